Source: an optimization exercise on an open RTL-to-GDS flow (aim: small area). Production flows keep margins and buffers that such runs may drop. At most, simulation tests tie the RTL to the original design; equivalence was not proved. Runs are listed by start time; runs that overlapped did not see each other's results, and the first one shown may already differ from the original design. Some runs may be left out. An edit can pass the tests and still lose a function that they never use. No functional check of the RTL was part of runs 8 to 10 and 18. Power is estimated from default activity; no workload was simulated.

[config.mk]
export PLATFORM = sky130hd
export DESIGN_NAME = easy_fifo_sync
export DESIGN_NICKNAME = easy_fifo_sync
export VERILOG_FILES = /design/flow/design.v
export SDC_FILE = /design/flow/constraint.sdc
export NUM_CORES = 4
export LEC_CHECK = 0
export CAP_MARGIN = 20
export CORE_MARGIN = 2
export CORE_UTILIZATION = 40
export PLACE_DENSITY = 0.6
export SLEW_MARGIN = 20
[run.sh]
#!/bin/bash
# synth_recipe.tcl (not shown) runs the flow's synth.tcl, then flattens the netlist and writes it again
# the make line also repeats each setting of config.mk as NAME=value (left out here)
make -C /OpenROAD-flow-scripts/flow DESIGN_CONFIG=/design/flow/config.mk WORK_HOME=/design/flow/orfs CLKGATE_MAP_FILE= SYNTH_SCRIPT=/design/flow/synth_recipe.tcl finish
[constraint.sdc]
create_clock -name core_clock -period 6.0 [get_ports {clk}]
set_input_delay 1.2000 -clock core_clock [delete_from_list [all_inputs] [get_ports {clk}]]
set_output_delay 1.2000 -clock core_clock [all_outputs]
set_load 0.01 [all_outputs]
[design.v]
`timescale 1ns/1ps
module sync_fifo #
(
	parameter int DWIDTH = 32,
	parameter int DEPTH	= 512
)
(
	input logic clk,
	input logic rst,
	input logic [DWIDTH-1:0] wr_data,
	input logic wr_en,
	input logic rd_en,
	output logic [DWIDTH-1:0] rd_data,
	output logic wr_full,
	output logic rd_empty,
	output logic [$clog2(DEPTH):0] fifo_cnt
);
	localparam int LUT_DEPTH = DEPTH < 16 ? DEPTH : 16;
	localparam int BRAM_DEPTH = 1 << $clog2(DEPTH-LUT_DEPTH);
	localparam RAM_STYLE = BRAM_DEPTH > 32 ? "block" : "distributed";
	logic [DWIDTH-1:0] fifo_lutram[LUT_DEPTH-1:0];
	logic [$clog2(LUT_DEPTH)-1:0] lutram_rd_addr;
	logic [$clog2(LUT_DEPTH)-1:0] lutram_wr_addr;
	logic [$clog2(LUT_DEPTH):0] lutram_rd_ptr;
	logic [$clog2(LUT_DEPTH):0] lutram_wr_ptr;
	logic [$clog2(LUT_DEPTH):0] lutram_cnt;
	logic [DWIDTH-1:0] data_from_fifo;
	logic lutram_empty;
	logic lutram_full;
	logic bram_full;
	logic bram_empty;
	logic input_to_output;
	logic input_to_lutram;
	if (DEPTH > 16) begin
		logic [DWIDTH-1:0] fifo_bram[BRAM_DEPTH-1:0];
		logic [$clog2(BRAM_DEPTH)-1:0] bram_rd_addr;
		logic [$clog2(BRAM_DEPTH)-1:0] bram_wr_addr;
		logic [$clog2(BRAM_DEPTH):0] bram_rd_ptr;
		logic [$clog2(BRAM_DEPTH):0] bram_wr_ptr;
		logic [DWIDTH-1:0] bram_reg_1, bram_reg_2;
		logic bram_valid_1, bram_valid_2;
		logic bram_to_lutram, bram_to_lutram_1, bram_to_lutram_2;
		logic input_to_bram;
		always_ff @(posedge clk) begin
			bram_reg_1 <= fifo_bram[bram_rd_addr];
			bram_reg_2 <= bram_reg_1;
		end
		always_ff @(posedge clk) begin
			if (rst) begin
				lutram_rd_ptr <= {{$clog2(LUT_DEPTH)+1}{1'b0}};
				lutram_wr_ptr <= {{$clog2(LUT_DEPTH)+1}{1'b0}};
				bram_rd_ptr <= {{$clog2(BRAM_DEPTH)+1}{1'b0}};
				bram_wr_ptr <= {{$clog2(BRAM_DEPTH)+1}{1'b0}};
				bram_valid_1 <= 1'b0;
				bram_valid_2 <= 1'b0;
				bram_to_lutram <= 1'b0;
				bram_to_lutram_1 <= 1'b0;
				bram_to_lutram_2 <= 1'b0;
				fifo_cnt <= {($clog2(DEPTH)+1){1'b0}};
			end
			else begin
				fifo_cnt <= bram_wr_ptr-bram_rd_ptr+lutram_cnt+(bram_to_lutram_1 & bram_valid_1)+(bram_to_lutram_2 & bram_valid_2);
				if (~bram_full & input_to_bram) begin
					fifo_bram[bram_wr_addr] <= wr_data;
					bram_wr_ptr <= bram_wr_ptr + 1'b1;
				end
				if (input_to_lutram)
					fifo_lutram[lutram_wr_addr] <= wr_data;
				else if (bram_to_lutram_2 & bram_valid_2)
					fifo_lutram[lutram_wr_addr] <= bram_reg_2;
				if (input_to_lutram | (bram_to_lutram_2 & bram_valid_2))
					lutram_wr_ptr <= lutram_wr_ptr + 1'b1;
				if (bram_rd_ptr != bram_wr_ptr && bram_to_lutram)
					bram_rd_ptr <= bram_rd_ptr + 1'b1;
				bram_valid_1 <= bram_rd_ptr != bram_wr_ptr;
				bram_valid_2 <= bram_valid_1;
				bram_to_lutram_1 <= bram_to_lutram;
				bram_to_lutram_2 <= bram_to_lutram_1;
				if (lutram_rd_addr + 3'd4 == lutram_wr_addr)
					bram_to_lutram <= 1'b1;
				else if (lutram_wr_addr + 3'd5 == lutram_rd_addr)
					bram_to_lutram <= 1'b0;
				if (rd_en && lutram_rd_ptr != lutram_wr_ptr)
					lutram_rd_ptr <= lutram_rd_ptr + 1'b1;
			end
		end
		assign wr_full = bram_full;
		assign bram_full = bram_rd_ptr == {~bram_wr_ptr[$clog2(BRAM_DEPTH)], bram_wr_addr};
		assign bram_empty = bram_rd_ptr == bram_wr_ptr && ~bram_valid_1 && ~bram_valid_2;
		assign bram_wr_addr = bram_wr_ptr[$clog2(BRAM_DEPTH)-1:0];
		assign bram_rd_addr = bram_rd_ptr[$clog2(BRAM_DEPTH)-1:0];
		assign input_to_bram = wr_en && (~bram_empty || lutram_full);
	end
	else begin
		always_ff @(posedge clk) begin
			if (rst) begin
				lutram_rd_ptr <= {($clog2(LUT_DEPTH)+1){1'b0}};
				lutram_wr_ptr <= {($clog2(LUT_DEPTH)+1){1'b0}};
				fifo_cnt <= {($clog2(DEPTH)+1){1'b0}};
			end
			else begin
				fifo_cnt <= lutram_wr_ptr - lutram_rd_ptr;
				if (input_to_lutram) begin
					fifo_lutram[lutram_wr_addr] <= wr_data;
					lutram_wr_ptr <= lutram_wr_ptr + 1'b1;
				end
				if (rd_en && lutram_rd_ptr != lutram_wr_ptr)
					lutram_rd_ptr <= lutram_rd_ptr + 1'b1;
			end
		end
		assign wr_full = lutram_full;
		assign bram_full = 1'b1;
		assign bram_empty = 1'b1;
	end
	assign lutram_wr_addr = lutram_wr_ptr[$clog2(LUT_DEPTH)-1:0];
	assign lutram_rd_addr = lutram_rd_ptr[$clog2(LUT_DEPTH)-1:0];
	assign lutram_full = lutram_rd_ptr == {~lutram_wr_ptr[$clog2(LUT_DEPTH)],lutram_wr_addr};
	assign lutram_empty = lutram_rd_ptr == lutram_wr_ptr;
	assign lutram_cnt = lutram_wr_ptr - lutram_rd_ptr;
	assign input_to_output = lutram_empty & bram_empty & rd_en;
	assign input_to_lutram = ~input_to_output & wr_en & ~lutram_full & bram_empty;
	assign rd_data = lutram_empty ? wr_data : data_from_fifo;
	assign rd_empty = lutram_empty & (~wr_en | ~bram_empty);
	assign data_from_fifo = fifo_lutram[lutram_rd_addr];
endmodule
`timescale 1ns/1ps
module easy_fifo_sync #
(
    parameter int DWIDTH = 32,
    parameter int DEPTH = 64,
    parameter int INPUT_REG = 0,
    parameter int OUTPUT_REG = 0
)
(
    input logic rst,
    input logic clk,
    input logic [DWIDTH-1:0] wr_data,
    input logic wr_en,
    output logic wr_full,
    input logic rd_en,
    output logic [DWIDTH-1:0] rd_data,
    output logic rd_empty,
	output logic [$clog2(DEPTH):0] fifo_cnt
);
    logic wr_clk_int, rd_clk_int;
    logic [DWIDTH-1:0] wr_data_int, rd_data_int;
    logic wr_en_int, rd_en_int;
    logic wr_full_int, rd_empty_int;
    assign wr_clk_int = clk;
    assign rd_clk_int = clk;
    if (INPUT_REG) begin
        always_ff @(posedge wr_clk_int) begin
            if (rst) begin
                wr_data_int <= {DWIDTH{1'b0}};
                wr_en_int <= 1'b0;
            end
            else if (~wr_full) begin
                wr_data_int <= wr_data;
                wr_en_int <= wr_en;
            end
        end
	 	assign wr_full = wr_full_int & wr_en_int;
    end
    else begin
        assign wr_data_int = wr_data;
        assign wr_en_int = wr_en;
		assign wr_full = wr_full_int;
    end
    if (OUTPUT_REG) begin
        always_ff @(posedge rd_clk_int) begin
            if (rst) begin
                rd_data <= {DWIDTH{1'b0}};
                rd_empty <= 1'b1;
            end
            else if (rd_en_int) begin
                rd_data <= rd_data_int;
                rd_empty <= rd_empty_int;
            end
        end
		assign rd_en_int = rd_en | rd_empty;
    end
    else begin
        assign rd_data = rd_data_int;
        assign rd_empty = rd_empty_int;
		assign rd_en_int = rd_en;
    end
    sync_fifo #(
        .DWIDTH   (DWIDTH),
        .DEPTH    (DEPTH)
    ) u_sync_fifo (
    	.clk      (clk),
        .rst      (rst),
        .wr_data  (wr_data_int),
        .wr_en    (wr_en_int),
        .rd_en    (rd_en_int),
        .rd_data  (rd_data_int),
        .wr_full  (wr_full_int),
        .rd_empty (rd_empty_int),
		.fifo_cnt (fifo_cnt)
    );
endmodule
==> summary.txt, run 1 <==
outcome=timing/DRC/antenna clean; YS warnings=1; Flop pwr share=between 50% and 60%; drt first-iter violations=~7000; element type at the critical path start=register; Final nets=between 5000 and 6000; Core Box Area=roughly 250000 um2; Max-Cap Viols=0; Psw=between 8 and 9 mW; worst hold path type=reg -> reg; Post-DP HPWL=~160000 um; Synth top area share=75.3%; PortBufs=76; fin crit share=around 87%; Post-synth ARST share=0%; Worst Path Required=4.80 ns; P per Cell Area=346 nW/um2; Slowest-stage cell, CP=dfxtp_4; min Tclk post-route=5.24 ns; #FFs+latches synth=around 2700; most frequent CP cell=mux4_2; vias in the first global route=48900; critical path's top delay family=multiplexers; Reg2Reg Depth=8; final setup vio count=0; Die Height=just over 500 um; worst clock skew=about 0.076 ns; Post-Syn Instances=between 4000 and 5000; Post-Synthesis Cell Area=102000 um2; Max Clock Freq=approximately 0.19 GHz; library cells used by synthesis=57; DRC Markers=0; Rows=185; cts hold-fix bufs=0; Worst slew margin=between 10% and 20%; Critical Path Max Stage Delay=between 0.7 and 0.8 ns; number of setup buffers added after CTS=0; Avg Vias per Cell=around 5.8; Worst Setup End Kind=output pin; Setup CP Type=reg -> out; Final Routed Wirelength=275000 um; Clk pin slew, worst setup/hold paths=around 0.06 ns; clock buffer depth=4; clock latency on the worst-skew pair=0.93 ns; Pleak=35.3 nW; Seq/Total Area, Yosys=approximately 77%; max-slew violations=0; Initial Util=between 40% and 50%; Max H-tree Level=5; post-route cell area=approximately 120000 um2; share of cells above drive strength 1=28.5%; internal power=between 30 and 40 mW; io pins=77; DP Area=~110000 um2; cts bufs inserted=between 200 and 300; post-CTS sizing=0; largest net degree at the start of global routing=107; Stages on worst setup path=5; clock root cell=clkbuf_16; CP bufs+invs=2; crit path cell chain=buf_4, mux4_2, mux4_2, mux2_2, clkdlybuf4s50_1; sw frac=between 20% and 30%; Min-Delay Path Depth=0; CTS tree=built; drt wl/cell=32.3 um; Worst Max-Slew Pin Slew=~1.2 ns; RSZ-0062 raised after global routing=false; first-pass GRT wire length=383000 um; combinational group share of total power=7.9%; die width=a little over 500 um; Die ar.=259000 um2; Final Hold Fails=0; vias=between 40000 and 50000; Num Clock Sinks=approximately 2700; cell taking the most area after synthesis=edfxtp_1; GRT Total Usage=around a fifth; crit-path max FO=31; gr ovfl total=0; Layout area overhead=14.5%; ANT nets after route=0; ys flop type=edfxtp_1; ranking of synthesized cells by area=edfxtp_1, mux4_2, dfxtp_1; Post-Syn Area per Cell=22.2 um2; number of synthesized flops with an enable pin=~2600; initial antenna violation count=40; first-pass iteration count of the detailed router=5; maximum VDD drop=265 uV; Total Neg Setup Slack=0 ns; global placer's final weighted congestion=between 0.8 and 0.9; clock power share=approximately two fifths; Syn Nets=around 4700; worst hold margin=approximately 0.3 ns; worst path arrival time=about 4.0 ns
-- per-layer routing --
metal / part of all wire (%) / wire length [um] / GRT usage [%]
met1: 41 / 113000 / 30.4
met2: 46 / 126000 / 32.1
met4: 3.3 / 8950 / 6.51
met5: 0.032 / 89 / 0
met3: 9.7 / 26500 / 4.86
-- synthesized netlist by cell type (3+ instances only) --
cell / number
a2111oi_0: 17
a211oi_1: 16
a21o_1: 4
a21oi_1: 69
a221oi_1: 7
a22oi_1: 10
a311oi_1: 8
a31oi_1: 22
and2_1: 3
and3_1: 39
buf_1: 22
buf_2: 65
buf_4: 35
buf_6: 15
clkbuf_1: 103
dfxtp_1: 104
edfxtp_1: 2560
fa_1: 7
ha_1: 29
inv_1: 25
mux2_2: 66
mux2i_1: 118
mux4_2: 679
nand2_1: 199
nand2b_1: 4
nand3_1: 31
nand4_1: 9
nor2_1: 158
nor2b_1: 17
nor3_1: 30
o21ai_0: 22
o221ai_1: 5
o22ai_1: 34
o311ai_0: 3
o41ai_1: 3
or3_1: 3
xnor2_1: 20
xor2_1: 16
-- flip-flops by register name, summed over array words and instances, names as in the netlist, named ones only --
signal and flops:
u_sync_fifo.genblk1.bram_to_lutram 1, u_sync_fifo.lutram_wr_ptr 5, u_sync_fifo.genblk1.bram_rd_ptr 7, u_sync_fifo.genblk1.bram_valid_1 1, u_sync_fifo.genblk1.bram_reg_1 32, u_sync_fifo.fifo_cnt 7
u_sync_fifo.genblk1.fifo_bram 2048, u_sync_fifo.genblk1.bram_reg_2 32, u_sync_fifo.lutram_rd_ptr 5, u_sync_fifo.fifo_lutram 512, u_sync_fifo.genblk1.bram_to_lutram_2 1, u_sync_fifo.genblk1.bram_valid_2 1
u_sync_fifo.genblk1.bram_wr_ptr 7, u_sync_fifo.genblk1.bram_to_lutram_1 1
-- cell type report --
| class | instances | area [um2] |
|---|---|---|
| antenna | 9 | 22.5 |
| clock buffer | 374 | 7710 |
| clock inverter | 100 | 886 |
| fill | 20700 | 137000 |
| inverter | 29 | 114 |
| multi-input combinational | 1668 | 22400 |
| sequential | 2664 | 79000 |
| tap | 3366 | 4210 |
| timing repair buffer | 294 | 2510 |
-- per-stage QoR --
| step | setup WS [ns] | util, % | total power [mW] | instances |
|---|---|---|---|---|
| 3_5_place_dp | 1.35 | 42.6 | 24.3 | 8021 |
| 5_1_grt | 0.557 | 46.0 | 41.6 | 8499 |
| 4_1_cts | 0.610 | 46.0 | 40.7 | 8495 |
| 3_3_place_gp | 1.30 | 42.6 | 24.3 | 8016 |
| 2_1_floorplan | 0.930 | - | 22.8 | 4602 |
| 6_report | 0.760 | 46.0 | 40.5 | 8504 |
-- path summary, 6_finish.rpt --
kind | from | to | slack, ns
setup reg to reg | u_sync_fifo.lutram_wr_ptr[3] | u_sync_fifo.fifo_lutram[5][7] | 1.50
hold / removal | u_sync_fifo.genblk1.bram_reg_1[23] | u_sync_fifo.genblk1.bram_reg_2[23] | 0.31
setup / recovery | register | rd_data[9] | 0.76
hold reg to reg | u_sync_fifo.genblk1.bram_reg_1[23] | u_sync_fifo.genblk1.bram_reg_2[23] | 0.31
-- placed cells by master (no fill, tap or decap), types with 43 or more instances in the layout --
cell             count
nor2_4              77
mux2_2              66
buf_4              196
nor2_1              81
a21oi_1             69
clkdlybuf4s50_1     43
dfxtp_1             96
mux4_2             679
edfxtp_1          2560
nand2_1            198
clkbuf_16          289
mux2i_1            118
clkbuf_1            69
-- cells by family after synthesis --
logic type,Yosys count,share of synthesized area [%]
multiplexers,863,16.9
flip-flops,2664,77.4
XOR/XNOR,36,0.309
AND/OR/NAND/NOR,501,2.13
AO/OA/AOI/OAI,232,1.48
buffers and inverters,270,1.32
adder cells (fa/ha/maj),36,0.493
-- power groups by stage --
stage	Sequential, mW	Clock (mW)	Combinational [mW]
finish	20.7	16.6	3.18
global route	20.7	17.5	3.42
CTS	20.7	16.8	3.23
detailed placement	21.1	0	3.22
global placement	21.1	0	3.18
floorplan	21.0	0	1.81
==> run 2: changes to the inputs <==
==> design.v (replaced) <==
`timescale 1ns/1ps
module sync_fifo #
(
	parameter int DWIDTH = 32,
	parameter int DEPTH	= 64
)
(
	input logic clk,
	input logic rst,
	input logic [DWIDTH-1:0] wr_data,
	input logic wr_en,
	input logic rd_en,
	output logic [DWIDTH-1:0] rd_data,
	output logic wr_full,
	output logic rd_empty,
	output logic [$clog2(DEPTH):0] fifo_cnt
);
	localparam int AW = $clog2(DEPTH);    
	localparam int CW = AW + 1;            
	localparam int SEG = 4;                
	localparam int SW = $clog2(SEG);
	localparam int NSEG = DEPTH / SEG;
	localparam int DL = SEG - 1;           
	logic [DWIDTH-1:0] ring [DEPTH-1:0];
	logic [DWIDTH-1:0] dly [DL-1:0];
	logic [DL-1:0] dly_v;                  
	logic [AW-1:0] hp;                     
	logic [CW-1:0] n;                      
	logic ring_empty;
	logic [CW-1:0] held;
	logic wr_acc, rd_acc, rd_ring, rd_wait;
	logic [AW-1:0] ins_pos;
	logic can_ins, ins, take;
	logic [DWIDTH-1:0] src;
	logic [DL:0] head_sel;                 
	logic [DL:0] pending;
	assign ring_empty = n == '0;
	always_comb begin
		held = n;
		for (int i = 0; i < DL; i++)
			held = held + CW'(dly_v[i]);
	end
	assign wr_full = held == CW'(DEPTH);
	assign wr_acc = wr_en & ~wr_full;
	assign pending = {wr_acc, dly_v};
	always_comb begin
		logic found;
		head_sel = '0;
		src = wr_data;
		found = 1'b0;
		for (int i = DL - 1; i >= 0; i--)
			if (dly_v[i] && !found) begin
				head_sel[i] = 1'b1;
				src = dly[i];
				found = 1'b1;
			end
		head_sel[DL] = ~found;
	end
	assign rd_empty = ring_empty ? ~(|dly_v | wr_en) : (hp[SW-1:0] != '0);
	assign rd_data = ring_empty ? src : ring[{hp[AW-1:SW], {SW{1'b0}}}];
	assign rd_acc = rd_en & ~rd_empty;
	assign rd_ring = rd_acc & ~ring_empty;
	assign rd_wait = rd_acc & ring_empty;
	assign ins_pos = ring_empty ? '0 : hp - n[AW-1:0] + 1'b1;
	assign can_ins = ins_pos[SW-1:0] == '0;
	assign ins = (|pending) & can_ins & ~rd_wait;
	assign take = ins | rd_wait;
	always_ff @(posedge clk) begin
		if (rst) begin
			n <= '0;
			hp <= '0;
			dly_v <= '0;
			fifo_cnt <= '0;
		end
		else begin
			n <= n + CW'(ins) - CW'(rd_ring);
			hp <= ring_empty ? '0 : hp + 1'b1 - AW'(rd_ring);
			dly_v[0] <= wr_acc & ~(take & head_sel[DL]);
			for (int i = 1; i < DL; i++)
				dly_v[i] <= dly_v[i-1] & ~(take & head_sel[i-1]);
			fifo_cnt <= held;
		end
	end
	always_ff @(posedge clk) begin
		dly[0] <= wr_data;
		for (int i = 1; i < DL; i++)
			dly[i] <= dly[i-1];
	end
	always_ff @(posedge clk) begin
		for (int p = 0; p < DEPTH; p++) begin
			if (p % SEG == 0 && ins && ins_pos[AW-1:SW] == (AW-SW)'(p / SEG))
				ring[p] <= src;
			else
				ring[p] <= ring[(p + DEPTH - 1) % DEPTH];
		end
	end
endmodule
`timescale 1ns/1ps
module easy_fifo_sync #
(
    parameter int DWIDTH = 32,
    parameter int DEPTH = 64,
    parameter int INPUT_REG = 0,
    parameter int OUTPUT_REG = 0
)
(
    input logic rst,
    input logic clk,
    input logic [DWIDTH-1:0] wr_data,
    input logic wr_en,
    output logic wr_full,
    input logic rd_en,
    output logic [DWIDTH-1:0] rd_data,
    output logic rd_empty,
	output logic [$clog2(DEPTH):0] fifo_cnt
);
    sync_fifo #(
        .DWIDTH   (DWIDTH),
        .DEPTH    (DEPTH)
    ) u_sync_fifo (
    	.clk      (clk),
        .rst      (rst),
        .wr_data  (wr_data),
        .wr_en    (wr_en),
        .rd_en    (rd_en),
        .rd_data  (rd_data),
        .wr_full  (wr_full),
        .rd_empty (rd_empty),
		.fifo_cnt (fifo_cnt)
    );
endmodule
==> run 2 against run 1 <==
  * Still clean on timing, DRC and antenna
  * Cell count shrank 33%
  * First-iteration DRC count is 72% lower
  * Sequential power decreased by 3%
  * Sequential share of layout area shrank 0.46 points
  * Power shrank 4.6%
  * Setup slack worse by 0.51 ns
  * Area after synthesis fell by 46%
  * Clock power decreased by 25%
  * Combinational power increased by about 90%
  * Final area fell by 45%
==> summary.txt, run 2 <==
first-pass iteration count of the detailed router=8; cts bufs inserted=~190; worst clock skew=approximately 0.017 ns; Final Hold Fails=0; setup ws final=0.251 ns; CTS tree=built; Largest regs=u_sync_fifo.ring x2048, u_sync_fifo.dly x96; Slowest-stage cell, CP=inv_1; commonest cells after routing, fill and taps aside=dfxtp_1, mux2_2, clkbuf_16; #FFs+latches synth=~2200; ranking of synthesized cells by area=dfxtp_1, mux2_2, a22oi_1; share of cells above drive strength 1=a little under a quarter; fin crit share=95.8%; Rows=approximately 140; pre-CTS setup slack=about 0.96 ns; clock root cell=clkbuf_16; first-pass GRT wire length=approximately 190000 um; Psw=around 10 mW; combinational group share of total power=between 10% and 20%; Critical Path Max Stage Delay=about 0.82 ns; maximum VDD drop=about 280 uV; Max Clock Freq=~0.17 GHz; largest net degree at the start of global routing=70; Core Box Area=~140000 um2; cell with the most instances after synthesis=dfxtp_1; library cells used by synthesis=62; PortBufs=between 70 and 80; Final Routed Wirelength=128000 um; Largest register FFs=about 2000; commonest non-fill, non-tap cell in the layout=dfxtp_1; Clk pin slew, worst setup/hold paths=0.06 ns; cell taking the most area after synthesis=dfxtp_1; drt wl/cell=~22 um; element type at the critical path start=register; Worst Path Required=approximately 4.8 ns; Setup CP Type=reg -> out; ys flop type=dfxtp_1; outcome=timing/DRC/antenna clean; CP bufs+invs=4; Total Neg Setup Slack=0 ns; min Tclk post-route=5.75 ns; Seq/Total Area, Yosys=between 70% and 80%; gr ovfl total=0; clock power share=about a third; GRT Total Usage=between 15 and 20%; Post-DP HPWL=approximately 70000 um; Syn Nets=3686; top post-synthesis cells by count=dfxtp_1, mux2_2, a22oi_1, o22ai_1, clkbuf_1; final setup vio count=0; Flop pwr share=between 50% and 60%; number of synthesized flops with an enable pin=0; Die Height=between 300 and 400 um; drt first-iter violations=roughly 2000; ANT nets after route=0; layout filler cell count=11800; die width=approximately 370 um; Synth top area share=78.8%; Layout area overhead=17.4%; critical path's top delay family=buffers and inverters; vias=between 20000 and 30000; Die ar.=141000 um2; worst path arrival time=around 4.6 ns; max-slew violations=0; Num Clock Sinks=2167; sw frac=roughly a quarter; vias in the first global route=about 27000; RSZ-0062 raised after global routing=false; internal power=roughly 28 mW; Avg Vias per Cell=approximately 4.8; number of setup buffers added after CTS=0; Post-Syn Instances=roughly 3600; YS warnings=3; Max-Cap Viols=0; Largest Register=u_sync_fifo.ring; cts hold-fix bufs=0; Initial Util=about 40%; Worst Max-Slew Pin Slew=about 1.1 ns; Pleak=approximately 26 nW; global placer's final weighted congestion=~0.74; clock buffer depth=3; post-CTS sizing=0; Worst slew margin=between 20% and 30%; Post-synth ARST share=0%; P per Cell Area=about 600 nW/um2; clock latency on the worst-skew pair=~0.79 ns; crit-path max FO=30; Worst Setup End Kind=output pin; Post-Synthesis Cell Area=about 55000 um2; most frequent CP cell=inv_1; Final nets=~3900; Max H-tree Level=4; worst hold path type=reg -> reg; initial antenna violation count=1; io pins=between 70 and 80; crit path cell chain=inv_1, ha_4, inv_1, buf_4, o22ai_1, nor4_1, a31oi_1, clkdlybuf4s50_1; DRC Markers=0; Post-Syn Area per Cell=~15 um2
## run 2: power by group through the flow
stage,clock network [mW],registers (mW),logic [mW]
after global placement,0,20.3,6.04
after CTS,12.7,20.1,6.13
final,12.5,20.1,6.04
after floorplan,0,19.7,3.50
after global routing,13.3,20.5,6.45
after detailed placement,0,20.3,6.07
## run 2: kinds of logic after synthesis
logic type	Yosys count	share of synthesized area, %
AOI/OAI and AO/OA	473	6.06
xor gates and xnor gates	19	0.302
adders and majority gates	39	0.941
buffers and inverters	214	1.69
DFF	2167	78.8
muxes	512	10.5
and+or+nand+nor	187	1.71
## run 2: routing by layer
metal  up-vias  routed length (um)  GRT usage (%)
met5         -                   0              0
met4         0                2860           5.52
met2       635               58100           28.4
met3       191                5490           2.59
met1     13700               61500           25.5
li1      12900                   -              -
## run 2: final timing paths
path,start,end,slack [ns],cells after the start
setup / recovery,u_sync_fifo.hp[2],rd_data[11],0.25,8
hold / removal,u_sync_fifo.ring[30][8],u_sync_fifo.ring[31][8],0.31,0
setup reg to reg,u_sync_fifo.n[0],u_sync_fifo.n[6],1.56,19
hold reg to reg,u_sync_fifo.ring[30][8],u_sync_fifo.ring[31][8],0.31,0
## run 2: worst register-to-register path, cell delays in order, from the launching register on
cell	delay, ns
dfxtp_1	0.37
fa_1	0.55
ha_1	0.18
inv_1	0.07
fa_1	0.48
nand3b_1	0.20
xor2_1	0.19
and4b_1	0.30
o21bai_4	0.20
o21ai_0	0.11
nor2_1	0.11
ha_1	0.19
inv_1	0.06
fa_1	0.43
nand2b_1	0.17
a21oi_1	0.19
o21ai_0	0.13
a21oi_1	0.18
or3_1	0.12
a21oi_1	0.06
## run 2: area by class of cell
class | count | area [um2] | share of cell area (%)
antenna | 1 | 2.50 | 0.00387
timing repair buffer | 165 | 1450 | 2.25
inverter | 33 | 124 | 0.192
sequential | 2167 | 43400 | 67.2
clock buffer | 283 | 5660 | 8.77
tap | 1794 | 2240 | 3.48
multi-input combinational | 1230 | 10900 | 16.9
clock inverter | 67 | 823 | 1.27
## run 2: through the flow
| step | power, mW | area [um2] | hold WS, ns | util, % | std cells |
|---|---|---|---|---|---|
| after floorplan | 23.2 | 55000 | 0.310 | - | 3611 |
| after global placement | 26.3 | 58100 | 0.310 | 42.4 | 5389 |
| after detailed placement | 26.4 | 58100 | 0.312 | 42.4 | 5389 |
| after CTS | 38.9 | 64600 | 0.317 | 47.1 | 5739 |
| after global routing | 40.2 | 64600 | 0.316 | 47.1 | 5739 |
| final | 38.6 | 64600 | 0.310 | 47.2 | 5740 |
==> run 3: changes to the inputs <==
--- a/config.mk
+++ b/config.mk
@@ -10,2 +10,4 @@
 export CORE_UTILIZATION = 40
+export CTS_BUF_LIST = sky130_fd_sc_hd__clkbuf_8
+export CTS_CLUSTER_SIZE = 20
 export PLACE_DENSITY = 0.6
==> run 3 against run 2 <==
  * First-iteration DRC count rose by 5.5%
  * Power down 2.2%
  * Critical path depth rose by 1
  * Via count up 2.5%
  * Wire length up 1.0%
  * Register-to-register slack worse by 0.04 ns
  * Clock-buffer cell count up 132
  * Sequential share of layout area is 0.059 points higher
  * Hold slack lost 0.015 ns
  * Final area barely moved
  * Combinational power hardly changed
  * Cell count grew 3.5%
==> summary.txt, run 3 <==
die width=approximately 370 um; number of synthesized flops with an enable pin=0; cell with the most instances after synthesis=dfxtp_1; ranking of synthesized cells by area=dfxtp_1, mux2_2, a22oi_1; Worst Min Path Start=u_sync_fifo.ring[46][6]; Final Routed Wirelength=between 100000 and 150000 um; Final Hold Fails=0; Post-DP HPWL=around 70000 um; Seq/Total Area, Yosys=roughly 80%; Syn Nets=~3700; initial antenna violation count=4; Layout area overhead=17.3%; cell taking the most area after synthesis=dfxtp_1; final setup vio count=0; largest net degree at the start of global routing=70; global placer's final weighted congestion=between 0.7 and 0.8; Largest register FFs=between 2000 and 2500; Max-Cap Viols=0; Post-Syn Instances=3611; top post-synthesis cells by count=dfxtp_1, mux2_2, a22oi_1, o22ai_1, clkbuf_1; Setup CP Type=reg -> out; Largest Register=u_sync_fifo.ring; worst path arrival time=approximately 4.5 ns; YS warnings=3; clock power share=between 30% and 40%; Avg Vias per Cell=around 4.7; Synth top area share=78.8%; Initial Util=40.2%; Die ar.=roughly 140000 um2; library cells used by synthesis=62; first-pass iteration count of the detailed router=6; outcome=timing/DRC/antenna clean; Psw=10.3 mW; drt wl/cell=21.8 um; Post-Syn Area per Cell=about 15 um2; Core Box Area=137000 um2; RSZ-0062 raised after global routing=false; crit-path max FO=15; vias in the first global route=28600; vias=28100; worst hold margin=0.295 ns; maximum VDD drop=around 270 uV; fin crit share=a little over nine tenths; #FFs+latches synth=2167; cts hold-fix bufs=0; Total Neg Setup Slack=0 ns; share of cells above drive strength 1=between 20% and 30%; P per Cell Area=a little under 600 nW/um2; worst hold path type=reg -> reg; ANT nets after route=0; Pleak=26.4 nW; clock buffer depth=4; DRC Markers=0; Flop pwr share=a little over half; gr ovfl total=0; combinational group share of total power=about 16%; commonest non-fill, non-tap cell in the layout=dfxtp_1; Max H-tree Level=5; drt first-iter violations=a little over 2000; GRT Total Usage=18.1%; max-slew violations=0; Rows=approximately 140; Post-synth ARST share=0%; Worst slew margin=roughly 28%; layout filler cell count=11900; Reg2Reg Depth=19; io pins=slightly below 80; Worst Setup End Kind=output pin; min Tclk post-route=5.74 ns; Max Clock Freq=around 0.17 GHz; Critical path origin=u_sync_fifo.hp[3]; ys flop type=dfxtp_1; PortBufs=76; Final nets=approximately 4000; Die Height=about 370 um; Worst Max-Slew Pin Slew=between 1 and 1.5 ns; Clk pin slew, worst setup/hold paths=0.06 ns; Worst R2R Start=u_sync_fifo.n[0]; worst clock skew=0.0480 ns; sw frac=a little over a quarter; Min-Delay Path Depth=0; first-pass GRT wire length=approximately 190000 um; clock latency on the worst-skew pair=~0.96 ns; commonest cells after routing, fill and taps aside=dfxtp_1, mux2_2, clkbuf_8; Worst Path Required=about 4.8 ns; element type at the critical path start=register; cts bufs inserted=roughly 320; internal power=approximately 27 mW; Largest regs=u_sync_fifo.ring x2048, u_sync_fifo.dly x96; CTS tree=built; Post-Synthesis Cell Area=roughly 55000 um2; Num Clock Sinks=roughly 2200; clock root cell=clkbuf_8
run 3: cells by family after synthesis:
family                     Yosys count  share of synthesized area (%)
DFF                               2167                           78.8
muxes                              512                           10.5
AOI/OAI and AO/OA                  473                           6.06
buffers and inverters              214                           1.69
and+or+nand+nor                    187                           1.71
adders and majority gates           39                          0.941
xor gates and xnor gates            19                          0.302
run 3: area by class of cell:
cell class                 instances  area [um2]  area share [%]
antenna                            3        7.51          0.0116
clock buffer                     415        5710            8.85
clock inverter                   133         687            1.06
inverter                          33         128           0.198
multi-input combinational       1230       10900            16.9
sequential                      2167       43400            67.2
tap                             1794        2240            3.48
timing repair buffer             166        1470            2.28
run 3: final timing paths:
check | end | slack (ns)
max | rd_data[25] | 0.26
min | u_sync_fifo.ring[47][6] | 0.29
max reg2reg | u_sync_fifo.n[6] | 1.52
min reg2reg | u_sync_fifo.ring[47][6] | 0.29
run 3: repair_timing:
action	CTS	global route
gates resized for setup	1	1
endpoints found under the setup margin	1	1
setup buffers	0	1
run 3: critical path: stages, from the launching register on:
cell and delay (ns):
dfxtp_1 0.49, inv_1 0.17, ha_4 0.21, inv_2 0.47
a41o_2 0.82, buf_4 0.32, a211o_1 0.14, nor3_1 0.05
nor2_1 0.28, clkdlybuf4s50_1 0.60
run 3: power by group through the flow:
| stage | clock network (mW) | registers, mW | logic [mW] |
|---|---|---|---|
| final | 11.6 | 20.1 | 6.05 |
| after global routing | 12.5 | 20.5 | 6.46 |
| after CTS | 11.9 | 20.1 | 6.13 |
| after detailed placement | 0 | 20.3 | 6.07 |
| after global placement | 0 | 20.3 | 6.04 |
| after floorplan | 0 | 19.7 | 3.50 |
run 3: per-layer routing:
layer	vias to the layer above	global-route usage [%]	wire [um]	share of wire, %
met1	13900	25.3	61700	48
met4	0	6.47	3060	2.4
met3	248	3.08	5780	4.5
li1	13200	-	-	-
met5	-	0	0	0
met2	734	28.4	58700	45
run 3: stage by stage:
stage / cell area, um2 / setup slack, ns / util, % / power [mW] / std cells
6_report: 64500 / 0.263 / 47.1 / 37.8 / 5941
5_1_grt: 64500 / 0.0760 / 47.1 / 39.5 / 5940
4_1_cts: 64500 / 0.0291 / 47.1 / 38.1 / 5937
3_5_place_dp: 58100 / 0.960 / 42.4 / 26.4 / 5389
3_3_place_gp: 58100 / 0.978 / 42.4 / 26.3 / 5389
2_1_floorplan: 55000 / 1.79 / - / 23.2 / 3611
==> run 4: changes to the inputs <==
--- a/config.mk
+++ b/config.mk
@@ -10,4 +10,4 @@
 export CORE_UTILIZATION = 40
-export CTS_BUF_LIST = sky130_fd_sc_hd__clkbuf_8
-export CTS_CLUSTER_SIZE = 20
+export CTS_BUF_LIST = sky130_fd_sc_hd__clkbuf_4 sky130_fd_sc_hd__clkbuf_8
+export CTS_CLUSTER_SIZE = 30
 export PLACE_DENSITY = 0.6
==> run 4 against run 3 <==
  * Still clean on timing, DRC and antenna
  * Final area rose by 0.58%
  * First-iteration DRC count rose by 1.0%
  * Flip-flop and latch count did not move
  * Core utilization rose by 0.27 points
  * Wire length rose by 0.26%
  * Combinational power barely moved
  * Maximum frequency barely moved
  * Via count barely moved
  * Clock power rose by 5%
  * Sequential power barely moved
  * Largest power group unchanged
==> summary.txt, run 4 <==
Core Box Area=between 100000 and 150000 um2; first-pass GRT wire length=188000 um; clock power share=31.9%; worst path arrival time=about 4.5 ns; combinational group share of total power=around 16%; Num Clock Sinks=2167; worst hold path type=reg -> reg; #FFs+latches synth=2167; share of cells above drive strength 1=~28%; Seq/Total Area, Yosys=between 70% and 80%; P per Cell Area=between 500 and 600 nW/um2; Final Hold Fails=0; internal power=between 20 and 30 mW; worst hold margin=0.293 ns; Worst Max-Slew Pin Slew=about 1.1 ns; io pins=slightly below 80; max-slew violations=0; Rows=approximately 140; Final nets=3997; Psw=between 10 and 15 mW; die width=around 370 um; first-pass iteration count of the detailed router=5; Die ar.=roughly 140000 um2; Worst Path Required=4.80 ns; Largest Register=u_sync_fifo.ring; min Tclk post-route=between 5 and 6 ns; Worst slew margin=between 20% and 30%; maximum VDD drop=273 uV; clock buffer depth=4; clock root cell=clkbuf_8; Final Routed Wirelength=about 130000 um; Worst Setup End Kind=output pin; YS warnings=3; Clk pin slew, worst setup/hold paths=around 0.060 ns; Initial Util=approximately two fifths; gr ovfl total=0; Max Clock Freq=about 0.17 GHz; Max-Cap Viols=0; vias in the first global route=between 20000 and 30000; Post-synth ARST share=0%; worst clock skew=~0.046 ns; PortBufs=76; Die Height=roughly 370 um; fin crit share=~96%; element type at the critical path start=register; drt first-iter violations=around 2100; vias=about 28000; Reg2Reg Depth=19; Largest regs=u_sync_fifo.ring x2048, u_sync_fifo.dly x96; number of synthesized flops with an enable pin=0; final setup vio count=0; library cells used by synthesis=a little over 60; cell with the most instances after synthesis=dfxtp_1; Post-DP HPWL=between 70000 and 80000 um; largest net degree at the start of global routing=70; Avg Vias per Cell=4.73; cts bufs inserted=roughly 320; Setup CP Type=reg -> out; Min-Delay Path Depth=0; ranking of synthesized cells by area=dfxtp_1, mux2_2, a22oi_1; Post-Synthesis Cell Area=55000 um2; sw frac=between 20 and 30%; GRT Total Usage=a little under a fifth; RSZ-0062 raised after global routing=false; initial antenna violation count=4; Post-Syn Instances=3611; ys flop type=dfxtp_1; clock latency on the worst-skew pair=approximately 0.96 ns; Flop pwr share=52.3%; outcome=timing/DRC/antenna clean; Syn Nets=around 3700; Synth top area share=around four fifths; Max H-tree Level=5; drt wl/cell=about 22 um; Largest register FFs=2048; Total Neg Setup Slack=0 ns; crit-path max FO=30; Post-Syn Area per Cell=around 15 um2; cell taking the most area after synthesis=dfxtp_1; DRC Markers=0; CTS tree=built; global placer's final weighted congestion=between 0.7 and 0.8; ANT nets after route=0; Layout area overhead=17.9%; commonest cells after routing, fill and taps aside=dfxtp_1, mux2_2, clkbuf_8; commonest non-fill, non-tap cell in the layout=dfxtp_1; Pleak=around 26 nW; top post-synthesis cells by count=dfxtp_1, mux2_2, a22oi_1, o22ai_1, clkbuf_1
## run 4: cell counts after synthesis
No cell type changed its count.
## run 4: kinds of logic (layout without fill, tap and decap cells)
family	count (synthesis)	count (layout)	share of synthesized area (%)
AOI/OAI and AO/OA	473	473	6.06
xor gates and xnor gates	19	19	0.302
adders and majority gates	39	39	0.941
buffers and inverters	214	747	1.69
DFF	2167	2167	78.8
muxes	512	512	10.5
other	0	4	0
and+or+nand+nor	187	187	1.71
## run 4: power groups by stage
| stage | combinational [mW] | clock [mW] | sequential [mW] |
|---|---|---|---|
| 2_1_floorplan | 3.50 | 0 | 19.7 |
| 3_3_place_gp | 6.04 | 0 | 20.3 |
| 3_5_place_dp | 6.07 | 0 | 20.3 |
| 4_1_cts | 6.13 | 12.5 | 20.1 |
| 5_1_grt | 6.47 | 13.1 | 20.5 |
| 6_report | 6.06 | 12.2 | 20.1 |
## run 4: worst max-delay path, cell delays in order, from the launching register on
cell and delay, ns:
dfxtp_1 0.40, inv_1 0.20, ha_4 0.61, clkinvlp_4 0.73
buf_4 0.40, o22ai_1 0.18, nor4_1 0.09, a31oi_1 0.36
clkdlybuf4s50_1 0.61
## run 4: path summary, 6_finish.rpt
| path | from | end | slack, ns |
|---|---|---|---|
| min | u_sync_fifo.ring[46][6] | u_sync_fifo.ring[47][6] | 0.29 |
| max | u_sync_fifo.hp[2] | rd_data[20] | 0.26 |
| min reg2reg | u_sync_fifo.ring[46][6] | u_sync_fifo.ring[47][6] | 0.29 |
| max reg2reg | u_sync_fifo.n[0] | u_sync_fifo.n[6] | 1.55 |
## run 4: metrics by stage
| step | instance area, um2 | utilization (%) | std cells | power (mW) | setup WS, ns |
|---|---|---|---|---|---|
| 2_1_floorplan | 55000 | - | 3611 | 23.2 | 1.79 |
| 3_3_place_gp | 58100 | 42.4 | 5389 | 26.3 | 0.978 |
| 3_5_place_dp | 58100 | 42.4 | 5389 | 26.4 | 0.960 |
| 4_1_cts | 64900 | 47.4 | 5937 | 38.7 | 0.0288 |
| 5_1_grt | 64900 | 47.4 | 5940 | 40.1 | 0.0799 |
| 6_report | 64900 | 47.4 | 5942 | 38.4 | 0.258 |
## run 4: per-layer routing
metal | vias to the layer above | GRT usage [%] | wire [um]
met5 | - | 0 | 0
met2 | 750 | 28.5 | 58900
met3 | 246 | 3.00 | 5620
li1 | 13200 | - | -
met4 | 0 | 6.46 | 2970
met1 | 13800 | 25.3 | 62100
## run 4: repair_timing
| action | in CTS | in global routing |
|---|---|---|
| setup endpoints to repair | 1 | 1 |
| gates cloned | 0 | 0 |
| buffers inserted | 0 | 1 |
| hold buffers | 0 | 0 |
| gates resized for setup | 1 | 1 |
## run 4: layout make-up
type / instances / area, um2
Antenna cell: 4 / 10.0
Fill cell: 11800 / 72100
Multi-Input combinational cell: 1230 / 10900
Sequential cell: 2167 / 43400
Clock inverter: 34 / 315
Tap cell: 1794 / 2240
Clock buffer: 514 / 6450
Timing Repair Buffer: 166 / 1470
Inverter: 33 / 128
==> run 5: changes to the inputs <==
==> flow/run.sh (new file) <==
#!/bin/bash
# Standard layout with smaller port buffers and a leaner clock tree.
set -o pipefail
export BUFFER_PORTS_ARGS="-buffer_cell sky130_fd_sc_hd__buf_1"
export CTS_ARGS="-sink_clustering_enable -repair_clock_nets -dont_use_dummy_load -sink_buffer_max_cap_derate 0.1"
cp standard.sh standard_copy.sh.txt 2>/dev/null
bash standard.sh finish > standard.log 2>&1
==> standard.sh (new file) <==
#!/bin/bash
# synth_recipe.tcl (not shown) runs the flow's synth.tcl, then flattens the netlist and writes it again
# the make line also repeats each setting of config.mk as NAME=value (left out here)
make -C /OpenROAD-flow-scripts/flow DESIGN_CONFIG=/design/flow/config.mk WORK_HOME=/design/flow/orfs CLKGATE_MAP_FILE= SYNTH_SCRIPT=/design/flow/synth_recipe.tcl "${@:-finish}"
--- a/config.mk
+++ b/config.mk
@@ -10,4 +10,2 @@
 export CORE_UTILIZATION = 40
-export CTS_BUF_LIST = sky130_fd_sc_hd__clkbuf_4 sky130_fd_sc_hd__clkbuf_8
-export CTS_CLUSTER_SIZE = 30
 export PLACE_DENSITY = 0.6
removed: run.sh
==> run 5 against run 4 <==
  * Core utilization fell by 2.0 points
  * Via count fell by 0.36%
  * Flip-flop and latch count did not move
  * First-iteration DRC count rose by 1.7%
  * Hold slack got worse by 0.11 ns
  * Sequential share of layout area rose by 2.9 points
  * Combinational power fell by 3%
  * Clock skew rose by 0.023 ns
  * Area after synthesis did not move
  * Critical endpoint is now rd_data[1]
==> summary.txt, run 5 <==
outcome=timing/DRC/antenna clean; vias in the first global route=28500; worst clock skew=approximately 0.069 ns; worst path arrival time=around 4.5 ns; Slowest-stage cell, CP=a41o_2; worst hold endpoint=u_sync_fifo.dly[0][14]; clock root cell=clkbuf_4; Worst Path Required=approximately 4.8 ns; Largest regs=u_sync_fifo.ring x2048, u_sync_fifo.dly x96; Rows=~140; Post-Synthesis Cell Area=around 55000 um2; Pleak=approximately 25 nW; YS warnings=3; Worst slew margin=29.5%; global placer's final weighted congestion=0.752; worst hold margin=0.181 ns; Max H-tree Level=5; io pins=a little under 80; Reg2Reg Depth=19; pre-CTS setup slack=between 1 and 1.5 ns; Post-synth ARST share=0%; Num Clock Sinks=around 2200; cts bufs inserted=~320; vias=around 28000; Die Height=between 300 and 400 um; internal power=25.3 mW; drt wl/cell=22.2 um; reg-to-reg endpoint=u_sync_fifo.n[6]; most frequent CP cell=a21oi_1; clock latency on the worst-skew pair=approximately 1.3 ns; element type at the critical path start=register; post-CTS sizing=0; Die ar.=~140000 um2; Core Box Area=about 140000 um2; Clk pin slew, worst setup/hold paths=roughly 0.06 ns; Syn Nets=approximately 3700; Worst Setup End Kind=output pin; Largest Register=u_sync_fifo.ring; Max-Cap Viols=0; cell taking the most area after synthesis=dfxtp_1; die width=375 um; layout filler cell count=roughly 12000; fin util=between 40 and 50%; Total Neg Setup Slack=0 ns; Worst Min Path Start=wr_data[14]; Critical Path Max Stage Delay=~0.57 ns; largest net degree at the start of global routing=52; worst hold path type=in -> reg; Avg Vias per Cell=between 4 and 5; Worst R2R Start=u_sync_fifo.n[0]; PortBufs=76; P per Cell Area=563 nW/um2; max-slew violations=0; ANT nets after route=0; sw frac=27.9%; fin crit share=~95%; Final Routed Wirelength=about 130000 um; setup ws final=0.308 ns; Synth top area share=~79%; number of synthesized flops with an enable pin=0; clock buffer depth=4; initial antenna violation count=1; Post-Syn Instances=3611; Layout area overhead=13.1%; crit path cell chain=inv_1, ha_4, inv_2, a41o_2, buf_4, a21oi_1, a21oi_1, buf_1; Post-Syn Area per Cell=~15 um2; crit-path max FO=17; Max Clock Freq=about 0.18 GHz; maximum VDD drop=about 270 uV; first-pass iteration count of the detailed router=6; share of cells above drive strength 1=a little under a quarter; top post-synthesis cells by count=dfxtp_1, mux2_2, a22oi_1, o22ai_1, clkbuf_1; ys flop type=dfxtp_1; Flop pwr share=a little under three fifths; Min-Delay Path Depth=1; final setup vio count=0; Overall Power=~35 mW; Post-DP HPWL=just under 70000 um; first-pass GRT wire length=~190000 um; Psw=roughly 10 mW; Final Hold Fails=0; Final nets=~4000; #FFs+latches synth=2167; library cells used by synthesis=62; Worst Max-Slew Pin Slew=between 1 and 1.5 ns; CTS tree=built; Initial Util=roughly 40%; cell with the most instances after synthesis=dfxtp_1; RSZ-0062 raised after global routing=false; commonest non-fill, non-tap cell in the layout=dfxtp_1; commonest cells after routing, fill and taps aside=dfxtp_1, mux2_2, clkbuf_8; combinational group share of total power=16.8%; Setup CP Type=reg -> out; Largest register FFs=approximately 2000; DRC Markers=0; FF-to-FF setup slack=roughly 1.2 ns; gr ovfl total=0; GRT Total Usage=between 10% and 20%; Seq/Total Area, Yosys=about four fifths; drt first-iter violations=about 2100; clock power share=between 20% and 30%; min Tclk post-route=5.69 ns; ranking of synthesized cells by area=dfxtp_1, mux2_2, a22oi_1
-- run 5: cell counts after synthesis --
No cell type changed its count.
-- run 5: worst max path at each step --
stage | startpoint | endpoint | slack, ns | cells after the start
5_1_grt | u_sync_fifo.hp[5] | rd_data[1] | 0.16 | 9
6_report | u_sync_fifo.hp[2] | rd_data[1] | 0.31 | 8
3_3_place_gp | u_sync_fifo.n[0] | u_sync_fifo.n[6] | 1.14 | 19
2_1_floorplan | u_sync_fifo.n[0] | u_sync_fifo.n[6] | 1.79 | 20
3_5_place_dp | u_sync_fifo.n[0] | u_sync_fifo.n[6] | 1.17 | 19
4_1_cts | u_sync_fifo.hp[2] | rd_data[1] | 0.15 | 8
-- run 5: cell families after synthesis --
family,after synthesis,synth area share (%)
muxes,512,10.5
adders and majority gates,39,0.941
and+or+nand+nor,187,1.71
DFF,2167,78.8
xor gates and xnor gates,19,0.302
buffers and inverters,214,1.69
AOI/OAI and AO/OA,473,6.06
-- run 5: routing by layer --
metal | wire length, um | up-vias | part of all wire, % | track usage [%]
met4 | 3370 | 0 | 2.6 | 6.93
met3 | 5940 | 243 | 4.7 | 3.34
met1 | 60500 | 13900 | 48 | 24.8
li1 | - | 13100 | - | -
met5 | 0 | - | 0 | 0
met2 | 57300 | 800 | 45 | 27.8
-- run 5: layout make-up --
cell class | instances | area [um2] | area share [%]
repair buffers | 192 | 1350 | 2.17
well taps | 1794 | 2240 | 3.61
inverters | 33 | 124 | 0.199
multi-input cells | 1230 | 10900 | 17.5
clock buffers | 322 | 4230 | 6.79
flip-flops and latches | 2167 | 43400 | 69.7
diodes | 1 | 2.50 | 0.00402
-- run 5: critical path, delay by kind of cell (launching register included) --
kind,cells,cell delay (ns)
adder cells (fa/ha/maj),1,0.21
flip-flops,1,0.48
AO/OA/AOI/OAI,3,1.15
buffers and inverters,4,1.38
-- run 5: power groups by stage --
| stage | Combinational (mW) | Clock (mW) | Sequential, mW |
|---|---|---|---|
| finish | 5.87 | 9.12 | 20.1 |
| global route | 6.29 | 10.0 | 20.4 |
| CTS | 5.95 | 9.38 | 20.1 |
| detailed placement | 5.90 | 0 | 20.3 |
| global placement | 5.86 | 0 | 20.3 |
| floorplan | 3.50 | 0 | 19.7 |
-- run 5: stage by stage --
| stage | area (um2) | instances |
|---|---|---|
| 3_5_place_dp | 57700 | 5384 |
| 6_report | 62200 | 5739 |
| 3_3_place_gp | 57700 | 5384 |
| 2_1_floorplan | 55000 | 3611 |
| 5_1_grt | 62200 | 5739 |
| 4_1_cts | 62200 | 5738 |
-- run 5: repair_timing --
item	CTS	global route
buffers inserted	1	0
hold buffers	31	0
hold endpoints to repair	31	0
setup endpoints to repair	2	0
==> run 6: changes to the inputs <==
==> flow/run.sh (replaced) <==
#!/bin/bash
# Standard layout with smaller port buffers and a leaner clock tree.
set -o pipefail
export BUFFER_PORTS_ARGS="-buffer_cell sky130_fd_sc_hd__buf_1"
export CTS_ARGS="-sink_clustering_enable -repair_clock_nets -dont_use_dummy_load -sink_clustering_size 20 -sink_clustering_max_diameter 50 -sink_clustering_buffer sky130_fd_sc_hd__clkbuf_8"
bash standard.sh finish > standard.log 2>&1
--- a/config.mk
+++ b/config.mk
@@ -9,4 +9,4 @@
 export CORE_MARGIN = 2
-export CORE_UTILIZATION = 40
-export PLACE_DENSITY = 0.6
+export CORE_UTILIZATION = 60
+export PLACE_DENSITY = 0.75
 export SLEW_MARGIN = 20
==> run 6 against run 5 <==
  * Still clean
  * Cell count decreased by 14%
  * Register-to-register slack better by 0.05 ns
  * Power down 8.7%
  * Combinational power decreased by 3.9%
  * Sequential power about the same
==> summary.txt, run 6 <==
Post-DP HPWL=65900 um; setup ws final=around 0.76 ns; cts bufs inserted=~130; Synth top area share=78.8%; P per Cell Area=between 500 and 600 nW/um2; worst clock skew=roughly 0.063 ns; maximum VDD drop=~400 uV; worst hold path type=reg -> reg; clock buffer depth=3; crit-path max FO=35; PortBufs=76; Post-Syn Area per Cell=approximately 15 um2; library cells used by synthesis=62; Die Height=a little over 300 um; DP Area=between 50000 and 60000 um2; Worst R2R Start=u_sync_fifo.n[0]; YS warnings=3; Worst Max-Slew Pin Slew=between 1 and 1.5 ns; combinational group share of total power=between 15 and 20%; drt wl/cell=between 20 and 25 um; share of cells above drive strength 1=approximately a fifth; Worst Min Path Start=u_sync_fifo.ring[1][6]; Post-Syn Instances=3611; largest net degree at the start of global routing=65; Post-synth ARST share=0%; ANT nets after route=0; number of setup buffers added after CTS=0; layout filler cell count=6461; clock power share=19.7%; Final Routed Wirelength=117000 um; first-pass GRT wire length=171000 um; Die ar.=94200 um2; Clk pin slew, worst setup/hold paths=~0.11 ns; Syn Nets=about 3700; cts hold-fix bufs=0; Setup CP Type=reg -> out; Num Clock Sinks=2167; n_diodes=0; RSZ-0062 raised after global routing=false; Post-Synthesis Cell Area=between 50000 and 60000 um2; clock latency on the worst-skew pair=between 0.7 and 0.8 ns; Overall Power=32.0 mW; CTS tree=built; Critical path origin=u_sync_fifo.hp[2]; post-route cell area=between 50000 and 60000 um2; gr ovfl total=0; Initial Util=between 60 and 70%; Max H-tree Level=4; outcome=timing/DRC/antenna clean; element type at the critical path start=register; GRT Total Usage=around a quarter; Total Neg Setup Slack=0 ns; number of synthesized flops with an enable pin=0; vias=approximately 27000; top post-synthesis cells by count=dfxtp_1, mux2_2, a22oi_1, o22ai_1, clkbuf_1; Core Box Area=91200 um2; Worst Path Required=4.80 ns; Pleak=around 24 nW; ranking of synthesized cells by area=dfxtp_1, mux2_2, a22oi_1; first-pass iteration count of the detailed router=6; Worst Setup End Kind=output pin; Post-Place Cells=between 4000 and 5000; commonest non-fill, non-tap cell in the layout=dfxtp_1; post-CTS sizing=0; internal power=about 23 mW; pre-CTS setup slack=between 1 and 1.5 ns; drt first-iter violations=2466; Flop pwr share=~63%; Psw=approximately 9.0 mW; Largest regs=u_sync_fifo.ring x2048, u_sync_fifo.dly x96; #FFs+latches synth=2167; min Tclk post-route=5.24 ns; Seq/Total Area, Yosys=between 70% and 80%; Largest Register=u_sync_fifo.ring; Max Clock Freq=about 0.19 GHz; cell with the most instances after synthesis=dfxtp_1; vias in the first global route=about 27000; sw frac=between 20% and 30%; Final Hold Fails=0; fin crit share=87.3%; ys flop type=dfxtp_1; DRC Markers=0; Layout area overhead=6.88%; io pins=between 70 and 80; Worst slew margin=between 20% and 30%; Avg Vias per Cell=about 5.5; initial antenna violation count=1; Final nets=roughly 3800; Rows=111; Largest register FFs=2048; die width=around 310 um; commonest cells after routing, fill and taps aside=dfxtp_1, mux2_2, a22oi_1; Max-Cap Viols=0; worst path arrival time=just over 4 ns; global placer's final weighted congestion=a little under 0.8; cell taking the most area after synthesis=dfxtp_1; max-slew violations=0; final setup vio count=0; fin cells=~4900; clock root cell=clkbuf_16
run 6: cell counts after synthesis:
No cell type changed its count.
run 6: cell families after synthesis:
family,Yosys count,synth area share [%]
AOI/OAI and AO/OA,473,6.06
xor gates and xnor gates,19,0.302
adders and majority gates,39,0.941
buffers and inverters,214,1.69
DFF,2167,78.8
muxes,512,10.5
and+or+nand+nor,187,1.71
run 6: per-stage QoR:
stage / utilization, % / hold slack [ns]
after floorplan: - / 0.310
after global routing: 64.5 / 0.288
after CTS: 64.5 / 0.278
after detailed placement: 62.2 / 0.312
final: 64.5 / 0.280
after global placement: 62.2 / 0.310
run 6: worst max-delay path, cell delays in order (launching register included):
cell	delay, ns
dfxtp_1	0.52
inv_1	0.18
ha_4	0.39
inv_1	0.92
o22ai_1	0.17
nor4_1	0.69
a31oi_1	0.22
buf_1	0.20
run 6: final timing paths:
path	end	slack, ns	depth (start not counted)
max	rd_data[11]	0.76	7
max reg2reg	u_sync_fifo.n[6]	1.22	19
min	u_sync_fifo.ring[2][6]	0.28	0
min reg2reg	u_sync_fifo.ring[2][6]	0.28	0
run 6: final cells by class:
cell class,instances,area (um2),share of cell area (%)
Clock buffer,134,2040,3.46
Timing Repair Buffer,158,901,1.53
Inverter,33,124,0.211
Multi-Input combinational cell,1230,10900,18.5
Sequential cell,2167,43400,73.8
Tap cell,1186,1480,2.52
run 6: power by group through the flow:
stage	Sequential, mW	Clock (mW)	Combinational (mW)
floorplan	19.7	0	3.50
global placement	20.2	0	5.54
global route	20.4	6.93	6.03
CTS	20.0	6.41	5.68
detailed placement	20.3	0	5.63
finish	20.1	6.30	5.64
run 6: per-layer routing:
metal	wire [um]	GRT usage (%)	share of wire (%)	vias up
met5	0	0	0	-
met4	2930	7.49	2.5	0
met3	7050	4.56	6.0	199
met2	53300	39.3	45	779
met1	53800	35.0	46	13600
li1	-	-	-	12600
==> run 7: changes to the inputs <==
--- a/config.mk
+++ b/config.mk
@@ -9,4 +9,4 @@
 export CORE_MARGIN = 2
-export CORE_UTILIZATION = 60
-export PLACE_DENSITY = 0.75
+export CORE_UTILIZATION = 40
+export PLACE_DENSITY = 0.6
 export SLEW_MARGIN = 20
==> run 7 against run 6 <==
  * Still clean
  * Highest routed layer unchanged
  * Area after synthesis is the same
  * Non-clock buffer count increased by 2
  * Synthesized cell count unchanged
  * Sequential power hardly changed
==> summary.txt, run 7 <==
P per Cell Area=~540 nW/um2; highest metal used=met4; cts bufs inserted=138; max-slew violations=0; die width=375 um; met1 wire length=60100 um; Post-synth ARST share=0%; min Tclk post-route=roughly 5.4 ns; commonest cells after routing, fill and taps aside=dfxtp_1, mux2_2, a22oi_1; Post-DP HPWL=roughly 69000 um; vias=~27000; RSZ-0062 raised after global routing=false; ANT nets after route=0; WL met3=approximately 5400 um; clock buffer depth=3; cell with the most instances after synthesis=dfxtp_1; Worst Path Required=between 4 and 5 ns; vias in the first global route=roughly 27000; Num Clock Sinks=2167; #FFs+latches synth=between 2000 and 2500; Max Clock Freq=~0.19 GHz; worst hold path type=reg -> reg; Worst Setup End Kind=output pin; gr ovfl total=0; global placer's final weighted congestion=0.752; crit-path max FO=slightly above 50; DRC Markers=0; Avg Vias per Cell=about 5; element type at the critical path start=register; Total Neg Setup Slack=0 ns; drt wl/cell=about 22 um; met2 wire length=55500 um; Final Hold Fails=0; ranking of synthesized cells by area=dfxtp_1, mux2_2, a22oi_1; Layout area overhead=8.58%; number of setup buffers added after CTS=0; PortBufs=76; Initial Util=between 40% and 50%; Syn Nets=3686; worst hold margin=~0.29 ns; Final nets=3805; Largest Register=u_sync_fifo.ring; Core Box Area=between 100000 and 150000 um2; largest net degree at the start of global routing=52; clock root cell=clkbuf_16; Clk pin slew, worst setup/hold paths=roughly 0.1 ns; ys flop type=dfxtp_1; Post-Place Cells=around 5400; layout filler cell count=12200; initial antenna violation count=0; Rows=~140; first-pass GRT wire length=180000 um; cell taking the most area after synthesis=dfxtp_1; fin cells=5524; Post-Syn Area per Cell=approximately 15 um2; worst path arrival time=~4.2 ns; commonest non-fill, non-tap cell in the layout=dfxtp_1; Die Height=between 300 and 400 um; Synth top area share=78.8%; fin crit share=roughly nine tenths; first-pass iteration count of the detailed router=8; post-CTS sizing=0; Worst slew margin=between 20% and 30%; Post-Syn Instances=~3600; Post-Synthesis Cell Area=55000 um2; Pleak=23.6 nW; final setup vio count=0; Largest regs=u_sync_fifo.ring x2048, u_sync_fifo.dly x96; Die ar.=~140000 um2; Seq/Total Area, Yosys=between 70% and 80%; top post-synthesis cells by count=dfxtp_1, mux2_2, a22oi_1, o22ai_1, clkbuf_1; library cells used by synthesis=62; share of cells above drive strength 1=20.2%; Largest register FFs=between 2000 and 2500; outcome=timing/DRC/antenna clean; drt first-iter violations=roughly 2100; worst clock skew=between 0.08 and 0.09 ns; clock latency on the worst-skew pair=between 0.7 and 0.8 ns; Max H-tree Level=4; maximum VDD drop=roughly 290 uV; GRT Total Usage=17.4%; Setup CP Type=reg -> out; Worst Max-Slew Pin Slew=1.06 ns; Final Routed Wirelength=approximately 120000 um; number of synthesized flops with an enable pin=0; io pins=slightly below 80; cts hold-fix bufs=0; CTS tree=built; YS warnings=3; Max-Cap Viols=0
==> run 7: cell counts after synthesis <==
Identical to the previous run, type by type.
==> run 7: final cells by class <==
type | count | area, um2 | area share [%]
inverter | 33 | 124 | 0.207
timing repair buffer | 160 | 1020 | 1.70
multi-input combinational | 1230 | 10900 | 18.2
antenna | 2 | 5.00 | 0.00838
clock buffer | 138 | 2090 | 3.50
tap | 1794 | 2240 | 3.76
sequential | 2167 | 43400 | 72.6
==> run 7: path summary, 6_finish.rpt <==
path,start,endpoint,slack (ns),cells past startpoint
max,u_sync_fifo.hp[3],rd_data[23],0.59,7
min,u_sync_fifo.ring[10][17],u_sync_fifo.ring[11][17],0.29,0
max reg2reg,u_sync_fifo.n[0],u_sync_fifo.n[6],1.15,19
min reg2reg,u_sync_fifo.ring[10][17],u_sync_fifo.ring[11][17],0.29,0
==> run 7: logic make-up (layout without fill, tap and decap cells) <==
| group | count (synthesis) | count (layout) | synth area share, % |
|---|---|---|---|
| buffers and inverters | 214 | 331 | 1.69 |
| other | 0 | 2 | 0 |
| adders and majority gates | 39 | 39 | 0.941 |
| DFF | 2167 | 2167 | 78.8 |
| muxes | 512 | 512 | 10.5 |
| xor gates and xnor gates | 19 | 19 | 0.302 |
| AOI/OAI and AO/OA | 473 | 473 | 6.06 |
| and+or+nand+nor | 187 | 187 | 1.71 |
==> run 7: per-stage QoR <==
stage          area [um2]  worst slack [ns]  utilization, %  total power, mW
6_report            59800             0.595            43.6             32.3
5_1_grt             59800             0.512            43.6             33.8
4_1_cts             59800             0.570            43.6             32.6
3_5_place_dp        57700              1.17            42.1             26.2
3_3_place_gp        57700              1.14            42.1             26.1
2_1_floorplan       55000              1.79               -             23.2
==> run 7: power by group <==
part | total, mW | switching [mW] | leakage [nW] | internal [mW]
combinational | 5.84 | 3.68 | 4.86 | 2.16
clock | 6.47 | 4.13 | 1.08 | 2.34
sequential | 20.0 | 1.41 | 17.7 | 18.6
==> run 7: layer usage <==
layer | vias up | global-route usage [%]
met1 | 13500 | 24.6
met4 | 0 | 5.50
met3 | 199 | 2.72
li1 | 12600 | -
met2 | 603 | 27.2
met5 | - | 0
==> run 7: worst max-delay path: stages (launching register included) <==
cell and delay, ns:
dfxtp_1 0.51, ha_4 0.85, inv_2 0.34, a41o_2 0.53
buf_4 0.28, a2111oi_0 0.46, a21oi_1 0.27, buf_1 0.22
==> run 8: changes to the inputs <==
==> design.v (replaced) <==
`timescale 1ns/1ps
module fifo_mux2i (
	input logic s,
	input logic a,      
	input logic b,
	output logic y
);
	assign y = ~(s ? a : b);
endmodule
module fifo_aoi222 (
	input logic a0, b0, a1, b1, a2, b2,
	output logic y
);
	assign y = ~((a0 & b0) | (a1 & b1) | (a2 & b2));
endmodule
module fifo_aoi22 (
	input logic a0, b0, a1, b1,
	output logic y
);
	assign y = ~((a0 & b0) | (a1 & b1));
endmodule
module fifo_oai22 (
	input logic a0, b0, a1, b1,
	output logic y
);
	assign y = ~((a0 | b0) & (a1 | b1));
endmodule
module fifo_nor4 (
	input logic a, b, c, d,
	output logic y
);
	assign y = ~(a | b | c | d);
endmodule
module fifo_nand4 (
	input logic a, b, c, d,
	output logic y
);
	assign y = ~(a & b & c & d);
endmodule
module fifo_nand2 (
	input logic a, b,
	output logic y
);
	assign y = ~(a & b);
endmodule
module fifo_inv (
	input logic a,
	output logic y
);
	assign y = ~a;
endmodule
`timescale 1ns/1ps
module easy_fifo_sync #
(
    parameter int DWIDTH = 32,
    parameter int DEPTH = 64,
    parameter int INPUT_REG = 0,
    parameter int OUTPUT_REG = 0
)
(
    input logic rst,
    input logic clk,
    input logic [DWIDTH-1:0] wr_data,
    input logic wr_en,
    output logic wr_full,
    input logic rd_en,
    output logic [DWIDTH-1:0] rd_data,
    output logic rd_empty,
	output logic [$clog2(DEPTH):0] fifo_cnt
);
	localparam int AW = $clog2(DEPTH);    
	localparam int CW = AW + 1;            
	localparam int SEG = 4;                
	localparam int SW = $clog2(SEG);
	localparam int NSEG = DEPTH / SEG;     
	localparam int DL = SEG - 1;           
	logic [DWIDTH-1:0] ring [DEPTH-1:0];
	logic [DWIDTH-1:0] dly [DL-1:0];
	logic [DL-1:0] dly_v;                  
	logic [AW-1:0] hp;                     
	logic [CW-1:0] n;                      
	logic ring_empty;
	logic [CW-1:0] held;
	logic wr_acc, rd_acc, rd_ring, rd_wait;
	logic [AW-1:0] ins_pos;
	logic can_ins, ins, take;
	logic [DL:0] head_sel;                 
	logic [NSEG-1:0] ins_seg;              
	logic [NSEG-1:0] tap_sel;              
	logic [DWIDTH-1:0] src, src_n;         
	logic [DWIDTH-1:0] ring_d [NSEG-1:0];  
	assign ring_empty = n == '0;
	always_comb begin
		held = n;
		for (int i = 0; i < DL; i++)
			held = held + CW'(dly_v[i]);
	end
	assign wr_full = held == CW'(DEPTH);
	assign wr_acc = wr_en & ~wr_full;
	always_comb begin
		logic found;
		head_sel = '0;
		found = 1'b0;
		for (int i = DL - 1; i >= 0; i--)
			if (dly_v[i] && !found) begin
				head_sel[i] = 1'b1;
				found = 1'b1;
			end
		head_sel[DL] = ~found;
	end
	assign rd_empty = ring_empty ? ~(|dly_v | wr_en) : (hp[SW-1:0] != '0);
	assign rd_acc = rd_en & ~rd_empty;
	assign rd_ring = rd_acc & ~ring_empty;
	assign rd_wait = rd_acc & ring_empty;
	always_comb
		for (int k = 0; k < NSEG; k++)
			tap_sel[k] = ~ring_empty && hp[AW-1:SW] == (AW-SW)'(k);
	assign ins_pos = ring_empty ? '0 : hp - n[AW-1:0] + 1'b1;
	assign can_ins = ins_pos[SW-1:0] == '0;
	assign ins = (|{wr_acc, dly_v}) & can_ins & ~rd_wait;
	assign take = ins | rd_wait;
	always_comb
		for (int k = 0; k < NSEG; k++)
			ins_seg[k] = ins && ins_pos[AW-1:SW] == (AW-SW)'(k);
	always_ff @(posedge clk) begin
		if (rst) begin
			n <= '0;
			hp <= '0;
			dly_v <= '0;
			fifo_cnt <= '0;
		end
		else begin
			n <= n + CW'(ins) - CW'(rd_ring);
			hp <= ring_empty ? '0 : hp + 1'b1 - AW'(rd_ring);
			dly_v[0] <= wr_acc & ~(take & head_sel[DL]);
			for (int i = 1; i < DL; i++)
				dly_v[i] <= dly_v[i-1] & ~(take & head_sel[i-1]);
			fifo_cnt <= held;
		end
	end
	always_ff @(posedge clk) begin
		dly[0] <= wr_data;
		for (int i = 1; i < DL; i++)
			dly[i] <= dly[i-1];
	end
	always_ff @(posedge clk) begin
		for (int p = 0; p < DEPTH; p++)
			if (p % SEG == 0)
				ring[p] <= ring_d[p / SEG];
			else
				ring[p] <= ring[p-1];
	end
	for (genvar b = 0; b < DWIDTH; b++) begin : g_bit
		logic src_lo0, src_lo1;
		fifo_aoi22 u_src0 (.a0(head_sel[2]), .b0(dly[2][b]), .a1(head_sel[1]), .b1(dly[1][b]), .y(src_lo0));
		fifo_aoi22 u_src1 (.a0(head_sel[0]), .b0(dly[0][b]), .a1(head_sel[3]), .b1(wr_data[b]), .y(src_lo1));
		fifo_nand2 u_src (.a(src_lo0), .b(src_lo1), .y(src[b]));
		fifo_inv u_srcn (.a(src[b]), .y(src_n[b]));
		for (genvar k = 0; k < NSEG; k++) begin : g_ins
			fifo_mux2i u_ins (.s(ins_seg[k]), .a((k % 2 == 1) ? src[b] : src_n[b]),
				.b(ring[(k * SEG + DEPTH - 1) % DEPTH][b]), .y(ring_d[k][b]));
		end
		logic ev0, ev1, ev2, od0, od1, od2, od3, od_n;
		fifo_aoi222 u_ev0 (.a0(tap_sel[0]), .b0(ring[0][b]), .a1(tap_sel[2]), .b1(ring[8][b]),
			.a2(tap_sel[4]), .b2(ring[16][b]), .y(ev0));
		fifo_aoi222 u_ev1 (.a0(tap_sel[6]), .b0(ring[24][b]), .a1(tap_sel[8]), .b1(ring[32][b]),
			.a2(tap_sel[10]), .b2(ring[40][b]), .y(ev1));
		fifo_aoi222 u_ev2 (.a0(tap_sel[12]), .b0(ring[48][b]), .a1(tap_sel[14]), .b1(ring[56][b]),
			.a2(ring_empty), .b2(src[b]), .y(ev2));
		fifo_oai22 u_od0 (.a0(~tap_sel[1]), .b0(ring[4][b]), .a1(~tap_sel[3]), .b1(ring[12][b]), .y(od0));
		fifo_oai22 u_od1 (.a0(~tap_sel[5]), .b0(ring[20][b]), .a1(~tap_sel[7]), .b1(ring[28][b]), .y(od1));
		fifo_oai22 u_od2 (.a0(~tap_sel[9]), .b0(ring[36][b]), .a1(~tap_sel[11]), .b1(ring[44][b]), .y(od2));
		fifo_oai22 u_od3 (.a0(~tap_sel[13]), .b0(ring[52][b]), .a1(~tap_sel[15]), .b1(ring[60][b]), .y(od3));
		fifo_nor4 u_od (.a(od0), .b(od1), .c(od2), .d(od3), .y(od_n));
		fifo_nand4 u_rd (.a(od_n), .b(ev0), .c(ev1), .d(ev2), .y(rd_data[b]));
	end
endmodule
==> flow/run.sh (replaced) <==
#!/bin/bash
# Standard layout (standard.sh) with two changes:
#  - ports are buffered with buf_1 instead of the default buffer cell;
#  - the clock tree uses fewer, larger sink clusters driven by clkbuf_16 and no
#    dummy loads.
set -o pipefail
export BUFFER_PORTS_ARGS="-buffer_cell sky130_fd_sc_hd__buf_1"
export CTS_ARGS="-sink_clustering_enable -repair_clock_nets -dont_use_dummy_load -sink_clustering_size 30 -sink_clustering_max_diameter 60 -sink_clustering_buffer sky130_fd_sc_hd__clkbuf_16 -buf_list sky130_fd_sc_hd__clkbuf_16"
bash standard.sh finish > standard.log 2>&1
--- a/config.mk
+++ b/config.mk
@@ -12 +12,3 @@
 export SLEW_MARGIN = 20
+export SYNTH_HIERARCHICAL = 1
+export SYNTH_MINIMUM_KEEP_SIZE = 0
==> run 8 against run 7 <==
  * Sequential share of layout area up 0.42 points
  * Hold slack worse by 0.0041 ns
  * Core utilization up 0.96 points
  * Final area down 0.56%
  * Cell count down 3.8%
  * Area after synthesis down 2.6%
  * Critical path depth up 2
  * Clock power up 13%
  * Combinational power about the same
  * Largest power group unchanged
==> summary.txt, run 8 <==
vias=approximately 26000; CTS tree=built; Worst Min Path Start=ring[50][14]; cell with the most instances after synthesis=dfxtp_1; DRC Markers=0; Core Box Area=about 130000 um2; Largest Register=ring; crit-path max FO=22; GRT Total Usage=~17%; Overall Power=33.9 mW; Critical Path Max Stage Delay=a little under 1 ns; Max-Cap Viols=0; Synth top area share=81.0%; Syn Nets=between 3000 and 4000; reg-to-reg endpoint=n[6]; initial antenna violation count=1; Final nets=3625; Reg2Reg Depth=19; drt wl/cell=about 22 um; CP bufs+invs=3; fin cells=5314; #FFs+latches synth=between 2000 and 2500; ANT nets after route=0; ranking of synthesized cells by area=dfxtp_1, mux2i_1, a222oi_1; DP Area=between 50000 and 60000 um2; Post-Syn Instances=~3300; final setup vio count=0; layout filler cell count=about 12000; Critical path origin=n[2]; Die Height=~370 um; Layout area overhead=10.9%; max-slew violations=0; largest net degree at the start of global routing=37; commonest cells after routing, fill and taps aside=dfxtp_1, mux2i_1, o22ai_1; n_diodes=0; io pins=77; Largest regs=ring x2048, dly x96; P per Cell Area=about 570 nW/um2; crit path cell chain=inv_1, ha_1, nand2_1, or4_1, and3_2, buf_4, a222oi_1, nand4_1, buf_1; Post-Synthesis Cell Area=53600 um2; Largest register FFs=just over 2000; critical path's top delay family=simple AND/OR/NAND/NOR gates; gr ovfl total=0; Final Hold Fails=0; Final Routed Wirelength=around 120000 um; ys flop type=dfxtp_1; post-route cell area=between 50000 and 60000 um2; Seq/Total Area, Yosys=just over 80%; maximum VDD drop=~330 uV; worst path arrival time=4.45 ns; Avg Vias per Cell=4.83; share of cells above drive strength 1=8.43%; worst clock skew=about 0.077 ns; fin util=44.6%; Rows=134; Worst slew margin=about a quarter; Max Clock Freq=0.177 GHz; number of setup buffers added after CTS=0; Slowest-stage cell, CP=and3_2; Num Clock Sinks=between 2000 and 2500; PortBufs=76; Worst Max-Slew Pin Slew=1.11 ns; cts hold-fix bufs=0; global placer's final weighted congestion=around 0.76; min Tclk post-route=~5.7 ns; Min-Delay Path Depth=0; element type at the critical path start=register; outcome=timing/DRC/antenna clean; pre-CTS setup slack=1.13 ns; setup ws final=0.348 ns; Die ar.=roughly 140000 um2; cell taking the most area after synthesis=dfxtp_1; Worst Path Required=around 4.8 ns; commonest non-fill, non-tap cell in the layout=dfxtp_1; die width=between 300 and 400 um; Post-Place Cells=between 5000 and 6000; first-pass GRT wire length=around 170000 um; fin crit share=94.2%; clock latency on the worst-skew pair=approximately 0.73 ns; Max H-tree Level=3; clock buffer depth=3; Post-synth ARST share=0%; Post-DP HPWL=between 60000 and 70000 um; YS warnings=12; top post-synthesis cells by count=dfxtp_1, mux2i_1, o22ai_1, a222oi_1, a22oi_2; Total Neg Setup Slack=0 ns; cts bufs inserted=roughly 110; Initial Util=40.2%; number of synthesized flops with an enable pin=0; drt first-iter violations=2070; worst hold endpoint=ring[51][14]; Worst Setup End Kind=output pin; worst hold margin=between 0.2 and 0.3 ns; Pleak=21.9 nW; FF-to-FF setup slack=1.10 ns; clock root cell=clkbuf_16; first-pass iteration count of the detailed router=6; library cells used by synthesis=54; post-CTS sizing=0; RSZ-0062 raised after global routing=false; Post-Syn Area per Cell=roughly 16 um2; worst hold path type=reg -> reg; Setup CP Type=reg -> out; vias in the first global route=between 20000 and 30000; Worst R2R Start=dly_v[0]; Clk pin slew, worst setup/hold paths=0.10 ns
==> run 8: changes by cell type after synthesis, sizes merged, moves of 39 or more <==
| cell | delta |
|---|---|
| a21oi | -83 |
| a222oi | +39 |
| a22oi | -72 |
| buf | -71 |
| clkbuf | -100 |
| mux2 | -512 |
| mux2i | +513 |
| nor2 | -63 |
==> run 8: metal layers <==
| metal | wire length [um] | part of all wire (%) | GRT usage (%) | vias up |
|---|---|---|---|---|
| li1 | - | - | - | 12000 |
| met4 | 2270 | 1.9 | 4.42 | 0 |
| met5 | 0 | 0 | 0 | - |
| met2 | 50400 | 42 | 25.4 | 631 |
| met1 | 60500 | 51 | 26.3 | 12900 |
| met3 | 6390 | 5.3 | 2.68 | 144 |
==> run 8: final cells by class <==
class / instances / area, um2 / area share [%]
Sequential cell: 2167 / 43400 / 73.0
Clock buffer: 107 / 2680 / 4.51
Multi-Input combinational cell: 1084 / 10200 / 17.2
Inverter: 60 / 225 / 0.379
Tap cell: 1768 / 2210 / 3.72
Timing Repair Buffer: 128 / 726 / 1.22
==> run 8: cell families (layout without fill, tap and decap cells) <==
family | after synthesis | after routing | share of synthesized area, %
AOI/OAI and AO/OA | 318 | 318 | 5.19
xor gates and xnor gates | 15 | 15 | 0.245
adders and majority gates | 41 | 41 | 1.01
buffers and inverters | 70 | 295 | 0.542
DFF | 2167 | 2167 | 81.0
muxes | 513 | 513 | 9.58
and+or+nand+nor | 197 | 197 | 2.46
==> run 8: worst register-to-register path, delay by kind of cell, from the launching register on <==
family / cells / cell delay [ns]
adder cells (fa/ha/maj): 6 / 1.93
flip-flops: 1 / 0.34
AND/OR/NAND/NOR: 6 / 1.46
AO/OA/AOI/OAI: 4 / 0.83
buffers and inverters: 3 / 0.16
==> run 8: worst max path at each step <==
stage	cells past startpoint	slack [ns]	end
floorplan	11	-0.32	ring[32][0]
finish	9	0.35	rd_data[2]
global route	9	0.12	rd_data[3]
detailed placement	9	1.13	rd_data[2]
global placement	9	1.13	rd_data[2]
CTS	9	0.37	rd_data[2]
==> run 8: power breakdown <==
group	leakage, nW	switching (mW)	internal [mW]	total [mW]
Sequential	18.2	1.62	19.1	20.7
Clock	1.32	4.15	3.17	7.32
Combinational	2.43	3.86	1.96	5.82
==> run 8: modules after synthesis, one instance, submodules excluded <==
module          cells inside  cell area [um2]  times used  flops+latches
easy_fifo_sync          2393            45100           1           2167
fifo_aoi22                 1             12.5          64              0
fifo_aoi222                1             10.0          96              0
fifo_inv                   1             3.75          32              0
fifo_mux2i                 1             10.0         512              0
fifo_nand2                 1             3.75          32              0
fifo_nand4                 1             6.26          32              0
fifo_nor4                  1             12.5          32              0
fifo_oai22                 1             6.26         128              0
==> run 9: changes to the inputs <==
--- a/design.v
+++ b/design.v
@@ -14,8 +14,2 @@
 	assign y = ~((a0 & b0) | (a1 & b1) | (a2 & b2));
-endmodule
-module fifo_aoi22 (
-	input logic a0, b0, a1, b1,
-	output logic y
-);
-	assign y = ~((a0 & b0) | (a1 & b1));
 endmodule
@@ -153,6 +147,7 @@
 	for (genvar b = 0; b < DWIDTH; b++) begin : g_bit
-		logic src_lo0, src_lo1;
-		fifo_aoi22 u_src0 (.a0(head_sel[2]), .b0(dly[2][b]), .a1(head_sel[1]), .b1(dly[1][b]), .y(src_lo0));
-		fifo_aoi22 u_src1 (.a0(head_sel[0]), .b0(dly[0][b]), .a1(head_sel[3]), .b1(wr_data[b]), .y(src_lo1));
-		fifo_nand2 u_src (.a(src_lo0), .b(src_lo1), .y(src[b]));
+		logic src_dly_n, src_in_n;
+		fifo_aoi222 u_src0 (.a0(head_sel[2]), .b0(dly[2][b]), .a1(head_sel[1]), .b1(dly[1][b]),
+			.a2(head_sel[0]), .b2(dly[0][b]), .y(src_dly_n));
+		fifo_nand2 u_src1 (.a(head_sel[3]), .b(wr_data[b]), .y(src_in_n));
+		fifo_nand2 u_src (.a(src_dly_n), .b(src_in_n), .y(src[b]));
 		fifo_inv u_srcn (.a(src[b]), .y(src_n[b]));
--- a/flow/run.sh
+++ b/flow/run.sh
@@ -1,3 +1,5 @@
 #!/bin/bash
-# Standard layout (standard.sh) with two changes:
+# Standard layout (standard.sh) with three changes:
+#  - after floorplan every combinational cell is set to its smallest drive
+#    strength (flow/downsize.tcl); the resizer upsizes only where needed;
 #  - ports are buffered with buf_1 instead of the default buffer cell;
@@ -6,2 +8,3 @@
 set -o pipefail
+export POST_FLOORPLAN_TCL="$PWD/flow/downsize.tcl"
 export BUFFER_PORTS_ARGS="-buffer_cell sky130_fd_sc_hd__buf_1"
==> flow/downsize.tcl (new file) <==
# Swap every combinational cell to the smallest drive strength of its kind;
# the resizer later upsizes only where slew, capacitance or timing needs it.
set n_swapped 0
foreach inst [get_cells *] {
  set master [get_property $inst ref_name]
  if {![regexp {^(sky130_fd_sc_hd__[a-z0-9]+)_([0-9]+)$} $master -> base size]} { continue }
  if {[regexp {df|dl|edf|sdf|clk|tap|fill|decap|conb|diode} $base]} { continue }
  foreach s {0 1} {
    if {$s >= $size} { break }
    set cand [get_lib_cells -quiet */${base}_$s]
    if {[llength $cand] > 0 && [lsearch $::env(DONT_USE_CELLS) ${base}_$s] < 0} {
      replace_cell $inst [get_full_name [lindex $cand 0]]
      incr n_swapped
      break
    }
  }
}
puts "downsize: swapped $n_swapped cells"
==> run 9 against run 8 <==
  * Clock skew grew 0.014 ns
  * Largest cell class unchanged
  * First-iteration DRC count grew 12%
  * Sequential power is essentially flat
  * Critical path type unchanged
  * Core utilization is essentially flat
  * Final area shrank 1.1%
  * Cell count shrank 0.28%
  * Flip-flop and latch count is the same
  * Highest routed layer unchanged
==> summary.txt, run 9 <==
ranking of synthesized cells by area=dfxtp_1, mux2i_1, a222oi_1; Synth top area share=about four fifths; multi-input combinational cell area=roughly 9600 um2; post-CTS sizing=0; Worst Setup End Kind=output pin; first-pass iteration count of the detailed router=6; number of setup buffers added after CTS=0; Total Neg Setup Slack=0 ns; commonest non-fill, non-tap cell in the layout=dfxtp_1; drt wl/cell=22.3 um; Setup CP Type=reg -> out; YS warnings=12; die width=369 um; library cells used by synthesis=between 50 and 60; Initial Util=between 40% and 50%; gr ovfl total=0; DRC Markers=0; Flop pwr share=between 60% and 70%; Max H-tree Level=3; Rows=approximately 130; Worst Path Required=4.80 ns; cts hold-fix bufs=0; worst hold path type=reg -> reg; Critical path origin=n[4]; RSZ-0062 raised after global routing=false; Die Height=369 um; Post-synth ARST share=0%; Worst R2R Start=dly_v[0]; number of synthesized flops with an enable pin=0; PortBufs=between 70 and 80; maximum VDD drop=~280 uV; combinational group share of total power=about 17%; global placer's final weighted congestion=about 0.77; FF-to-FF setup slack=about 1.2 ns; Die ar.=~140000 um2; Core Box Area=~130000 um2; Max Clock Freq=0.179 GHz; drt first-iter violations=approximately 2300; worst path arrival time=4.38 ns; Largest regs=ring x2048, dly x96; worst clock skew=~0.090 ns; fin crit share=around 93%; clock latency on the worst-skew pair=roughly 0.7 ns; largest net degree at the start of global routing=34; cell taking the most area after synthesis=dfxtp_1; Num Clock Sinks=roughly 2200; clock root cell=clkbuf_16; top post-synthesis cells by count=dfxtp_1, mux2i_1, a222oi_1, o22ai_1, nand2_1; clock power share=between 20 and 25%; max-slew violations=0; Final nets=between 3000 and 4000; vias=roughly 26000; P per Cell Area=569 nW/um2; element type at the critical path start=register; sw frac=28.2%; first-pass GRT wire length=between 150000 and 200000 um; crit-path max FO=25; Worst Min Path Start=ring[61][18]; Overall Power=around 33 mW; Worst slew margin=around 30%; clock buffer depth=3; Min-Delay Path Depth=0; Worst Max-Slew Pin Slew=1.05 ns; #FFs+latches synth=approximately 2200; layout filler cell count=~12000; io pins=just under 80; Largest register FFs=2048; cts bufs inserted=around 110; CTS tree=built; Largest Register=ring; min Tclk post-route=approximately 5.6 ns; final setup vio count=0; fin cells=5299; Post-Syn Instances=approximately 3300; Seq/Total Area, Yosys=81.5%; commonest cells after routing, fill and taps aside=dfxtp_1, mux2i_1, a222oi_1, o22ai_1, clkbuf_16; Post-DP HPWL=around 68000 um; Pleak=about 22 nW; register area=approximately 43000 um2; Final Routed Wirelength=118000 um; GRT Total Usage=17.1%; Layout area overhead=10.4%; Max-Cap Viols=0; outcome=timing/DRC/antenna clean; ys flop type=dfxtp_1; vias in the first global route=~25000; share of cells above drive strength 1=about 5.5%; Post-Place Cells=around 5200; Post-Syn Area per Cell=around 16 um2; ANT nets after route=0; Psw=9.42 mW; Post-Synthesis Cell Area=53200 um2; Syn Nets=approximately 3400; n_diodes=0; Reg2Reg Depth=20; Avg Vias per Cell=between 4 and 5; Clk pin slew, worst setup/hold paths=0.10 ns; internal power=approximately 24 mW; initial antenna violation count=3; Final Hold Fails=0; cell with the most instances after synthesis=dfxtp_1; fin util=around 45%
run 9: changes by cell type after synthesis, sizes merged:
cell	before	now
a22oi	64	0
a222oi	96	128
nand2	38	70
run 9: power by group through the flow:
stage	sequential (mW)	clock [mW]	combinational, mW
5_1_grt	21.1	7.99	5.97
3_3_place_gp	20.9	0	5.50
3_5_place_dp	20.9	0	5.56
4_1_cts	20.7	7.49	5.59
2_1_floorplan	20.2	0	3.42
6_report	20.6	7.30	5.51
run 9: layout make-up:
class                      count  area share [%]
sequential                  2167            73.8
multi-input combinational   1084            16.3
clock buffer                 107            4.56
tap                         1755            3.74
timing repair buffer         126            1.23
inverter                      60           0.383
run 9: path summary, 6_finish.rpt:
check                 endpoint
hold / removal    ring[62][18]
setup reg to reg          n[6]
setup / recovery    rd_data[8]
hold reg to reg   ring[62][18]
run 9: through the flow:
step,worst slack [ns],instance area (um2),hold slack [ns]
final,0.419,58800,0.286
after global routing,0.254,58800,0.288
after CTS,0.412,58700,0.288
after detailed placement,1.16,56100,0.312
after global placement,1.23,56100,0.310
after floorplan,-1.94,53300,0.310
run 9: cells by family (layout without fill, tap and decap cells):
| group | after synthesis | count (layout) | synth area share (%) |
|---|---|---|---|
| adders and majority gates | 41 | 41 | 1.02 |
| muxes | 513 | 513 | 9.65 |
| xor gates and xnor gates | 15 | 15 | 0.247 |
| AOI/OAI and AO/OA | 286 | 286 | 4.33 |
| DFF | 2167 | 2167 | 81.5 |
| buffers and inverters | 70 | 293 | 0.545 |
| and+or+nand+nor | 229 | 229 | 2.70 |
run 9: routing by layer:
layer | track usage, % | vias to the layer above | part of all wire, %
met2 | 24.9 | 696 | 42
met1 | 26.0 | 12800 | 50
met3 | 2.89 | 169 | 5.8
li1 | - | 12000 | -
met5 | 0 | - | 0
met4 | 4.57 | 0 | 2.1
run 9: Yosys stat by module (local to each module, per instance), a selection:
module / copies in the design / cells inside
easy_fifo_sync: 1 / 2393
fifo_aoi222: 128 / 1
fifo_mux2i: 512 / 1
fifo_nand4: 32 / 1
fifo_nor4: 32 / 1
fifo_oai22: 128 / 1
run 9: worst max-delay path: stages, from the launching register on:
cell     delay (ns)
dfxtp_1        0.39
inv_1          0.14
ha_1           0.17
nand2_1        0.05
or4_1          0.82
buf_4          0.34
nand3_4        0.48
buf_4          0.31
o22ai_1        0.10
nor4_1         0.33
nand4_1        0.30
buf_1          0.22
==> run 10: changes to the inputs <==
--- a/design.v
+++ b/design.v
@@ -1,10 +1,2 @@
 `timescale 1ns/1ps
-module fifo_mux2i (
-	input logic s,
-	input logic a,      
-	input logic b,
-	output logic y
-);
-	assign y = ~(s ? a : b);
-endmodule
 module fifo_aoi222 (
@@ -82,2 +74,3 @@
 	logic [NSEG-1:0] ins_seg;              
+	logic [NSEG-1:0] ins_seg_n;
 	logic [NSEG-1:0] tap_sel;              
@@ -118,2 +111,3 @@
 			ins_seg[k] = ins && ins_pos[AW-1:SW] == (AW-SW)'(k);
+	assign ins_seg_n = ~ins_seg;
 	always_ff @(posedge clk) begin
@@ -154,4 +148,4 @@
 		for (genvar k = 0; k < NSEG; k++) begin : g_ins
-			fifo_mux2i u_ins (.s(ins_seg[k]), .a((k % 2 == 1) ? src[b] : src_n[b]),
-				.b(ring[(k * SEG + DEPTH - 1) % DEPTH][b]), .y(ring_d[k][b]));
+			fifo_oai22 u_ins (.a0(ins_seg[k]), .b0(ring[(k * SEG + DEPTH - 1) % DEPTH][b]),
+				.a1(ins_seg_n[k]), .b1((k % 2 == 1) ? src[b] : src_n[b]), .y(ring_d[k][b]));
 		end
==> run 10 against run 9 <==
  * Still clean
  * Synthesized cell count rose by 0.57%
  * Global-route usage rose by 3.2 points
  * Clock-buffer cell count rose by 2
  * Final area fell by 3.1%
  * Non-clock buffer count rose by 9
  * Sequential power barely moved
  * Cell count fell by 1.2%
  * Largest power group unchanged
  * Highest routed layer is now met5
==> summary.txt, run 10 <==
outcome=timing/DRC/antenna clean; vias in the first global route=about 27000; Critical path origin=n[4]; Largest register FFs=between 2000 and 2500; Worst slew margin=between 20% and 30%; RSZ-0062 raised after global routing=false; crit-path max FO=24; Setup CP Type=reg -> out; Post-synth ARST share=0%; Largest regs=ring x2048, dly x96; Psw=9.61 mW; sw frac=approximately 29%; drt wl/cell=between 20 and 30 um; DP Area=54200 um2; share of cells above drive strength 1=under 10%; Seq/Total Area, Yosys=approximately 84%; ANT nets after route=0; Max H-tree Level=3; Synth top area share=84.4%; Worst Setup End Kind=output pin; cts hold-fix bufs=0; Max Clock Freq=between 0.15 and 0.2 GHz; min Tclk post-route=5.62 ns; ys flop type=dfxtp_1; Pleak=21.9 nW; Core Box Area=~130000 um2; library cells used by synthesis=between 40 and 50; clock buffer depth=3; Num Clock Sinks=between 2000 and 2500; first-pass GRT wire length=193000 um; element type at the critical path start=register; Die Height=362 um; first-pass iteration count of the detailed router=6; DRC Markers=0; io pins=77; combinational group share of total power=17.0%; Post-Synthesis Cell Area=a little over 50000 um2; drt first-iter violations=3171; max-slew violations=0; Die ar.=about 130000 um2; Syn Nets=between 3000 and 4000; Worst Min Path Start=ring[49][1]; final setup vio count=0; clock latency on the worst-skew pair=~0.74 ns; commonest cells after routing, fill and taps aside=dfxtp_1, o22ai_1, a222oi_1; Layout area overhead=10.8%; Post-Syn Instances=approximately 3300; die width=362 um; Final Routed Wirelength=between 100000 and 150000 um; worst path arrival time=4.42 ns; cell with the most instances after synthesis=dfxtp_1; worst hold path type=reg -> reg; Final Hold Fails=0; Flop pwr share=about three fifths; gr ovfl total=0; Rows=between 100 and 150; ranking of synthesized cells by area=dfxtp_1, o22ai_1, a222oi_1; largest net degree at the start of global routing=33; CTS tree=built; Avg Vias per Cell=5.38; Largest Register=ring; maximum VDD drop=between 300 and 400 uV; post-CTS sizing=0; GRT Total Usage=20.3%; Worst Path Required=between 4 and 5 ns; clock power share=a little over a fifth; global placer's final weighted congestion=0.788; Post-DP HPWL=between 70000 and 80000 um; fin crit share=between 90% and 100%; PortBufs=between 70 and 80; Clk pin slew, worst setup/hold paths=roughly 0.1 ns; commonest non-fill, non-tap cell in the layout=dfxtp_1; Max-Cap Viols=0; Total Neg Setup Slack=0 ns; top post-synthesis cells by count=dfxtp_1, o22ai_1, a222oi_1, nand2_1, inv_1; number of setup buffers added after CTS=0; clock root cell=clkbuf_16; post-route cell area=between 50000 and 60000 um2; cts bufs inserted=109; initial antenna violation count=4; P per Cell Area=591 nW/um2; vias=~28000; Initial Util=between 40 and 50%; Final nets=between 3000 and 4000; Worst R2R Start=dly_v[1]; internal power=roughly 24 mW; layout filler cell count=11300; worst clock skew=just under 0.09 ns; YS warnings=12; #FFs+latches synth=around 2200; cell taking the most area after synthesis=dfxtp_1; Worst Max-Slew Pin Slew=~1.2 ns; number of synthesized flops with an enable pin=0; Post-Syn Area per Cell=approximately 15 um2
run 10: changes by cell type in the layout (fill, tap and decap cells not counted), sizes merged, moves of 6 or more:
cell / delta
nand3: +9
nor3: -6
o22ai: +512
mux2i: -511
and3: +10
buf: +9
run 10: power by group through the flow:
| stage | Combinational, mW | Sequential, mW | Clock [mW] |
|---|---|---|---|
| after detailed placement | 5.65 | 20.8 | 0 |
| after global placement | 5.58 | 20.7 | 0 |
| after floorplan | 3.30 | 20.1 | 0 |
| after CTS | 5.68 | 20.5 | 7.50 |
| after global routing | 6.07 | 20.9 | 8.02 |
| final | 5.71 | 20.5 | 7.40 |
run 10: routing by layer:
metal | vias up | global-route usage [%] | routed length (um)
met5 | - | 0 | 12
met4 | 2 | 5.70 | 3330
met3 | 205 | 3.17 | 10400
met2 | 1076 | 30.4 | 58800
met1 | 14200 | 30.2 | 63900
li1 | 12700 | - | -
run 10: layout make-up:
cell class	count	area, um2	area share (%)
Sequential cell	2167	43400	76.2
Clock buffer	109	2730	4.79
Inverter	59	221	0.389
Timing Repair Buffer	135	773	1.36
Antenna cell	2	5.00	0.00879
Multi-Input combinational cell	1104	7740	13.6
Tap cell	1662	2080	3.65
run 10: cell families after synthesis:
logic type	after synthesis	share of synthesized area [%]
flops	2167	84.4
buf+inv	69	0.528
xor+xnor	15	0.270
simple gates	247	2.94
mux	2	0.0390
fa+ha+maj	41	1.06
compound gates	799	10.8
run 10: metrics by stage:
stage / cells / setup slack, ns / utilization, % / hold slack (ns) / total power [mW]
detailed placement: 5126 / 1.05 / 42.5 / 0.312 / 26.4
global placement: 5126 / 1.05 / 42.5 / 0.310 / 26.3
finish: 5238 / 0.377 / 44.6 / 0.262 / 33.6
global route: 5236 / 0.251 / 44.6 / 0.263 / 35.0
CTS: 5235 / 0.331 / 44.6 / 0.266 / 33.7
floorplan: 3340 / 0.819 / - / 0.310 / 23.4
run 10: critical path, stage by stage (launching register included):
cell and delay (ns):
dfxtp_1 0.38, inv_1 0.17, ha_1 0.16, nand2_1 0.04, or4_1 0.74, and3_2 0.72
buf_4 0.37, a222oi_1 0.56, nand4_1 0.36, buf_1 0.22
run 10: final timing paths:
path | end | slack, ns | cells after the start
hold / removal | ring[50][1] | 0.26 | 0
setup / recovery | rd_data[19] | 0.38 | 9
setup reg to reg | n[6] | 1.27 | 19
hold reg to reg | ring[50][1] | 0.26 | 0
run 10: Yosys stat by module, one instance, submodules excluded:
module	cells	flip-flops and latches	copies in the design
easy_fifo_sync	2412	2167	1
fifo_nor4	1	0	32
fifo_aoi222	1	0	128
fifo_nand4	1	0	32
fifo_oai22	1	0	640
fifo_inv	1	0	32
fifo_nand2	1	0	64
==> run 11: changes to the inputs <==
--- a/design.v
+++ b/design.v
@@ -66,4 +66,5 @@
 	logic [AW-1:0] hp;                     
-	logic [CW-1:0] n;                      
-	logic ring_empty;
+	logic [AW-1:0] tp;                     
+	logic ring_empty;                      
+	logic wr_prev, rd_prev;                
 	logic [CW-1:0] held;
@@ -78,9 +79,4 @@
 	logic [DWIDTH-1:0] ring_d [NSEG-1:0];  
-	assign ring_empty = n == '0;
-	always_comb begin
-		held = n;
-		for (int i = 0; i < DL; i++)
-			held = held + CW'(dly_v[i]);
-	end
-	assign wr_full = held == CW'(DEPTH);
+	assign held = fifo_cnt + CW'(wr_prev) - CW'(rd_prev);
+	assign wr_full = held[CW-1];           
 	assign wr_acc = wr_en & ~wr_full;
@@ -104,3 +100,3 @@
 			tap_sel[k] = ~ring_empty && hp[AW-1:SW] == (AW-SW)'(k);
-	assign ins_pos = ring_empty ? '0 : hp - n[AW-1:0] + 1'b1;
+	assign ins_pos = ring_empty ? '0 : tp;
 	assign can_ins = ins_pos[SW-1:0] == '0;
@@ -114,10 +110,14 @@
 		if (rst) begin
-			n <= '0;
+			ring_empty <= 1'b1;
 			hp <= '0;
+			tp <= '0;
 			dly_v <= '0;
 			fifo_cnt <= '0;
+			wr_prev <= 1'b0;
+			rd_prev <= 1'b0;
 		end
 		else begin
-			n <= n + CW'(ins) - CW'(rd_ring);
-			hp <= ring_empty ? '0 : hp + 1'b1 - AW'(rd_ring);
+			ring_empty <= ring_empty ? ~ins : (rd_ring & ~ins & (hp == tp));
+			hp <= ring_empty ? '0 : hp + {{(AW-1){1'b0}}, ~rd_ring};
+			tp <= ins_pos + {{(AW-1){1'b0}}, ~ins};
 			dly_v[0] <= wr_acc & ~(take & head_sel[DL]);
@@ -126,2 +126,4 @@
 			fifo_cnt <= held;
+			wr_prev <= wr_acc;
+			rd_prev <= rd_acc;
 		end
==> run 11 against run 10 <==
  * Still clean
  * Non-clock buffer count is 28 higher
  * Clock-buffer cell count increased by 1
  * Via count up 1.7%
  * Clock power rose by 1%
  * Hold slack got worse by 0.0094 ns
  * Critical path depth fell by 2
  * Setup slack better by 0.25 ns
  * Power shrank 11%
  * Critical path type unchanged
  * Largest cell class unchanged
==> summary.txt, run 11 <==
outcome=timing/DRC/antenna clean; ANT nets after route=0; number of synthesized flops with an enable pin=0; gr ovfl total=0; internal power=between 20 and 25 mW; commonest non-fill, non-tap cell in the layout=dfxtp_1; worst path arrival time=~4.2 ns; initial antenna violation count=4; Final Routed Wirelength=145000 um; ranking of synthesized cells by area=dfxtp_1, o22ai_1, a222oi_1; Die ar.=roughly 130000 um2; first-pass GRT wire length=approximately 200000 um; clock buffer depth=3; cell taking the most area after synthesis=dfxtp_1; Synth top area share=between 80 and 90%; drt wl/cell=around 28 um; Worst Setup End Kind=output pin; maximum VDD drop=288 uV; P per Cell Area=~530 nW/um2; Final nets=between 3000 and 4000; Core Box Area=126000 um2; share of cells above drive strength 1=approximately 7%; Largest register FFs=a little over 2000; final setup vio count=0; Post-Place Cells=between 5000 and 6000; number of setup buffers added after CTS=0; #FFs+latches synth=~2200; Seq/Total Area, Yosys=roughly 85%; PortBufs=between 70 and 80; Max-Cap Viols=0; DRC Markers=0; Worst Max-Slew Pin Slew=~1.2 ns; Worst Min Path Start=ring[6][11]; library cells used by synthesis=40; Worst Path Required=about 4.8 ns; cts hold-fix bufs=0; crit-path max FO=21; clock power share=between 20 and 25%; clock latency on the worst-skew pair=approximately 0.74 ns; Rows=130; Setup CP Type=reg -> out; Post-synth ARST share=0%; Largest regs=ring x2048, dly x96, fifo_cnt x7; cell with the most instances after synthesis=dfxtp_1; commonest cells after routing, fill and taps aside=dfxtp_1, o22ai_1, a222oi_1; RSZ-0062 raised after global routing=false; fin crit share=about 89%; Psw=7.29 mW; io pins=77; Critical path origin=ring_empty; combinational group share of total power=approximately 8.5%; post-CTS sizing=0; Total Neg Setup Slack=0 ns; Max Clock Freq=approximately 0.19 GHz; Post-Syn Instances=3311; max-slew violations=0; Num Clock Sinks=between 2000 and 2500; drt first-iter violations=approximately 3500; YS warnings=12; met3 usage=3.69%; die width=approximately 360 um; grt met2 use=33.4%; Die Height=361 um; largest net degree at the start of global routing=38; fin cells=approximately 5200; GRT Total Usage=approximately 22%; Post-Synthesis Cell Area=51000 um2; busiest grt layer=met2; Clk pin slew, worst setup/hold paths=0.10 ns; worst hold path type=reg -> reg; first-pass iteration count of the detailed router=8; Worst R2R Start=wr_prev; vias in the first global route=between 20000 and 30000; Max H-tree Level=3; Pleak=between 20 and 25 nW; Initial Util=40.4%; element type at the critical path start=register; vias=around 29000; cts bufs inserted=between 100 and 150; Final Hold Fails=0; Syn Nets=roughly 3400; ys flop type=dfxtp_1; CTS tree=built; n_diodes=0; sw frac=24.2%; min Tclk post-route=approximately 5.4 ns; Largest Register=ring; Avg Vias per Cell=5.49; clock root cell=clkbuf_16; global placer's final weighted congestion=approximately 0.80; Layout area overhead=11.3%; Worst slew margin=20.7%; Post-DP HPWL=around 84000 um; worst clock skew=just under 0.08 ns; top post-synthesis cells by count=dfxtp_1, o22ai_1, a222oi_1, nand2_1, inv_1; M1 GR Usage=a little under a third; Post-Syn Area per Cell=approximately 15 um2; Flop pwr share=66.6%
run 11: cell count changes in the layout (fill, tap and decap cells not counted), moves of 6 or more:
cell     change
nor3_1       -8
inv_1        -8
and3_2      -19
ha_1        -25
buf_4       +32
nor3_2      +11
nand3_4      -6
nor2_1       +8
run 11: metrics by stage:
stage                     utilization [%]  power [mW]  instance area, um2  hold WS [ns]  setup slack, ns
after detailed placement             42.8        22.8               54000         0.312             1.40
final                                45.0        30.1               56700         0.253            0.630
after floorplan                         -        21.1               51000         0.310             1.20
after global routing                 45.0        31.2               56700         0.247            0.558
after CTS                            45.0        30.1               56700         0.249            0.622
after global placement               42.8        22.7               54000         0.310             1.48
run 11: power groups by stage:
stage / clock network [mW] / registers, mW / logic [mW]
floorplan: 0 / 19.6 / 1.55
global placement: 0 / 20.2 / 2.49
detailed placement: 0 / 20.3 / 2.54
CTS: 7.57 / 20.0 / 2.56
global route: 8.07 / 20.3 / 2.75
finish: 7.49 / 20.0 / 2.56
run 11: layout make-up:
cell class / count / area [um2]
fill: 11100 / 69300
sequential: 2169 / 43400
multi-input combinational: 1079 / 7370
clock buffer: 110 / 2750
tap: 1650 / 2060
timing repair buffer: 163 / 938
inverter: 50 / 188
run 11: cell families (layout without fill, tap and decap cells):
kind of cell	Yosys count	count (layout)	share of synthesized area [%]
AOI/OAI and AO/OA	793	793	10.7
and+or+nand+nor	253	253	2.93
DFF	2169	2169	85.2
buffers and inverters	63	323	0.467
adders and majority gates	13	13	0.334
xor gates and xnor gates	17	17	0.292
muxes	3	3	0.0589
run 11: worst paths after layout:
| check | slack (ns) | to | depth (start not counted) |
|---|---|---|---|
| max | 0.63 | rd_data[9] | 7 |
| min | 0.25 | ring[7][11] | 0 |
| min reg2reg | 0.25 | ring[7][11] | 0 |
| max reg2reg | 1.47 | ring[60][30] | 12 |
run 11: modules after synthesis (local to each module, per instance):
| module | copies in the design | cell area [um2] | flip-flops and latches |
|---|---|---|---|
| fifo_nand4 | 32 | 6.26 | 0 |
| fifo_nand2 | 64 | 3.75 | 0 |
| easy_fifo_sync | 1 | 44700 | 2169 |
| fifo_inv | 32 | 3.75 | 0 |
| fifo_aoi222 | 128 | 10.0 | 0 |
| fifo_oai22 | 640 | 6.26 | 0 |
| fifo_nor4 | 32 | 12.5 | 0 |
run 11: per-layer routing:
metal	part of all wire, %	routed length (um)	vias to the layer above
met1	45	66100	14600
met3	7.8	11300	264
met5	0.014	21	-
met4	2.8	4070	4
met2	44	63800	1239
li1	-	-	12600
run 11: critical path, stage by stage, from the launching register on:
cell and delay (ns):
dfxtp_2 0.53, nor3b_1 0.68, nand3_2 0.90, buf_4 0.56
o22ai_1 0.20, nor4_1 0.08, nand4_1 0.29, buf_1 0.19
==> run 12: changes to the inputs <==
--- a/config.mk
+++ b/config.mk
@@ -7,3 +7,3 @@
 export LEC_CHECK = 0
-export CAP_MARGIN = 20
+export CAP_MARGIN = 5
 export CORE_MARGIN = 2
@@ -11,3 +11,3 @@
 export PLACE_DENSITY = 0.6
-export SLEW_MARGIN = 20
+export SLEW_MARGIN = 5
 export SYNTH_HIERARCHICAL = 1
==> run 12 against run 11 <==
  * Still clean on timing, DRC and antenna
  * Clock power fell by 0.8%
  * Die area did not move
  * First-iteration DRC count fell by 2.5%
  * Final area barely moved
  * Clock skew rose by 0.017 ns
  * Flip-flop and latch count did not move
  * Global-route usage rose by 0.070 points
  * Cell count barely moved
  * Synthesized cell count did not move
  * Setup slack improved by 0.021 ns
  * Critical path type unchanged
  * Critical endpoint unchanged
  * Largest cell class unchanged
  * Highest routed layer unchanged
==> summary.txt, run 12 <==
Psw=roughly 7.3 mW; Post-Syn Instances=about 3300; fin crit share=between 80% and 90%; cts bufs inserted=~110; ranking of synthesized cells by area=dfxtp_1, o22ai_1, a222oi_1; Largest register FFs=slightly above 2000; global placer's final weighted congestion=0.796; Max-Cap Viols=0; number of synthesized flops with an enable pin=0; cell taking the most area after synthesis=dfxtp_1; Flop pwr share=66.7%; Layout area overhead=11.3%; RSZ-0062 raised after global routing=false; largest net degree at the start of global routing=38; drt wl/cell=about 28 um; Final Routed Wirelength=145000 um; ys flop type=dfxtp_1; #FFs+latches synth=around 2200; crit path cell chain=nor3b_1, nand3_2, buf_4, o22ai_1, nor4_1, nand4_1, buf_1; CTS tree=built; Max H-tree Level=3; DRC Markers=0; clock power share=about a quarter; die width=~360 um; YS warnings=12; Worst Max-Slew Pin Slew=1.28 ns; top post-synthesis cells by count=dfxtp_1, o22ai_1, a222oi_1, nand2_1, inv_1; vias in the first global route=around 27000; Largest regs=ring x2048, dly x96, fifo_cnt x7; P per Cell Area=529 nW/um2; worst clock skew=~0.095 ns; Syn Nets=3360; Num Clock Sinks=between 2000 and 2500; min Tclk post-route=between 5 and 6 ns; Max Clock Freq=approximately 0.19 GHz; Largest Register=ring; io pins=77; initial antenna violation count=3; first-pass GRT wire length=approximately 200000 um; cell with the most instances after synthesis=dfxtp_1; sw frac=24.2%; first-pass iteration count of the detailed router=9; library cells used by synthesis=40; Worst slew margin=14.3%; post-CTS sizing=0; Worst Path Required=between 4 and 5 ns; vias=28600; Worst Setup End Kind=output pin; clock buffer depth=3; GRT Total Usage=a little over a fifth; Post-synth ARST share=0%; Post-Synthesis Cell Area=slightly above 50000 um2; crit-path max FO=21; ANT nets after route=0; PortBufs=between 70 and 80; Final Hold Fails=0; Clk pin slew, worst setup/hold paths=roughly 0.09 ns; Die Height=between 300 and 400 um; Slowest-stage cell, CP=nand3_2; Initial Util=between 40% and 50%; final setup vio count=0; commonest cells after routing, fill and taps aside=dfxtp_1, o22ai_1, a222oi_1; clock root cell=clkbuf_16; internal power=~23 mW; number of setup buffers added after CTS=0; Seq/Total Area, Yosys=between 80% and 90%; fin util=between 40% and 50%; max-slew violations=0; commonest non-fill, non-tap cell in the layout=dfxtp_1; drt first-iter violations=3368; Avg Vias per Cell=between 5 and 6; Critical Path Max Stage Delay=between 0.9 and 1 ns; gr ovfl total=0; combinational group share of total power=~8.5%; Rows=130; Pleak=between 20 and 25 nW; worst hold path type=reg -> reg; clock latency on the worst-skew pair=around 0.74 ns; worst path arrival time=4.15 ns; n_diodes=0; share of cells above drive strength 1=under 10%; Post-Syn Area per Cell=around 15 um2; Synth top area share=85.2%; outcome=timing/DRC/antenna clean; maximum VDD drop=between 300 and 400 uV; Die ar.=130000 um2; Core Box Area=roughly 130000 um2; Setup CP Type=reg -> out; Post-DP HPWL=between 80000 and 90000 um; Total Neg Setup Slack=0 ns; cts hold-fix bufs=0; Final nets=about 3600; element type at the critical path start=register
## run 12: metrics by stage
| step | power (mW) | setup slack (ns) | instance area, um2 | hold slack (ns) | std cells |
|---|---|---|---|---|---|
| detailed placement | 22.8 | 1.42 | 54000 | 0.312 | 5111 |
| global route | 31.1 | 0.608 | 56700 | 0.271 | 5220 |
| global placement | 22.7 | 1.48 | 54000 | 0.310 | 5111 |
| CTS | 30.1 | 0.658 | 56700 | 0.261 | 5220 |
| finish | 30.0 | 0.651 | 56700 | 0.270 | 5220 |
| floorplan | 21.1 | 1.20 | 51000 | 0.310 | 3311 |
## run 12: final timing paths
| check | start | endpoint | slack [ns] | cells past startpoint |
|---|---|---|---|---|
| setup / recovery | ring_empty | rd_data[9] | 0.65 | 7 |
| hold / removal | ring[14][15] | ring[15][15] | 0.27 | 0 |
| setup reg to reg | wr_prev | ring[60][5] | 1.54 | 12 |
| hold reg to reg | ring[14][15] | ring[15][15] | 0.27 | 0 |
## run 12: worst max-delay path, delay by kind of cell (launching register included)
kind / cells / cell delay [ns]
AND/OR/NAND/NOR: 4 / 1.91
AO/OA/AOI/OAI: 1 / 0.20
flip-flops: 1 / 0.54
buffers and inverters: 2 / 0.78
## run 12: cell families after synthesis
logic type,share of synthesized area [%]
XOR/XNOR,0.292
multiplexers,0.0589
buffers and inverters,0.467
flip-flops,85.2
AO/OA/AOI/OAI,10.7
adder cells (fa/ha/maj),0.334
AND/OR/NAND/NOR,2.93
## run 12: routing by layer
metal  wire length (um)  GRT usage [%]  vias up  share of wire (%)
met5                  7              0        -             0.0048
met4               4070           6.41        2                2.8
met3              11100           3.52      246                7.6
met2              63700           33.2     1217                 44
met1              66600           31.5    14500                 46
li1                   -              -    12600                  -
## run 12: power groups by stage
stage | clock network (mW) | registers [mW] | logic [mW]
after floorplan | 0 | 19.6 | 1.55
after global placement | 0 | 20.2 | 2.49
after detailed placement | 0 | 20.3 | 2.55
after CTS | 7.52 | 20.0 | 2.55
after global routing | 8.03 | 20.3 | 2.75
final | 7.43 | 20.0 | 2.56
## run 12: cell type report
| class | count | area [um2] |
|---|---|---|
| Fill cell | 11000 | 69400 |
| Clock buffer | 109 | 2730 |
| Inverter | 50 | 188 |
| Sequential cell | 2169 | 43400 |
| Tap cell | 1650 | 2060 |
| Multi-Input combinational cell | 1079 | 7360 |
| Timing Repair Buffer | 163 | 938 |
## run 12: modules after synthesis, one instance, submodules excluded
module	area, um2	copies in the design	flops+latches
fifo_nand2	3.75	64	0
fifo_oai22	6.26	640	0
easy_fifo_sync	44700	1	2169
fifo_inv	3.75	32	0
fifo_nand4	6.26	32	0
fifo_nor4	12.5	32	0
fifo_aoi222	10.0	128	0
==> run 13: changes to the inputs <==
--- a/config.mk
+++ b/config.mk
@@ -7,7 +7,7 @@
 export LEC_CHECK = 0
-export CAP_MARGIN = 5
+export CAP_MARGIN = 20
 export CORE_MARGIN = 2
-export CORE_UTILIZATION = 40
-export PLACE_DENSITY = 0.6
-export SLEW_MARGIN = 5
+export CORE_UTILIZATION = 50
+export PLACE_DENSITY = 0.65
+export SLEW_MARGIN = 20
 export SYNTH_HIERARCHICAL = 1
==> run 13 against run 12 <==
  * Critical path depth is the same
  * Hold slack lost 0.0061 ns
  * Still clean
  * Sequential power is essentially flat
  * Flip-flop and latch count is the same
  * Largest power group unchanged
==> summary.txt, run 13 <==
outcome=timing/DRC/antenna clean; Core Box Area=101000 um2; Seq/Total Area, Yosys=85.2%; maximum VDD drop=between 300 and 400 uV; highest metal used=met4; critical path's top delay family=simple AND/OR/NAND/NOR gates; gr ovfl total=0; Worst Setup End Kind=output pin; Final nets=about 3600; Stages on worst setup path=7; Initial Util=around half; min Tclk post-route=about 5.3 ns; Layout area overhead=10.2%; vias in the first global route=26900; share of cells above drive strength 1=under 10%; cell taking the most area after synthesis=dfxtp_1; multi-input combinational cell area=7400 um2; clock latency on the worst-skew pair=a little over 0.7 ns; library cells used by synthesis=40; worst clock skew=between 0.07 and 0.08 ns; Post-synth ARST share=0%; drt wl/cell=roughly 27 um; DRC Markers=0; Clk pin slew, worst setup/hold paths=roughly 0.1 ns; vias=between 20000 and 30000; complex-gate fraction of the synthesized area=between 10% and 20%; final setup vio count=0; ys flop type=dfxtp_1; Avg Vias per Cell=approximately 5.7; io pins=a little under 80; max-slew violations=0; Critical path origin=ring_empty; largest net degree at the start of global routing=slightly above 50; Setup CP Type=reg -> out; Critical Path Max Stage Delay=0.96 ns; post-CTS sizing=0; PortBufs=76; Slowest-stage cell, CP=dfxtp_4; P per Cell Area=530 nW/um2; Worst R2R Start=rd_prev; CP bufs+invs=2; Syn Nets=roughly 3400; Max H-tree Level=3; crit path cell chain=nor3b_1, nand2_2, buf_4, o22ai_1, nor4_1, nand4_1, buf_1; CTS tree=built; first-pass iteration count of the detailed router=9; Post-Synthesis Cell Area=~51000 um2; met2 wire length=roughly 60000 um; drt first-iter violations=around 3100; Max Clock Freq=about 0.19 GHz; Rows=around 120; clock root cell=clkbuf_16; Num Clock Sinks=2169; Post-DP HPWL=approximately 73000 um; first-pass GRT wire length=between 150000 and 200000 um; top post-synthesis cells by count=dfxtp_1, o22ai_1, a222oi_1, nand2_1, inv_1; global placer's final weighted congestion=between 0.7 and 0.8; Setup crit end=rd_data[7]; cell with the most instances after synthesis=dfxtp_1; Post-Syn Instances=between 3000 and 4000; Largest Register=ring; RSZ-0062 raised after global routing=false; Largest regs=ring x2048, dly x96, fifo_cnt x7; GRT Total Usage=24.8%; Pleak=21.6 nW; post-synthesis mux area share=less than 1%; main combinational cell family by area after synthesis=compound AO/OA/AOI/OAI gates; layout filler cell count=just over 8000; WL met3=about 8600 um; commonest non-fill, non-tap cell in the layout=dfxtp_1; cts hold-fix bufs=0; element type at the critical path start=register; crit-path max FO=50; worst hold margin=around 0.26 ns; Synth top area share=between 80% and 90%; Largest register FFs=~2000; ranking of synthesized cells by area=dfxtp_1, o22ai_1, a222oi_1; ANT nets after route=0; Total Neg Setup Slack=0 ns; FF-to-FF setup slack=approximately 2.0 ns; Max-Cap Viols=0; Synth Area in XOR/XNOR=less than 1%; initial antenna violation count=1; number of synthesized flops with an enable pin=0; Final Routed Wirelength=between 100000 and 150000 um; number of setup buffers added after CTS=0; register area=43400 um2; die width=323 um; Post-Synth Adder-Cell Area=less than 1%; fin crit share=88.7%; simple-gate portion of the synthesized area=2.93%; Worst Max-Slew Pin Slew=between 1 and 1.5 ns; worst hold path type=reg -> reg; reg-to-reg endpoint=ring[48][6]; Worst Path Required=between 4 and 5 ns; met1 wire length=59000 um; Worst slew margin=about 17%; Reg2Reg Depth=11; cts bufs inserted=approximately 110; #FFs+latches synth=2169; Worst Min Path Start=ring[53][20]; Die Height=323 um; commonest cells after routing, fill and taps aside=dfxtp_1, o22ai_1, a222oi_1; Die ar.=104000 um2; YS warnings=12; Final Hold Fails=0; worst path arrival time=slightly above 4 ns; clock buffer depth=3; Post-Syn Area per Cell=roughly 15 um2
run 13: cell counts after synthesis:
Identical to the previous run, type by type.
run 13: per-module statistics from Yosys (local to each module, per instance):
module	area, um2	times used
fifo_nand2	3.75	64
fifo_nor4	12.5	32
fifo_oai22	6.26	640
easy_fifo_sync	44700	1
fifo_inv	3.75	32
fifo_aoi222	10.0	128
fifo_nand4	6.26	32
run 13: metal layers:
metal | global-route usage, % | up-vias
met3 | 3.50 | 238
met5 | 0 | -
met1 | 34.9 | 14200
li1 | - | 12500
met4 | 7.29 | 0
met2 | 40.1 | 1116
run 13: power breakdown:
| group | internal (mW) | switching (mW) | total (mW) |
|---|---|---|---|
| logic | 1.03 | 1.39 | 2.42 |
| registers | 18.5 | 1.57 | 20.0 |
| clock network | 3.11 | 4.15 | 7.26 |
run 13: kinds of logic after synthesis:
kind of cell,after synthesis
DFF,2169
AOI/OAI and AO/OA,793
and+or+nand+nor,253
buffers and inverters,63
xor gates and xnor gates,17
adders and majority gates,13
muxes,3
run 13: stage by stage:
| step | std cells | utilization [%] | worst slack [ns] | area (um2) | power, mW |
|---|---|---|---|---|---|
| 6_report | 4913 | 55.3 | 0.676 | 56100 | 29.7 |
| 5_1_grt | 4912 | 55.3 | 0.622 | 56100 | 30.8 |
| 4_1_cts | 4912 | 55.3 | 0.701 | 56100 | 29.8 |
| 3_5_place_dp | 4807 | 52.7 | 1.42 | 53500 | 22.7 |
| 3_3_place_gp | 4807 | 52.7 | 1.52 | 53500 | 22.5 |
| 2_1_floorplan | 3311 | - | 1.20 | 51000 | 21.1 |
run 13: worst min path at each step:
stage | end | slack [ns] | cells past startpoint
after floorplan | ring[10][0] | 0.31 | 0
after global placement | ring[55][0] | 0.31 | 0
after detailed placement | ring[35][5] | 0.31 | 0
after CTS | ring[54][20] | 0.27 | 0
after global routing | ring[54][20] | 0.27 | 0
final | ring[54][20] | 0.26 | 0
run 13: cell type report:
| type | count | area share, % |
|---|---|---|
| multi-input combinational | 1079 | 13.2 |
| antenna | 1 | 0.00446 |
| tap | 1368 | 3.05 |
| inverter | 50 | 0.334 |
| timing repair buffer | 141 | 1.38 |
| clock buffer | 105 | 4.68 |
| sequential | 2169 | 77.4 |
run 13: worst reg2reg max path: cells and delay by family (launching register included):
kind,cells,cell delay [ns]
AO/OA/AOI/OAI,2,0.48
flip-flops,1,0.31
buffers and inverters,2,0.69
adder cells (fa/ha/maj),3,0.89
AND/OR/NAND/NOR,3,1.25
multiplexers,1,0.27
==> run 14: changes to the inputs <==
--- a/design.v
+++ b/design.v
@@ -18,2 +18,8 @@
 	assign y = ~(a | b | c | d);
+endmodule
+module fifo_nor2 (
+	input logic a, b,
+	output logic y
+);
+	assign y = ~(a | b);
 endmodule
@@ -62,2 +68,4 @@
 	localparam int DL = SEG - 1;           
+	localparam int TAPD = 5;               
+	localparam int NTAP = (DEPTH + TAPD - 1) / TAPD;
 	logic [DWIDTH-1:0] ring [DEPTH-1:0];
@@ -76,3 +84,4 @@
 	logic [NSEG-1:0] ins_seg_n;
-	logic [NSEG-1:0] tap_sel;              
+	logic [NTAP-1:0] tap_sel;              
+	logic at_tap;                          
 	logic [DWIDTH-1:0] src, src_n;         
@@ -93,3 +102,3 @@
 	end
-	assign rd_empty = ring_empty ? ~(|dly_v | wr_en) : (hp[SW-1:0] != '0);
+	assign rd_empty = ring_empty ? ~(|dly_v | wr_en) : ~at_tap;
 	assign rd_acc = rd_en & ~rd_empty;
@@ -97,5 +106,10 @@
 	assign rd_wait = rd_acc & ring_empty;
+	always_comb begin
+		at_tap = 1'b0;
+		for (int j = 0; j < NTAP; j++)
+			at_tap = at_tap | (hp == AW'(j * TAPD));
+	end
 	always_comb
-		for (int k = 0; k < NSEG; k++)
-			tap_sel[k] = ~ring_empty && hp[AW-1:SW] == (AW-SW)'(k);
+		for (int j = 0; j < NTAP; j++)
+			tap_sel[j] = ~ring_empty && hp == AW'(j * TAPD);
 	assign ins_pos = ring_empty ? '0 : tp;
@@ -154,12 +168,11 @@
 		logic ev0, ev1, ev2, od0, od1, od2, od3, od_n;
-		fifo_aoi222 u_ev0 (.a0(tap_sel[0]), .b0(ring[0][b]), .a1(tap_sel[2]), .b1(ring[8][b]),
-			.a2(tap_sel[4]), .b2(ring[16][b]), .y(ev0));
-		fifo_aoi222 u_ev1 (.a0(tap_sel[6]), .b0(ring[24][b]), .a1(tap_sel[8]), .b1(ring[32][b]),
-			.a2(tap_sel[10]), .b2(ring[40][b]), .y(ev1));
-		fifo_aoi222 u_ev2 (.a0(tap_sel[12]), .b0(ring[48][b]), .a1(tap_sel[14]), .b1(ring[56][b]),
-			.a2(ring_empty), .b2(src[b]), .y(ev2));
-		fifo_oai22 u_od0 (.a0(~tap_sel[1]), .b0(ring[4][b]), .a1(~tap_sel[3]), .b1(ring[12][b]), .y(od0));
-		fifo_oai22 u_od1 (.a0(~tap_sel[5]), .b0(ring[20][b]), .a1(~tap_sel[7]), .b1(ring[28][b]), .y(od1));
-		fifo_oai22 u_od2 (.a0(~tap_sel[9]), .b0(ring[36][b]), .a1(~tap_sel[11]), .b1(ring[44][b]), .y(od2));
-		fifo_oai22 u_od3 (.a0(~tap_sel[13]), .b0(ring[52][b]), .a1(~tap_sel[15]), .b1(ring[60][b]), .y(od3));
+		fifo_aoi222 u_ev0 (.a0(tap_sel[0]), .b0(ring[0][b]), .a1(tap_sel[2]), .b1(ring[10][b]),
+			.a2(tap_sel[5]), .b2(ring[25][b]), .y(ev0));
+		fifo_aoi222 u_ev1 (.a0(tap_sel[7]), .b0(ring[35][b]), .a1(tap_sel[8]), .b1(ring[40][b]),
+			.a2(tap_sel[10]), .b2(ring[50][b]), .y(ev1));
+		fifo_nand2 u_ev2 (.a(ring_empty), .b(src[b]), .y(ev2));
+		fifo_oai22 u_od0 (.a0(~tap_sel[1]), .b0(ring[5][b]), .a1(~tap_sel[3]), .b1(ring[15][b]), .y(od0));
+		fifo_oai22 u_od1 (.a0(~tap_sel[4]), .b0(ring[20][b]), .a1(~tap_sel[6]), .b1(ring[30][b]), .y(od1));
+		fifo_oai22 u_od2 (.a0(~tap_sel[9]), .b0(ring[45][b]), .a1(~tap_sel[11]), .b1(ring[55][b]), .y(od2));
+		fifo_nor2 u_od3 (.a(~tap_sel[12]), .b(ring[60][b]), .y(od3));
 		fifo_nor4 u_od (.a(od0), .b(od1), .c(od2), .d(od3), .y(od_n));
--- a/config.mk
+++ b/config.mk
@@ -9,4 +9,4 @@
 export CORE_MARGIN = 2
-export CORE_UTILIZATION = 50
-export PLACE_DENSITY = 0.65
+export CORE_UTILIZATION = 40
+export PLACE_DENSITY = 0.6
 export SLEW_MARGIN = 20
==> run 14 against run 13 <==
  * Maximum frequency rose by 2.7%
  * Setup slack improved by 0.14 ns
  * Sequential share of layout area decreased by 0.25 points
  * Still clean on timing, DRC and antenna
  * First-iteration DRC count is 5.7% lower
  * Critical path type unchanged
  * Cell count up 6.2%
==> summary.txt, run 14 <==
ANT nets after route=0; post-CTS sizing=0; gr ovfl total=0; ranking of synthesized cells by area=dfxtp_1, o22ai_1, a222oi_1; element type at the critical path start=register; crit path cell chain=nor2_1, nand2_1, nor2_1, nand2_2, buf_4, o22ai_1, nor4_1, nand4_1, buf_1; Clk pin slew, worst setup/hold paths=0.10 ns; DRC Markers=0; Worst slew margin=between 10% and 20%; register area=around 43000 um2; worst path arrival time=3.98 ns; share of cells above drive strength 1=6.36%; io pins=slightly below 80; RSZ-0062 raised after global routing=false; Post-Syn Area per Cell=15.2 um2; clock buffer depth=3; Seq/Total Area, Yosys=a little under nine tenths; Rows=130; worst hold endpoint=ring[42][5]; Post-synth ARST share=0%; PortBufs=76; Num Clock Sinks=approximately 2200; multi-input combinational cell area=7120 um2; met2 wire length=between 50000 and 60000 um; Core Box Area=between 100000 and 150000 um2; Reg2Reg Depth=14; ys flop type=dfxtp_1; met1 wire length=about 63000 um; highest metal used=met5; initial antenna violation count=5; final setup vio count=0; drt wl/cell=24.8 um; Max Clock Freq=0.193 GHz; Avg Vias per Cell=between 5 and 6; Min-Delay Path Depth=0; Post-Syn Instances=3331; clock root cell=clkbuf_16; WL met3=just over 8000 um; Synth top area share=between 80% and 90%; maximum VDD drop=321 uV; commonest non-fill, non-tap cell in the layout=dfxtp_1; Worst Max-Slew Pin Slew=approximately 1.2 ns; most frequent CP cell=nor2_1; outcome=timing/DRC/antenna clean; number of synthesized flops with an enable pin=0; Slowest-stage cell, CP=dfxtp_4; library cells used by synthesis=45; max-slew violations=0; worst clock skew=approximately 0.11 ns; layout filler cell count=between 10000 and 15000; first-pass GRT wire length=roughly 180000 um; vias in the first global route=roughly 26000; clock latency on the worst-skew pair=about 0.73 ns; Final Routed Wirelength=129000 um; Largest regs=ring x2048, dly x96, fifo_cnt x7; Die Height=between 300 and 400 um; min Tclk post-route=just over 5 ns; Worst Setup End Kind=output pin; Setup CP Type=reg -> out; vias=27200; cts bufs inserted=107; Die ar.=roughly 130000 um2; Final nets=3618; post-route cell area=between 50000 and 60000 um2; Post-Synthesis Cell Area=50800 um2; first-pass iteration count of the detailed router=6; fin cells=about 5200; Final Hold Fails=0; Total Neg Setup Slack=0 ns; Worst Min Path Start=ring[41][5]; Critical Path Max Stage Delay=1.00 ns; worst hold path type=reg -> reg; P per Cell Area=about 510 nW/um2; largest net degree at the start of global routing=54; Max H-tree Level=3; Worst Path Required=~4.8 ns; Max-Cap Viols=0; reg-to-reg endpoint=ring[28][0]; Largest Register=ring; #FFs+latches synth=between 2000 and 2500; FF-to-FF setup slack=between 1 and 1.5 ns; DP Area=around 54000 um2; Largest register FFs=between 2000 and 2500; fin crit share=approximately 86%; Post-Place Cells=approximately 5100; worst hold margin=approximately 0.28 ns; crit-path max FO=53; GRT Total Usage=19.3%; die width=360 um; drt first-iter violations=just under 3000; Post-DP HPWL=between 70000 and 80000 um; Worst R2R Start=wr_prev; number of setup buffers added after CTS=0; Pleak=roughly 22 nW; Initial Util=around two fifths; cts hold-fix bufs=0; CTS tree=built; YS warnings=12; Syn Nets=about 3400; Overall Power=approximately 29 mW; commonest cells after routing, fill and taps aside=dfxtp_1, o22ai_1, nand2_1, clkbuf_16, a222oi_1; Layout area overhead=10.9%; global placer's final weighted congestion=between 0.7 and 0.8; cell taking the most area after synthesis=dfxtp_1; top post-synthesis cells by count=dfxtp_1, o22ai_1, nand2_1, a222oi_1, nor2_1; cell with the most instances after synthesis=dfxtp_1
==> run 14: area by class of cell <==
cell class,instances,share of cell area [%]
well taps,1650,3.67
inverters,51,0.340
diodes,2,0.00889
multi-input cells,1094,12.6
clock buffers,107,4.75
flip-flops and latches,2169,77.1
repair buffers,147,1.48
==> run 14: power breakdown <==
part | switching (mW) | internal (mW) | leakage (nW)
Clock | 4.17 | 3.17 | 1.32
Combinational | 1.26 | 0.900 | 2.33
Sequential | 1.29 | 18.0 | 18.2
Total | 6.72 | 22.0 | 21.9
==> run 14: worst max-delay path by stage <==
stage / startpoint / endpoint / slack [ns] / depth (start not counted)
2_1_floorplan: ring_empty / rd_data[0] / 0.78 / 7
3_3_place_gp: wr_prev / ring[40][5] / 1.27 / 13
3_5_place_dp: wr_prev / ring[32][28] / 0.98 / 14
4_1_cts: ring_empty / rd_data[4] / 0.76 / 9
5_1_grt: ring_empty / rd_data[6] / 0.65 / 9
6_report: ring_empty / rd_data[4] / 0.82 / 9
==> run 14: cell families (layout without fill, tap and decap cells) <==
family,after synthesis,in the layout,share of synthesized area [%]
mux,3,3,0.0591
buf+inv,68,305,0.505
xor+xnor,19,19,0.328
fa+ha+maj,12,12,0.311
compound gates,726,726,9.66
other cells,0,2,0
flops,2169,2169,85.5
simple gates,334,334,3.61
==> run 14: metal layers <==
metal / track usage (%) / vias to the layer above
li1: - / 12400
met4: 5.11 / 2
met3: 3.61 / 178
met2: 28.9 / 882
met1: 28.5 / 13800
met5: 0 / -
==> run 14: stage by stage <==
stage          setup WS, ns  util, %
3_5_place_dp          0.984     42.7
4_1_cts               0.764     44.8
3_3_place_gp           1.27     42.6
2_1_floorplan         0.777        -
5_1_grt               0.651     44.8
6_report              0.819     44.8
==> run 14: critical path: cells and delay by family (launching register included) <==
kind,cells,cell delay (ns)
compound gates,1,0.11
simple gates,6,1.51
buf+inv,2,0.65
flops,1,1.00
==> run 14: per-module statistics from Yosys (local to each module, per instance) <==
module | flops+latches | times used
easy_fifo_sync | 2169 | 1
fifo_aoi222 | 0 | 96
fifo_inv | 0 | 32
fifo_nand2 | 0 | 96
fifo_nand4 | 0 | 32
fifo_nor2 | 0 | 32
fifo_nor4 | 0 | 32
fifo_oai22 | 0 | 608
==> run 15: changes to the inputs <==
--- a/config.mk
+++ b/config.mk
@@ -9,4 +9,4 @@
 export CORE_MARGIN = 2
-export CORE_UTILIZATION = 40
-export PLACE_DENSITY = 0.6
+export CORE_UTILIZATION = 50
+export PLACE_DENSITY = 0.65
 export SLEW_MARGIN = 20
==> run 15 against run 14 <==
  * Clock power about the same
  * Combinational power about the same
  * Critical endpoint is now rd_data[8]
  * Final area fell by 0.60%
  * Largest power group unchanged
  * Setup slack got worse by 0.13 ns
  * First-iteration DRC count is 2.6% higher
  * Hold slack lost 0.012 ns
  * Sequential share of layout area grew 0.46 points
  * Register-to-register slack better by 0.17 ns
  * Clock-buffer cell count up 1
  * Clock skew down 0.044 ns
  * Die area down 20%
==> summary.txt, run 15 <==
outcome=timing/DRC/antenna clean; number of synthesized flops with an enable pin=0; Post-Synthesis Cell Area=between 50000 and 60000 um2; cell taking the most area after synthesis=dfxtp_1; initial antenna violation count=0; Post-DP HPWL=roughly 73000 um; Initial Util=~51%; Post-Syn Area per Cell=15.2 um2; ranking of synthesized cells by area=dfxtp_1, o22ai_1, a222oi_1; CTS tree=built; Max H-tree Level=3; cell with the most instances after synthesis=dfxtp_1; drt first-iter violations=2995; Core Box Area=100000 um2; Largest register FFs=2048; clock latency on the worst-skew pair=around 0.71 ns; Post-Syn Instances=between 3000 and 4000; Max-Cap Viols=0; busiest grt layer=met2; final setup vio count=0; number of setup buffers added after CTS=0; worst hold path type=reg -> reg; PortBufs=76; DRC Markers=0; M1 GR Usage=between 30% and 40%; Overall Power=roughly 29 mW; worst clock skew=0.0611 ns; Syn Nets=3379; n_diodes=0; Largest regs=ring x2048, dly x96, fifo_cnt x7; maximum VDD drop=about 260 uV; P per Cell Area=514 nW/um2; layout filler cell count=roughly 8100; Die Height=approximately 320 um; Largest Register=ring; Worst Path Required=around 4.8 ns; first-pass GRT wire length=182000 um; GRT Total Usage=around a quarter; clock buffer depth=3; complex-gate fraction of the synthesized area=9.66%; top post-synthesis cells by count=dfxtp_1, o22ai_1, nand2_1, a222oi_1, nor2_1; ys flop type=dfxtp_1; global placer's final weighted congestion=0.776; Post-synth ARST share=0%; Seq/Total Area, Yosys=a little under nine tenths; commonest cells after routing, fill and taps aside=dfxtp_1, o22ai_1, clkbuf_16; Critical Path Max Stage Delay=between 1 and 1.5 ns; fin crit share=approximately nine tenths; Layout area overhead=10.3%; Synth top area share=a little under nine tenths; vias=27400; io pins=between 70 and 80; Avg Vias per Cell=5.57; cts hold-fix bufs=0; crit-path max FO=53; Worst Max-Slew Pin Slew=1.06 ns; clock root cell=clkbuf_16; worst hold margin=0.266 ns; share of cells above drive strength 1=just over 6%; YS warnings=12; largest net degree at the start of global routing=between 50 and 60; simple-gate portion of the synthesized area=about 3.6%; Final Hold Fails=0; Max Clock Freq=between 0.15 and 0.2 GHz; library cells used by synthesis=between 40 and 50; Post-Synth Adder-Cell Area=less than 1%; commonest non-fill, non-tap cell in the layout=dfxtp_1; #FFs+latches synth=about 2200; Num Clock Sinks=2169; met3 usage=under 10%; grt met2 use=a little under two fifths; Worst slew margin=~29%; drt wl/cell=25.9 um; die width=323 um; post-synthesis mux area share=less than 1%; post-CTS sizing=0; Final Routed Wirelength=between 100000 and 150000 um; Pleak=21.8 nW; Slowest-stage cell, CP=dfxtp_4; Clk pin slew, worst setup/hold paths=approximately 0.1 ns; Total Neg Setup Slack=0 ns; main combinational cell family by area after synthesis=compound AO/OA/AOI/OAI gates; cts bufs inserted=~110; gr ovfl total=0; min Tclk post-route=around 5.3 ns; element type at the critical path start=register; Final nets=3611; worst path arrival time=4.11 ns; Rows=about 120; first-pass iteration count of the detailed router=9; Synth Area in XOR/XNOR=less than 1%; fin cells=between 4000 and 5000; Worst Setup End Kind=output pin; vias in the first global route=roughly 27000; max-slew violations=0; Setup CP Type=reg -> out; crit path cell chain=nand2b_1, nor2_1, nand3_2, buf_4, o22ai_1, nor4_1, nand4_1, buf_1; Post-Place Cells=between 4000 and 5000; Die ar.=between 100000 and 150000 um2; RSZ-0062 raised after global routing=false; ANT nets after route=0
==> run 15: cell types whose count changed in the layout (fill, tap and decap cells not counted), sizes merged <==
cell,delta
diode,-2
buf,-8
clkbuf,+1
==> run 15: cell type report <==
| class | count | area (um2) | area share (%) |
|---|---|---|---|
| sequential | 2169 | 43400 | 77.6 |
| timing repair buffer | 139 | 873 | 1.56 |
| tap | 1357 | 1700 | 3.03 |
| inverter | 51 | 191 | 0.342 |
| clock buffer | 108 | 2700 | 4.83 |
| multi-input combinational | 1094 | 7090 | 12.7 |
==> run 15: cells by family (layout without fill, tap and decap cells) <==
group / count (synthesis) / count (layout)
buffers and inverters: 68 / 298
muxes: 3 / 3
AOI/OAI and AO/OA: 726 / 726
adders and majority gates: 12 / 12
xor gates and xnor gates: 19 / 19
DFF: 2169 / 2169
and+or+nand+nor: 334 / 334
==> run 15: worst max-delay path, delay by kind of cell (launching register included) <==
kind	cells	cell delay [ns]
and+or+nand+nor	5	1.60
AOI/OAI and AO/OA	1	0.12
buffers and inverters	2	0.64
DFF	1	1.02
==> run 15: path summary, 6_finish.rpt <==
check / start / endpoint / cells past startpoint / slack, ns
setup / recovery: ring_empty / rd_data[8] / 8 / 0.69
hold / removal: ring[13][19] / ring[14][19] / 0 / 0.27
setup reg to reg: wr_prev / ring[60][26] / 14 / 1.39
hold reg to reg: ring[13][19] / ring[14][19] / 0 / 0.27
==> run 15: stage by stage <==
step                      util (%)  cell area, um2  worst slack, ns
after floorplan                  -           50800            0.777
after global placement        53.0           53200             1.45
after detailed placement      53.0           53300             1.44
after CTS                     55.7           56000            0.785
after global routing          55.7           56000            0.691
final                         55.7           56000            0.689
==> run 15: Yosys stat by module (local to each module, per instance) <==
module | area, um2 | flops+latches
easy_fifo_sync | 44800 | 2169
fifo_nor4 | 12.5 | 0
fifo_aoi222 | 10.0 | 0
fifo_nand4 | 6.26 | 0
fifo_oai22 | 6.26 | 0
fifo_inv | 3.75 | 0
fifo_nand2 | 3.75 | 0
fifo_nor2 | 3.75 | 0
==> run 15: routing by layer <==
metal | wire (um) | vias to the layer above
met3 | 9100 | 235
met4 | 3890 | 0
met5 | 0 | -
met1 | 57800 | 13700
li1 | - | 12400
met2 | 56800 | 1053
==> run 15: power by group <==
| part | switching, mW | leakage (nW) | internal (mW) | total, mW |
|---|---|---|---|---|
| Sequential | 1.28 | 18.2 | 18.0 | 19.2 |
| Combinational | 1.27 | 2.28 | 0.893 | 2.17 |
| Clock | 4.15 | 1.33 | 3.20 | 7.35 |
==> run 16: changes to the inputs <==
--- a/config.mk
+++ b/config.mk
@@ -9,4 +9,4 @@
 export CORE_MARGIN = 2
-export CORE_UTILIZATION = 50
-export PLACE_DENSITY = 0.65
+export CORE_UTILIZATION = 55
+export PLACE_DENSITY = 0.7
 export SLEW_MARGIN = 20
==> run 16 against run 15 <==
  * Still clean
  * Clock power is 4.4% lower
  * Sequential power hardly changed
  * Combinational power hardly changed
  * Cell count is 3.8% lower
  * Hold slack better by 0.0091 ns
  * Via count is 1.3% lower
  * Register-to-register slack better by 0.07 ns
  * Critical path type unchanged
==> summary.txt, run 16 <==
share of cells above drive strength 1=5.73%; DRC Markers=0; cts bufs inserted=100; worst hold endpoint=ring[42][17]; Final Routed Wirelength=between 100000 and 150000 um; Post-Place Cells=around 4600; drt wl/cell=between 20 and 25 um; number of setup buffers added after CTS=0; first-pass iteration count of the detailed router=7; Post-synth ARST share=0%; drt first-iter violations=approximately 2700; Critical path origin=ring_empty; GRT Total Usage=about a quarter; worst path arrival time=4.03 ns; ys flop type=dfxtp_1; cell taking the most area after synthesis=dfxtp_1; Synth top area share=a little under nine tenths; Largest register FFs=~2000; Worst slew margin=22.1%; Num Clock Sinks=roughly 2200; sw frac=between 20% and 30%; Max-Cap Viols=0; io pins=slightly below 80; max-slew violations=0; PortBufs=between 70 and 80; crit-path max FO=29; Largest Register=ring; initial antenna violation count=2; library cells used by synthesis=45; reg-to-reg endpoint=ring[16][22]; die width=308 um; worst clock skew=roughly 0.081 ns; met1 wire length=approximately 53000 um; ANT nets after route=0; internal power=roughly 22 mW; min Tclk post-route=roughly 5.2 ns; Die ar.=roughly 95000 um2; ranking of synthesized cells by area=dfxtp_1, o22ai_1, a222oi_1; commonest cells after routing, fill and taps aside=dfxtp_1, o22ai_1, nand2_1; FF-to-FF setup slack=1.46 ns; Post-Syn Instances=roughly 3300; #FFs+latches synth=approximately 2200; Syn Nets=3379; clock root cell=clkbuf_16; commonest non-fill, non-tap cell in the layout=dfxtp_1; vias in the first global route=around 26000; Rows=about 110; Post-DP HPWL=between 70000 and 80000 um; Core Box Area=between 90000 and 100000 um2; Worst R2R Start=wr_prev; Pleak=approximately 22 nW; number of synthesized flops with an enable pin=0; Layout area overhead=9.17%; maximum VDD drop=about 250 uV; vias=roughly 27000; CTS tree=built; global placer's final weighted congestion=between 0.8 and 0.9; Worst Min Path Start=ring[41][17]; Initial Util=around 55%; Post-Synthesis Cell Area=approximately 50000 um2; largest net degree at the start of global routing=33; outcome=timing/DRC/antenna clean; Final Hold Fails=0; Largest regs=ring x2048, dly x96, fifo_cnt x7; Worst Setup End Kind=output pin; cell with the most instances after synthesis=dfxtp_1; worst hold path type=reg -> reg; Clk pin slew, worst setup/hold paths=roughly 0.10 ns; Worst Max-Slew Pin Slew=1.17 ns; Post-Syn Area per Cell=between 15 and 20 um2; RSZ-0062 raised after global routing=false; clock latency on the worst-skew pair=roughly 0.71 ns; fin cells=roughly 4700; Reg2Reg Depth=14; Max Clock Freq=0.191 GHz; top post-synthesis cells by count=dfxtp_1, o22ai_1, nand2_1, a222oi_1, nor2_1; Final nets=between 3000 and 4000; final setup vio count=0; gr ovfl total=0; Total Neg Setup Slack=0 ns; Seq/Total Area, Yosys=between 80% and 90%; Psw=6.55 mW; Flop pwr share=a little under 70%; first-pass GRT wire length=approximately 170000 um; clock power share=between 20% and 30%; Setup CP Type=reg -> out; met2 wire length=roughly 53000 um; Avg Vias per Cell=roughly 5.7; Die Height=308 um; post-CTS sizing=0; highest metal used=met5; Min-Delay Path Depth=0; combinational group share of total power=7.5%; Max H-tree Level=3; element type at the critical path start=register; Worst Path Required=4.80 ns; P per Cell Area=a little over 500 nW/um2; YS warnings=12; WL met3=about 8400 um; clock buffer depth=3; cts hold-fix bufs=0; fin crit share=between 80% and 90%
[run 16: cell types whose count changed in the layout (fill, tap and decap cells not counted)]
cell / delta
clkbuf_16: -8
buf_16: -2
buf_4: -3
dfxtp_2: +1
buf_12: -3
dfxtp_4: -1
diode_2: +1
[run 16: logic make-up (layout without fill, tap and decap cells)]
| kind of cell | count (synthesis) | in the layout | share of synthesized area, % |
|---|---|---|---|
| and+or+nand+nor | 334 | 334 | 3.61 |
| adders and majority gates | 12 | 12 | 0.311 |
| other | 0 | 1 | 0 |
| xor gates and xnor gates | 19 | 19 | 0.328 |
| AOI/OAI and AO/OA | 726 | 726 | 9.66 |
| DFF | 2169 | 2169 | 85.5 |
| buffers and inverters | 68 | 282 | 0.505 |
| muxes | 3 | 3 | 0.0591 |
[run 16: cell type report]
class | instances | area, um2
Tap cell | 1186 | 1480
Timing Repair Buffer | 131 | 736
Multi-Input combinational cell | 1094 | 7090
Sequential cell | 2169 | 43400
Clock buffer | 100 | 2500
Antenna cell | 1 | 2.50
Fill cell | 6798 | 36100
Inverter | 51 | 191
[run 16: worst max path at each step]
stage                   endpoint  slack, ns
finish                rd_data[7]       0.77
global route          rd_data[7]       0.74
CTS                   rd_data[7]       0.85
detailed placement  ring[16][11]       1.51
global placement    ring[16][22]       1.50
floorplan             rd_data[0]       0.78
[run 16: layer usage]
metal | global-route usage [%] | vias up
met1 | 34.9 | 13500
met4 | 7.31 | 2
met3 | 4.12 | 201
met2 | 38.3 | 1014
li1 | - | 12300
met5 | 0 | -
[run 16: Yosys stat by module, one instance, submodules excluded, a selection]
| module | times used | flip-flops and latches | cell area [um2] |
|---|---|---|---|
| easy_fifo_sync | 1 | 2169 | 44800 |
| fifo_inv | 32 | 0 | 3.75 |
| fifo_nor4 | 32 | 0 | 12.5 |
| fifo_nand2 | 96 | 0 | 3.75 |
| fifo_nor2 | 32 | 0 | 3.75 |
| fifo_oai22 | 608 | 0 | 6.26 |
| fifo_aoi222 | 96 | 0 | 10.0 |
[run 16: power groups by stage]
stage	clock network (mW)	registers [mW]	logic [mW]
finish	7.03	19.2	2.14
global route	7.61	19.5	2.30
CTS	7.11	19.2	2.13
detailed placement	0	19.5	2.12
global placement	0	19.4	2.06
floorplan	0	18.9	1.39
[run 16: worst max-delay path: stages, from the launching register on]
cell and delay (ns):
dfxtp_2 0.85, buf_4 0.57, or2_2 0.86, buf_4 0.28, o22ai_1 0.08, nor4_1 0.25
nand4_1 0.26, buf_1 0.20
[run 16: per-stage QoR]
| stage | instance area (um2) | utilization, % | setup slack, ns | hold WS [ns] | total power [mW] |
|---|---|---|---|---|---|
| 4_1_cts | 55400 | 60.6 | 0.852 | 0.266 | 28.4 |
| 3_3_place_gp | 52900 | 57.8 | 1.50 | 0.310 | 21.4 |
| 6_report | 55400 | 60.6 | 0.775 | 0.275 | 28.4 |
| 5_1_grt | 55400 | 60.6 | 0.745 | 0.266 | 29.4 |
| 2_1_floorplan | 50800 | - | 0.777 | 0.310 | 20.3 |
| 3_5_place_dp | 52900 | 57.8 | 1.51 | 0.312 | 21.6 |
==> run 17: changes to the inputs <==
==> design.v: back to that of run 11 <==
==> run 17 against run 16 <==
  * Cell count grew 1.3%
  * Power rose by 4.2%
  * Via count is 4.2% higher
  * Non-clock buffer count is 21 higher
  * Critical path depth stayed put
  * Wire length grew 11%
  * Combinational power rose by 17%
  * Area after synthesis increased by 0.36%
  * Critical endpoint is now rd_data[29]
  * Sequential share of layout area fell by 0.69 points
  * Global-route usage increased by 2.7 points
==> summary.txt, run 17 <==
post-CTS sizing=0; Critical Path Max Stage Delay=a little over 0.9 ns; final setup vio count=0; RSZ-0062 raised after global routing=false; Layout area overhead=9.74%; reg-to-reg endpoint=ring[56][31]; clock latency on the worst-skew pair=between 0.7 and 0.8 ns; Min-Delay Path Depth=0; clock buffer depth=3; Final Hold Fails=0; Post-Syn Area per Cell=about 15 um2; worst hold path type=reg -> reg; Largest regs=ring x2048, dly x96, fifo_cnt x7; maximum VDD drop=about 310 uV; io pins=77; Largest Register=ring; element type at the critical path start=register; global placer's final weighted congestion=0.847; commonest non-fill, non-tap cell in the layout=dfxtp_1; Worst Min Path Start=ring[49][5]; Slowest-stage cell, CP=dfxtp_2; commonest cells after routing, fill and taps aside=dfxtp_1, o22ai_1, a222oi_1; first-pass GRT wire length=around 190000 um; drt first-iter violations=approximately 3400; Overall Power=just under 30 mW; worst path arrival time=between 4 and 5 ns; vias in the first global route=between 20000 and 30000; first-pass iteration count of the detailed router=7; DRC Markers=0; cts hold-fix bufs=0; Initial Util=between 50% and 60%; gr ovfl total=0; Reg2Reg Depth=8; PortBufs=76; ANT nets after route=0; Total Neg Setup Slack=0 ns; CP bufs+invs=2; Seq/Total Area, Yosys=a little under nine tenths; Avg Vias per Cell=~5.9; Post-Synthesis Cell Area=slightly above 50000 um2; P per Cell Area=529 nW/um2; #FFs+latches synth=approximately 2200; Post-synth ARST share=0%; min Tclk post-route=approximately 5.2 ns; ranking of synthesized cells by area=dfxtp_1, o22ai_1, a222oi_1; Max-Cap Viols=0; Final nets=~3600; Worst Path Required=roughly 4.8 ns; crit path cell chain=nor3b_1, nand2_2, buf_4, o22ai_1, nor4_1, nand4_1, buf_1; Final Routed Wirelength=131000 um; fin crit share=86.9%; critical path's top delay family=simple AND/OR/NAND/NOR gates; worst hold endpoint=ring[50][5]; YS warnings=12; Worst Setup End Kind=output pin; Synth top area share=a little under nine tenths; fin util=about three fifths; cell with the most instances after synthesis=dfxtp_1; vias=about 28000; Syn Nets=roughly 3400; pre-CTS setup slack=1.57 ns; Worst slew margin=about a quarter; CTS tree=built; Die ar.=95100 um2; crit-path max FO=22; Die Height=between 300 and 400 um; GRT Total Usage=27.1%; Setup CP Type=reg -> out; top post-synthesis cells by count=dfxtp_1, o22ai_1, a222oi_1, nand2_1, inv_1; Worst Max-Slew Pin Slew=1.12 ns; Post-Syn Instances=about 3300; ys flop type=dfxtp_1; Core Box Area=just over 90000 um2; die width=roughly 300 um; drt wl/cell=roughly 27 um; share of cells above drive strength 1=6.42%; number of synthesized flops with an enable pin=0; setup ws final=slightly below 0.8 ns; worst clock skew=0.0973 ns; Rows=roughly 110; FF-to-FF setup slack=about 1.6 ns; cts bufs inserted=100; Num Clock Sinks=2169; Max Clock Freq=approximately 0.19 GHz; Max H-tree Level=3; initial antenna violation count=2; Post-DP HPWL=between 70000 and 80000 um; Worst R2R Start=ring_empty; largest net degree at the start of global routing=31; Largest register FFs=2048; clock root cell=clkbuf_16; number of setup buffers added after CTS=0; Pleak=21.6 nW; max-slew violations=0; cell taking the most area after synthesis=dfxtp_1; Clk pin slew, worst setup/hold paths=~0.10 ns; library cells used by synthesis=40; outcome=timing/DRC/antenna clean
==> run 17: changes by cell type after synthesis, sizes merged, moves of 4 or more <==
cell,before,now
nor2,68,28
xor2,11,7
a222oi,96,128
o22ai,608,640
o21ai,4,8
and3,6,2
nand2,119,79
or3,2,6
or4,1,6
==> run 17: area by class of cell <==
class	instances	area [um2]
well taps	1243	1560
fillers	6922	35900
flip-flops and latches	2169	43400
inverters	50	188
repair buffers	152	918
multi-input cells	1079	7330
diodes	2	5.00
clock buffers	100	2500
==> run 17: worst max-delay path by stage <==
stage	start	depth (start not counted)	to	slack, ns
global placement	dly_v[2]	7	rd_data[15]	1.63
finish	ring_empty	7	rd_data[29]	0.79
CTS	dly_v[2]	7	rd_data[15]	0.86
global route	dly_v[2]	7	rd_data[15]	0.77
floorplan	wr_en	7	ring[0][0]	1.20
detailed placement	dly_v[2]	7	rd_data[15]	1.57
==> run 17: report_power, final <==
group          switching [mW]  leakage [nW]  internal, mW
logic                    1.47          2.17          1.04
clock network            4.06          1.23          2.97
registers                1.55          18.2          18.5
total                    7.08          21.6          22.5
==> run 17: cell families after synthesis <==
| logic type | Yosys count | share of synthesized area [%] |
|---|---|---|
| AND/OR/NAND/NOR | 253 | 2.93 |
| adder cells (fa/ha/maj) | 13 | 0.334 |
| buffers and inverters | 63 | 0.467 |
| XOR/XNOR | 17 | 0.292 |
| multiplexers | 3 | 0.0589 |
| flip-flops | 2169 | 85.2 |
| AO/OA/AOI/OAI | 793 | 10.7 |
==> run 17: Yosys stat by module (local to each module, per instance) <==
| module | flip-flops and latches | copies in the design | cell area (um2) |
|---|---|---|---|
| easy_fifo_sync | 2169 | 1 | 44700 |
| fifo_aoi222 | 0 | 128 | 10.0 |
| fifo_inv | 0 | 32 | 3.75 |
| fifo_nand2 | 0 | 64 | 3.75 |
| fifo_nand4 | 0 | 32 | 6.26 |
| fifo_nor4 | 0 | 32 | 12.5 |
| fifo_oai22 | 0 | 640 | 6.26 |
==> run 17: metrics by stage <==
step	area [um2]	std cells	hold slack, ns
floorplan	51000	3311	0.310
global placement	53400	4692	0.310
detailed placement	53400	4692	0.312
CTS	55900	4792	0.265
global route	55900	4793	0.252
finish	55900	4795	0.258
==> run 17: per-layer routing <==
layer	share of wire [%]	GRT usage, %
met4	4.0	10.2
met5	0.0061	0
met2	43	40.9
met1	43	38.4
met3	9.7	5.99
==> run 18: changes to the inputs <==
==> design.v (replaced) <==
`timescale 1ns/1ps
module fifo_aoi222 (
	input logic a0, b0, a1, b1, a2, b2,
	output logic y
);
	assign y = ~((a0 & b0) | (a1 & b1) | (a2 & b2));
endmodule
module fifo_oai22 (
	input logic a0, b0, a1, b1,
	output logic y
);
	assign y = ~((a0 | b0) & (a1 | b1));
endmodule
module fifo_nor4 (
	input logic a, b, c, d,
	output logic y
);
	assign y = ~(a | b | c | d);
endmodule
module fifo_nand4 (
	input logic a, b, c, d,
	output logic y
);
	assign y = ~(a & b & c & d);
endmodule
module fifo_nand2 (
	input logic a, b,
	output logic y
);
	assign y = ~(a & b);
endmodule
module fifo_inv (
	input logic a,
	output logic y
);
	assign y = ~a;
endmodule
module fifo_oa22 (
	input logic a0, b0, a1, b1,
	output logic y
);
	assign y = (a0 | b0) & (a1 | b1);
endmodule
`timescale 1ns/1ps
module easy_fifo_sync #
(
    parameter int DWIDTH = 32,
    parameter int DEPTH = 64,
    parameter int INPUT_REG = 0,
    parameter int OUTPUT_REG = 0
)
(
    input logic rst,
    input logic clk,
    input logic [DWIDTH-1:0] wr_data,
    input logic wr_en,
    output logic wr_full,
    input logic rd_en,
    output logic [DWIDTH-1:0] rd_data,
    output logic rd_empty,
	output logic [$clog2(DEPTH):0] fifo_cnt
);
	localparam int CW = $clog2(DEPTH) + 1;  
	localparam int NBUF = 3;                
	localparam int RING = DEPTH - NBUF;     
	localparam int AW = $clog2(RING);       
	localparam int SEG = 4;                 
	localparam int NSEG = (RING + SEG - 1) / SEG;  
	localparam int LAST = RING - 1;         
	logic [DWIDTH-1:0] ring [RING-1:0];
	logic [DWIDTH-1:0] buf_w [NBUF-1:0];
	logic [AW-1:0] hp;                      
	logic [AW-1:0] tp;                      
	logic [AW-1:0] n;                       
	logic [1:0] bc;                         
	logic [1:0] br;                         
	logic wr_prev, rd_prev;                 
	logic [CW-1:0] held;
	logic ring_empty, ring_full, from_buf, at_tap;
	logic wr_acc, rd_acc, rd_ring, rd_wait;
	logic [AW-1:0] ins_pos;
	logic can_ins, ins, take, store;
	logic [1:0] bw;                         
	logic [AW-1:0] hp_inc, ins_pos_inc;     
	logic [NBUF-1:0] buf_we, buf_we_n;
	logic [NBUF-1:0] buf_sel;               
	logic [NSEG-1:0] ins_seg;               
	logic [NSEG-1:0] ins_seg_n;
	logic [NSEG-1:0] tap_sel;               
	logic [DWIDTH-1:0] src, src_n;          
	logic [DWIDTH-1:0] ring_d [NSEG-1:0];   
	assign held = fifo_cnt + CW'(wr_prev) - CW'(rd_prev);
	assign wr_full = held[CW-1];            
	assign wr_acc = wr_en & ~wr_full;
	assign ring_empty = n == '0;
	assign ring_full = n == AW'(RING);
	assign from_buf = bc != '0;
	assign at_tap = (hp[1:0] == 2'b11) | (hp == AW'(LAST));
	always_comb
		for (int k = 0; k < NSEG; k++)
			tap_sel[k] = ~ring_empty && hp == ((k == 0) ? AW'(LAST) : AW'(k * SEG - 1));
	assign rd_empty = ring_empty ? ~(from_buf | wr_en) : ~at_tap;
	assign rd_acc = rd_en & ~rd_empty;
	assign rd_ring = rd_acc & ~ring_empty;
	assign rd_wait = rd_acc & ring_empty;
	assign ins_pos = ring_empty ? AW'(LAST) : tp;
	assign hp_inc = (hp == AW'(LAST)) ? '0 : hp + 1'b1;
	assign ins_pos_inc = (ins_pos == AW'(LAST)) ? '0 : ins_pos + 1'b1;
	assign can_ins = (ins_pos[1:0] == 2'b00) & (~ring_full | rd_ring);
	assign ins = (from_buf | wr_acc) & can_ins & ~rd_wait;
	assign take = ins | rd_wait;
	always_comb
		for (int k = 0; k < NSEG; k++)
			ins_seg[k] = ins && ins_pos[AW-1:2] == (AW-2)'(k);
	assign ins_seg_n = ~ins_seg;
	assign store = wr_acc & ~(take & ~from_buf);
	always_comb begin
		logic [2:0] s;
		s = {1'b0, br} + {1'b0, bc};
		bw = (s >= 3'(NBUF)) ? 2'(s - 3'(NBUF)) : s[1:0];
	end
	always_comb
		for (int i = 0; i < NBUF; i++) begin
			buf_we[i] = store && bw == 2'(i);
			buf_sel[i] = from_buf && br == 2'(i);
		end
	assign buf_we_n = ~buf_we;
	always_ff @(posedge clk) begin
		if (rst) begin
			n <= '0;
			hp <= '0;
			tp <= '0;
			bc <= '0;
			br <= '0;
			fifo_cnt <= '0;
			wr_prev <= 1'b0;
			rd_prev <= 1'b0;
		end
		else begin
			n <= n + AW'(ins) - AW'(rd_ring);
			hp <= ring_empty ? AW'(LAST) : (rd_ring ? hp : hp_inc);
			tp <= ins ? ins_pos : ins_pos_inc;
			bc <= bc + 2'(store) - 2'(take & from_buf);
			if (take & from_buf)
				br <= (br == 2'(NBUF - 1)) ? '0 : br + 1'b1;
			fifo_cnt <= held;
			wr_prev <= wr_acc;
			rd_prev <= rd_acc;
		end
	end
	always_ff @(posedge clk) begin
		for (int p = 0; p < RING; p++)
			if (p % SEG == 0)
				ring[p] <= ring_d[p / SEG];
			else
				ring[p] <= ring[p-1];
	end
	for (genvar b = 0; b < DWIDTH; b++) begin : g_bit
		for (genvar i = 0; i < NBUF; i++) begin : g_buf
			logic d;
			fifo_oa22 u_buf (.a0(buf_we[i]), .b0(buf_w[i][b]), .a1(buf_we_n[i]), .b1(wr_data[b]), .y(d));
			always_ff @(posedge clk)
				buf_w[i][b] <= d;
		end
		logic src_buf_n, src_in_n;
		fifo_aoi222 u_src0 (.a0(buf_sel[0]), .b0(buf_w[0][b]), .a1(buf_sel[1]), .b1(buf_w[1][b]),
			.a2(buf_sel[2]), .b2(buf_w[2][b]), .y(src_buf_n));
		fifo_nand2 u_src1 (.a(~from_buf), .b(wr_data[b]), .y(src_in_n));
		fifo_nand2 u_src (.a(src_buf_n), .b(src_in_n), .y(src[b]));
		fifo_inv u_srcn (.a(src[b]), .y(src_n[b]));
		for (genvar k = 0; k < NSEG; k++) begin : g_ins
			fifo_oai22 u_ins (.a0(ins_seg[k]), .b0(ring[(k * SEG + RING - 1) % RING][b]),
				.a1(ins_seg_n[k]), .b1((k % 2 == 1) ? src[b] : src_n[b]), .y(ring_d[k][b]));
		end
		logic ev0, ev1, ev2, od0, od1, od2, od3, od_n;
		fifo_aoi222 u_ev0 (.a0(tap_sel[1]), .b0(ring[3][b]), .a1(tap_sel[3]), .b1(ring[11][b]),
			.a2(tap_sel[5]), .b2(ring[19][b]), .y(ev0));
		fifo_aoi222 u_ev1 (.a0(tap_sel[7]), .b0(ring[27][b]), .a1(tap_sel[9]), .b1(ring[35][b]),
			.a2(tap_sel[11]), .b2(ring[43][b]), .y(ev1));
		fifo_aoi222 u_ev2 (.a0(tap_sel[13]), .b0(ring[51][b]), .a1(tap_sel[15]), .b1(ring[59][b]),
			.a2(ring_empty), .b2(src[b]), .y(ev2));
		fifo_oai22 u_od0 (.a0(~tap_sel[0]), .b0(ring[60][b]), .a1(~tap_sel[2]), .b1(ring[7][b]), .y(od0));
		fifo_oai22 u_od1 (.a0(~tap_sel[4]), .b0(ring[15][b]), .a1(~tap_sel[6]), .b1(ring[23][b]), .y(od1));
		fifo_oai22 u_od2 (.a0(~tap_sel[8]), .b0(ring[31][b]), .a1(~tap_sel[10]), .b1(ring[39][b]), .y(od2));
		fifo_oai22 u_od3 (.a0(~tap_sel[12]), .b0(ring[47][b]), .a1(~tap_sel[14]), .b1(ring[55][b]), .y(od3));
		fifo_nor4 u_od (.a(od0), .b(od1), .c(od2), .d(od3), .y(od_n));
		fifo_nand4 u_rd (.a(od_n), .b(ev0), .c(ev1), .d(ev2), .y(rd_data[b]));
	end
endmodule
==> run 18 against run 17 <==
  * Still clean on timing, DRC and antenna
  * Combinational power increased to 2.5 times the previous value
  * Sequential power up 7%
  * Highest routed layer is now met4
  * Synthesized cell count up 2.7%
  * First-iteration DRC count grew 18%
  * Global-route usage up 0.39 points
  * Non-clock buffer count unchanged
  * Maximum frequency down 6.0%
  * Flip-flop and latch count shrank 90
  * Power up 18%
  * Die area fell by 0.82%
==> summary.txt, run 18 <==
final setup vio count=0; worst hold path type=reg -> reg; ys flop type=dfxtp_1; global placer's final weighted congestion=slightly above 0.8; post-CTS sizing=0; commonest non-fill, non-tap cell in the layout=dfxtp_1; main combinational cell family by area after synthesis=compound AO/OA/AOI/OAI gates; #FFs+latches synth=2079; Rows=roughly 110; RSZ-0062 raised after global routing=false; initial antenna violation count=2; vias=roughly 30000; Psw=10.1 mW; commonest cells after routing, fill and taps aside=dfxtp_1, o22ai_1, a222oi_1; Layout area overhead=9.61%; Synth top area share=around 80%; ranking of synthesized cells by area=dfxtp_1, o22ai_1, a222oi_1; cell taking the most area after synthesis=dfxtp_1; worst path arrival time=4.34 ns; Die Height=about 310 um; cts hold-fix bufs=0; fin cells=between 4000 and 5000; Min-Delay Path Depth=0; FF-to-FF setup slack=around 1.1 ns; largest net degree at the start of global routing=48; CTS tree=built; die width=between 300 and 400 um; cell with the most instances after synthesis=dfxtp_1; ANT nets after route=0; Post-Place Cells=~4700; Initial Util=between 50 and 60%; Worst Min Path Start=ring[46][15]; Worst Path Required=~4.8 ns; PortBufs=76; Max-Cap Viols=0; worst clock skew=around 0.085 ns; drt first-iter violations=about 4000; maximum VDD drop=roughly 480 uV; drt wl/cell=27.6 um; worst hold margin=~0.25 ns; io pins=between 70 and 80; clock power share=between 15 and 20%; combinational group share of total power=18.2%; Final nets=3705; number of setup buffers added after CTS=0; post-synthesis mux area share=less than 1%; multi-input combinational cell area=8640 um2; DRC Markers=0; Max H-tree Level=3; layout filler cell count=6930; Largest Register=ring; register area=around 42000 um2; crit-path max FO=22; min Tclk post-route=5.54 ns; sw frac=between 20 and 30%; Synth Area in XOR/XNOR=less than 1%; Post-Syn Instances=3400; first-pass GRT wire length=roughly 190000 um; Seq/Total Area, Yosys=between 80% and 90%; Post-Syn Area per Cell=between 10 and 15 um2; Core Box Area=91400 um2; Largest regs=ring x1952, buf_w x96, fifo_cnt x7; number of synthesized flops with an enable pin=0; reg-to-reg endpoint=ring[32][3]; GRT Total Usage=around 28%; cts bufs inserted=100; Reg2Reg Depth=13; clock latency on the worst-skew pair=about 0.70 ns; clock buffer depth=3; vias in the first global route=28600; Avg Vias per Cell=around 6.2; Syn Nets=between 3000 and 4000; Die ar.=94300 um2; Overall Power=~35 mW; Setup CP Type=reg -> out; Num Clock Sinks=about 2100; internal power=between 20 and 25 mW; element type at the critical path start=register; Final Routed Wirelength=around 130000 um; P per Cell Area=approximately 630 nW/um2; Largest register FFs=1952; Max Clock Freq=about 0.18 GHz; Post-Synthesis Cell Area=approximately 50000 um2; Clk pin slew, worst setup/hold paths=roughly 0.10 ns; Flop pwr share=approximately three fifths; clock root cell=clkbuf_16; Worst R2R Start=wr_prev; simple-gate portion of the synthesized area=under 10%; Worst Max-Slew Pin Slew=~1.2 ns; fin crit share=92.4%; Final Hold Fails=0; library cells used by synthesis=between 50 and 60; gr ovfl total=0; Post-synth ARST share=0%; Worst Setup End Kind=output pin; share of cells above drive strength 1=roughly 6.4%; top post-synthesis cells by count=dfxtp_1, o22ai_1, a222oi_1, nand2_1, o22a_1; Post-DP HPWL=between 70000 and 80000 um; max-slew violations=0; YS warnings=12; complex-gate fraction of the synthesized area=between 10% and 20%; Worst slew margin=17.6%; first-pass iteration count of the detailed router=10; Pleak=between 20 and 25 nW; Post-Synth Adder-Cell Area=less than 1%; Total Neg Setup Slack=0 ns; outcome=timing/DRC/antenna clean; worst hold endpoint=ring[47][15]
[run 18: cell type report]
class	count	area share, %
Antenna cell	3	0.0136
Multi-Input combinational cell	1244	15.6
Clock buffer	100	4.52
Timing Repair Buffer	152	1.61
Tap cell	1186	2.68
Sequential cell	2079	75.1
Inverter	64	0.434
[run 18: power by group through the flow]
| stage | Clock (mW) | Combinational, mW | Sequential, mW |
|---|---|---|---|
| after floorplan | 0 | 3.96 | 20.8 |
| after global placement | 0 | 6.05 | 21.5 |
| after detailed placement | 0 | 6.16 | 21.7 |
| after CTS | 6.98 | 6.19 | 21.5 |
| after global routing | 7.45 | 6.69 | 22.0 |
| final | 6.92 | 6.33 | 21.5 |
[run 18: logic make-up after synthesis]
| logic type | after synthesis |
|---|---|
| and+or+nand+nor | 283 |
| adders and majority gates | 28 |
| xor gates and xnor gates | 12 |
| AOI/OAI and AO/OA | 918 |
| DFF | 2079 |
| buffers and inverters | 77 |
| muxes | 3 |
[run 18: per-layer routing]
metal  part of all wire, %  track usage [%]  up-vias
met4                   3.9             10.1        0
met1                    43             39.4    14900
met3                    10             6.49      340
met2                    43             40.8     1688
met5                     0                0        -
li1                      -                -    13000
[run 18: critical path, cell delays in order (launching register included)]
cell       delay (ns)
dfxtp_1          0.36
inv_1            0.07
ha_1             0.19
nand4bb_1        0.20
buf_4            0.25
inv_2            0.07
nor3_1           0.44
nor2b_4          1.03
buf_4            0.46
a222oi_1         0.17
nand4_1          0.21
buf_1            0.19
[run 18: modules after synthesis (local to each module, per instance)]
module / flops+latches / copies in the design / cells inside
easy_fifo_sync: 2079 / 1 / 2376
fifo_nor4: 0 / 32 / 1
fifo_aoi222: 0 / 128 / 1
fifo_oa22: 0 / 96 / 1
fifo_nand4: 0 / 32 / 1
fifo_oai22: 0 / 640 / 1
fifo_inv: 0 / 32 / 1
fifo_nand2: 0 / 64 / 1
[run 18: worst max-delay path by stage]
stage | endpoint | cells after the start | from | slack [ns]
floorplan | ring[36][0] | 13 | wr_prev | 1.03
finish | rd_data[30] | 11 | n[2] | 0.46
global route | rd_data[30] | 11 | n[2] | 0.34
global placement | ring[32][0] | 13 | wr_prev | 1.34
detailed placement | ring[32][26] | 13 | wr_prev | 1.21
CTS | rd_data[30] | 11 | n[2] | 0.55
[run 18: through the flow]
step	setup slack [ns]	utilization (%)	cell area, um2
final	0.456	60.6	55400
after global routing	0.339	60.6	55400
after CTS	0.550	60.6	55400
after detailed placement	1.21	57.9	52900
after global placement	1.34	57.9	52900
after floorplan	1.03	-	50500
==> run 19: changes to the inputs <==
--- a/design.v
+++ b/design.v
@@ -73,5 +73,3 @@
 	logic [AW-1:0] tp;                      
-	logic [AW-1:0] n;                       
 	logic [1:0] bc;                         
-	logic [1:0] br;                         
 	logic wr_prev, rd_prev;                 
@@ -82,5 +80,4 @@
 	logic can_ins, ins, take, store;
-	logic [1:0] bw;                         
 	logic [AW-1:0] hp_inc, ins_pos_inc;     
-	logic [NBUF-1:0] buf_we, buf_we_n;
+	logic store_n;
 	logic [NBUF-1:0] buf_sel;               
@@ -94,4 +91,4 @@
 	assign wr_acc = wr_en & ~wr_full;
-	assign ring_empty = n == '0;
-	assign ring_full = n == AW'(RING);
+	assign ring_empty = held == CW'(bc);
+	assign ring_full = held == CW'(RING) + CW'(bc);
 	assign from_buf = bc != '0;
@@ -116,16 +113,8 @@
 	assign store = wr_acc & ~(take & ~from_buf);
-	always_comb begin
-		logic [2:0] s;
-		s = {1'b0, br} + {1'b0, bc};
-		bw = (s >= 3'(NBUF)) ? 2'(s - 3'(NBUF)) : s[1:0];
-	end
+	assign store_n = ~store;
 	always_comb
-		for (int i = 0; i < NBUF; i++) begin
-			buf_we[i] = store && bw == 2'(i);
-			buf_sel[i] = from_buf && br == 2'(i);
-		end
-	assign buf_we_n = ~buf_we;
+		for (int i = 0; i < NBUF; i++)
+			buf_sel[i] = bc == 2'(i + 1);
 	always_ff @(posedge clk) begin
 		if (rst) begin
-			n <= '0;
 			hp <= '0;
@@ -133,3 +122,2 @@
 			bc <= '0;
-			br <= '0;
 			fifo_cnt <= '0;
@@ -139,3 +127,2 @@
 		else begin
-			n <= n + AW'(ins) - AW'(rd_ring);
 			hp <= ring_empty ? AW'(LAST) : (rd_ring ? hp : hp_inc);
@@ -143,4 +130,2 @@
 			bc <= bc + 2'(store) - 2'(take & from_buf);
-			if (take & from_buf)
-				br <= (br == 2'(NBUF - 1)) ? '0 : br + 1'b1;
 			fifo_cnt <= held;
@@ -160,3 +145,4 @@
 			logic d;
-			fifo_oa22 u_buf (.a0(buf_we[i]), .b0(buf_w[i][b]), .a1(buf_we_n[i]), .b1(wr_data[b]), .y(d));
+			fifo_oa22 u_buf (.a0(store), .b0(buf_w[i][b]), .a1(store_n),
+				.b1((i == 0) ? wr_data[b] : buf_w[(i == 0) ? 0 : i - 1][b]), .y(d));
 			always_ff @(posedge clk)
==> run 19 against run 18 <==
  * Still clean on timing, DRC and antenna
  * Via count decreased by 0.86%
  * Global-route usage up 0.82 points
  * Combinational power rose by 3%
==> summary.txt, run 19 <==
Die Height=~310 um; multi-input combinational cell area=~8300 um2; P per Cell Area=roughly 620 nW/um2; die width=just over 300 um; Rows=between 100 and 150; first-pass GRT wire length=191000 um; Slowest-stage cell, CP=fa_2; Largest register FFs=just under 2000; Final nets=between 3000 and 4000; PortBufs=between 70 and 80; commonest non-fill, non-tap cell in the layout=dfxtp_1; #FFs+latches synth=about 2100; Clk pin slew, worst setup/hold paths=approximately 0.1 ns; Initial Util=55.6%; Setup crit end=rd_data[31]; register area=between 40000 and 50000 um2; Post-synth ARST share=0%; Worst Setup End Kind=output pin; Critical Path Max Stage Delay=0.39 ns; clock root cell=clkbuf_16; YS warnings=12; top post-synthesis cells by count=dfxtp_1, o22ai_1, a222oi_1, o22a_1, nand2_1; Overall Power=34.5 mW; fin cells=roughly 4800; RSZ-0062 raised after global routing=false; DRC Markers=0; Total Neg Setup Slack=0 ns; Min-Delay Path Depth=0; io pins=77; first-pass iteration count of the detailed router=7; Die ar.=between 90000 and 100000 um2; maximum VDD drop=about 580 uV; number of synthesized flops with an enable pin=0; Stages on worst setup path=19; GRT Total Usage=about 28%; CP bufs+invs=6; global placer's final weighted congestion=0.825; setup ws final=roughly 0.14 ns; Synth top area share=slightly above 80%; Max H-tree Level=3; critical path's top delay family=simple AND/OR/NAND/NOR gates; ranking of synthesized cells by area=dfxtp_1, o22ai_1, a222oi_1; worst clock skew=a little over 0.08 ns; Worst Path Required=about 4.8 ns; ANT nets after route=0; Num Clock Sinks=about 2100; CTS tree=built; max-slew violations=0; Worst Max-Slew Pin Slew=0.860 ns; FF-to-FF setup slack=0.63 ns; drt first-iter violations=slightly below 4000; Post-DP HPWL=roughly 77000 um; fin crit share=approximately 98%; Post-Syn Instances=3350; Critical path origin=wr_prev; Reg2Reg Depth=19; Post-Synthesis Cell Area=between 50000 and 60000 um2; Setup CP Type=reg -> out; Max-Cap Viols=0; crit path cell chain=inv_1, ha_1, inv_1, ha_1, fa_2, a211oi_2, nor2_1, a31oi_2, and2_4, nand3_2, buf_6, inv_2, nor3_2, nand3_2, buf_12, o22ai_1, nor4_1, nand4_1, buf_1; Layout area overhead=10.9%; pre-CTS setup slack=approximately 0.19 ns; Worst R2R Start=wr_prev; gr ovfl total=0; Final Routed Wirelength=between 100000 and 150000 um; outcome=timing/DRC/antenna clean; clock latency on the worst-skew pair=~0.71 ns; worst hold path type=reg -> reg; fin util=approximately three fifths; min Tclk post-route=roughly 5.9 ns; layout filler cell count=around 6700; ys flop type=dfxtp_1; share of cells above drive strength 1=7.73%; Post-Place Cells=about 4700; cell taking the most area after synthesis=dfxtp_1; reg-to-reg endpoint=ring[16][19]; library cells used by synthesis=59; Largest Register=ring; Syn Nets=3403; largest net degree at the start of global routing=just under 100; cell with the most instances after synthesis=dfxtp_1; final setup vio count=0; commonest cells after routing, fill and taps aside=dfxtp_1, o22ai_1, a222oi_1; Post-Syn Area per Cell=15.0 um2; crit-path max FO=32; Max Clock Freq=about 0.17 GHz; Worst slew margin=~43%; cts bufs inserted=101; Final Hold Fails=0; drt wl/cell=28.3 um; initial antenna violation count=2; vias=around 30000; Avg Vias per Cell=just over 6; Seq/Total Area, Yosys=between 80% and 90%; vias in the first global route=approximately 28000; element type at the critical path start=register; Largest regs=ring x1952, buf_w x96, fifo_cnt x7; Core Box Area=90100 um2; worst path arrival time=~4.7 ns; Pleak=21.9 nW; clock buffer depth=3
[run 19: changes by cell type in the layout (fill, tap and decap cells not counted), moves of 8 or more]
cell	change
buf_12	+26
ha_1	-13
nand2_2	-10
inv_1	-9
inv_2	+9
nor2_4	-9
nor3_1	+9
dfxtp_1	-8
[run 19: logic make-up (layout without fill, tap and decap cells)]
kind of cell               count (synthesis)  count (layout)  share of synthesized area [%]
AOI/OAI and AO/OA                        914             914                           12.9
xor gates and xnor gates                   8               8                          0.140
adders and majority gates                 17              17                          0.439
buffers and inverters                     77             351                          0.582
DFF                                     2071            2071                           82.7
muxes                                      3               3                         0.0599
other                                      0               1                              0
and+or+nand+nor                          260             260                           3.13
[run 19: worst register-to-register path, stage by stage (launching register included)]
cell      delay, ns
dfxtp_1        0.31
inv_1          0.04
ha_1           0.26
inv_1          0.04
ha_1           0.21
fa_2           0.39
a211oi_2       0.22
nor2_1         0.12
a31oi_2        0.21
and2_4         0.19
nand3_2        0.16
buf_6          0.23
nand2_1        0.14
ha_1           0.19
a21bo_1        0.27
or4_1          0.64
nor2_1         0.50
nand2_2        0.64
buf_4          0.45
o22ai_1        0.12
[run 19: per-module statistics from Yosys, one instance, submodules excluded, a selection]
| module | area (um2) | flops+latches | cells inside |
|---|---|---|---|
| fifo_nand4 | 6.26 | 0 | 1 |
| easy_fifo_sync | 43000 | 2071 | 2326 |
| fifo_oai22 | 6.26 | 0 | 1 |
| fifo_inv | 3.75 | 0 | 1 |
| fifo_aoi222 | 10.0 | 0 | 1 |
| fifo_nand2 | 3.75 | 0 | 1 |
| fifo_nor4 | 12.5 | 0 | 1 |
[run 19: routing by layer]
| layer | part of all wire, % | GRT usage [%] | up-vias |
|---|---|---|---|
| li1 | - | - | 12900 |
| met1 | 41 | 39.3 | 14400 |
| met2 | 43 | 42.7 | 1790 |
| met3 | 11 | 6.39 | 448 |
| met4 | 4.9 | 12.7 | 0 |
| met5 | 0 | 0 | - |
[run 19: where the power goes]
group	switching (mW)	internal, mW	leakage (nW)
Combinational	4.13	2.37	3.41
Sequential	1.97	19.0	17.2
Clock	3.96	3.00	1.24
Total	10.1	24.4	21.9
[run 19: what timing repair did]
item / 4_1_cts / 5_1_grt
hold buffers: 0 / 0
pin swaps: 5 / 9
setup endpoints to repair: 32 / 32
resized for setup: 14 / 14
hold endpoints to repair: 0 / 0
gates cloned: 1 / 1
setup buffers: 6 / 3
[run 19: per-stage QoR]
stage	area [um2]	hold slack, ns
4_1_cts	55500	0.278
6_report	55600	0.273
2_1_floorplan	50100	0.310
3_5_place_dp	52800	0.312
5_1_grt	55600	0.281
3_3_place_gp	52800	0.309
[run 19: layout make-up]
| type | instances | share of cell area, % |
|---|---|---|
| timing repair buffer | 185 | 2.75 |
| antenna | 1 | 0.00450 |
| multi-input combinational | 1202 | 15.0 |
| clock buffer | 101 | 4.55 |
| tap | 1176 | 2.65 |
| inverter | 65 | 0.443 |
| sequential | 2071 | 74.6 |
[run 19: worst min-delay path by stage]
stage	endpoint	slack (ns)	start
2_1_floorplan	ring[10][0]	0.31	ring[9][0]
3_3_place_gp	ring[17][7]	0.31	ring[16][7]
3_5_place_dp	ring[15][5]	0.31	ring[14][5]
4_1_cts	ring[59][16]	0.28	ring[58][16]
5_1_grt	ring[9][26]	0.28	ring[8][26]
6_report	ring[26][27]	0.27	ring[25][27]
==> run 20: changes to the inputs <==
--- a/design.v
+++ b/design.v
@@ -73,2 +73,3 @@
 	logic [AW-1:0] tp;                      
+	logic [AW-1:0] n;                       
 	logic [1:0] bc;                         
@@ -91,4 +92,4 @@
 	assign wr_acc = wr_en & ~wr_full;
-	assign ring_empty = held == CW'(bc);
-	assign ring_full = held == CW'(RING) + CW'(bc);
+	assign ring_empty = n == '0;
+	assign ring_full = n == AW'(RING);
 	assign from_buf = bc != '0;
@@ -119,2 +120,3 @@
 		if (rst) begin
+			n <= '0;
 			hp <= '0;
@@ -127,2 +129,3 @@
 		else begin
+			n <= n + AW'(ins) - AW'(rd_ring);
 			hp <= ring_empty ? AW'(LAST) : (rd_ring ? hp : hp_inc);
==> run 20 against run 19 <==
  * Sequential power rose by 3%
  * Synthesized cell count is 0.69% higher
  * Die area rose by 0.58%
  * Global-route usage shrank 1.9 points
  * Cell count hardly changed
  * Clock power is 2% lower
  * Flip-flop and latch count up 6
  * Wire length is 6.5% lower
  * First-iteration DRC count shrank 7.9%
  * Combinational power down 5.2%
  * Critical path type unchanged
  * Largest cell class unchanged
  * Largest power group unchanged
  * Highest routed layer is now met5
==> summary.txt, run 20 <==
fin crit share=~90%; Final Routed Wirelength=between 100000 and 150000 um; worst clock skew=roughly 0.11 ns; CTS tree=built; commonest non-fill, non-tap cell in the layout=dfxtp_1; Setup crit end=rd_data[8]; Largest Register=ring; Pleak=~22 nW; maximum VDD drop=between 300 and 400 uV; Max H-tree Level=3; Post-synth ARST share=0%; Synth Area in XOR/XNOR=less than 1%; io pins=slightly below 80; Worst R2R Start=wr_prev; top post-synthesis cells by count=dfxtp_1, o22ai_1, a222oi_1, o22a_1, nand2_1; Max Clock Freq=approximately 0.18 GHz; Syn Nets=3434; commonest cells after routing, fill and taps aside=dfxtp_1, o22ai_1, a222oi_1; DRC Markers=0; Post-Synth Adder-Cell Area=0.650%; ANT nets after route=0; vias=~29000; Critical Path Max Stage Delay=~0.64 ns; ys flop type=dfxtp_1; cts bufs inserted=just under 100; crit path cell chain=inv_1, ha_1, nand4bb_1, buf_4, inv_2, nor2_1, nand3_2, buf_4, o22ai_1, nor4_1, nand4_1, buf_1; final setup vio count=0; initial antenna violation count=3; clock buffer depth=3; Worst Max-Slew Pin Slew=1.19 ns; Seq/Total Area, Yosys=slightly above 80%; main combinational cell family by area after synthesis=compound AO/OA/AOI/OAI gates; die width=just over 300 um; outcome=timing/DRC/antenna clean; most frequent CP cell=buf_4; first-pass iteration count of the detailed router=9; clock root cell=clkbuf_16; Layout area overhead=9.50%; drt wl/cell=26.5 um; largest net degree at the start of global routing=50; Post-Syn Instances=approximately 3400; Synth top area share=just over 80%; Die Height=307 um; Rows=between 100 and 150; RSZ-0062 raised after global routing=false; Worst Path Required=around 4.8 ns; simple-gate portion of the synthesized area=under 10%; Reg2Reg Depth=13; GRT Total Usage=about a quarter; Initial Util=55.2%; worst path arrival time=between 4 and 5 ns; share of cells above drive strength 1=approximately 6.4%; cts hold-fix bufs=0; Clk pin slew, worst setup/hold paths=0.10 ns; drt first-iter violations=3561; post-synthesis mux area share=less than 1%; layout filler cell count=6876; clock latency on the worst-skew pair=between 0.7 and 0.8 ns; Final Hold Fails=0; vias in the first global route=between 20000 and 30000; Largest register FFs=a little under 2000; Slowest-stage cell, CP=nand3_2; element type at the critical path start=register; complex-gate fraction of the synthesized area=approximately an eighth; Final nets=3677; Stages on worst setup path=12; post-CTS sizing=0; YS warnings=12; Post-Syn Area per Cell=~15 um2; Total Neg Setup Slack=0 ns; library cells used by synthesis=between 50 and 60; Post-Synthesis Cell Area=~50000 um2; Overall Power=about 35 mW; fin util=between 60% and 70%; gr ovfl total=0; Setup CP Type=reg -> out; Worst Setup End Kind=output pin; Worst slew margin=roughly a fifth; Num Clock Sinks=just over 2000; first-pass GRT wire length=approximately 180000 um; ranking of synthesized cells by area=dfxtp_1, o22ai_1, a222oi_1; number of synthesized flops with an enable pin=0; critical path's top delay family=simple AND/OR/NAND/NOR gates; Max-Cap Viols=0; Critical path origin=n[2]; reg-to-reg endpoint=ring[8][29]; #FFs+latches synth=approximately 2100; worst hold path type=reg -> reg; Post-DP HPWL=77400 um; Core Box Area=slightly above 90000 um2; CP bufs+invs=5; max-slew violations=0; Die ar.=around 94000 um2; Largest regs=ring x1952, buf_w x96, fifo_cnt x7; cell taking the most area after synthesis=dfxtp_1; P per Cell Area=~630 nW/um2; cell with the most instances after synthesis=dfxtp_1; PortBufs=76; global placer's final weighted congestion=0.833; FF-to-FF setup slack=1.11 ns; worst hold margin=approximately 0.28 ns; crit-path max FO=17; min Tclk post-route=5.42 ns; number of setup buffers added after CTS=0; Avg Vias per Cell=around 6
-- run 20: worst register-to-register path: stages (launching register included) --
cell and delay [ns]:
dfxtp_1 0.29, inv_1 0.04, ha_1 0.27, inv_1 0.04, ha_1 0.20, fa_1 0.42, a211oi_1 0.45, o2111a_1 0.28
or4_1 0.31, o211a_1 0.93, nand3_2 0.76, buf_4 0.43, buf_4 0.26, o22ai_1 0.16
-- run 20: modules after synthesis, one instance, submodules excluded --
module / cells / cell area, um2
fifo_nor4: 1 / 12.5
fifo_oai22: 1 / 6.26
fifo_nand4: 1 / 6.26
fifo_inv: 1 / 3.75
easy_fifo_sync: 2349 / 43300
fifo_aoi222: 1 / 10.0
fifo_oa22: 1 / 8.76
fifo_nand2: 1 / 3.75
-- run 20: logic make-up (layout without fill, tap and decap cells) --
logic type	Yosys count	after routing
flops	2077	2077
compound gates	913	913
simple gates	268	268
buf+inv	74	315
fa+ha+maj	25	25
xor+xnor	11	11
mux	5	5
other cells	0	2
-- run 20: stage by stage --
stage / cell area, um2 / setup slack, ns / instances
final: 55200 / 0.579 / 4802
after global routing: 55200 / 0.466 / 4800
after global placement: 52700 / 1.28 / 4702
after detailed placement: 52700 / 1.19 / 4702
after CTS: 55200 / 0.619 / 4800
after floorplan: 50400 / 0.947 / 3373
-- run 20: layout make-up --
cell class,instances,area [um2],area share (%)
antenna,2,5.00,0.00907
sequential,2077,41600,75.3
tap,1186,1480,2.69
inverter,61,229,0.415
timing repair buffer,156,911,1.65
clock buffer,98,2450,4.44
multi-input combinational,1222,8530,15.5
-- run 20: worst min-delay path by stage --
stage / startpoint / end / slack [ns] / depth (start not counted)
floorplan: ring[9][0] / ring[10][0] / 0.31 / 0
global placement: ring[2][26] / ring[3][26] / 0.31 / 0
detailed placement: ring[0][17] / ring[1][17] / 0.31 / 0
CTS: ring[2][23] / ring[3][23] / 0.28 / 0
global route: ring[40][30] / ring[41][30] / 0.28 / 0
finish: ring[2][23] / ring[3][23] / 0.28 / 0
-- run 20: where the power goes --
group | switching (mW) | internal, mW
clock network | 3.91 | 2.91
logic | 3.89 | 2.28
registers | 2.15 | 19.5
-- run 20: layer usage --
metal / vias to the layer above / part of all wire (%) / global-route usage, %
met1: 14400 / 43 / 38.0
met2: 1503 / 43 / 39.5
met5: - / 0.11 / 0
met4: 2 / 4.1 / 11.0
met3: 335 / 9.3 / 4.77
li1: 13000 / - / -
==> run 21: changes to the inputs <==
--- a/design.v
+++ b/design.v
@@ -74,2 +74,4 @@
 	logic [AW-1:0] n;                       
+	logic [AW-1:0] n_next;
+	logic ring_empty;                       
 	logic [1:0] bc;                         
@@ -77,3 +79,3 @@
 	logic [CW-1:0] held;
-	logic ring_empty, ring_full, from_buf, at_tap;
+	logic ring_full, from_buf, at_tap;
 	logic wr_acc, rd_acc, rd_ring, rd_wait;
@@ -92,3 +94,2 @@
 	assign wr_acc = wr_en & ~wr_full;
-	assign ring_empty = n == '0;
 	assign ring_full = n == AW'(RING);
@@ -109,2 +110,3 @@
 	assign take = ins | rd_wait;
+	assign n_next = n + AW'(ins) - AW'(rd_ring);
 	always_comb
@@ -121,2 +123,3 @@
 			n <= '0;
+			ring_empty <= 1'b1;
 			hp <= '0;
@@ -129,3 +132,4 @@
 		else begin
-			n <= n + AW'(ins) - AW'(rd_ring);
+			n <= n_next;
+			ring_empty <= n_next == '0;
 			hp <= ring_empty ? AW'(LAST) : (rd_ring ? hp : hp_inc);
==> run 21 against run 20 <==
  * Via count rose by 0.19%
  * Core utilization barely moved
  * Wire length rose by 0.72%
  * Clock power rose by 3%
  * Synthesized cell count rose by 0.18%
  * Sequential power barely moved
  * Setup slack improved by 0.26 ns
  * Critical endpoint is now rd_data[18]
  * Clock-buffer cell count rose by 6
  * Still clean
  * Power fell by 0.67%
  * Sequential share of layout area rose by 0.058 points
==> summary.txt, run 21 <==
max-slew violations=0; Rows=about 110; clock latency on the worst-skew pair=0.73 ns; ranking of synthesized cells by area=dfxtp_1, o22ai_1, a222oi_1; number of synthesized flops with an enable pin=0; worst hold margin=0.268 ns; clock buffer depth=3; global placer's final weighted congestion=approximately 0.83; ys flop type=dfxtp_1; cts bufs inserted=roughly 100; Worst Setup End Kind=output pin; Seq/Total Area, Yosys=82.5%; Final nets=3675; clock root cell=clkbuf_16; worst clock skew=0.124 ns; Core Box Area=91200 um2; Post-DP HPWL=between 70000 and 80000 um; cell with the most instances after synthesis=dfxtp_1; largest net degree at the start of global routing=75; Clk pin slew, worst setup/hold paths=roughly 0.09 ns; worst path arrival time=between 3 and 4 ns; min Tclk post-route=between 5 and 6 ns; Final Hold Fails=0; maximum VDD drop=roughly 410 uV; worst hold path type=reg -> reg; Max H-tree Level=3; Worst Path Required=about 4.8 ns; Post-Syn Instances=roughly 3400; gr ovfl total=0; YS warnings=12; Post-Syn Area per Cell=between 10 and 15 um2; drt wl/cell=26.7 um; share of cells above drive strength 1=6.23%; outcome=timing/DRC/antenna clean; post-route cell area=around 55000 um2; Post-Synthesis Cell Area=50400 um2; Worst slew margin=between 20% and 30%; vias in the first global route=about 28000; number of setup buffers added after CTS=0; library cells used by synthesis=63; io pins=77; n_diodes=0; Initial Util=55.3%; Max-Cap Viols=0; fin crit share=between 80% and 90%; P per Cell Area=623 nW/um2; Die ar.=94200 um2; element type at the critical path start=register; Max Clock Freq=0.194 GHz; commonest non-fill, non-tap cell in the layout=dfxtp_1; drt first-iter violations=between 3000 and 4000; Num Clock Sinks=just over 2000; Largest register FFs=1952; Setup CP Type=reg -> out; RSZ-0062 raised after global routing=false; GRT Total Usage=around a quarter; Post-synth ARST share=0%; Largest regs=ring x1952, buf_w x96, fifo_cnt x7; first-pass GRT wire length=approximately 180000 um; cell taking the most area after synthesis=dfxtp_1; Final Routed Wirelength=128000 um; CTS tree=built; cts hold-fix bufs=0; initial antenna violation count=1; DRC Markers=0; ANT nets after route=0; Avg Vias per Cell=about 6; top post-synthesis cells by count=dfxtp_1, o22ai_1, a222oi_1, o22a_1, nand2_1; Largest Register=ring; vias=~29000; Worst Max-Slew Pin Slew=between 1 and 1.5 ns; first-pass iteration count of the detailed router=9; post-CTS sizing=0; Total Neg Setup Slack=0 ns; FF-to-FF setup slack=1.62 ns; crit-path max FO=17; DP Area=between 50000 and 60000 um2; PortBufs=76; die width=just over 300 um; Layout area overhead=9.39%; Syn Nets=around 3400; final setup vio count=0; Pleak=approximately 22 nW; #FFs+latches synth=slightly above 2000; fin util=60.5%; Die Height=307 um; Synth top area share=around 82%; commonest cells after routing, fill and taps aside=dfxtp_1, o22ai_1, a222oi_1
==> run 21: cell types whose count changed in the layout (fill, tap and decap cells not counted), sizes merged, moves of 4 or more <==
| cell | before | now |
|---|---|---|
| nor3 | 5 | 13 |
| a21oi | 10 | 21 |
| clkbuf | 98 | 104 |
| a221oi | 4 | 0 |
| and2 | 2 | 10 |
| nand2 | 82 | 92 |
| buf | 156 | 146 |
| nand3 | 23 | 13 |
| and3 | 22 | 9 |
| nor2 | 38 | 33 |
==> run 21: cell families (layout without fill, tap and decap cells) <==
logic type               Yosys count  after routing  share of synthesized area [%]
flip-flops                      2078           2078                           82.5
AO/OA/AOI/OAI                    917            917                           12.9
adder cells (fa/ha/maj)           23             23                          0.600
multiplexers                       2              2                         0.0496
AND/OR/NAND/NOR                  268            268                           3.18
XOR/XNOR                          12             12                          0.208
buffers and inverters             79            314                          0.623
==> run 21: modules after synthesis, one instance, submodules excluded <==
module	cells inside	area, um2	flip-flops and latches
easy_fifo_sync	2355	43400	2078
fifo_aoi222	1	10.0	0
fifo_inv	1	3.75	0
fifo_nand2	1	3.75	0
fifo_nand4	1	6.26	0
fifo_nor4	1	12.5	0
fifo_oa22	1	8.76	0
fifo_oai22	1	6.26	0
==> run 21: final timing paths <==
check | from | end | cells past startpoint
min | ring[52][11] | ring[53][11] | 0
min reg2reg | ring[52][11] | ring[53][11] | 0
max | hp[0] | rd_data[18] | 9
max reg2reg | wr_prev | ring[52][11] | 15
==> run 21: cell type report <==
class | instances | area (um2)
Timing Repair Buffer | 146 | 836
Inverter | 64 | 243
Tap cell | 1186 | 1480
Clock buffer | 104 | 2600
Fill cell | 6914 | 36100
Multi-Input combinational cell | 1222 | 8410
Sequential cell | 2078 | 41600
==> run 21: report_power, final <==
group	switching (mW)	total, mW	internal (mW)
registers	2.16	21.7	19.6
logic	3.51	5.66	2.15
clock network	3.94	7.02	3.08
==> run 21: layer usage <==
metal	vias to the layer above	wire, um	GRT usage, %
met1	14400	55900	38.2
li1	12900	-	-
met5	-	13	0.103
met3	352	12200	5.19
met2	1567	54400	39.2
met4	2	5580	11.2
==> run 21: critical path, stage by stage, from the launching register on <==
cell and delay [ns]:
dfxtp_1 0.37, ha_1 0.35, nand2_1 0.21, nor3_1 0.34, nand3_2 0.79, buf_4 0.53, o22ai_1 0.24, nor4_1 0.11
nand4_1 0.20, buf_1 0.18
==> run 21: through the flow <==
| stage | setup slack, ns | total power [mW] | cells |
|---|---|---|---|
| final | 0.843 | 34.4 | 4800 |
| after global routing | 0.789 | 35.8 | 4800 |
| after CTS | 0.865 | 34.4 | 4800 |
| after detailed placement | 1.54 | 27.5 | 4696 |
| after global placement | 1.55 | 27.2 | 4696 |
| after floorplan | 0.870 | 24.8 | 3379 |
==> run 22: changes to the inputs <==
--- a/flow/run.sh
+++ b/flow/run.sh
@@ -10,3 +10,3 @@
 export BUFFER_PORTS_ARGS="-buffer_cell sky130_fd_sc_hd__buf_1"
-export CTS_ARGS="-sink_clustering_enable -repair_clock_nets -dont_use_dummy_load -sink_clustering_size 30 -sink_clustering_max_diameter 60 -sink_clustering_buffer sky130_fd_sc_hd__clkbuf_16 -buf_list sky130_fd_sc_hd__clkbuf_16"
+export CTS_ARGS="-sink_clustering_enable -repair_clock_nets -dont_use_dummy_load -sink_clustering_size 28 -sink_clustering_max_diameter 80 -sink_clustering_buffer sky130_fd_sc_hd__clkbuf_16 -buf_list sky130_fd_sc_hd__clkbuf_16"
 bash standard.sh finish > standard.log 2>&1
==> run 22 against run 21 <==
  * Critical path type unchanged
  * Critical path depth stayed put
  * Still clean on timing, DRC and antenna
  * Largest cell class unchanged
  * Largest power group unchanged
  * Combinational power hardly changed
  * Maximum frequency hardly changed
  * Non-clock buffer count stayed put
  * Core utilization is 0.49 points lower
  * Clock-buffer cell count is 18 lower
  * Highest routed layer unchanged
  * Sequential power hardly changed
  * Via count is 1.1% lower
  * Flip-flop and latch count stayed put
  * Final area is 0.82% lower
  * Hold slack better by 0.014 ns
==> summary.txt, run 22 <==
outcome=timing/DRC/antenna clean; RSZ-0062 raised after global routing=false; die width=307 um; element type at the critical path start=register; Psw=~9.5 mW; Initial Util=between 50 and 60%; gr ovfl total=0; Largest Register=ring; Worst Max-Slew Pin Slew=~1.2 ns; vias in the first global route=approximately 28000; #FFs+latches synth=2078; Post-DP HPWL=between 70000 and 80000 um; Post-Place Cells=roughly 4700; Total Neg Setup Slack=0 ns; sw frac=28.1%; YS warnings=12; worst hold path type=reg -> reg; main combinational cell family by area after synthesis=compound AO/OA/AOI/OAI gates; first-pass GRT wire length=~180000 um; max-slew violations=0; DRC Markers=0; Final Hold Fails=0; crit path cell chain=ha_1, nand2_1, nor3_1, nand3_2, buf_4, o22ai_1, nor4_1, nand4_1, buf_1; Layout area overhead=8.49%; vias=28900; largest net degree at the start of global routing=75; ranking of synthesized cells by area=dfxtp_1, o22ai_1, a222oi_1; worst path arrival time=between 3 and 4 ns; complex-gate fraction of the synthesized area=between 10% and 20%; Critical Path Max Stage Delay=slightly below 0.8 ns; internal power=24.3 mW; fin crit share=between 80 and 90%; Post-Syn Instances=between 3000 and 4000; clock root cell=clkbuf_16; Max Clock Freq=0.194 GHz; combinational group share of total power=16.7%; Synth top area share=around 82%; cell taking the most area after synthesis=dfxtp_1; clock latency on the worst-skew pair=0.69 ns; Clk pin slew, worst setup/hold paths=0.10 ns; Setup CP Type=reg -> out; crit-path max FO=17; clock buffer depth=3; drt first-iter violations=~3800; Rows=approximately 110; CP bufs+invs=2; Max H-tree Level=3; Post-Synth Adder-Cell Area=less than 1%; ys flop type=dfxtp_1; Final nets=around 3700; Die ar.=94200 um2; Max-Cap Viols=0; cts hold-fix bufs=0; first-pass iteration count of the detailed router=9; Flop pwr share=between 60% and 70%; library cells used by synthesis=63; Final Routed Wirelength=128000 um; drt wl/cell=around 27 um; post-CTS sizing=0; Post-synth ARST share=0%; fin cells=4782; Syn Nets=3438; top post-synthesis cells by count=dfxtp_1, o22ai_1, a222oi_1, o22a_1, nand2_1; commonest cells after routing, fill and taps aside=dfxtp_1, o22ai_1, a222oi_1; clock power share=a little under a fifth; number of synthesized flops with an enable pin=0; critical path's top delay family=simple AND/OR/NAND/NOR gates; Core Box Area=around 91000 um2; worst clock skew=0.123 ns; n_diodes=0; Die Height=a little over 300 um; PortBufs=76; global placer's final weighted congestion=0.835; CTS tree=built; Largest regs=ring x1952, buf_w x96, fifo_cnt x7; number of setup buffers added after CTS=0; commonest non-fill, non-tap cell in the layout=dfxtp_1; cts bufs inserted=86; simple-gate portion of the synthesized area=around 3.2%; worst hold margin=~0.28 ns; GRT Total Usage=about a quarter; Worst Setup End Kind=output pin; fin util=approximately three fifths; Avg Vias per Cell=slightly above 6; P per Cell Area=between 600 and 700 nW/um2; Worst slew margin=22.3%; Largest register FFs=between 1500 and 2000; cell with the most instances after synthesis=dfxtp_1; initial antenna violation count=1; share of cells above drive strength 1=5.76%; Seq/Total Area, Yosys=just over 80%; io pins=between 70 and 80; layout filler cell count=6955; Synth Area in XOR/XNOR=less than 1%; Worst Path Required=4.80 ns; Slowest-stage cell, CP=nand3_2; Post-Synthesis Cell Area=about 50000 um2; final setup vio count=0; min Tclk post-route=5.16 ns; post-synthesis mux area share=less than 1%; Post-Syn Area per Cell=about 15 um2; Pleak=roughly 22 nW; ANT nets after route=0; maximum VDD drop=approximately 400 uV; Num Clock Sinks=2078
[run 22: modules after synthesis (local to each module, per instance), excerpt]
module | area [um2] | copies in the design
fifo_nor4 | 12.5 | 32
fifo_aoi222 | 10.0 | 128
fifo_oa22 | 8.76 | 96
fifo_oai22 | 6.26 | 640
fifo_nand4 | 6.26 | 32
fifo_nand2 | 3.75 | 64
fifo_inv | 3.75 | 32
[run 22: through the flow]
| step | cell area [um2] | setup WS [ns] | total power, mW |
|---|---|---|---|
| 2_1_floorplan | 50400 | 0.870 | 24.8 |
| 3_3_place_gp | 52600 | 1.55 | 27.2 |
| 3_5_place_dp | 52600 | 1.54 | 27.5 |
| 4_1_cts | 54700 | 0.902 | 33.7 |
| 5_1_grt | 54700 | 0.781 | 35.2 |
| 6_report | 54700 | 0.844 | 33.8 |
[run 22: worst paths after layout]
check / cells after the start / slack, ns / start / endpoint
max reg2reg: 16 / 1.65 / wr_prev / ring[20][14]
min: 0 / 0.28 / ring[29][5] / ring[30][5]
min reg2reg: 0 / 0.28 / ring[29][5] / ring[30][5]
max: 9 / 0.84 / hp[1] / rd_data[18]
[run 22: per-layer routing]
| layer | global-route usage (%) | share of wire (%) | vias to the layer above |
|---|---|---|---|
| met5 | 0 | 0.010 | - |
| met4 | 10.1 | 4.3 | 2 |
| met3 | 4.91 | 10 | 360 |
| met2 | 38.9 | 42 | 1531 |
| met1 | 38.8 | 43 | 14100 |
| li1 | - | - | 12900 |
[run 22: logic make-up (layout without fill, tap and decap cells)]
logic type / count (synthesis) / after routing
flops: 2078 / 2078
compound gates: 917 / 917
xor+xnor: 12 / 12
simple gates: 268 / 268
buf+inv: 79 / 296
mux: 2 / 2
fa+ha+maj: 23 / 23
[run 22: power groups by stage]
stage	clock (mW)	sequential (mW)	combinational (mW)
3_3_place_gp	0	21.7	5.45
5_1_grt	6.97	22.2	6.05
4_1_cts	6.50	21.7	5.59
2_1_floorplan	0	21.1	3.74
3_5_place_dp	0	21.9	5.55
6_report	6.44	21.7	5.65
[run 22: cell type report]
| type | count | area, um2 | share of cell area [%] |
|---|---|---|---|
| multi-input combinational | 1222 | 8410 | 15.4 |
| inverter | 64 | 243 | 0.444 |
| timing repair buffer | 146 | 836 | 1.53 |
| tap | 1186 | 1480 | 2.71 |
| clock buffer | 86 | 2150 | 3.93 |
| sequential | 2078 | 41600 | 76.0 |
[run 22: worst register-to-register path: cells and delay by family (launching register included)]
family / cells / cell delay [ns]
buf+inv: 7 / 1.99
fa+ha+maj: 3 / 0.89
compound gates: 3 / 0.66
simple gates: 3 / 0.50
flops: 1 / 0.31
==> run 23: changes to the inputs <==
--- a/design.v
+++ b/design.v
@@ -7,2 +7,8 @@
 endmodule
+module fifo_aoi22 (
+	input logic a0, b0, a1, b1,
+	output logic y
+);
+	assign y = ~((a0 & b0) | (a1 & b1));
+endmodule
 module fifo_oai22 (
@@ -13,7 +19,7 @@
 endmodule
-module fifo_nor4 (
-	input logic a, b, c, d,
+module fifo_nor3 (
+	input logic a, b, c,
 	output logic y
 );
-	assign y = ~(a | b | c | d);
+	assign y = ~(a | b | c);
 endmodule
@@ -63,7 +69,8 @@
 	localparam int CW = $clog2(DEPTH) + 1;  
-	localparam int NBUF = 3;                
+	localparam int SEG = 5;                 
+	localparam int NBUF = SEG - 1;          
+	localparam int BW = $clog2(NBUF + 1);   
 	localparam int RING = DEPTH - NBUF;     
 	localparam int AW = $clog2(RING);       
-	localparam int SEG = 4;                 
-	localparam int NSEG = (RING + SEG - 1) / SEG;  
+	localparam int NSEG = RING / SEG;       
 	localparam int LAST = RING - 1;         
@@ -76,11 +83,10 @@
 	logic ring_empty;                       
-	logic [1:0] bc;                         
+	logic [BW-1:0] bc;                      
 	logic wr_prev, rd_prev;                 
 	logic [CW-1:0] held;
-	logic ring_full, from_buf, at_tap;
+	logic ring_full, from_buf, at_tap, at_ins;
 	logic wr_acc, rd_acc, rd_ring, rd_wait;
 	logic [AW-1:0] ins_pos;
-	logic can_ins, ins, take, store;
+	logic can_ins, ins, take, store, store_n;
 	logic [AW-1:0] hp_inc, ins_pos_inc;     
-	logic store_n;
 	logic [NBUF-1:0] buf_sel;               
@@ -96,6 +102,9 @@
 	assign from_buf = bc != '0;
-	assign at_tap = (hp[1:0] == 2'b11) | (hp == AW'(LAST));
-	always_comb
-		for (int k = 0; k < NSEG; k++)
-			tap_sel[k] = ~ring_empty && hp == ((k == 0) ? AW'(LAST) : AW'(k * SEG - 1));
+	always_comb begin
+		at_tap = 1'b0;
+		for (int k = 0; k < NSEG; k++) begin
+			tap_sel[k] = ~ring_empty && hp == AW'((k * SEG + RING - 1) % RING);
+			at_tap = at_tap | (hp == AW'((k * SEG + RING - 1) % RING));
+		end
+	end
 	assign rd_empty = ring_empty ? ~(from_buf | wr_en) : ~at_tap;
@@ -104,6 +113,11 @@
 	assign rd_wait = rd_acc & ring_empty;
-	assign ins_pos = ring_empty ? AW'(LAST) : tp;
+	assign ins_pos = ring_empty ? '0 : tp;
 	assign hp_inc = (hp == AW'(LAST)) ? '0 : hp + 1'b1;
 	assign ins_pos_inc = (ins_pos == AW'(LAST)) ? '0 : ins_pos + 1'b1;
-	assign can_ins = (ins_pos[1:0] == 2'b00) & (~ring_full | rd_ring);
+	always_comb begin
+		at_ins = 1'b0;
+		for (int k = 0; k < NSEG; k++)
+			at_ins = at_ins | (ins_pos == AW'(k * SEG));
+	end
+	assign can_ins = at_ins & (~ring_full | rd_ring);
 	assign ins = (from_buf | wr_acc) & can_ins & ~rd_wait;
@@ -113,3 +127,3 @@
 		for (int k = 0; k < NSEG; k++)
-			ins_seg[k] = ins && ins_pos[AW-1:2] == (AW-2)'(k);
+			ins_seg[k] = ins && ins_pos == AW'(k * SEG);
 	assign ins_seg_n = ~ins_seg;
@@ -119,3 +133,3 @@
 		for (int i = 0; i < NBUF; i++)
-			buf_sel[i] = bc == 2'(i + 1);
+			buf_sel[i] = bc == BW'(i + 1);
 	always_ff @(posedge clk) begin
@@ -134,5 +148,5 @@
 			ring_empty <= n_next == '0;
-			hp <= ring_empty ? AW'(LAST) : (rd_ring ? hp : hp_inc);
+			hp <= ring_empty ? '0 : (rd_ring ? hp : hp_inc);
 			tp <= ins ? ins_pos : ins_pos_inc;
-			bc <= bc + 2'(store) - 2'(take & from_buf);
+			bc <= bc + BW'(store) - BW'(take & from_buf);
 			fifo_cnt <= held;
@@ -157,7 +171,7 @@
 		end
-		logic src_buf_n, src_in_n;
+		logic src_lo0, src_lo1;
 		fifo_aoi222 u_src0 (.a0(buf_sel[0]), .b0(buf_w[0][b]), .a1(buf_sel[1]), .b1(buf_w[1][b]),
-			.a2(buf_sel[2]), .b2(buf_w[2][b]), .y(src_buf_n));
-		fifo_nand2 u_src1 (.a(~from_buf), .b(wr_data[b]), .y(src_in_n));
-		fifo_nand2 u_src (.a(src_buf_n), .b(src_in_n), .y(src[b]));
+			.a2(buf_sel[2]), .b2(buf_w[2][b]), .y(src_lo0));
+		fifo_aoi22 u_src1 (.a0(buf_sel[3]), .b0(buf_w[3][b]), .a1(~from_buf), .b1(wr_data[b]), .y(src_lo1));
+		fifo_nand2 u_src (.a(src_lo0), .b(src_lo1), .y(src[b]));
 		fifo_inv u_srcn (.a(src[b]), .y(src_n[b]));
@@ -167,14 +181,12 @@
 		end
-		logic ev0, ev1, ev2, od0, od1, od2, od3, od_n;
-		fifo_aoi222 u_ev0 (.a0(tap_sel[1]), .b0(ring[3][b]), .a1(tap_sel[3]), .b1(ring[11][b]),
-			.a2(tap_sel[5]), .b2(ring[19][b]), .y(ev0));
-		fifo_aoi222 u_ev1 (.a0(tap_sel[7]), .b0(ring[27][b]), .a1(tap_sel[9]), .b1(ring[35][b]),
-			.a2(tap_sel[11]), .b2(ring[43][b]), .y(ev1));
-		fifo_aoi222 u_ev2 (.a0(tap_sel[13]), .b0(ring[51][b]), .a1(tap_sel[15]), .b1(ring[59][b]),
-			.a2(ring_empty), .b2(src[b]), .y(ev2));
-		fifo_oai22 u_od0 (.a0(~tap_sel[0]), .b0(ring[60][b]), .a1(~tap_sel[2]), .b1(ring[7][b]), .y(od0));
-		fifo_oai22 u_od1 (.a0(~tap_sel[4]), .b0(ring[15][b]), .a1(~tap_sel[6]), .b1(ring[23][b]), .y(od1));
-		fifo_oai22 u_od2 (.a0(~tap_sel[8]), .b0(ring[31][b]), .a1(~tap_sel[10]), .b1(ring[39][b]), .y(od2));
-		fifo_oai22 u_od3 (.a0(~tap_sel[12]), .b0(ring[47][b]), .a1(~tap_sel[14]), .b1(ring[55][b]), .y(od3));
-		fifo_nor4 u_od (.a(od0), .b(od1), .c(od2), .d(od3), .y(od_n));
+		logic ev0, ev1, ev2, od0, od1, od2, od_n;
+		fifo_aoi222 u_ev0 (.a0(tap_sel[1]), .b0(ring[4][b]), .a1(tap_sel[3]), .b1(ring[14][b]),
+			.a2(tap_sel[5]), .b2(ring[24][b]), .y(ev0));
+		fifo_aoi222 u_ev1 (.a0(tap_sel[7]), .b0(ring[34][b]), .a1(tap_sel[9]), .b1(ring[44][b]),
+			.a2(tap_sel[11]), .b2(ring[54][b]), .y(ev1));
+		fifo_nand2 u_ev2 (.a(ring_empty), .b(src[b]), .y(ev2));
+		fifo_oai22 u_od0 (.a0(~tap_sel[0]), .b0(ring[59][b]), .a1(~tap_sel[2]), .b1(ring[9][b]), .y(od0));
+		fifo_oai22 u_od1 (.a0(~tap_sel[4]), .b0(ring[19][b]), .a1(~tap_sel[6]), .b1(ring[29][b]), .y(od1));
+		fifo_oai22 u_od2 (.a0(~tap_sel[8]), .b0(ring[39][b]), .a1(~tap_sel[10]), .b1(ring[49][b]), .y(od2));
+		fifo_nor3 u_od (.a(od0), .b(od1), .c(od2), .y(od_n));
 		fifo_nand4 u_rd (.a(od_n), .b(ev0), .c(ev1), .d(ev2), .y(rd_data[b]));
==> run 23 against run 22 <==
  * Register-to-register slack worse by 0.40 ns
  * Sequential share of layout area up 0.85 points
  * Hold slack improved by 0.017 ns
  * Setup slack better by 0.037 ns
  * Cell count is 2.5% lower
  * Largest cell class unchanged
==> summary.txt, run 23 <==
crit-path max FO=45; drt first-iter violations=slightly below 3000; Critical path origin=ring_empty; Rows=between 100 and 150; final setup vio count=0; first-pass GRT wire length=roughly 160000 um; element type at the critical path start=register; Worst Max-Slew Pin Slew=about 1.2 ns; Initial Util=55.6%; worst clock skew=roughly 0.069 ns; top post-synthesis cells by count=dfxtp_1, o22ai_1, o22a_1, a222oi_1, nand2_1; largest net degree at the start of global routing=~130; Seq/Total Area, Yosys=between 80 and 90%; post-CTS sizing=0; drt wl/cell=24.4 um; #FFs+latches synth=between 2000 and 2500; worst hold endpoint=ring[3][16]; io pins=77; Num Clock Sinks=between 2000 and 2500; Pleak=about 21 nW; FF-to-FF setup slack=1.25 ns; clock latency on the worst-skew pair=around 0.67 ns; initial antenna violation count=1; n_diodes=0; RSZ-0062 raised after global routing=false; Die Height=approximately 300 um; commonest non-fill, non-tap cell in the layout=dfxtp_1; Overall Power=31.1 mW; Worst R2R Start=ring_empty; max-slew violations=0; cts bufs inserted=86; GRT Total Usage=about a quarter; clock root cell=clkbuf_16; Post-Syn Area per Cell=15.2 um2; Die ar.=about 94000 um2; CTS tree=built; Min-Delay Path Depth=0; Worst slew margin=a little under a quarter; Synth top area share=between 80 and 90%; cell taking the most area after synthesis=dfxtp_1; ranking of synthesized cells by area=dfxtp_1, o22ai_1, o22a_1; worst path arrival time=between 3 and 4 ns; ANT nets after route=0; Largest register FFs=between 1500 and 2000; cts hold-fix bufs=0; fin util=between 60% and 70%; first-pass iteration count of the detailed router=6; ys flop type=dfxtp_1; Post-Syn Instances=3292; Avg Vias per Cell=roughly 5.8; Worst Path Required=between 4 and 5 ns; commonest cells after routing, fill and taps aside=dfxtp_1, o22ai_1, o22a_1; fin crit share=roughly 85%; Layout area overhead=7.98%; min Tclk post-route=between 5 and 6 ns; Core Box Area=between 90000 and 100000 um2; Final Hold Fails=0; vias in the first global route=25600; PortBufs=between 70 and 80; vias=about 27000; die width=~300 um; clock buffer depth=3; Max H-tree Level=3; Post-synth ARST share=0%; gr ovfl total=0; Syn Nets=between 3000 and 4000; Post-DP HPWL=63700 um; Largest regs=ring x1920, buf_w x128, fifo_cnt x7; Setup CP Type=reg -> out; share of cells above drive strength 1=under 10%; P per Cell Area=around 570 nW/um2; number of synthesized flops with an enable pin=0; Clk pin slew, worst setup/hold paths=~0.1 ns; Total Neg Setup Slack=0 ns; Max Clock Freq=0.195 GHz; maximum VDD drop=slightly below 500 uV; Worst Min Path Start=ring[2][16]; DRC Markers=0; cell with the most instances after synthesis=dfxtp_1; worst hold path type=reg -> reg; Reg2Reg Depth=8; Max-Cap Viols=0; Worst Setup End Kind=output pin; YS warnings=12; Final Routed Wirelength=roughly 110000 um; Largest Register=ring; number of setup buffers added after CTS=0; outcome=timing/DRC/antenna clean; library cells used by synthesis=approximately 70; global placer's final weighted congestion=0.797; Final nets=between 3000 and 4000; Post-Synthesis Cell Area=about 50000 um2; reg-to-reg endpoint=ring[45][16]
[run 23: changes by cell type in the layout (fill, tap and decap cells not counted), moves of 7 or more]
cell,before,now
o22ai_1,641,481
nor4_1,35,1
a22oi_1,0,33
a222oi_1,128,96
o22a_1,96,128
nor3_1,8,37
buf_4,68,51
nand2_2,13,1
and4_2,0,8
and2_2,7,0
inv_1,57,64
nand2b_1,1,8
[run 23: modules after synthesis (local to each module, per instance), excerpt]
| module | copies in the design | flops+latches |
|---|---|---|
| fifo_aoi22 | 32 | 0 |
| fifo_nand2 | 64 | 0 |
| fifo_aoi222 | 96 | 0 |
| fifo_oai22 | 480 | 0 |
| fifo_inv | 32 | 0 |
| easy_fifo_sync | 1 | 2079 |
| fifo_nand4 | 32 | 0 |
| fifo_nor3 | 32 | 0 |
[run 23: worst max path at each step]
stage                       end  slack (ns)  cells past startpoint
floorplan            rd_data[0]        0.39                      5
global placement     ring_empty        1.48                     22
detailed placement   ring_empty        1.38                     22
CTS                 rd_data[12]        0.93                      8
global route        rd_data[29]        0.84                      8
finish              rd_data[12]        0.88                      8
[run 23: metal layers]
metal	vias to the layer above	track usage (%)	wire length, um
met5	-	0.258	0
met4	0	8.72	4090
met3	267	4.32	9410
met2	1152	36.2	49600
met1	13100	33.9	50700
li1	12300	-	-
[run 23: cells by family (layout without fill, tap and decap cells)]
logic type | count (synthesis) | in the layout | share of synthesized area (%)
DFF | 2079 | 2079 | 83.0
buffers and inverters | 88 | 282 | 0.749
and+or+nand+nor | 284 | 284 | 3.36
muxes | 5 | 5 | 0.105
xor gates and xnor gates | 12 | 12 | 0.225
adders and majority gates | 28 | 28 | 0.744
AOI/OAI and AO/OA | 796 | 796 | 11.8
[run 23: report_power, final]
part           switching (mW)  internal [mW]
logic                    3.32           1.95
registers                1.49           17.9
clock network            3.83           2.58
total                    8.64           22.5
[run 23: per-stage QoR]
stage,cell area [um2],setup slack [ns],hold slack [ns],cells
after global placement,52000,1.48,0.310,4576
after detailed placement,52000,1.38,0.312,4576
after global routing,54100,0.836,0.303,4662
after floorplan,50200,0.391,0.310,3292
after CTS,54100,0.925,0.298,4662
final,54100,0.881,0.299,4662
[run 23: final cells by class]
| type | count | area, um2 |
|---|---|---|
| Sequential cell | 2079 | 41600 |
| Fill cell | 6744 | 36000 |
| Multi-Input combinational cell | 1125 | 7910 |
| Clock buffer | 86 | 2150 |
| Tap cell | 1176 | 1470 |
| Timing Repair Buffer | 131 | 748 |
| Inverter | 65 | 244 |
[run 23: critical path, cell delays in order, from the launching register on]
cell	delay (ns)
dfxtp_2	0.40
buf_4	0.74
nor2b_1	0.22
nand2_2	0.82
buf_4	0.36
o22ai_1	0.10
nor3_1	0.24
nand4_1	0.19
buf_1	0.18
==> run 24: changes to the inputs <==
--- a/design.v
+++ b/design.v
@@ -75,7 +75,9 @@
 	localparam int NSEG = RING / SEG;       
-	localparam int LAST = RING - 1;         
+	localparam int OW = $clog2(SEG);        
+	localparam int GW = $clog2(NSEG);       
+	localparam int PW = GW + OW;            
 	logic [DWIDTH-1:0] ring [RING-1:0];
 	logic [DWIDTH-1:0] buf_w [NBUF-1:0];
-	logic [AW-1:0] hp;                      
-	logic [AW-1:0] tp;                      
+	logic [PW-1:0] hp;                      
+	logic [PW-1:0] tp;                      
 	logic [AW-1:0] n;                       
@@ -88,5 +90,5 @@
 	logic wr_acc, rd_acc, rd_ring, rd_wait;
-	logic [AW-1:0] ins_pos;
+	logic [PW-1:0] ins_pos;
 	logic can_ins, ins, take, store, store_n;
-	logic [AW-1:0] hp_inc, ins_pos_inc;     
+	logic [PW-1:0] hp_inc, ins_pos_inc;     
 	logic [NBUF-1:0] buf_sel;               
@@ -102,9 +104,6 @@
 	assign from_buf = bc != '0;
-	always_comb begin
-		at_tap = 1'b0;
-		for (int k = 0; k < NSEG; k++) begin
-			tap_sel[k] = ~ring_empty && hp == AW'((k * SEG + RING - 1) % RING);
-			at_tap = at_tap | (hp == AW'((k * SEG + RING - 1) % RING));
-		end
-	end
+	assign at_tap = hp[OW-1:0] == OW'(SEG - 1);
+	always_comb
+		for (int k = 0; k < NSEG; k++)
+			tap_sel[k] = ~ring_empty && at_tap && hp[PW-1:OW] == GW'((k + NSEG - 1) % NSEG);
 	assign rd_empty = ring_empty ? ~(from_buf | wr_en) : ~at_tap;
@@ -114,9 +113,17 @@
 	assign ins_pos = ring_empty ? '0 : tp;
-	assign hp_inc = (hp == AW'(LAST)) ? '0 : hp + 1'b1;
-	assign ins_pos_inc = (ins_pos == AW'(LAST)) ? '0 : ins_pos + 1'b1;
 	always_comb begin
-		at_ins = 1'b0;
-		for (int k = 0; k < NSEG; k++)
-			at_ins = at_ins | (ins_pos == AW'(k * SEG));
-	end
+		if (hp[OW-1:0] != OW'(SEG - 1))
+			hp_inc = {hp[PW-1:OW], hp[OW-1:0] + 1'b1};
+		else if (hp[PW-1:OW] != GW'(NSEG - 1))
+			hp_inc = {hp[PW-1:OW] + 1'b1, {OW{1'b0}}};
+		else
+			hp_inc = '0;
+		if (ins_pos[OW-1:0] != OW'(SEG - 1))
+			ins_pos_inc = {ins_pos[PW-1:OW], ins_pos[OW-1:0] + 1'b1};
+		else if (ins_pos[PW-1:OW] != GW'(NSEG - 1))
+			ins_pos_inc = {ins_pos[PW-1:OW] + 1'b1, {OW{1'b0}}};
+		else
+			ins_pos_inc = '0;
+	end
+	assign at_ins = ins_pos[OW-1:0] == '0;
 	assign can_ins = at_ins & (~ring_full | rd_ring);
@@ -127,3 +134,3 @@
 		for (int k = 0; k < NSEG; k++)
-			ins_seg[k] = ins && ins_pos == AW'(k * SEG);
+			ins_seg[k] = ins && ins_pos[PW-1:OW] == GW'(k);
 	assign ins_seg_n = ~ins_seg;
==> run 24 against run 23 <==
  * Still clean on timing, DRC and antenna
  * Final area decreased by 0.68%
  * Core utilization down 0.23 points
  * Sequential power grew 5%
  * Maximum frequency shrank 5.1%
  * Via count is 2.0% lower
  * Highest routed layer is now met5
==> summary.txt, run 24 <==
n_diodes=0; Reg2Reg Depth=13; vias in the first global route=around 25000; Post-Syn Instances=between 3000 and 4000; Min-Delay Path Depth=0; library cells used by synthesis=52; Flop pwr share=a little under two thirds; Final nets=3507; ranking of synthesized cells by area=dfxtp_1, o22ai_1, o22a_1; sw frac=27.8%; share of cells above drive strength 1=slightly above 5%; Final Hold Fails=0; ys flop type=dfxtp_1; drt wl/cell=24.1 um; DP Area=slightly above 50000 um2; P per Cell Area=between 500 and 600 nW/um2; number of synthesized flops with an enable pin=0; Largest regs=ring x1920, buf_w x128; element type at the critical path start=register; outcome=timing/DRC/antenna clean; Synth top area share=83.8%; global placer's final weighted congestion=approximately 0.79; Setup CP Type=reg -> out; Worst Path Required=approximately 4.8 ns; post-CTS sizing=0; cts hold-fix bufs=0; Max H-tree Level=3; number of setup buffers added after CTS=0; cell taking the most area after synthesis=dfxtp_1; fin crit share=between 80% and 90%; Critical Path Max Stage Delay=0.78 ns; min Tclk post-route=between 5 and 6 ns; crit path cell chain=inv_1, ha_1, nand2_1, nor4_1, nand2_2, buf_4, o22ai_1, nor3_1, nand4_1, buf_1; internal power=about 23 mW; cts bufs inserted=86; Initial Util=a little under three fifths; Rows=110; Clk pin slew, worst setup/hold paths=approximately 0.10 ns; Max Clock Freq=about 0.19 GHz; clock latency on the worst-skew pair=0.65 ns; Post-Synthesis Cell Area=approximately 50000 um2; ANT nets after route=0; Syn Nets=~3300; Slowest-stage cell, CP=nand2_2; Seq/Total Area, Yosys=83.8%; first-pass iteration count of the detailed router=6; final setup vio count=0; Num Clock Sinks=2081; Worst Min Path Start=ring[8][1]; initial antenna violation count=1; Worst R2R Start=wr_prev; maximum VDD drop=602 uV; clock power share=between 20% and 30%; Max-Cap Viols=0; Post-synth ARST share=0%; worst hold endpoint=ring[9][1]; Core Box Area=around 90000 um2; vias=about 26000; clock root cell=clkbuf_16; commonest non-fill, non-tap cell in the layout=dfxtp_1; cell with the most instances after synthesis=dfxtp_1; RSZ-0062 raised after global routing=false; Worst Setup End Kind=output pin; post-route cell area=53800 um2; commonest cells after routing, fill and taps aside=dfxtp_1, o22ai_1, o22a_1; Final Routed Wirelength=111000 um; Layout area overhead=8.13%; Largest Register=ring; FF-to-FF setup slack=1.51 ns; Largest register FFs=between 1500 and 2000; clock buffer depth=3; Worst Max-Slew Pin Slew=around 1.2 ns; worst path arrival time=about 4.2 ns; YS warnings=12; GRT Total Usage=23.2%; fin util=59.8%; Psw=~9 mW; Total Neg Setup Slack=0 ns; gr ovfl total=0; Die Height=305 um; setup ws final=around 0.60 ns; DRC Markers=0; worst clock skew=between 0.07 and 0.08 ns; io pins=77; combinational group share of total power=16.5%; Avg Vias per Cell=~5.7; pre-CTS setup slack=between 1 and 1.5 ns; #FFs+latches synth=2081; drt first-iter violations=2966; max-slew violations=0; top post-synthesis cells by count=dfxtp_1, o22ai_1, o22a_1, a222oi_1, nand2_1; first-pass GRT wire length=~160000 um; Pleak=roughly 21 nW; Worst slew margin=between 20% and 30%; worst hold path type=reg -> reg; Post-DP HPWL=about 66000 um; CTS tree=built; PortBufs=76; crit-path max FO=18; Die ar.=slightly above 90000 um2; die width=between 300 and 400 um; largest net degree at the start of global routing=129; Post-Syn Area per Cell=15.4 um2; reg-to-reg endpoint=ring[35][27]
-- run 24: worst max path at each step --
| stage | start | to | cells after the start |
|---|---|---|---|
| after global placement | wr_en | ring_empty | 15 |
| after detailed placement | wr_en | ring[30][7] | 7 |
| after global routing | hp[0] | rd_data[22] | 10 |
| after CTS | hp[0] | rd_data[17] | 10 |
| final | hp[0] | rd_data[22] | 10 |
| after floorplan | bc[2] | rd_data[0] | 5 |
-- run 24: modules after synthesis, one instance, submodules excluded --
| module | cell area [um2] | flops+latches | copies in the design | cells inside |
|---|---|---|---|---|
| easy_fifo_sync | 43400 | 2081 | 1 | 2335 |
| fifo_aoi22 | 12.5 | 0 | 32 | 1 |
| fifo_aoi222 | 10.0 | 0 | 96 | 1 |
| fifo_nor3 | 10.0 | 0 | 32 | 1 |
| fifo_oa22 | 8.76 | 0 | 128 | 1 |
| fifo_nand4 | 6.26 | 0 | 32 | 1 |
| fifo_oai22 | 6.26 | 0 | 480 | 1 |
| fifo_inv | 3.75 | 0 | 32 | 1 |
| fifo_nand2 | 3.75 | 0 | 64 | 1 |
-- run 24: final cells by class --
type                    instances  area [um2]
clock buffers                  86        2150
fillers                      6795       36100
inverters                      65         244
multi-input cells            1074        7530
flip-flops and latches       2081       41700
well taps                    1176        1470
repair buffers                131         714
-- run 24: worst max-delay path: cells and delay by family, from the launching register on --
family / cells / cell delay, ns
compound gates: 1 / 0.32
fa+ha+maj: 1 / 0.18
buf+inv: 3 / 0.74
flops: 1 / 0.34
simple gates: 5 / 1.98
-- run 24: metal layers --
| metal | GRT usage (%) | wire length [um] |
|---|---|---|
| met4 | 7.02 | 2840 |
| met2 | 34.1 | 47400 |
| met1 | 34.7 | 51700 |
| met3 | 4.51 | 9250 |
| met5 | 0 | 13 |
-- run 24: stage by stage --
step | cells | total power, mW | hold WS [ns]
after floorplan | 3231 | 23.4 | 0.310
after global placement | 4526 | 25.5 | 0.309
after detailed placement | 4526 | 25.8 | 0.312
after CTS | 4612 | 32.0 | 0.288
after global routing | 4613 | 33.4 | 0.290
final | 4613 | 32.0 | 0.285
-- run 24: power by group through the flow --
stage          logic, mW  clock network [mW]  registers, mW
2_1_floorplan       3.58                   0           19.8
3_3_place_gp        5.13                   0           20.4
3_5_place_dp        5.23                   0           20.5
4_1_cts             5.26                6.50           20.3
5_1_grt             5.67                6.99           20.7
6_report            5.29                6.41           20.3
-- run 24: logic make-up after synthesis --
logic type / Yosys count / share of synthesized area (%)
xor+xnor: 12 / 0.211
fa+ha+maj: 32 / 0.850
buf+inv: 76 / 0.596
simple gates: 249 / 2.92
flops: 2081 / 83.8
compound gates: 775 / 11.5
mux: 6 / 0.123

-- port drivers added, routing unchanged --
In the flow no input, the clock included, has a driving cell. The finished layouts below were timed again as built, in two steps.
Step 1, drivers: a clkbuf_16 drives clk and a buf_2 each remaining input, both assumed.
Step 2, shift: input delay + t, output delay - t, t = (earliest + latest rising clock arrival at the registers) / 2. This alone moves slack from input paths to output paths.
a / b / c = no drivers / after step 1 / after step 2; a / b = the first two.
run | t, ns | slack for setup (ns) | worst setup path at the end | slew at the worst register clock pin (ns)
run 1 | 1.000 | 0.760 / 0.657 / 1.282 | input to register | 0.07 / 0.07
run 2 | 0.852 | 0.251 / 0.176 / 1.028 | register to output | 0.07 / 0.07
run 3 | 1.008 | 0.263 / 0.191 / 1.119 | input to output | 0.07 / 0.07
run 4 | 1.004 | 0.258 / 0.187 / 1.143 | input to output | 0.07 / 0.07
run 5 | 1.323 | 0.308 / 0.239 / 1.168 | register to register | 0.07 / 0.07
run 6 | 0.761 | 0.762 / 0.696 / 1.223 | register to register | 0.12 / 0.12
run 7 | 0.787 | 0.595 / 0.522 / 1.150 | register to register | 0.12 / 0.12
run 8 | 0.766 | 0.348 / 0.274 / 1.041 | register to output | 0.11 / 0.11
run 9 | 0.750 | 0.419 / 0.348 / 1.097 | register to output | 0.11 / 0.11
run 10 | 0.756 | 0.377 / 0.307 / 1.063 | register to output | 0.11 / 0.11
run 11 | 0.765 | 0.630 / 0.557 / 1.323 | register to output | 0.11 / 0.11
run 12 | 0.763 | 0.651 / 0.580 / 1.343 | register to output | 0.11 / 0.11
run 13 | 0.733 | 0.676 / 0.611 / 1.344 | register to output | 0.11 / 0.11
run 14 | 0.749 | 0.819 / 0.747 / 1.218 | register to register | 0.11 / 0.11
run 15 | 0.757 | 0.689 / 0.612 / 1.369 | register to output | 0.11 / 0.11
run 16 | 0.713 | 0.775 / 0.712 / 1.425 | register to output | 0.11 / 0.11
run 17 | 0.734 | 0.787 / 0.721 / 1.454 | register to output | 0.11 / 0.11
run 18 | 0.742 | 0.456 / 0.385 / 1.078 | register to register | 0.11 / 0.11
run 19 | 0.744 | 0.136 / 0.060 / 0.629 | register to register | 0.11 / 0.11
run 20 | 0.746 | 0.579 / 0.506 / 1.056 | input to register | 0.11 / 0.11
run 21 | 0.734 | 0.843 / 0.776 / 1.510 | register to output | 0.11 / 0.11
run 22 | 0.695 | 0.844 / 0.776 / 1.470 | register to output | 0.11 / 0.11
run 23 | 0.699 | 0.881 / 0.814 / 1.248 | register to register | 0.10 / 0.10
run 24 | 0.697 | 0.604 / 0.534 / 1.231 | register to output | 0.11 / 0.11
After both steps every run listed still meets setup and hold.
